From an optimization exercise on the open Yosys and OpenROAD flow, aimed at small area, a short achievable clock period and few clock cycles per item; shortcuts taken in it are not production practice.
At most, simulation tests tie the RTL to the original design; equivalence was not proved.
Order is by start time. A run may have started before the one above it ended, and the first run may already hold edits.
The series may have gaps, and a smaller design here may also do less where the tests do not look.
The RTL of runs 3 to 8, 11, 12 and 17 was laid out without a check of its function.
No activity file was given, so power comes from the tool's default toggle rates.

[flow/run.sh]
#!/bin/bash
# synth_recipe.tcl (not shown) runs the flow's synth.tcl, then flattens the netlist and writes it again
# the make line also repeats each setting of config.mk as NAME=value (left out here)
make -C /OpenROAD-flow-scripts/flow DESIGN_CONFIG=/design/flow/config.mk WORK_HOME=/design/flow/orfs CLKGATE_MAP_FILE= SYNTH_SCRIPT=/design/flow/synth_recipe.tcl finish
[flow/config.mk]
export PLATFORM = sky130hd
export DESIGN_NAME = custom_master_slave
export DESIGN_NICKNAME = custom_master_slave
export VERILOG_FILES = /design/flow/design.v
export SDC_FILE = /design/flow/constraint.sdc
export NUM_CORES = 4
export LEC_CHECK = 0
export CAP_MARGIN = 20
export CORE_MARGIN = 2
export CORE_UTILIZATION = 40
export PLACE_DENSITY = 0.6
export SLEW_MARGIN = 20
[flow/constraint.sdc]
create_clock -name core_clock -period 8.0 [get_ports {clk}]
set_input_delay 1.6000 -clock core_clock [delete_from_list [all_inputs] [get_ports {clk}]]
set_output_delay 1.6000 -clock core_clock [all_outputs]
set_load 0.01 [all_outputs]
[flow/design.v]
module flex_counter
#(
  parameter NUM_CNT_BITS=4
)
(
	input wire clk,
	input wire n_rst,
	input wire clear,
	input wire count_enable,
	input wire [NUM_CNT_BITS-1:0]rollover_val,
	output reg [NUM_CNT_BITS-1:0]count_out,
	output reg rollover_flag
);
reg flag_reg;
reg [NUM_CNT_BITS-1:0] counter_reg;
always_ff @(posedge clk)
begin
	if(n_rst == 0)
	begin
		count_out<='0;
		rollover_flag<='0;
	end
	else
	begin
		count_out <= counter_reg;
		rollover_flag<= flag_reg;
	end
end
always_comb
begin
	if(clear == 1)
	begin
		counter_reg = '0;
		flag_reg = '0;
	end
	else if (count_enable == 1)
	begin
		counter_reg=(count_out == rollover_val)? 1: count_out+1;
		flag_reg = (counter_reg == rollover_val)? 1:0;
	end else
	begin
		counter_reg= count_out;
		flag_reg = rollover_flag;
	end
end
endmodule
module color_invert(
	input wire clk,
	input wire n_rst,	
	input wire [23:0] rgb_in,
	output reg [23:0] rgb_out
);
reg [23:0] rgb_next;
always_ff @ (posedge clk) begin
  if (n_rst == 0)
	rgb_out <= 8'h0;
  else 
	rgb_out <= rgb_next;
end
assign rgb_next = {8'hFF - rgb_in[23:16], 8'hFF - rgb_in[15:8], 8'hFF - rgb_in[7:0]};
endmodule
module invert_toplevel
(
	input wire clk, 
	input wire n_rst,
	input wire [7:0] red_data,
	input wire [7:0] green_data,
	input wire [7:0] blue_data, 
	input wire w_count_enable,      
	input wire w_flag_clear,        
	output wire w_image_done,       
	output wire [23:0] pixel_data  	
);
	reg [7:0] r_out;
  	reg [7:0] g_out;
  	reg [7:0] b_out;
	color_invert inv_calc(.clk(clk), .n_rst(n_rst), .rgb_in({red_data, green_data, blue_data}), .rgb_out(pixel_data));
	flex_counter #(.NUM_CNT_BITS(18)) numpixels ( .clk(clk), .n_rst(n_rst), .clear(w_flag_clear), .count_enable(w_count_enable), .rollover_flag(w_image_done), .rollover_val(18'd307200)); 
endmodule 
module edge_detect_filter
  (
  input wire clk,
  input wire n_rst,
  input wire [71:0] r_in,
  input wire [71:0] g_in,
  input wire [71:0] b_in,
  output reg [7:0] r_out,
  output reg [7:0] g_out,
  output reg [7:0] b_out
  );
reg [7:0] r_next;
reg [7:0] g_next;
reg [7:0] b_next;
reg r_overflow;   
reg r_underflow;   
reg g_overflow;   
reg g_underflow;   
reg b_overflow;   
reg b_underflow;   
always_ff @ (posedge clk) begin
  if (n_rst == 0) begin
	r_out <= 8'h0;
	g_out <= 8'h0;
	b_out <= 8'h0;
  end else begin
	r_out <= r_next;
	g_out <= g_next;
	b_out <= b_next;
  end
end
  wire [10:0]r_ext_reg_2 ;
  wire [10:0]r_ext_reg_4 ;
  wire [10:0]r_ext_reg_6 ;
  wire [10:0]r_ext_reg_8 ;
  wire [10:0]r_ext_reg_5 ;
  wire [10:0]g_ext_reg_2 ;
  wire [10:0]g_ext_reg_4 ;
  wire [10:0]g_ext_reg_6 ;
  wire [10:0]g_ext_reg_8 ;
  wire [10:0]g_ext_reg_5 ;
  wire [10:0]b_ext_reg_2 ;
  wire [10:0]b_ext_reg_4 ;
  wire [10:0]b_ext_reg_6 ;
  wire [10:0]b_ext_reg_8 ;
  wire [10:0]b_ext_reg_5 ;
  reg [10:0]r_neg_reg_2;
  reg [10:0]r_neg_reg_4;
  reg [10:0]r_neg_reg_6;
  reg [10:0]r_neg_reg_8;
  reg [10:0]g_neg_reg_2;
  reg [10:0]g_neg_reg_4;
  reg [10:0]g_neg_reg_6;
  reg [10:0]g_neg_reg_8;
  reg [10:0]b_neg_reg_2;
  reg [10:0]b_neg_reg_4;
  reg [10:0]b_neg_reg_6;
  reg [10:0]b_neg_reg_8;
  reg [10:0]r_out_p1;
  reg [10:0]r_out_p2;
  reg [10:0]r_temp;
  reg [10:0]g_out_p1;
  reg [10:0]g_out_p2;
  reg [10:0]g_temp;
  reg [10:0]b_out_p1;
  reg [10:0]b_out_p2;
  reg [10:0]b_temp;
  assign r_ext_reg_5 = {1'b0,r_in[39:32],2'b00};
  assign g_ext_reg_5 = {1'b0,g_in[39:32],2'b00};
  assign b_ext_reg_5 = {1'b0,b_in[39:32],2'b00};
  assign r_ext_reg_8 = {3'b111, (~r_in[15:8])};
  assign r_ext_reg_6 = {3'b111,(~r_in[31:24])};
  assign r_ext_reg_4 = {3'b111,(~r_in[47:40])};
  assign r_ext_reg_2 = {3'b111,(~r_in[63:56])};
  assign g_ext_reg_8 = {3'b111, (~g_in[15:8])};
  assign g_ext_reg_6 = {3'b111,(~g_in[31:24])};
  assign g_ext_reg_4 = {3'b111,(~g_in[47:40])};
  assign g_ext_reg_2 = {3'b111,(~g_in[63:56])};
  assign b_ext_reg_8 = {3'b111, (~b_in[15:8])};
  assign b_ext_reg_6 = {3'b111,(~b_in[31:24])};
  assign b_ext_reg_4 = {3'b111,(~b_in[47:40])};
  assign b_ext_reg_2 = {3'b111,(~b_in[63:56])};
  always @(r_ext_reg_2, r_ext_reg_4, r_ext_reg_6, r_ext_reg_8)
  begin
    r_neg_reg_2 = r_ext_reg_2 + 11'd1;
    r_neg_reg_4 = r_ext_reg_4 + 11'd1;  
    r_neg_reg_6 = r_ext_reg_6 + 11'd1;
    r_neg_reg_8 = r_ext_reg_8 + 11'd1;
  end
  always @(g_ext_reg_2, g_ext_reg_4, g_ext_reg_6, g_ext_reg_8)
  begin
    g_neg_reg_2 = g_ext_reg_2 + 11'd1;
    g_neg_reg_4 = g_ext_reg_4 + 11'd1;  
    g_neg_reg_6 = g_ext_reg_6 + 11'd1;
    g_neg_reg_8 = g_ext_reg_8 + 11'd1;
  end
  always @(b_ext_reg_2, b_ext_reg_4, b_ext_reg_6, b_ext_reg_8)
  begin
    b_neg_reg_2 = b_ext_reg_2 + 11'd1;
    b_neg_reg_4 = b_ext_reg_4 + 11'd1;  
    b_neg_reg_6 = b_ext_reg_6 + 11'd1;
    b_neg_reg_8 = b_ext_reg_8 + 11'd1;
  end
  always @(r_neg_reg_2,r_neg_reg_4,r_ext_reg_5,r_neg_reg_6,r_neg_reg_8)
  begin
    r_out_p1 = r_neg_reg_2 + r_neg_reg_4;
    r_out_p2 = r_neg_reg_6 + r_neg_reg_8;  
    r_temp = r_out_p1 + r_out_p2 + r_ext_reg_5;   
  end  
  always @(g_neg_reg_2,g_neg_reg_4,g_ext_reg_5,g_neg_reg_6,g_neg_reg_8)
  begin
    g_out_p1 = g_neg_reg_2 + g_neg_reg_4;
    g_out_p2 = g_neg_reg_6 + g_neg_reg_8;  
    g_temp = g_out_p1 + g_out_p2 + g_ext_reg_5;   
  end 
  always @(b_neg_reg_2,b_neg_reg_4,b_ext_reg_5,b_neg_reg_6,b_neg_reg_8)
  begin
    b_out_p1 = b_neg_reg_2 + b_neg_reg_4;
    b_out_p2 = b_neg_reg_6 + b_neg_reg_8;  
    b_temp = b_out_p1 + b_out_p2 + b_ext_reg_5;   
  end 
  assign r_next = (r_overflow == 1'b1)? 8'hFF : (r_underflow == 1'b1)? 8'h00 : r_temp[7:0];
  assign r_underflow = r_temp[10];
  assign r_overflow = (r_underflow == 1'b0)? r_temp[8] | r_temp[9]:0;
  assign g_next = (g_overflow == 1'b1)? 8'hFF : (g_underflow == 1'b1)? 8'h00 : g_temp[7:0];
  assign g_underflow = g_temp[10];
  assign g_overflow = (g_underflow == 1'b0)? g_temp[8] | g_temp[9]:0; 
  assign b_next = (b_overflow == 1'b1)? 8'hFF : (b_underflow == 1'b1)? 8'h00 : b_temp[7:0];
  assign b_underflow = b_temp[10];
  assign b_overflow = (b_underflow == 1'b0)? b_temp[8] | b_temp[9]:0;
endmodule
module noise_toplevel
(
	input wire clk, 
	input wire n_rst,
	input wire [71:0] red_data,
	input wire [71:0] green_data,
	input wire [71:0] blue_data, 
	output wire [23:0] pixel_data  	
);
	reg [7:0] r_out;
  	reg [7:0] g_out;
  	reg [7:0] b_out;
	edge_detect_filter edge_calc(.clk(clk), .n_rst(n_rst), .r_in(red_data), .g_in(green_data), .b_in(blue_data), .r_out(r_out), .g_out(g_out), .b_out(b_out));
	assign pixel_data = {r_out, g_out, b_out};
endmodule 
module min_max_finder
(
  input wire clk,
  input wire n_rst,
  input wire [71:0] r_in,
  input wire [71:0] g_in,
  input wire [71:0] b_in,
  output reg [7:0] r_out,
  output reg [7:0] g_out,
  output reg [7:0] b_out
);
reg [7:0] r_next;  
reg [7:0] min_r_12;  
reg [7:0] min_r_34; 
reg [7:0] min_r_67; 
reg [7:0] min_r_89;
reg [7:0] min_r_1234;  
reg [7:0] min_r_6789;
reg [7:0] min_r_final;   
reg [7:0] max_r_12;
reg [7:0] max_r_34;
reg [7:0] max_r_67;
reg [7:0] max_r_89;
reg [7:0] max_r_1234;
reg [7:0] max_r_6789;
reg [7:0] max_r_final;
reg [7:0] g_next;
reg [7:0] min_g_12;
reg [7:0] min_g_34;
reg [7:0] min_g_67;
reg [7:0] min_g_89;
reg [7:0] min_g_1234;
reg [7:0] min_g_6789;
reg [7:0] min_g_final;  
reg [7:0] max_g_12;
reg [7:0] max_g_34;
reg [7:0] max_g_67;
reg [7:0] max_g_89;
reg [7:0] max_g_1234;
reg [7:0] max_g_6789;
reg [7:0] max_g_final;
reg [7:0] b_next;
reg [7:0] min_b_12;
reg [7:0] min_b_34;
reg [7:0] min_b_67;
reg [7:0] min_b_89;
reg [7:0] min_b_1234;
reg [7:0] min_b_6789;
reg [7:0] min_b_final;  
reg [7:0] max_b_12;
reg [7:0] max_b_34;
reg [7:0] max_b_67;
reg [7:0] max_b_89;
reg [7:0] max_b_1234;
reg [7:0] max_b_6789;
reg [7:0] max_b_final;
always_ff @ (posedge clk) begin
  if (n_rst == 0) begin
	r_out <= 8'h0;
	g_out <= 8'h0;
	b_out <= 8'h0;
  end else begin
	r_out <= r_next;
	g_out <= g_next;
	b_out <= b_next;
  end
end
assign min_r_12 = (r_in[71:64]<r_in[63:56]?r_in[71:64]:r_in[63:56]);
assign min_r_34 = (r_in[55:48]<r_in[47:40]?r_in[55:48]:r_in[47:40]);
assign min_r_67 = (r_in[31:24]<r_in[23:16]?r_in[31:24]:r_in[23:16]);
assign min_r_89 = (r_in[15:8]<r_in[7:0]?r_in[15:8]:r_in[7:0]);
assign min_r_1234 = (min_r_12 < min_r_34 ? min_r_12 : min_r_34);
assign min_r_6789 = (min_r_67 < min_r_89 ? min_r_67 : min_r_89);
assign min_r_final = (min_r_1234 < min_r_6789 ? min_r_1234 : min_r_6789);
assign max_r_12 = (r_in[71:64]>r_in[63:56]?r_in[71:64]:r_in[63:56]);
assign max_r_34 = (r_in[55:48]>r_in[47:40]?r_in[55:48]:r_in[47:40]);
assign max_r_67 = (r_in[31:24]>r_in[23:16]?r_in[31:24]:r_in[23:16]);
assign max_r_89 = (r_in[15:8]>r_in[7:0]?r_in[15:8]:r_in[7:0]);
assign max_r_1234 = (max_r_12 > max_r_34 ? max_r_12 : max_r_34);
assign max_r_6789 = (max_r_67 > max_r_89 ? max_r_67 : max_r_89);
assign max_r_final = (max_r_1234 > max_r_6789 ? max_r_1234 : max_r_6789);
assign r_next = (r_in[39:32] > max_r_final ? max_r_final : (r_in[39:32] < min_r_final ? min_r_final : r_in[39:32]));
assign min_g_12 = (g_in[71:64]<g_in[63:56]?g_in[71:64]:g_in[63:56]);
assign min_g_34 = (g_in[55:48]<g_in[47:40]?g_in[55:48]:g_in[47:40]);
assign min_g_67 = (g_in[31:24]<g_in[23:16]?g_in[31:24]:g_in[23:16]);
assign min_g_89 = (g_in[15:8]<g_in[7:0]?g_in[15:8]:g_in[7:0]);
assign min_g_1234 = (min_g_12 < min_g_34 ? min_g_12 : min_g_34);
assign min_g_6789 = (min_g_67 < min_g_89 ? min_g_67 : min_g_89);
assign min_g_final = (min_g_1234 < min_g_6789 ? min_g_1234 : min_g_6789);
assign max_g_12 = (g_in[71:64]>g_in[63:56]?g_in[71:64]:g_in[63:56]);
assign max_g_34 = (g_in[55:48]>g_in[47:40]?g_in[55:48]:g_in[47:40]);
assign max_g_67 = (g_in[31:24]>g_in[23:16]?g_in[31:24]:g_in[23:16]);
assign max_g_89 = (g_in[15:8]>g_in[7:0]?g_in[15:8]:g_in[7:0]);
assign max_g_1234 = (max_g_12 > max_g_34 ? max_g_12 : max_g_34);
assign max_g_6789 = (max_g_67 > max_g_89 ? max_g_67 : max_g_89);
assign max_g_final = (max_g_1234 > max_g_6789 ? max_g_1234 : max_g_6789);
assign g_next = (g_in[39:32] > max_g_final ? max_g_final : (g_in[39:32] < min_g_final ? min_g_final : g_in[39:32]));
assign min_b_12 = (b_in[71:64]<b_in[63:56]?b_in[71:64]:b_in[63:56]);
assign min_b_34 = (b_in[55:48]<b_in[47:40]?b_in[55:48]:b_in[47:40]);
assign min_b_67 = (b_in[31:24]<b_in[23:16]?b_in[31:24]:b_in[23:16]);
assign min_b_89 = (b_in[15:8]<b_in[7:0]?b_in[15:8]:b_in[7:0]);
assign min_b_1234 = (min_b_12 < min_b_34 ? min_b_12 : min_b_34);
assign min_b_6789 = (min_b_67 < min_b_89 ? min_b_67 : min_b_89);
assign min_b_final = (min_b_1234 < min_b_6789 ? min_b_1234 : min_b_6789);
assign max_b_12 = (b_in[71:64]>b_in[63:56]?b_in[71:64]:b_in[63:56]);
assign max_b_34 = (b_in[55:48]>b_in[47:40]?b_in[55:48]:b_in[47:40]);
assign max_b_67 = (b_in[31:24]>b_in[23:16]?b_in[31:24]:b_in[23:16]);
assign max_b_89 = (b_in[15:8]>b_in[7:0]?b_in[15:8]:b_in[7:0]);
assign max_b_1234 = (max_b_12 > max_b_34 ? max_b_12 : max_b_34);
assign max_b_6789 = (max_b_67 > max_b_89 ? max_b_67 : max_b_89);
assign max_b_final = (max_b_1234 > max_b_6789 ? max_b_1234 : max_b_6789);
assign b_next = (b_in[39:32] > max_b_final ? max_b_final : (b_in[39:32] < min_b_final ? min_b_final : b_in[39:32]));
endmodule
module smooth_toplevel
(
	input wire clk, 
	input wire n_rst,
	input wire [71:0] red_data,
	input wire [71:0] green_data,
	input wire [71:0] blue_data, 
	output wire [23:0] pixel_data  	
);
	reg [7:0] r_out;
  	reg [7:0] g_out;
  	reg [7:0] b_out;
	min_max_finder smooth_calc(.clk(clk), .n_rst(n_rst), .r_in(red_data), .g_in(green_data), .b_in(blue_data), .r_out(r_out), .g_out(g_out), .b_out(b_out));
	assign pixel_data = {b_out, g_out, r_out};
endmodule 
module custom_master_slave #(
	parameter MASTER_ADDRESSWIDTH = 28 ,  	 
	parameter DATAWIDTH = 32     		 
)	
(	
	input logic  clk,
        input logic  reset_n,
	input logic [2:0] filter_sel,
        output logic [MASTER_ADDRESSWIDTH-1:0] master_address,
        output logic [DATAWIDTH-1:0] master_writedata,
        output logic  master_write,
        output logic  master_read,
        input logic [DATAWIDTH-1:0] master_readdata,
        input logic  master_readdatavalid,
        input logic  master_waitrequest
);
logic [15:0] rdwr_address;
assign rdwr_address = {1'b0, filter_sel, 12'h000};
parameter START_BYTE = 32'hF00BF00B;
parameter STOP_BYTE = 32'hDEADF00B;
parameter SDRAM_ADDR = 32'h08000000;
parameter BYTEENABLEWIDTH = 32;
logic [MASTER_ADDRESSWIDTH-1:0] address_r_invert, nextAddress_r_invert;
logic [23:0] write_data_edge;
logic [23:0] write_data_invert;
logic [23:0] write_data_smooth;
logic [MASTER_ADDRESSWIDTH-1:0] top_r_address, next_top_r_address,mid_r_address, next_mid_r_address,bot_r_address, next_bot_r_address;
logic [MASTER_ADDRESSWIDTH-1:0] address_w_edge, nextAddress_w_edge;
logic [MASTER_ADDRESSWIDTH-1:0] address_w_invert, nextAddress_w_invert;
logic [DATAWIDTH-1:0] nextRead_data, read_data;
logic [DATAWIDTH-1:0] nextData, wr_data;
logic w_image_done;
logic new_data_flag;
logic w_count_enable;
logic w_flag_clear;
logic next_w_flag_clear;
logic next_w_count_enable;
logic [1:0] filter_select;
reg [23:0] pixel1;
reg [23:0] pixel2;
reg [23:0] pixel3;
reg [23:0] pixel4;
reg [23:0] pixel5;
reg [23:0] pixel6;
reg [23:0] pixel7;
reg [23:0] pixel8;
reg [23:0] pixel9;
reg [23:0] pixel10;
reg [23:0] pixel11;
reg [23:0] pixel12;
reg [23:0] pixel1_next;
reg [23:0] pixel2_next;
reg [23:0] pixel3_next;
reg [23:0] pixel4_next;
reg [23:0] pixel5_next;
reg [23:0] pixel6_next;
reg [23:0] pixel7_next;
reg [23:0] pixel8_next;
reg [23:0] pixel9_next;
reg [23:0] pixel10_next;
reg [23:0] pixel11_next;
reg [23:0] pixel12_next;
reg row_end;
reg [31:0] row_end_address;
reg [31:0] next_row_end_address;
typedef enum {IDLE, WRITE, DUMMY,DELAY1, DELAY2, TRAP,READ_REQ, READ_DATA, CALC_INVERT,CHOICE_IDLE,INVERT_IDLE,EDGE_IDLE, ADDR_LOAD,BOT_READ_REQ1,BOT_READ_DATA1,MID_READ_REQ1,MID_READ_DATA1,TOP_READ_REQ1,TOP_READ_DATA1,BOT_READ_REQ2,BOT_READ_DATA2,MID_READ_REQ2,MID_READ_DATA2,TOP_READ_REQ2,TOP_READ_DATA2,BOT_READ_REQ3,BOT_READ_DATA3,MID_READ_REQ3,MID_READ_DATA3,TOP_READ_REQ3,TOP_READ_DATA3,BOT_READ_REQ4,BOT_READ_DATA4,MID_READ_REQ4,MID_READ_DATA4,TOP_READ_REQ4,TOP_READ_DATA4,PIXEL_WRITE,ADDR_INC,ADDR_INC1,ADDR_INC2,ADDR_INC3} state_t;
state_t state, nextState;
noise_toplevel TOP(
	.clk(clk),
	.n_rst(reset_n),
	.red_data({pixel1[23:16],pixel4[23:16],pixel7[23:16],pixel2[23:16],pixel5[23:16],pixel8[23:16],pixel3[23:16],pixel6[23:16],pixel9[23:16]}),  
	.green_data({pixel1[15:8],pixel4[15:8],pixel7[15:8],pixel2[15:8],pixel5[15:8],pixel8[15:8],pixel3[15:8],pixel6[15:8],pixel9[15:8]}),
	.blue_data({pixel1[7:0],pixel4[7:0],pixel7[7:0],pixel2[7:0],pixel5[7:0],pixel8[7:0],pixel3[7:0],pixel6[7:0],pixel9[7:0]}),
	.pixel_data(write_data_edge) 
);
smooth_toplevel TOP3(
	.clk(clk),
	.n_rst(reset_n),
	.red_data({pixel1[23:16],pixel4[23:16],pixel7[23:16],pixel2[23:16],pixel5[23:16],pixel8[23:16],pixel3[23:16],pixel6[23:16],pixel9[23:16]}),  
	.green_data({pixel1[15:8],pixel4[15:8],pixel7[15:8],pixel2[15:8],pixel5[15:8],pixel8[15:8],pixel3[15:8],pixel6[15:8],pixel9[15:8]}),
	.blue_data({pixel1[7:0],pixel4[7:0],pixel7[7:0],pixel2[7:0],pixel5[7:0],pixel8[7:0],pixel3[7:0],pixel6[7:0],pixel9[7:0]}),
	.pixel_data(write_data_smooth) 
);
invert_toplevel TOP2(
	.clk(clk),
	.n_rst(reset_n),
	.red_data(read_data[15:8]),
	.green_data(read_data[23:16]),
	.blue_data(read_data[31:24]),
	.w_count_enable(w_count_enable),
	.w_flag_clear(w_flag_clear),
	.w_image_done(w_image_done), 
	.pixel_data(write_data_invert) 
);
always_ff @ ( posedge clk ) begin 
	if (!reset_n) begin 
		address_r_invert <= 32'h0812C000;
		address_w_invert <= 32'h08000000;
		row_end_address <= 32'h080013FC;
		top_r_address <= 32'h0812C000;
		mid_r_address <= 32'h0812CA00;
		bot_r_address <= 32'h0812D400;
		address_w_edge <= 32'h08000A04;
		w_flag_clear <= 1;
		w_count_enable <= 0;
		state <= CHOICE_IDLE;
		read_data <= 32'hFEEDFEED;
		pixel1 <= 0;
		pixel2 <= 0;
		pixel3 <= 0;
		pixel4 <= 0;
		pixel5 <= 0;
		pixel6 <= 0;
		pixel7 <= 0;
		pixel8 <= 0;
		pixel9 <= 0;
		pixel10 <= 0;
		pixel11 <= 0;
		pixel12 <= 0;
	end else begin 
		address_r_invert <= nextAddress_r_invert;
		address_w_invert <= nextAddress_w_invert;
		row_end_address <= next_row_end_address;
		state <= nextState;
		top_r_address <= next_top_r_address;
		mid_r_address <= next_mid_r_address;
		bot_r_address <= next_bot_r_address;
		address_w_edge <= nextAddress_w_edge;
		w_flag_clear <= next_w_flag_clear;
		w_count_enable <= next_w_count_enable;
		read_data <= nextRead_data;
		pixel1 <= pixel1_next;
		pixel2 <= pixel2_next;
		pixel3 <= pixel3_next;
		pixel4 <= pixel4_next;
		pixel5 <= pixel5_next;
		pixel6 <= pixel6_next;
		pixel7 <= pixel7_next;
		pixel8 <= pixel8_next;
		pixel9 <= pixel9_next;
		pixel10 <= pixel10_next;
		pixel11 <= pixel11_next;
		pixel12 <= pixel12_next;
	end
end
always_comb begin 
	nextAddress_r_invert = address_r_invert;
	nextAddress_w_invert = address_w_invert;
	nextRead_data = read_data;
	pixel1_next = pixel1;
	pixel2_next = pixel2;
	pixel3_next = pixel3;
	pixel4_next = pixel4;
	pixel5_next = pixel5;
	pixel6_next = pixel6;
	pixel7_next = pixel7;
	pixel8_next = pixel8;
	pixel9_next = pixel9;
	pixel10_next = pixel10;
	pixel11_next = pixel11;
	pixel12_next = pixel12;
	next_row_end_address = row_end_address;
	next_w_flag_clear = 0;
	next_w_count_enable = 0;
	nextState = state;
	next_top_r_address = top_r_address;
	next_mid_r_address = mid_r_address;
	next_bot_r_address = bot_r_address;
	nextAddress_w_edge = address_w_edge;
	case( state ) 
		TRAP : begin
			nextState = TRAP;
		end
		CHOICE_IDLE : begin
				next_w_flag_clear = 1;
				if (rdwr_address[12] == 1 || rdwr_address[14] == 1)  
					nextState = EDGE_IDLE;
				else if (rdwr_address[13] == 1)
					nextState = INVERT_IDLE;
				else 
					nextState = CHOICE_IDLE;
		end
		INVERT_IDLE : begin 
				if (address_w_invert <= 32'h0812BFFC) begin 
					nextState = READ_REQ;
				end else begin 
					nextState = CHOICE_IDLE; 				
				end
		end 
		WRITE: begin
				if (!master_waitrequest) begin 
					nextAddress_w_invert = address_w_invert + 4;
					nextState = INVERT_IDLE;
				end
		end 
		DUMMY : begin
			nextState = WRITE;
		end
		CALC_INVERT : begin
			nextState = DUMMY;
		end
		READ_REQ : begin 
				if (!master_waitrequest) begin
					nextState = READ_DATA;
					nextAddress_r_invert = address_r_invert + 4;	
				end
		end
		READ_DATA : begin
				if ( master_readdatavalid) begin
					nextRead_data = master_readdata;
					nextState = CALC_INVERT;
				end
		end
		EDGE_IDLE : begin 
				if (address_w_edge <= 32'h0812B5F8) begin 
					nextState = BOT_READ_REQ1;				
				end
		end 
		BOT_READ_REQ1: begin
			if (!master_waitrequest) begin
				nextState = BOT_READ_DATA1;
			end
		end
		BOT_READ_DATA1: begin
			if ( master_readdatavalid) begin
				pixel3_next = master_readdata[31:8];
				nextState = MID_READ_REQ1;
			end
		end
		MID_READ_REQ1: begin
			if (!master_waitrequest) begin
				nextState = MID_READ_DATA1;
			end
		end
		MID_READ_DATA1: begin
			if ( master_readdatavalid) begin
				pixel2_next = master_readdata[31:8];
				nextState = TOP_READ_REQ1;
			end
		end
		TOP_READ_REQ1: begin
			if (!master_waitrequest) begin
				nextState = TOP_READ_DATA1;
			end
		end
		TOP_READ_DATA1: begin
			if ( master_readdatavalid) begin
				pixel1_next = master_readdata[31:8];
				nextState = ADDR_INC1;
			end
		end
		ADDR_INC1: begin
			next_top_r_address = top_r_address + 4;
			next_bot_r_address = bot_r_address + 4;
			next_mid_r_address = mid_r_address + 4;
			nextState = BOT_READ_REQ2;			
		end	
		BOT_READ_REQ2: begin
			if (!master_waitrequest) begin
				nextState = BOT_READ_DATA2;
			end
		end
		BOT_READ_DATA2: begin
			if ( master_readdatavalid) begin
				pixel6_next = master_readdata[31:8];
				nextState = MID_READ_REQ2;
			end
		end
		MID_READ_REQ2: begin
			if (!master_waitrequest) begin
				nextState = MID_READ_DATA2;
			end
		end
		MID_READ_DATA2: begin
			if ( master_readdatavalid) begin
				pixel5_next = master_readdata[31:8];
				nextState = TOP_READ_REQ2;
			end
		end
		TOP_READ_REQ2: begin
			if (!master_waitrequest) begin
				nextState = TOP_READ_DATA2;
			end
		end
		TOP_READ_DATA2: begin
			if ( master_readdatavalid) begin
				pixel4_next = master_readdata[31:8];
				nextState = ADDR_INC2;
			end
		end
		ADDR_INC2: begin
			next_top_r_address = top_r_address + 4;
			next_bot_r_address = bot_r_address + 4;
			next_mid_r_address = mid_r_address + 4;
			nextState = BOT_READ_REQ3;			
		end	
		BOT_READ_REQ3: begin
			if (!master_waitrequest) begin
				nextState = BOT_READ_DATA3;
			end
		end
		BOT_READ_DATA3: begin
			if ( master_readdatavalid) begin
				pixel9_next = master_readdata[31:8];
				nextState = MID_READ_REQ3;
			end
		end
		MID_READ_REQ3: begin
			if (!master_waitrequest) begin
				nextState = MID_READ_DATA3;
			end
		end
		MID_READ_DATA3: begin
			if ( master_readdatavalid) begin
				pixel8_next = master_readdata[31:8];
				nextState = TOP_READ_REQ3;
			end
		end
		TOP_READ_REQ3: begin
			if (!master_waitrequest) begin
				nextState = TOP_READ_DATA3;
			end
		end
		TOP_READ_DATA3: begin
			if ( master_readdatavalid) begin
				pixel7_next = master_readdata[31:8];
				nextState = ADDR_INC3;
			end
		end
		ADDR_INC3: begin  
			next_top_r_address = top_r_address + 4;
			next_bot_r_address = bot_r_address + 4;
			next_mid_r_address = mid_r_address + 4;
			nextState = BOT_READ_REQ4;			
		end	
		BOT_READ_REQ4: begin
			if (!master_waitrequest) begin
				nextState = BOT_READ_DATA4;
			end
		end
		BOT_READ_DATA4: begin
			if ( master_readdatavalid) begin
				pixel12_next = master_readdata[31:8];
				nextState = MID_READ_REQ4;
			end
		end
		MID_READ_REQ4: begin
			if (!master_waitrequest) begin
				nextState = MID_READ_DATA4;
			end
		end
		MID_READ_DATA4: begin
			if ( master_readdatavalid) begin
				pixel11_next = master_readdata[31:8];
				nextState = TOP_READ_REQ4;
			end
		end
		TOP_READ_REQ4: begin
			if (!master_waitrequest) begin
				nextState = TOP_READ_DATA4;
			end
		end
		TOP_READ_DATA4: begin
			if ( master_readdatavalid) begin
				pixel10_next = master_readdata[31:8];
				nextState = DELAY1;
			end
		end
		PIXEL_WRITE: begin
			if (!master_waitrequest) begin 
				nextState = ADDR_INC;
			end			
		end
		DELAY1: begin
				nextState = DELAY2;
		end
		DELAY2: begin
				nextState = PIXEL_WRITE;
		end
		ADDR_INC: begin
			nextAddress_w_edge =  address_w_edge + 4;
			next_top_r_address = top_r_address + 4;
			next_bot_r_address = bot_r_address + 4;
			next_mid_r_address = mid_r_address + 4;
			pixel1_next = pixel4;
			pixel2_next = pixel5;
			pixel3_next = pixel6;
			pixel4_next = pixel7;
			pixel5_next = pixel8;
			pixel6_next = pixel9;
			pixel7_next = pixel10;
			pixel8_next = pixel11;
			pixel9_next = pixel12;
			if (address_w_edge >= 32'h0812B5F8)
				nextState = TRAP;
			else begin
				if (address_w_edge == (row_end_address - 4)) 
				begin
					next_row_end_address = row_end_address + 32'h00000A00;
					nextAddress_w_edge = address_w_edge + 12;
					nextState = BOT_READ_REQ1;
					next_top_r_address = top_r_address; 
					next_mid_r_address = mid_r_address; 
					next_bot_r_address = bot_r_address; 
				end 
				else		
					nextState = BOT_READ_REQ4;	
			end		
		end
	endcase
end
always_comb begin 
	master_write = 1'b0;
	master_read = 1'b0;
	master_writedata = 32'h0;
	master_address = {MASTER_ADDRESSWIDTH{1'b0}};
	case(state) 
		WRITE : begin 
			master_write = 1;
			master_address =  address_w_invert;
			master_writedata = {8'h00,write_data_invert};
		end 
		READ_REQ : begin 
			master_address = address_r_invert;
			master_read = 1;	
		end
		PIXEL_WRITE : begin 
			master_write = 1;
			master_address =  address_w_edge;
			if (rdwr_address[12] == 1)
				master_writedata = {8'h00,write_data_edge};
			else
				master_writedata = {8'h00,write_data_smooth};
		end 
		BOT_READ_REQ1 : begin 
			master_address = bot_r_address;
			master_read = 1;	
		end
		BOT_READ_REQ2 : begin 
			master_address = bot_r_address;
			master_read = 1;	
		end
		BOT_READ_REQ3 : begin 
			master_address = bot_r_address;
			master_read = 1;	
		end
		BOT_READ_REQ4 : begin 
			master_address = bot_r_address;
			master_read = 1;	
		end
		MID_READ_REQ1 : begin
			master_address = mid_r_address;
			master_read = 1;	
		end
		MID_READ_REQ2 : begin
			master_address = mid_r_address;
			master_read = 1;	
		end
		MID_READ_REQ3 : begin
			master_address = mid_r_address;
			master_read = 1;	
		end
		MID_READ_REQ4 : begin
			master_address = mid_r_address;
			master_read = 1;	
		end
		TOP_READ_REQ1 : begin
			master_address = top_r_address;
			master_read = 1;	
		end
		TOP_READ_REQ2 : begin
			master_address = top_r_address;
			master_read = 1;	
		end
		TOP_READ_REQ3 : begin
			master_address = top_r_address;
			master_read = 1;	
		end
		TOP_READ_REQ4 : begin
			master_address = top_r_address;
			master_read = 1;	
		end
	endcase
end
endmodule
==> out/metrics.cfg, run 1 <==
[sta]
maxSlewHeadroom_pct=26.38
clock.fmax_mhz=130.7
hold_viol_final=0
tightest_slew_ps=1104
min_period_ps=7652
finalCritPeriodShare_pct=95.65
finClkSkew_ps=25.30
finalSetupViolCount=0
finalMaxSlewViolations=0
tns_ps=0

[grt]
first_global_vias=32028
grt_max_degree=177
grt_pass1_wl_um=191400
grt-ovfl-total=0
antenna_found_initial=2
grt_util_all_layers_pct=24.37

[yosys]
synth_area_leaders=dfxtp_1 (29%), ha_1 (10%), mux2i_1 (8.9%)
ys_seq_area_share_pct=29.03
synth.distinct_cells=86
ys.flop_type=dfxtp_1
synth-edff-count=0
syn_area_mm2=0.03924
synth_top_area_cell=dfxtp_1
synth_top_area_share_pct=29.03
ys_seq_elements=569
post-synth-top-count-cell=nand2_1
synth_cells=4765
ys_async_sr_fraction_pct=0
synth_warnings=61
synth_area_per_cell_um2=8.235
synthTopCellsByCount=nand2_1 (600), dfxtp_1 (569), a21oi_1 (389), inv_1 (352), mux2i_1 (349)

[clock_tree]
cts_tree=yes
clkTransAtPathRegs_ps=60
cts-root-buf=clkbuf_16
cts.sinks=569
cts_buffers=71
clk_latency_ps=650
clock_path_buffers=3
h-tree-depth=3
ctsHoldBuffers=0

[outcome]
status=timing/DRC/antenna clean

[finish]
fin_nets=5187
syn_to_final_growth_pct=12.32
finalInstanceArea_mm2=0.04408
drive_gt1_share_pct=7.459
finalNonFillerCells=6090

[drt]
num_vias=34205
ant_nets=0
wl_per_cell_um=20.50
drcViolationCount=0
drt_iter0_markers=2977
drt_wl_total_um=124800
firstDrtPassIters=6
viasPerCell=5.617

[critical_path]
startpoint_type=flip-flop
max_stage_delay_ps=390
required_ps=8490
r2r-end=TOP3.smooth_calc.g_out[0]
critPathMostFrequentCell=a21oi_1
rrSetupSlack_ps=350
worstSetupEndpointType=flip-flop
slowest_stage=dfxtp_1
criticalPathCategory=reg -> reg
worstReg2RegStart=pixel3[13]
crit_path_max_fanout=13
worst-endpoint-arrival_ps=8140
reg2regPathDepth=36

[floorplanning]
dieArea_mm2=0.1006
dieHeight_um=317.2
initial_core_util_pct=40.46
coreArea_mm2=0.09699
die-width_um=317.2
pin_count=101
rows=114

[pwr]
power_mw=9.486
ir_worst_vdd_uv=238.2
power_switching_mw=3.374
p_leak_nw=20.89
swShare_pct=35.56
pwr-share-clk_pct=34.1
power_frac_comb_pct=34.4
sequentialPowerShare_pct=31.5
power.density_mw_per_mm2=215.2
power.internal_mw=6.112

[placement]
dp_hpwl_um=89550
postPlaceCellArea_mm2=0.04146
port_buffers=82
gp_congestion=0.9446
dp.cells=5954

[min_path]
min_to=TOP2.inv_calc.rgb_out[7]
hp-class=reg -> reg
min_from=read_data[31]
holdPathStages=1

[job]
max-cap-violations=0

worst max path at each step:
stage | start | endpoint | slack [ps] | cells after the start
final | pixel3[13] | TOP3.smooth_calc.g_out[0] | 350 | 36
after global routing | pixel3[14] | TOP3.smooth_calc.g_out[7] | -50 | 36
after CTS | pixel9[9] | TOP3.smooth_calc.g_out[0] | 150 | 34
after detailed placement | pixel9[9] | TOP3.smooth_calc.g_out[1] | 230 | 34
after global placement | pixel9[9] | TOP3.smooth_calc.g_out[1] | 280 | 34
after floorplan | pixel4[17] | TOP3.smooth_calc.r_out[2] | 960 | 36
cell type report:
cell class	count	area, um^2
fillers	9547	52920
multi-input cells	3580	25780
flip-flops and latches	569	11390
clock buffers	100	2047
repair buffers	187	1667
well taps	1276	1597
inverters	352	1324
clock inverters	25	264.0
diodes	1	2.502
through the flow:
stage / setup slack, ps / utilization, % / hold slack (ps)
after CTS: 149.3 / 45.12 / 409.8
after global placement: 279.1 / 42.73 / 395.4
after detailed placement: 225.2 / 42.74 / 400.6
final: 348.4 / 45.44 / 407.7
after global routing: -46.01 / 45.44 / 426.0
after floorplan: 962.3 / - / 391.6
sequential cells by signal (all words and copies together) (netlist names), 26 cells and up:
signal and count:
address_r_invert 26, address_w_edge 26, address_w_invert 26, bot_r_address 26
mid_r_address 26, top_r_address 26
critical path: cells and delay by family (launching register included):
| family | cells | cell delay [ps] |
|---|---|---|
| AO/OA/AOI/OAI | 21 | 3840 |
| adder cells (fa/ha/maj) | 4 | 1170 |
| AND/OR/NAND/NOR | 6 | 1080 |
| multiplexers | 2 | 630 |
| flip-flops | 1 | 390 |
| buffers and inverters | 3 | 360 |
per-layer routing:
layer | GRT usage (%) | share of wire (%) | vias to the layer above
met5 | 0 | 0 | -
met4 | 7.896 | 3.2 | 0
met3 | 2.576 | 5.3 | 190
met2 | 38.60 | 45 | 898
met1 | 34.60 | 47 | 16491
li1 | - | - | 16626
repair_timing:
item,in CTS,in global routing
setup endpoints to repair,0,24
setup buffers,0,8
gates resized for setup,0,40
power by group through the flow:
stage	Sequential (mW)	Combinational, mW	Clock [mW]
CTS	2.99	3.11	3.29
global route	3.00	3.57	3.40
finish	2.99	3.26	3.23
detailed placement	3.05	3.09	0
global placement	3.05	3.06	0
floorplan	3.02	2.26	0
cell families after synthesis:
group	Yosys count	share of synthesized area, %
other	1	0.009556
xor gates and xnor gates	194	4.330
adders and majority gates	389	13.65
buffers and inverters	625	6.084
muxes	399	10.34
DFF	569	29.03
AOI/OAI and AO/OA	1130	19.58
and+or+nand+nor	1458	16.98
cells in the final DEF (no fill, tap or decap), types with 11 or more instances in the layout:
master	Yosys	final
nor2_1	324	320
or2_2	14	14
nor2b_1	74	73
o21ai_0	178	176
a21boi_0	79	79
o211a_1	168	168
a222oi_1	26	26
clkbuf_8	0	14
clkbuf_1	227	14
nand3_1	142	140
clkinv_2	0	11
and4_1	14	14
inv_1	352	351
or3_1	14	14
mux2_2	48	48
a22oi_1	33	33
xnor2_1	70	70
nor3_1	37	34
xor2_1	124	124
ha_1	321	321
o211ai_1	19	19
mux2i_1	349	345
dfxtp_1	569	569
clkdlybuf4s50_1	0	80
fa_1	66	66
a21oi_1	389	385
o22ai_1	17	11
a211oi_1	14	12
a21o_1	52	52
and2_1	47	45
buf_4	10	101
clkbuf_16	0	72
nand4_1	74	74
nand2b_1	25	25
o21a_1	41	39
and3_1	57	55
nand2_1	600	593
Testbench counts, summed over its fixed seeds: cycles 33,370,768, pixels 2,751,384.
==> run 2: changes to the inputs <==
==> flow/design.v (replaced) <==
module custom_master_slave #(
	parameter MASTER_ADDRESSWIDTH = 28,
	parameter DATAWIDTH = 32
)
(
	input  logic clk,
	input  logic reset_n,
	input  logic [2:0] filter_sel,
	output logic [MASTER_ADDRESSWIDTH-1:0] master_address,
	output logic [DATAWIDTH-1:0] master_writedata,
	output logic master_write,
	output logic master_read,
	input  logic [DATAWIDTH-1:0] master_readdata,
	input  logic master_readdatavalid,
	input  logic master_waitrequest
);
localparam int D = 4;                  
localparam int PW = 2;                 
localparam logic [19:0] IN_BASE  = 20'd307200;    
localparam logic [19:0] W_EDGE0  = 20'd641;       
logic running, inv, edge_m;
logic [19:0] maddr;                    
logic [23:0] wdata;
assign master_address   = {1'b1, 5'b00000, maddr, 2'b00};
assign master_writedata = {8'h00, wdata};
logic [19:0] raddr;
logic [1:0]  rj;                       
logic [9:0]  rc;                       
logic [8:0]  rr;                       
logic        rdone;
logic [PW:0] cnt;                      
logic [19:0] waddr;
logic        wj;
logic [9:0]  wc;
logic [1:0]  aj;
logic [9:0]  ac;
logic [23:0] dl [0:10];                
logic        v0, v1;
logic [23:0] fmem [0:D-1];
logic [PW-1:0] fwp, frp;
logic [PW:0] fcnt;
logic go, want_w, r_prod, r_last, rd_ok, do_w, do_r;
assign go     = !(master_read || master_write) || !master_waitrequest;
assign want_w = (fcnt != '0);
assign r_prod = inv || (rj[1] && (rc[9:1] != 9'd0));
assign r_last = (rc == 10'd639) && (inv ? (rr == 9'd479) : (rr == 9'd238 && rj == 2'd3));
assign rd_ok  = running && !rdone && (!r_prod || cnt < D);
assign do_w   = go && want_w;
assign do_r   = go && !want_w && rd_ok;
logic [19:0] rinc, winc;
always_comb begin
	if (inv)               rinc = 20'd1;
	else if (rj != 2'd3)   rinc = 20'd640;
	else if (rc != 10'd639) rinc = -20'd1919;
	else                   rinc = -20'd1279;
	if (inv)               winc = 20'd1;
	else if (!wj)          winc = 20'd640;
	else if (wc != 10'd638) winc = -20'd639;
	else                   winc = 20'd3;
end
always_ff @(posedge clk) begin
	if (!reset_n) begin
		running <= 1'b0;
		inv     <= 1'b0;
		edge_m  <= 1'b0;
		master_read  <= 1'b0;
		master_write <= 1'b0;
		raddr <= IN_BASE;
		waddr <= W_EDGE0;
		rj <= 2'd0; rc <= 10'd0; rr <= 9'd0;
		rdone <= 1'b0;
		cnt <= '0;
		wj <= 1'b0; wc <= 10'd1;
		frp <= '0;
	end else begin
		if (!running) begin
			if (filter_sel != 3'b000) begin
				running <= 1'b1;
				edge_m  <= filter_sel[0];
				inv     <= !filter_sel[0] && !filter_sel[2];
				if (!filter_sel[0] && !filter_sel[2]) waddr <= 20'd0;
			end
		end
		if (go) begin
			master_write <= want_w;
			master_read  <= !want_w && rd_ok;
		end
		if (do_w) begin
			maddr <= waddr;
			wdata <= fmem[frp];
			frp   <= (frp == PW'(D-1)) ? '0 : frp + 1'b1;
			waddr <= waddr + winc;
			wj    <= !wj;
			if (wj) wc <= (wc == 10'd638) ? 10'd1 : wc + 10'd1;
		end
		if (do_r) begin
			maddr <= raddr;
			raddr <= raddr + rinc;
			if (inv) begin
				if (rc == 10'd639) begin rc <= 10'd0; rr <= rr + 9'd1; end
				else rc <= rc + 10'd1;
			end else begin
				rj <= rj + 2'd1;
				if (rj == 2'd3) begin
					if (rc == 10'd639) begin rc <= 10'd0; rr <= rr + 9'd1; end
					else rc <= rc + 10'd1;
				end
			end
			if (r_last) rdone <= 1'b1;
		end
		cnt <= cnt + (PW+1)'(do_r && r_prod) - (PW+1)'(do_w);
	end
end
always_ff @(posedge clk) begin
	if (!reset_n) begin
		aj <= 2'd0; ac <= 10'd0;
		v0 <= 1'b0; v1 <= 1'b0;
	end else begin
		v0 <= master_readdatavalid && (inv || (aj[1] && (ac[9:1] != 9'd0)));
		v1 <= v0;
		if (master_readdatavalid) begin
			aj <= aj + 2'd1;
			if (aj == 2'd3) ac <= (ac == 10'd639) ? 10'd0 : ac + 10'd1;
		end
	end
end
always_ff @(posedge clk) begin
	if (master_readdatavalid) begin
		dl[0] <= master_readdata[31:8];
		for (int i = 1; i < 11; i++) dl[i] <= dl[i-1];
	end
end
logic [7:0]  cq [0:2];
logic [7:0]  mnq [0:2];
logic [7:0]  mxq [0:2];
logic [10:0] tq [0:2];
genvar L;
generate
for (L = 0; L < 3; L++) begin : lane
	wire [7:0] n0 = dl[10][8*L+7:8*L];
	wire [7:0] n1 = dl[6][8*L+7:8*L];
	wire [7:0] n2 = dl[2][8*L+7:8*L];
	wire [7:0] n3 = dl[9][8*L+7:8*L];
	wire [7:0] n4 = dl[1][8*L+7:8*L];
	wire [7:0] n5 = dl[8][8*L+7:8*L];
	wire [7:0] n6 = dl[4][8*L+7:8*L];
	wire [7:0] n7 = dl[0][8*L+7:8*L];
	wire [7:0] c  = dl[5][8*L+7:8*L];
	wire c01 = n0 < n1;
	wire c23 = n2 < n3;
	wire c45 = n4 < n5;
	wire c67 = n6 < n7;
	wire [7:0] lo01 = c01 ? n0 : n1;
	wire [7:0] hi01 = c01 ? n1 : n0;
	wire [7:0] lo23 = c23 ? n2 : n3;
	wire [7:0] hi23 = c23 ? n3 : n2;
	wire [7:0] lo45 = c45 ? n4 : n5;
	wire [7:0] hi45 = c45 ? n5 : n4;
	wire [7:0] lo67 = c67 ? n6 : n7;
	wire [7:0] hi67 = c67 ? n7 : n6;
	wire [7:0] lo03 = (lo01 < lo23) ? lo01 : lo23;
	wire [7:0] lo47 = (lo45 < lo67) ? lo45 : lo67;
	wire [7:0] hi03 = (hi01 > hi23) ? hi01 : hi23;
	wire [7:0] hi47 = (hi45 > hi67) ? hi45 : hi67;
	wire [7:0] mn = (lo03 < lo47) ? lo03 : lo47;
	wire [7:0] mx = (hi03 > hi47) ? hi03 : hi47;
	wire [10:0] t = {1'b0, c, 2'b00} - {3'b000, n1} - {3'b000, n6} - {3'b000, n3} - {3'b000, n4};
	always_ff @(posedge clk) begin
		cq[L]  <= inv ? dl[0][8*L+7:8*L] : c;
		mnq[L] <= mn;
		mxq[L] <= mx;
		tq[L]  <= t;
	end
end
endgenerate
logic [23:0] res, e_w, s_w, i_w;
generate
for (L = 0; L < 3; L++) begin : fin
	assign e_w[8*L+7:8*L] = tq[L][10] ? 8'h00 : (tq[L][9] || tq[L][8]) ? 8'hFF : tq[L][7:0];
	assign s_w[23-8*L:16-8*L] = (cq[L] > mxq[L]) ? mxq[L] : (cq[L] < mnq[L]) ? mnq[L] : cq[L];
	assign i_w[23-8*L:16-8*L] = ~cq[L];
end
endgenerate
assign res = inv ? i_w : edge_m ? e_w : s_w;
always_ff @(posedge clk) begin
	if (v1) fmem[fwp] <= res;
end
always_ff @(posedge clk) begin
	if (!reset_n) begin
		fwp  <= '0;
		fcnt <= '0;
	end else begin
		if (v1) fwp <= (fwp == PW'(D-1)) ? '0 : fwp + 1'b1;
		fcnt <= fcnt + (PW+1)'(v1) - (PW+1)'(do_w);
	end
end
endmodule
==> run 2 against run 1 <==
  * Count of clock-buffer cells in the layout decreased by 14
  * Flip-flop and latch count grew 42
  * Die area down 9.4%
  * Global-route usage shrank 6.3 points
  * Sequential share of layout area grew 15 points
  * Power rose by 30%
  * Setup slack better by 1000 ps
  * Critical path depth is 9 lower
  * Routed wire length down 34%
  * Register-to-register slack improved by 1000 ps
==> out/metrics.cfg, run 2 <==
[finish]
diodes=0
layout_commonest_cell=edfxtp_1
fin_nets=3742
syn_to_final_growth_pct=12.96
largest_reg_flops=264
seq_area_mm2=0.01628
largest_registers=dl x264, fmem x96, tq x33
drive_gt1_share_pct=9.238
largest_register=dl
finalNonFillerCells=4510
mostFrequentLayoutCells=edfxtp_1 (404), inv_1 (355), ha_1 (341)
multiInputGateArea_mm2=0.01756
num-fill-cells=8241

[critical_path]
worstSetupEndpointType=flip-flop
worstReg2RegStart=dl[6][4]
r2r-end=mxq[0][7]
reg2regPathDepth=27
startpoint_type=flip-flop
crit_path_max_fanout=12
criticalPathCategory=reg -> reg
rrSetupSlack_ps=1370
worst-endpoint-arrival_ps=7150
required_ps=8520

[sta]
tightest_slew_ps=1047
tns_ps=0
finalSetupViolCount=0
min_period_ps=6634
finalMaxSlewViolations=0
finClkSkew_ps=22.72
rsz0062_at_grt=no
hold_viol_final=0
finalCritPeriodShare_pct=82.93
fin_hold_ws_ps=404.4
maxSlewHeadroom_pct=29.72
clock.fmax_mhz=150.7

[pwr]
power.density_mw_per_mm2=306.6
swShare_pct=34.17
sequentialPowerShare_pct=35.7
p_leak_nw=17.07
ir_worst_vdd_uv=183.2
power_frac_comb_pct=36.6
power_mw=12.29
power_switching_mw=4.200
power.internal_mw=8.090
pwr-share-clk_pct=27.7

[clock_tree]
cts-root-buf=clkbuf_16
post_cts_resized=0
h-tree-depth=3
cts.sinks=611
ctsHoldBuffers=0
cts_buffers=70
clk_latency_ps=630
clkTransAtPathRegs_ps=60
postCtsSetupBuffers=0
clock_path_buffers=3
cts_tree=yes

[yosys]
ys_seq_area_share_pct=45.86
synth-edff-count=404
synthTopCellsByCount=edfxtp_1 (404), inv_1 (356), ha_1 (341), a21oi_1 (229), nor2_1 (215)
syn_area_mm2=0.03549
synth.distinct_cells=90
post-synth-top-count-cell=edfxtp_1
ys.flop_type=edfxtp_1
synth_top_area_share_pct=34.19
ys_seq_elements=611
synth_area_leaders=edfxtp_1 (34%), ha_1 (12%), dfxtp_1 (12%)
synth_warnings=6
synth_top_area_cell=edfxtp_1
synth_area_per_cell_um2=11.10
synth_cells=3198
ys_async_sr_fraction_pct=0

[min_path]
min_to=dl[8][13]
min_from=dl[7][13]
hp-class=reg -> reg
holdPathStages=0

[floorplanning]
die-width_um=301.9
pin_count=101
dieHeight_um=301.9
initial_core_util_pct=40.28
dieArea_mm2=0.09112
rows=109
coreArea_mm2=0.08810

[placement]
dp.cells=4382
dp_hpwl_um=61250
gp_congestion=0.8637
port_buffers=76

[grt]
grt_max_degree=74
grt_pass1_wl_um=128100
antenna_found_initial=0
grt_util_all_layers_pct=18.05
grt-ovfl-total=0
first_global_vias=22531

[drt]
drcViolationCount=0
firstDrtPassIters=5
wl_per_cell_um=18.18
num_vias=23273
drt_wl_total_um=81990
ant_nets=0
drt_iter0_markers=1356
viasPerCell=5.160

[job]
max-cap-violations=0

[outcome]
status=timing/DRC/antenna clean

## run 2: changes by cell type in the layout (fill, tap and decap cells not counted), sizes merged, moves of 80 or more
cell,delta
mux2i,-169
a21oi,-159
nand3,-86
o211a,-165
buf,-80
edfxtp,+404
nand2,-410
dfxtp,-362
o21ai,-86
nor2,-116
## run 2: worst max path at each step
stage	cells past startpoint	to	from
after floorplan	27	mxq[0][0]	dl[6][2]
after detailed placement	27	mxq[0][7]	dl[6][4]
after CTS	27	mxq[0][7]	dl[6][2]
after global routing	27	mxq[1][3]	dl[8][10]
after global placement	27	mxq[0][7]	dl[6][4]
final	27	mxq[0][7]	dl[6][4]
## run 2: worst max-delay path, cell delays in order (launching register included)
cell and delay [ps]:
edfxtp_1 440, inv_1 150, ha_1 260, a21oi_1 130, a2bb2oi_1 320, o211ai_1 170, a21oi_2 490, buf_4 290
mux2_2 360, ha_1 310, a21o_1 160, a21o_1 170, a21o_1 190, a211oi_1 280, nor2_1 110, a222oi_1 390
buf_4 260, a21oi_1 80, a31oi_1 240, ha_1 200, o21a_1 120, o21ai_0 70, nand2b_1 80, a21oi_1 60
nor2_1 90, a211oi_1 50, a21oi_1 640, mux2_2 420
## run 2: cells by family after synthesis
logic type,share of synthesized area (%)
and+or+nand+nor,9.403
DFF,45.86
AOI/OAI and AO/OA,11.33
buffers and inverters,5.014
adders and majority gates,16.17
muxes,9.752
xor gates and xnor gates,2.443
other,0.02116
## run 2: metrics by stage
stage / setup slack (ps) / util, % / cell area, um^2
detailed placement: 1467 / 42.67 / 37590
global route: 782.7 / 45.50 / 40090
CTS: 1423 / 45.48 / 40070
floorplan: 2182 / - / 35540
global placement: 1510 / 42.66 / 37580
finish: 1366 / 45.50 / 40090
## run 2: routing by layer
metal | vias up | track usage (%) | share of wire (%)
li1 | 11625 | - | -
met1 | 11102 | 26.49 | 49
met2 | 448 | 27.74 | 44
met3 | 98 | 2.507 | 4.5
met4 | 0 | 5.328 | 2.2
met5 | - | 0 | 0
## run 2: final cells by class
class	instances	area share, %
multi-input cells	2147	43.79
flip-flops and latches	611	40.61
inverters	358	3.352
repair buffers	102	2.416
clock inverters	41	1.358
clock buffers	86	4.832
well taps	1165	3.636
## run 2: power by group through the flow
stage / combinational [mW] / clock, mW / sequential, mW
final: 4.50 / 3.40 / 4.39
after CTS: 4.51 / 3.50 / 4.40
after global routing: 5.05 / 3.63 / 4.45
after floorplan: 3.33 / 0 / 4.30
after global placement: 4.43 / 0 / 4.46
after detailed placement: 4.48 / 0 / 4.46
Testbench counts for the RTL of run 2, summed over its fixed seeds: cycles 9,354,121, pixels 2,751,384.
==> run 3: changes to the inputs <==
--- a/flow/design.v
+++ b/flow/design.v
@@ -1,2 +1,19 @@
+module lt8 (
+	input  wire [7:0] a,
+	input  wire [7:0] b,
+	output wire       lt
+);
+	wire [7:0] g = ~a & b;           
+	wire [7:0] n = ~a | b;           
+	wire [8:0] c;
+	assign c[0] = 1'b0;
+	genvar i;
+	generate
+	for (i = 0; i < 8; i++) begin : ch
+		assign c[i+1] = g[i] | (n[i] & c[i]);
+	end
+	endgenerate
+	assign lt = c[8];
+endmodule
 module custom_master_slave #(
 	parameter MASTER_ADDRESSWIDTH = 28,
@@ -147,8 +164,9 @@
 	wire [7:0] n7 = dl[0][8*L+7:8*L];
 	wire [7:0] c  = dl[5][8*L+7:8*L];
-	wire c01 = n0 < n1;
-	wire c23 = n2 < n3;
-	wire c45 = n4 < n5;
-	wire c67 = n6 < n7;
+	wire c01, c23, c45, c67, l03, l47, h03, h47, cmn, cmx;
+	lt8 u01 (.a(n0), .b(n1), .lt(c01));
+	lt8 u23 (.a(n2), .b(n3), .lt(c23));
+	lt8 u45 (.a(n4), .b(n5), .lt(c45));
+	lt8 u67 (.a(n6), .b(n7), .lt(c67));
 	wire [7:0] lo01 = c01 ? n0 : n1;
 	wire [7:0] hi01 = c01 ? n1 : n0;
@@ -159,10 +177,16 @@
 	wire [7:0] lo67 = c67 ? n6 : n7;
 	wire [7:0] hi67 = c67 ? n7 : n6;
-	wire [7:0] lo03 = (lo01 < lo23) ? lo01 : lo23;
-	wire [7:0] lo47 = (lo45 < lo67) ? lo45 : lo67;
-	wire [7:0] hi03 = (hi01 > hi23) ? hi01 : hi23;
-	wire [7:0] hi47 = (hi45 > hi67) ? hi45 : hi67;
-	wire [7:0] mn = (lo03 < lo47) ? lo03 : lo47;
-	wire [7:0] mx = (hi03 > hi47) ? hi03 : hi47;
+	lt8 ul03 (.a(lo01), .b(lo23), .lt(l03));
+	lt8 ul47 (.a(lo45), .b(lo67), .lt(l47));
+	lt8 uh03 (.a(hi23), .b(hi01), .lt(h03));
+	lt8 uh47 (.a(hi67), .b(hi45), .lt(h47));
+	wire [7:0] lo03 = l03 ? lo01 : lo23;
+	wire [7:0] lo47 = l47 ? lo45 : lo67;
+	wire [7:0] hi03 = h03 ? hi01 : hi23;
+	wire [7:0] hi47 = h47 ? hi45 : hi67;
+	lt8 umn (.a(lo03), .b(lo47), .lt(cmn));
+	lt8 umx (.a(hi47), .b(hi03), .lt(cmx));
+	wire [7:0] mn = cmn ? lo03 : lo47;
+	wire [7:0] mx = cmx ? hi03 : hi47;
 	wire [10:0] t = {1'b0, c, 2'b00} - {3'b000, n1} - {3'b000, n6} - {3'b000, n3} - {3'b000, n4};
 	always_ff @(posedge clk) begin
@@ -178,5 +202,8 @@
 for (L = 0; L < 3; L++) begin : fin
 	assign e_w[8*L+7:8*L] = tq[L][10] ? 8'h00 : (tq[L][9] || tq[L][8]) ? 8'hFF : tq[L][7:0];
-	assign s_w[23-8*L:16-8*L] = (cq[L] > mxq[L]) ? mxq[L] : (cq[L] < mnq[L]) ? mnq[L] : cq[L];
+	wire sgt, slt;
+	lt8 usg (.a(mxq[L]), .b(cq[L]), .lt(sgt));
+	lt8 usl (.a(cq[L]), .b(mnq[L]), .lt(slt));
+	assign s_w[23-8*L:16-8*L] = sgt ? mxq[L] : slt ? mnq[L] : cq[L];
 	assign i_w[23-8*L:16-8*L] = ~cq[L];
 end
--- a/flow/config.mk
+++ b/flow/config.mk
@@ -6,7 +6,9 @@
 export NUM_CORES = 4
 export LEC_CHECK = 0
+export ABC_CLOCK_PERIOD_IN_PS = 3000
 export CAP_MARGIN = 20
 export CORE_MARGIN = 2
 export CORE_UTILIZATION = 40
 export PLACE_DENSITY = 0.6
+export SETUP_SLACK_MARGIN = 4.5
 export SLEW_MARGIN = 20
==> run 3 against run 2 <==
  * First-iteration DRC count grew 55%
  * Synthesized cell count shrank 3.3%
  * Critical path depth shrank 9
  * Non-clock buffer count grew 360
  * Clock skew grew 14 ps
  * Global-route usage grew 3.0 points
  * Setup slack gained 1700 ps
  * Synthesized area shrank 5.7%
  * Critical path type unchanged
  * Highest routed layer unchanged
==> out/metrics.cfg, run 3 <==
[outcome]
status=timing/DRC/antenna clean

[drt]
viasPerCell=5.527
drt_iter0_markers=2102
firstDrtPassIters=7
wl_per_cell_um=20.13
drcViolationCount=0
drt_wl_total_um=94400
num_vias=25914
ant_nets=0

[floorplanning]
initial_core_util_pct=40.17
coreArea_mm2=0.08329
dieArea_mm2=0.08598
pin_count=101
dieHeight_um=293.2
die-width_um=293.2
rows=106

[yosys]
synth_top_area_cell=edfxtp_1
synthTopCellsByCount=edfxtp_1 (404), inv_1 (240), nand2_1 (230), nor2_1 (230), dfxtp_1 (207)
synth_area_leaders=edfxtp_1 (36%), dfxtp_1 (12%), mux2i_1 (4.5%)
synth_top_area_share_pct=36.26
synth.distinct_cells=103
synth_warnings=11
syn_area_mm2=0.03346
ys_seq_area_share_pct=48.64
synth_area_per_cell_um2=10.82
synth_cells=3092
synth-edff-count=404
ys.flop_type=edfxtp_1
ys_async_sr_fraction_pct=0
ys_seq_elements=611
post-synth-top-count-cell=edfxtp_1

[critical_path]
path_cells=nor2b_1 -> maj3_2 -> o221ai_4 -> a221oi_4 -> or2_4 -> mux2_4 -> maj3_2 -> a2111oi_4 -> buf_4 -> buf_4 -> nor3_4 -> or3_4 -> mux2_4 -> maj3_2 -> a311oi_4 -> o31ai_4 -> buf_6 -> mux2_4
criticalPathCategory=reg -> reg
worstSetupEndpointType=flip-flop
required_ps=8530
crit_path_max_fanout=6
slowest_stage=or3_4
worst-endpoint-arrival_ps=5450
startpoint_type=flip-flop
max_stage_delay_ps=430

[job]
max-cap-violations=0

[clock_tree]
cts_buffers=72
h-tree-depth=3
cts_tree=yes
clock_path_buffers=3
clkTransAtPathRegs_ps=60
cts-root-buf=clkbuf_16
cts.sinks=611
clk_latency_ps=650

[grt]
grt_pass1_wl_um=142000
grt_util_all_layers_pct=21.06
antenna_found_initial=1
grt_max_degree=133
grt-ovfl-total=0
first_global_vias=24622

[sta]
finalSetupViolCount=0
hold_viol_final=0
min_period_ps=4924
clock.fmax_mhz=203.1
finalCritPeriodShare_pct=61.55
finClkSkew_ps=36.23
maxSlewHeadroom_pct=27.99
setup_ws_ps=3076
tns_ps=0
finalMaxSlewViolations=0
rsz0062_at_grt=yes
tightest_slew_ps=1080

[placement]
gp_congestion=0.8859
pre_cts_ws_ps=2078
port_buffers=76
dp_hpwl_um=60210

[finish]
diodes=0
num-fill-cells=7127
largest_register=dl
largest_registers=dl x264, fmem x96, tq x33
fin_nets=3744
drive_gt1_share_pct=30.76
mostFrequentLayoutCells=edfxtp_1 (404), buf_4 (310), inv_1 (225)
post-route-util_pct=52.60
syn_to_final_growth_pct=30.95
largest_reg_flops=264
layout_commonest_cell=edfxtp_1

[pwr]
p_leak_nw=17.14
power.density_mw_per_mm2=289.3
ir_worst_vdd_uv=161.5
power_mw=12.68

[min_path]
hp-class=reg -> reg

## run 3: final timing paths
path	startpoint	to	slack, ps	cells past startpoint
setup / recovery	dl[0][8]	mnq[1][1]	3080	18
setup reg to reg	dl[0][8]	mnq[1][1]	3080	18
hold reg to reg	dl[3][16]	dl[4][16]	420	0
hold / removal	dl[3][16]	dl[4][16]	420	0
## run 3: layout make-up
cell class                 instances  area, um^2  area share, %
clock buffer                      95        2036          4.646
tap                             1080        1351          3.084
multi-input combinational       2163       18590          42.43
sequential                       611       16330          37.27
clock inverter                    38       489.2          1.117
timing repair buffer             462        4113          9.387
inverter                         240       905.9          2.068
## run 3: power by group
part / internal, mW / switching (mW)
clock network: 2.00 / 1.43
registers: 3.94 / 0.374
logic: 2.44 / 2.49
## run 3: routing by layer
| layer | vias up | wire length (um) | global-route usage [%] |
|---|---|---|---|
| li1 | 12206 | - | - |
| met1 | 12598 | 42290 | 29.95 |
| met2 | 918 | 43130 | 33.29 |
| met3 | 192 | 6075 | 3.018 |
| met4 | 0 | 2911 | 6.496 |
| met5 | - | 0 | 0 |
## run 3: through the flow
stage                     hold slack [ps]  instances  area (um^2)
final                               415.3       4689        43810
after global placement              400.8       4175        35770
after global routing                421.7       4689        43810
after CTS                           406.6       4595        42040
after floorplan                     400.3       3106        34130
after detailed placement            404.5       4175        35770
## run 3: cells by family (layout without fill, tap and decap cells)
group           after synthesis  after routing  share of synthesized area, %
simple gates                847            848                         12.08
buf+inv                     344            835                         4.121
compound gates              709            716                         14.12
flops                       611            611                         48.64
mux                         258            258                         8.960
fa+ha+maj                   230            234                         9.674
other cells                   2             16                       0.02245
xor+xnor                     91             91                         2.382
## run 3: worst max-delay path: cells and delay by family (launching register included)
kind,cells,cell delay (ps)
flops,1,390
fa+ha+maj,3,990
mux,3,950
simple gates,4,940
buf+inv,3,440
compound gates,5,1070
## run 3: what timing repair did
action	CTS	global route
setup buffers	277	89
hold buffers	0	0
setup endpoints to repair	153	159
gates cloned	10	5
pin swaps	206	185
gates resized for setup	363	222
==> run 4: changes to the inputs <==
--- a/flow/config.mk
+++ b/flow/config.mk
@@ -6,9 +6,9 @@
 export NUM_CORES = 4
 export LEC_CHECK = 0
-export ABC_CLOCK_PERIOD_IN_PS = 3000
+export ABC_CLOCK_PERIOD_IN_PS = 4000
 export CAP_MARGIN = 20
 export CORE_MARGIN = 2
 export CORE_UTILIZATION = 40
 export PLACE_DENSITY = 0.6
-export SETUP_SLACK_MARGIN = 4.5
+export SETUP_SLACK_MARGIN = 3.5
 export SLEW_MARGIN = 20
==> run 4 against run 3 <==
  * Worst hold slack worse by 37 ps
  * Clock power decreased by 6.1%
  * Flip-flop and latch count did not move
  * Utilization decreased by 3.3 points
  * Count of clock-buffer cells in the layout shrank 8
  * Power fell by 8.5%
  * Final cell count shrank 3.4%
  * Clock skew increased by 10 ps
  * Synthesized area unchanged
  * First-iteration DRC count decreased by 1.0%
  * Via count down 4.5%
  * Combinational power fell by 17%
  * Critical path type unchanged
  * Largest power group is now registers
==> out/metrics.cfg, run 4 <==
[outcome]
status=timing/DRC/antenna clean

[sta]
finalCritPeriodShare_pct=61.24
rsz0062_at_grt=yes
finalMaxSlewViolations=0
clock.fmax_mhz=204.1
maxSlewHeadroom_pct=34.39
setup_ws_ps=3101
finalSetupViolCount=0
min_period_ps=4899
finClkSkew_ps=46.23
hold_viol_final=0
tns_ps=0
tightest_slew_ps=984.1

[finish]
num-fill-cells=7448
mostFrequentLayoutCells=edfxtp_1 (404), inv_1 (235), nor2_1 (226)
drive_gt1_share_pct=20.98
fin_nets=3588
finalNonFillerCells=4531
seq_area_mm2=0.01628
multiInputGateArea_mm2=0.01748
largest_registers=dl x264, fmem x96, tq x33
syn_to_final_growth_pct=22.86
diodes=0
largest_reg_flops=264
layout_commonest_cell=edfxtp_1
largest_register=dl
post-route-util_pct=49.35

[pwr]
p_leak_nw=15.98
power.density_mw_per_mm2=282.1
ir_worst_vdd_uv=175.8

[placement]
dp.cells=4178
port_buffers=76
gp_congestion=0.8905
pre_cts_ws_ps=2184
dp_hpwl_um=59580

[yosys]
syn_area_mm2=0.03346
ys_async_sr_fraction_pct=0
post-synth-top-count-cell=edfxtp_1
ys_seq_area_share_pct=48.64
synth_area_per_cell_um2=10.82
synthTopCellsByCount=edfxtp_1 (404), inv_1 (240), nand2_1 (230), nor2_1 (230), dfxtp_1 (207)
synth-edff-count=404
ys_seq_elements=611
synth_warnings=11
synth_top_area_share_pct=36.26
synth_cells=3092
ys.flop_type=edfxtp_1
synth_top_area_cell=edfxtp_1
synth_area_leaders=edfxtp_1 (36%), dfxtp_1 (12%), mux2i_1 (4.5%)
synth.distinct_cells=103

[grt]
globalRouteMet2Util_pct=32.13
met3_usage_pct=2.360
gr-max-usage-layer=met2
grt-ovfl-total=0
grt_max_degree=92
antenna_found_initial=0
first_global_vias=23371
grt_util_all_layers_pct=19.87
grt_pass1_wl_um=134000
met1_usage_pct=27.91

[floorplanning]
pin_count=101
dieHeight_um=293.2
rows=106
coreArea_mm2=0.08329
initial_core_util_pct=40.17
dieArea_mm2=0.08598
die-width_um=293.2

[critical_path]
max_stage_delay_ps=470
criticalPathCategory=reg -> reg
slowest_stage=edfxtp_1
critPathLaunch=dl[9][23]
path_cells=nand2b_4 -> nor3b_1 -> a311o_1 -> a21oi_4 -> buf_12 -> mux2_4 -> a211o_1 -> o41a_1 -> o311a_1 -> or2_1 -> a221o_1 -> maj3_2 -> o221ai_2 -> o211ai_1 -> maj3_2 -> a211oi_4 -> mux2_4
worstSetupEndpointType=flip-flop
worst-endpoint-arrival_ps=5400
crit_path_max_fanout=7
worstReg2RegStart=dl[9][23]
startpoint_type=flip-flop
required_ps=8500

[clock_tree]
cts_tree=yes
clock_path_buffers=3
clkTransAtPathRegs_ps=60
cts-root-buf=clkbuf_16
cts.sinks=611
clk_latency_ps=640
cts_buffers=69
ctsHoldBuffers=0
h-tree-depth=3

[drt]
viasPerCell=5.460
drcViolationCount=0
num_vias=24741
firstDrtPassIters=9
drt_wl_total_um=87550
wl_per_cell_um=19.32
drt_iter0_markers=2081
ant_nets=0

[min_path]
min_from=dl[3][1]
hp-class=reg -> reg

[job]
max-cap-violations=0

-- run 4: cell counts after synthesis --
Identical to the previous run, type by type.
-- run 4: worst paths after layout --
| kind | end | slack [ps] | cells past startpoint |
|---|---|---|---|
| setup / recovery | mxq[2][2] | 3100 | 17 |
| hold / removal | dl[4][1] | 380 | 0 |
| setup reg to reg | mxq[2][2] | 3100 | 17 |
| hold reg to reg | dl[4][1] | 380 | 0 |
-- run 4: critical path: cells and delay by family (launching register included) --
kind / cells / cell delay, ps
compound gates: 9 / 2250
fa+ha+maj: 2 / 680
mux: 2 / 630
simple gates: 3 / 590
flops: 1 / 470
buf+inv: 1 / 150
-- run 4: report_power, final --
part           total [mW]  switching [mW]  internal, mW
clock network        3.22            1.36          1.86
logic                4.10            2.18          1.92
registers            4.28           0.348          3.93
-- run 4: timing repair --
action,4_1_cts,5_1_grt
endpoints found under the setup margin,39,67
resized for setup,171,157
buffers inserted,147,73
pin swaps,74,74
cloned,3,2
-- run 4: metrics by stage --
stage,cell area (um^2),hold WS [ps],power [mW]
final,41110,377.9,11.60
after global routing,41110,390.1,12.24
after CTS,39830,368.2,11.43
after detailed placement,35440,404.5,7.760
after global placement,35440,400.5,7.731
after floorplan,33630,400.3,6.748
-- run 4: cell type report --
| class | instances | share of cell area (%) |
|---|---|---|
| clock buffers | 87 | 4.462 |
| well taps | 1080 | 3.287 |
| clock inverters | 41 | 1.236 |
| multi-input cells | 2155 | 42.53 |
| repair buffers | 317 | 6.678 |
| inverters | 240 | 2.201 |
| flip-flops and latches | 611 | 39.61 |
-- run 4: kinds of logic (layout without fill, tap and decap cells) --
| group | count (synthesis) | after routing | synth area share [%] |
|---|---|---|---|
| adder cells (fa/ha/maj) | 230 | 230 | 9.674 |
| AO/OA/AOI/OAI | 709 | 712 | 14.12 |
| other | 2 | 16 | 0.02245 |
| flip-flops | 611 | 611 | 48.64 |
| AND/OR/NAND/NOR | 847 | 848 | 12.08 |
| buffers and inverters | 344 | 685 | 4.121 |
| XOR/XNOR | 91 | 91 | 2.382 |
| multiplexers | 258 | 258 | 8.960 |
-- run 4: layer usage --
metal	part of all wire (%)	wire length (um)	up-vias
met4	2.9	2572	0
met2	46	40360	745
met1	46	40150	11970
met5	0	0	-
met3	5.1	4469	165
li1	-	-	11861
==> run 5: changes to the inputs <==
--- a/flow/design.v
+++ b/flow/design.v
@@ -15,4 +15,30 @@
 	endgenerate
 	assign lt = c[8];
+endmodule
+module minmax4 (
+	input  wire [7:0] v0,
+	input  wire [7:0] v1,
+	input  wire [7:0] v2,
+	input  wire [7:0] v3,
+	output wire [7:0] mn,
+	output wire [7:0] mx
+);
+	wire x01, x02, x03, x12, x13, x23;
+	lt8 c01 (.a(v1), .b(v0), .lt(x01));
+	lt8 c02 (.a(v2), .b(v0), .lt(x02));
+	lt8 c03 (.a(v3), .b(v0), .lt(x03));
+	lt8 c12 (.a(v2), .b(v1), .lt(x12));
+	lt8 c13 (.a(v3), .b(v1), .lt(x13));
+	lt8 c23 (.a(v3), .b(v2), .lt(x23));
+	wire n0 = !x01 && !x02 && !x03;
+	wire n1 =  x01 && !x12 && !x13;
+	wire n2 =  x02 &&  x12 && !x23;
+	wire n3 =  x03 &&  x13 &&  x23;
+	wire m0 =  x01 &&  x02 &&  x03;
+	wire m1 = !x01 &&  x12 &&  x13;
+	wire m2 = !x02 && !x12 &&  x23;
+	wire m3 = !x03 && !x13 && !x23;
+	assign mn = ({8{n0}} & v0) | ({8{n1}} & v1) | ({8{n2}} & v2) | ({8{n3}} & v3);
+	assign mx = ({8{m0}} & v0) | ({8{m1}} & v1) | ({8{m2}} & v2) | ({8{m3}} & v3);
 endmodule
 module custom_master_slave #(
@@ -148,51 +174,27 @@
 	end
 end
-logic [7:0]  cq [0:2];
-logic [7:0]  mnq [0:2];
-logic [7:0]  mxq [0:2];
-logic [10:0] tq [0:2];
+logic [7:0]  cq  [0:2];               
+logic [7:0]  la  [0:2];               
+logic [7:0]  lb  [0:2];               
+logic [7:0]  ha  [0:2];               
+logic [7:0]  hb  [0:2];               
+logic [9:0]  sq  [0:2];               
 genvar L;
 generate
 for (L = 0; L < 3; L++) begin : lane
-	wire [7:0] n0 = dl[10][8*L+7:8*L];
-	wire [7:0] n1 = dl[6][8*L+7:8*L];
-	wire [7:0] n2 = dl[2][8*L+7:8*L];
-	wire [7:0] n3 = dl[9][8*L+7:8*L];
-	wire [7:0] n4 = dl[1][8*L+7:8*L];
-	wire [7:0] n5 = dl[8][8*L+7:8*L];
-	wire [7:0] n6 = dl[4][8*L+7:8*L];
-	wire [7:0] n7 = dl[0][8*L+7:8*L];
-	wire [7:0] c  = dl[5][8*L+7:8*L];
-	wire c01, c23, c45, c67, l03, l47, h03, h47, cmn, cmx;
-	lt8 u01 (.a(n0), .b(n1), .lt(c01));
-	lt8 u23 (.a(n2), .b(n3), .lt(c23));
-	lt8 u45 (.a(n4), .b(n5), .lt(c45));
-	lt8 u67 (.a(n6), .b(n7), .lt(c67));
-	wire [7:0] lo01 = c01 ? n0 : n1;
-	wire [7:0] hi01 = c01 ? n1 : n0;
-	wire [7:0] lo23 = c23 ? n2 : n3;
-	wire [7:0] hi23 = c23 ? n3 : n2;
-	wire [7:0] lo45 = c45 ? n4 : n5;
-	wire [7:0] hi45 = c45 ? n5 : n4;
-	wire [7:0] lo67 = c67 ? n6 : n7;
-	wire [7:0] hi67 = c67 ? n7 : n6;
-	lt8 ul03 (.a(lo01), .b(lo23), .lt(l03));
-	lt8 ul47 (.a(lo45), .b(lo67), .lt(l47));
-	lt8 uh03 (.a(hi23), .b(hi01), .lt(h03));
-	lt8 uh47 (.a(hi67), .b(hi45), .lt(h47));
-	wire [7:0] lo03 = l03 ? lo01 : lo23;
-	wire [7:0] lo47 = l47 ? lo45 : lo67;
-	wire [7:0] hi03 = h03 ? hi01 : hi23;
-	wire [7:0] hi47 = h47 ? hi45 : hi67;
-	lt8 umn (.a(lo03), .b(lo47), .lt(cmn));
-	lt8 umx (.a(hi47), .b(hi03), .lt(cmx));
-	wire [7:0] mn = cmn ? lo03 : lo47;
-	wire [7:0] mx = cmx ? hi03 : hi47;
-	wire [10:0] t = {1'b0, c, 2'b00} - {3'b000, n1} - {3'b000, n6} - {3'b000, n3} - {3'b000, n4};
+	wire [7:0] c = dl[5][8*L+7:8*L];
+	wire [7:0] lo_a, hi_a, lo_b, hi_b;
+	minmax4 ga (.v0(dl[10][8*L+7:8*L]), .v1(dl[6][8*L+7:8*L]), .v2(dl[2][8*L+7:8*L]), .v3(dl[9][8*L+7:8*L]),
+	            .mn(lo_a), .mx(hi_a));
+	minmax4 gb (.v0(dl[1][8*L+7:8*L]), .v1(dl[8][8*L+7:8*L]), .v2(dl[4][8*L+7:8*L]), .v3(dl[0][8*L+7:8*L]),
+	            .mn(lo_b), .mx(hi_b));
 	always_ff @(posedge clk) begin
-		cq[L]  <= inv ? dl[0][8*L+7:8*L] : c;
-		mnq[L] <= mn;
-		mxq[L] <= mx;
-		tq[L]  <= t;
+		cq[L] <= inv ? dl[0][8*L+7:8*L] : c;
+		la[L] <= lo_a;
+		lb[L] <= lo_b;
+		ha[L] <= hi_a;
+		hb[L] <= hi_b;
+		sq[L] <= {2'b00, dl[6][8*L+7:8*L]} + {2'b00, dl[4][8*L+7:8*L]}
+		       + {2'b00, dl[9][8*L+7:8*L]} + {2'b00, dl[1][8*L+7:8*L]};
 	end
 end
@@ -201,9 +203,18 @@
 generate
 for (L = 0; L < 3; L++) begin : fin
-	assign e_w[8*L+7:8*L] = tq[L][10] ? 8'h00 : (tq[L][9] || tq[L][8]) ? 8'hFF : tq[L][7:0];
-	wire sgt, slt;
-	lt8 usg (.a(mxq[L]), .b(cq[L]), .lt(sgt));
-	lt8 usl (.a(cq[L]), .b(mnq[L]), .lt(slt));
-	assign s_w[23-8*L:16-8*L] = sgt ? mxq[L] : slt ? mnq[L] : cq[L];
+	wire [10:0] t = {1'b0, cq[L], 2'b00} - {1'b0, sq[L]};
+	assign e_w[8*L+7:8*L] = t[10] ? 8'h00 : (t[9] || t[8]) ? 8'hFF : t[7:0];
+	wire p, q, cla, clb, hac, hbc;
+	lt8 u0 (.a(lb[L]), .b(la[L]), .lt(p));      
+	lt8 u1 (.a(ha[L]), .b(hb[L]), .lt(q));      
+	lt8 u2 (.a(cq[L]), .b(la[L]), .lt(cla));
+	lt8 u3 (.a(cq[L]), .b(lb[L]), .lt(clb));
+	lt8 u4 (.a(ha[L]), .b(cq[L]), .lt(hac));
+	lt8 u5 (.a(hb[L]), .b(cq[L]), .lt(hbc));
+	wire above = hac && hbc;                    
+	wire below = cla && clb;                    
+	assign s_w[23-8*L:16-8*L] = ({8{above &&  q}} & hb[L]) | ({8{above && !q}} & ha[L])
+	                          | ({8{below &&  p}} & lb[L]) | ({8{below && !p}} & la[L])
+	                          | ({8{!above && !below}} & cq[L]);
 	assign i_w[23-8*L:16-8*L] = ~cq[L];
 end
--- a/flow/config.mk
+++ b/flow/config.mk
@@ -6,9 +6,9 @@
 export NUM_CORES = 4
 export LEC_CHECK = 0
-export ABC_CLOCK_PERIOD_IN_PS = 4000
+export ABC_CLOCK_PERIOD_IN_PS = 3000
 export CAP_MARGIN = 20
 export CORE_MARGIN = 2
 export CORE_UTILIZATION = 40
 export PLACE_DENSITY = 0.6
-export SETUP_SLACK_MARGIN = 3.5
+export SETUP_SLACK_MARGIN = 5
 export SLEW_MARGIN = 20
==> run 5 against run 4 <==
  * Synthesized area increased by 6.2%
  * Worst hold slack better by 22 ps
  * Maximum frequency up 54%
  * Critical path depth stayed put
  * Clock skew shrank 30 ps
  * Die area is 6.1% higher
  * Sequential power up 6.5%
  * Cell area increased by 6.7%
  * First-iteration DRC count rose by 46%
  * Power rose by 4.0%
  * Critical path type unchanged
  * Critical endpoint is now waddr[16]
==> out/metrics.cfg, run 5 <==
[yosys]
ys_async_sr_fraction_pct=0
syn_area_mm2=0.03553
synth-simple-area-share_pct=13.78
ys_seq_area_share_pct=48.34
synth_compound_area_share_pct=16.90
synth-xor-area-share_pct=2.514
ys.flop_type=edfxtp_1
synth_area_leaders=edfxtp_1 (34%), dfxtp_1 (14%), ha_1 (5.0%)
synth_cells=3369
synth_mux_area_share_pct=3.102
synth_warnings=15
synth.distinct_cells=90
synthTopCellsByCount=edfxtp_1 (404), inv_1 (306), nand2_1 (271), dfxtp_1 (252), nor2_1 (220)
synth_top_family_by_area=compound AO/OA/AOI/OAI gates
synth-edff-count=404
synth_top_area_share_pct=34.14
synth_top_area_cell=edfxtp_1
synth_fa_ha_area_share_pct=10.73
synth_area_per_cell_um2=10.55
post-synth-top-count-cell=edfxtp_1
ys_seq_elements=656

[drt]
wl_met2_um=45130
drt_wl_total_um=96850
dr_wl_met3_um=5570
wl_per_cell_um=19.77
maxUsedRoutingLayer=met4
ant_nets=0
firstDrtPassIters=9
wl_met1_um=43690
drcViolationCount=0
drt_iter0_markers=3029
viasPerCell=5.673
num_vias=27790

[pwr]
power.density_mw_per_mm2=275.0
power.internal_mw=7.970
p_leak_nw=16.86
swShare_pct=33.89
power_frac_comb_pct=33.3
ir_worst_vdd_uv=164.2
power_switching_mw=4.085
sequentialPowerShare_pct=37.9
pwr-share-clk_pct=28.8

[sta]
finalCritPeriodShare_pct=39.85
clock.fmax_mhz=313.7
tns_ps=0
min_period_ps=3188
maxSlewHeadroom_pct=46.38
finalMaxSlewViolations=0
tightest_slew_ps=804.2
rsz0062_at_grt=yes
hold_viol_final=0
finalSetupViolCount=0
finClkSkew_ps=16.32

[critical_path]
path_cells=inv_2 -> ha_4 -> nand2_2 -> nor3_2 -> and3_4 -> and3_4 -> fa_2 -> and3_4 -> a41oi_2 -> o21bai_1 -> a211oi_2 -> o31ai_2 -> o41ai_2 -> buf_4 -> xnor2_1 -> a22oi_1 -> nor2_1
critPathMostFrequentCell=and3_4
worstReg2RegStart=wc[0]
criticalPathCategory=reg -> reg
startpoint_type=flip-flop
slowest_stage=o41ai_2
worstSetupEndpointType=flip-flop
max_stage_delay_ps=390
reg2regPathDepth=17
rrSetupSlack_ps=4810
worst-endpoint-arrival_ps=3680
required_ps=8500
critPathBufInv=2
crit_path_max_fanout=4
cp_top_family=compound AO/OA/AOI/OAI gates
r2r-end=waddr[16]

[clock_tree]
cts_tree=yes
cts.sinks=656
clk_latency_ps=640
ctsHoldBuffers=0
clock_path_buffers=3
cts_buffers=75
h-tree-depth=3
clkTransAtPathRegs_ps=60
cts-root-buf=clkbuf_16

[finish]
largest_reg_flops=264
mostFrequentLayoutCells=edfxtp_1 (404), inv_1 (287), nand2_1 (267)
diodes=0
multiInputGateArea_mm2=0.01877
largest_register=dl
largest_registers=dl x264, fmem x96, sq x30
num-fill-cells=7841
seq_area_mm2=0.01723
drive_gt1_share_pct=21.13
syn_to_final_growth_pct=23.39
fin_nets=3904
finalNonFillerCells=4899
layout_commonest_cell=edfxtp_1

[placement]
dp_hpwl_um=64550
dp.cells=4534
gp_congestion=0.9001
port_buffers=76

[grt]
grt_max_degree=131
grt_util_all_layers_pct=20.49
grt-ovfl-total=0
antenna_found_initial=3
first_global_vias=25850
grt_pass1_wl_um=147900

[min_path]
hp-class=reg -> reg
min_from=dl[7][5]
min_to=dl[8][5]
holdPathStages=0

[job]
max-cap-violations=0

[outcome]
status=timing/DRC/antenna clean

[floorplanning]
coreArea_mm2=0.08824
rows=109
die-width_um=302.0
dieHeight_um=302.0
pin_count=101
initial_core_util_pct=40.27
dieArea_mm2=0.09123

## run 5: cell types whose count changed after synthesis, moves of 27 or more
cell,previous run,this run
nand2_1,230,271
a222oi_1,9,42
a22oi_1,10,52
dfxtp_1,207,252
and2_1,60,30
inv_1,240,306
mux2_2,75,33
ha_1,83,143
a221oi_1,10,37
mux2i_1,151,19
## run 5: per-layer routing
metal  vias up  track usage [%]
met2       932            32.70
li1      13163                -
met3       165            2.815
met5         -                0
met1     13530            28.94
met4         0            6.271
## run 5: timing repair
| action | in CTS | in global routing |
|---|---|---|
| buffers inserted | 127 | 93 |
| gates resized for setup | 303 | 218 |
| setup endpoints to repair | 475 | 312 |
| pin swaps | 98 | 181 |
| cloned | 3 | 2 |
## run 5: cells by family after synthesis
logic type      after synthesis
compound gates              837
xor+xnor                    102
fa+ha+maj                   293
buf+inv                     418
flops                       656
mux                          76
other cells                   2
simple gates                985
## run 5: how the worst max path moves through the flow
stage               cells past startpoint               start  slack [ps]   endpoint
finish                                 17               wc[0]        4810  waddr[16]
global route                           15               wc[5]        4640  waddr[16]
CTS                                    16               wc[0]        4870  waddr[19]
detailed placement                      7  master_waitrequest        3230  wdata[23]
global placement                        7  master_waitrequest        3240  wdata[23]
floorplan                              13  master_waitrequest        4680     cnt[2]
## run 5: final cells by class
class / count / share of cell area (%)
Timing Repair Buffer: 316 / 6.119
Tap cell: 1165 / 3.325
Clock inverter: 30 / 0.7163
Multi-Input combinational cell: 2312 / 42.81
Inverter: 309 / 2.671
Clock buffer: 110 / 5.037
Timing Repair inverter: 1 / 0.01712
Sequential cell: 656 / 39.30
## run 5: power by group through the flow
stage	registers (mW)	clock network (mW)	logic, mW
after floorplan	4.47	0	2.41
after global placement	4.65	0	3.22
after detailed placement	4.65	0	3.25
after CTS	4.56	3.56	3.64
after global routing	4.62	3.70	4.39
final	4.56	3.48	4.02
## run 5: per-stage QoR
step / total power [mW] / setup slack [ps] / utilization, % / instance area, um^2 / hold WS (ps)
finish: 12.06 / 4812 / 49.68 / 43840 / 400.0
global route: 12.71 / 4643 / 49.68 / 43840 / 419.8
CTS: 11.76 / 4873 / 47.72 / 42110 / 404.7
detailed placement: 7.907 / 3234 / 42.70 / 37680 / 404.5
global placement: 7.872 / 3241 / 42.70 / 37680 / 400.1
floorplan: 6.877 / 4676 / - / 35810 / 400.3
==> run 6: changes to the inputs <==
--- a/flow/config.mk
+++ b/flow/config.mk
@@ -6,9 +6,9 @@
 export NUM_CORES = 4
 export LEC_CHECK = 0
-export ABC_CLOCK_PERIOD_IN_PS = 3000
+export ABC_CLOCK_PERIOD_IN_PS = 3500
 export CAP_MARGIN = 20
 export CORE_MARGIN = 2
 export CORE_UTILIZATION = 40
 export PLACE_DENSITY = 0.6
-export SETUP_SLACK_MARGIN = 5
+export SETUP_SLACK_MARGIN = 4
 export SLEW_MARGIN = 20
==> run 6 against run 5 <==
  * Sequential power is essentially flat
  * Sequential share of layout area grew 3.5 points
  * Setup slack lost 550 ps
  * Worst hold slack gained 3.4 ps
  * Critical path type is now in -> reg
  * Critical endpoint is now fcnt[2]
  * Highest routed layer unchanged
==> out/metrics.cfg, run 6 <==
[outcome]
status=timing/DRC/antenna clean

[pwr]
power_switching_mw=3.734
p_leak_nw=15.35
sequentialPowerShare_pct=40.5
power.internal_mw=7.566
swShare_pct=33.04
power_mw=11.30
power.density_mw_per_mm2=281.6
pwr-share-clk_pct=30.7
power_frac_comb_pct=28.8
ir_worst_vdd_uv=181.4

[grt]
antenna_found_initial=2
grt_pass1_wl_um=143700
grt-ovfl-total=0
first_global_vias=25117
grt_max_degree=156
grt_util_all_layers_pct=19.97

[floorplanning]
die-width_um=302.0
dieArea_mm2=0.09123
rows=109
dieHeight_um=302.0
pin_count=101
coreArea_mm2=0.08824
initial_core_util_pct=40.27

[finish]
mostFrequentLayoutCells=edfxtp_1 (404), inv_1 (305), nand2_1 (271)
num-fill-cells=8155
layout_commonest_cell=edfxtp_1
fin_nets=3683
syn_to_final_growth_pct=12.92
seq_area_mm2=0.01718
largest_registers=dl x264, fmem x96, sq x30
largest_register=dl
largest_reg_flops=264
drive_gt1_share_pct=7.062
multiInputGateArea_mm2=0.01683

[yosys]
synth_area_per_cell_um2=10.55
ys.flop_type=edfxtp_1
synth_area_leaders=edfxtp_1 (34%), dfxtp_1 (14%), ha_1 (5.0%)
post-synth-top-count-cell=edfxtp_1
ys_async_sr_fraction_pct=0
ys_seq_area_share_pct=48.34
synth_cells=3369
syn_area_mm2=0.03553
synth.distinct_cells=90
synth_warnings=15
synth_top_area_share_pct=34.14
synthTopCellsByCount=edfxtp_1 (404), inv_1 (306), nand2_1 (271), dfxtp_1 (252), nor2_1 (220)
synth_top_area_cell=edfxtp_1
synth-edff-count=404
ys_seq_elements=656

[clock_tree]
cts-root-buf=clkbuf_16
clk_latency_ps=650
h-tree-depth=3
clkTransAtPathRegs_ps=60
cts.sinks=656
cts_tree=yes
cts_buffers=75
clock_path_buffers=3

[drt]
ant_nets=0
wl_per_cell_um=19.69
drt_iter0_markers=2573
drt_wl_total_um=92130
firstDrtPassIters=8
viasPerCell=5.639
num_vias=26378
drcViolationCount=0

[job]
max-cap-violations=0

[sta]
clock.fmax_mhz=267.9
finalMaxSlewViolations=0
min_period_ps=3733
hold_viol_final=0
finClkSkew_ps=28.76
finalSetupViolCount=0
rsz0062_at_grt=no
maxSlewHeadroom_pct=26.44
tightest_slew_ps=1103
finalCritPeriodShare_pct=46.67
tns_ps=0

[critical_path]
startpoint_type=input pin
slowest_stage=clkdlybuf4s50_1
crit_path_max_fanout=15
max_stage_delay_ps=490
critPathBufInv=4
path_cells=clkdlybuf4s50_1 -> o21ai_0 -> nand2b_2 -> clkinvlp_4 -> ha_1 -> inv_1 -> ha_1 -> inv_1 -> fa_1 -> xor2_1 -> xnor2_1 -> nor2_1
required_ps=8510
worstSetupEndpointType=flip-flop
worst-endpoint-arrival_ps=4240
criticalPathCategory=in -> reg
cp_top_family=buffers and inverters

[min_path]
hp-class=reg -> reg

[placement]
dp_hpwl_um=65150
port_buffers=76
gp_congestion=0.9030

[run 6: kinds of logic (layout without fill, tap and decap cells)]
logic type | after synthesis | after routing | synth area share, %
adders and majority gates | 293 | 293 | 10.73
other | 2 | 17 | 0.02114
muxes | 76 | 76 | 3.102
AOI/OAI and AO/OA | 837 | 837 | 16.90
xor gates and xnor gates | 102 | 102 | 2.514
buffers and inverters | 418 | 547 | 4.613
and+or+nand+nor | 985 | 985 | 13.78
DFF | 656 | 656 | 48.34
[run 6: layout make-up]
| type | count | area share [%] |
|---|---|---|
| multi-input cells | 2309 | 41.96 |
| inverters | 309 | 2.919 |
| well taps | 1165 | 3.633 |
| clock inverters | 37 | 0.9387 |
| flip-flops and latches | 656 | 42.83 |
| clock buffers | 102 | 5.227 |
| repair buffers | 99 | 2.489 |
| diodes | 1 | 0.006237 |
[run 6: final timing paths]
path | from | endpoint | slack (ps) | cells past startpoint
max | master_waitrequest | fcnt[2] | 4270 | 12
min | dl[7][15] | dl[8][15] | 400 | 0
max reg2reg | cq[2][0] | fmem[0][19] | 4280 | 10
min reg2reg | dl[7][15] | dl[8][15] | 400 | 0
[run 6: worst reg2reg max path: cells and delay by family, from the launching register on]
| family | cells | cell delay, ps |
|---|---|---|
| flip-flops | 1 | 530 |
| AND/OR/NAND/NOR | 1 | 150 |
| multiplexers | 1 | 320 |
| AO/OA/AOI/OAI | 7 | 2100 |
| adder cells (fa/ha/maj) | 1 | 350 |
[run 6: stage by stage]
stage	std cells	cell area, um^2	setup slack (ps)	hold WS, ps	utilization, %
CTS	4675	40060	4013	415.1	45.41
global placement	4531	37490	2840	400.3	42.49
global route	4677	40120	3992	424.1	45.46
finish	4678	40120	4267	403.4	45.47
floorplan	3383	35590	4135	400.3	-
detailed placement	4533	37530	2808	404.5	42.54
[run 6: power by group through the flow]
stage	logic, mW	clock network (mW)	registers [mW]
final	3.26	3.46	4.58
after global routing	3.63	3.68	4.64
after CTS	3.23	3.55	4.58
after detailed placement	3.20	0	4.65
after global placement	3.16	0	4.65
after floorplan	2.33	0	4.47
[run 6: repair_timing]
action,in CTS,in global routing
setup endpoints to repair,35,51
pin swaps,1,0
gates cloned,0,0
resized for setup,8,7
setup buffers,3,2
hold buffers,0,0
[run 6: per-layer routing]
layer	vias to the layer above	global-route usage [%]	wire, um
met5	-	0	0
met4	0	6.306	2264
met3	157	2.442	4960
met2	772	31.82	42000
met1	12745	28.38	42900
li1	12704	-	-
==> run 7: changes to the inputs <==
--- a/flow/design.v
+++ b/flow/design.v
@@ -58,8 +58,9 @@
 	input  logic master_waitrequest
 );
-localparam int D = 4;                  
-localparam int PW = 2;                 
-localparam logic [19:0] IN_BASE  = 20'd307200;    
-localparam logic [19:0] W_EDGE0  = 20'd641;       
+localparam int D  = 5;                 
+localparam int PW = 3;                 
+localparam int H  = 6;                 
+localparam logic [19:0] IN_BASE = 20'd307200;     
+localparam logic [19:0] W_EDGE0 = 20'd641;        
 logic running, inv, edge_m;
 logic [19:0] maddr;                    
@@ -68,5 +69,5 @@
 assign master_writedata = {8'h00, wdata};
 logic [19:0] raddr;
-logic [1:0]  rj;                       
+logic [2:0]  rj;                       
 logic [9:0]  rc;                       
 logic [8:0]  rr;                       
@@ -74,9 +75,11 @@
 logic [PW:0] cnt;                      
 logic [19:0] waddr;
-logic        wj;
-logic [9:0]  wc;
-logic [1:0]  aj;
+logic [1:0]  wj;                       
+logic [9:0]  wc;                       
+logic [6:0]  ws;                       
+logic [2:0]  aj;
 logic [9:0]  ac;
-logic [23:0] dl [0:10];                
+logic [6:0]  as_;
+logic [23:0] dl [0:2*H+2];             
 logic        v0, v1;
 logic [23:0] fmem [0:D-1];
@@ -84,8 +87,15 @@
 logic [PW:0] fcnt;
 logic go, want_w, r_prod, r_last, rd_ok, do_w, do_r;
+logic r_jend, r_cend, w_jend, w_cend, w_lastst;
+logic r_jend_q, r_cend_q, w_jend_q, w_cend_q, w_last_q;
+assign r_jend   = r_jend_q;
+assign r_cend   = r_cend_q;
+assign w_lastst = w_last_q;
+assign w_jend   = w_jend_q;
+assign w_cend   = w_cend_q;
 assign go     = !(master_read || master_write) || !master_waitrequest;
 assign want_w = (fcnt != '0);
-assign r_prod = inv || (rj[1] && (rc[9:1] != 9'd0));
-assign r_last = (rc == 10'd639) && (inv ? (rr == 9'd479) : (rr == 9'd238 && rj == 2'd3));
+assign r_prod = inv || (rj >= 3'd2 && rc >= 10'd2 && !(rr == 9'd119 && rj >= 3'd4));
+assign r_last = r_cend && (inv ? (rr == 9'd479) : (rr == 9'd119 && r_jend));
 assign rd_ok  = running && !rdone && (!r_prod || cnt < D);
 assign do_w   = go && want_w;
@@ -94,10 +104,10 @@
 always_comb begin
 	if (inv)               rinc = 20'd1;
-	else if (rj != 2'd3)   rinc = 20'd640;
-	else if (rc != 10'd639) rinc = -20'd1919;
+	else if (!r_jend)      rinc = 20'd640;
+	else if (!r_cend)      rinc = -20'd3199;
 	else                   rinc = -20'd1279;
 	if (inv)               winc = 20'd1;
-	else if (!wj)          winc = 20'd640;
-	else if (wc != 10'd638) winc = -20'd639;
+	else if (!w_jend)      winc = 20'd640;
+	else if (!w_cend)      winc = w_lastst ? -20'd639 : -20'd1919;
 	else                   winc = 20'd3;
 end
@@ -111,8 +121,10 @@
 		raddr <= IN_BASE;
 		waddr <= W_EDGE0;
-		rj <= 2'd0; rc <= 10'd0; rr <= 9'd0;
+		rj <= 3'd0; rc <= 10'd0; rr <= 9'd0;
 		rdone <= 1'b0;
 		cnt <= '0;
-		wj <= 1'b0; wc <= 10'd1;
+		wj <= 2'd0; wc <= 10'd1; ws <= 7'd0;
+		r_jend_q <= 1'b0; r_cend_q <= 1'b0;
+		w_jend_q <= 1'b0; w_cend_q <= 1'b0; w_last_q <= 1'b0;
 		frp <= '0;
 	end else begin
@@ -134,19 +146,38 @@
 			frp   <= (frp == PW'(D-1)) ? '0 : frp + 1'b1;
 			waddr <= waddr + winc;
-			wj    <= !wj;
-			if (wj) wc <= (wc == 10'd638) ? 10'd1 : wc + 10'd1;
+			if (!w_jend) begin
+				wj <= wj + 2'd1;
+				w_jend_q <= w_last_q ? 1'b1 : (wj == 2'd2);
+			end else begin
+				wj <= 2'd0;
+				w_jend_q <= 1'b0;
+				if (w_cend) begin
+					wc <= 10'd1;
+					w_cend_q <= 1'b0;
+					ws <= ws + 7'd1;
+					w_last_q <= (ws == 7'd118);
+				end else begin
+					wc <= wc + 10'd1;
+					w_cend_q <= (wc == 10'd637);
+				end
+			end
 		end
 		if (do_r) begin
 			maddr <= raddr;
 			raddr <= raddr + rinc;
-			if (inv) begin
-				if (rc == 10'd639) begin rc <= 10'd0; rr <= rr + 9'd1; end
-				else rc <= rc + 10'd1;
+			if (inv || r_jend) begin
+				rj <= 3'd0;
+				r_jend_q <= 1'b0;
+				if (r_cend) begin
+					rc <= 10'd0;
+					r_cend_q <= 1'b0;
+					rr <= rr + 9'd1;
+				end else begin
+					rc <= rc + 10'd1;
+					r_cend_q <= (rc == 10'd638);
+				end
 			end else begin
-				rj <= rj + 2'd1;
-				if (rj == 2'd3) begin
-					if (rc == 10'd639) begin rc <= 10'd0; rr <= rr + 9'd1; end
-					else rc <= rc + 10'd1;
-				end
+				rj <= rj + 3'd1;
+				r_jend_q <= (rj == 3'd4);
 			end
 			if (r_last) rdone <= 1'b1;
@@ -157,12 +188,15 @@
 always_ff @(posedge clk) begin
 	if (!reset_n) begin
-		aj <= 2'd0; ac <= 10'd0;
+		aj <= 3'd0; ac <= 10'd0; as_ <= 7'd0;
 		v0 <= 1'b0; v1 <= 1'b0;
 	end else begin
-		v0 <= master_readdatavalid && (inv || (aj[1] && (ac[9:1] != 9'd0)));
+		v0 <= master_readdatavalid && (inv || (aj >= 3'd2 && ac >= 10'd2 && !(as_ == 7'd119 && aj >= 3'd4)));
 		v1 <= v0;
 		if (master_readdatavalid) begin
-			aj <= aj + 2'd1;
-			if (aj == 2'd3) ac <= (ac == 10'd639) ? 10'd0 : ac + 10'd1;
+			if (aj == 3'd5) begin
+				aj <= 3'd0;
+				if (ac == 10'd639) begin ac <= 10'd0; as_ <= as_ + 7'd1; end
+				else ac <= ac + 10'd1;
+			end else aj <= aj + 3'd1;
 		end
 	end
@@ -171,5 +205,5 @@
 	if (master_readdatavalid) begin
 		dl[0] <= master_readdata[31:8];
-		for (int i = 1; i < 11; i++) dl[i] <= dl[i-1];
+		for (int i = 1; i <= 2*H+2; i++) dl[i] <= dl[i-1];
 	end
 end
@@ -183,9 +217,9 @@
 generate
 for (L = 0; L < 3; L++) begin : lane
-	wire [7:0] c = dl[5][8*L+7:8*L];
+	wire [7:0] c = dl[H+1][8*L+7:8*L];
 	wire [7:0] lo_a, hi_a, lo_b, hi_b;
-	minmax4 ga (.v0(dl[10][8*L+7:8*L]), .v1(dl[6][8*L+7:8*L]), .v2(dl[2][8*L+7:8*L]), .v3(dl[9][8*L+7:8*L]),
+	minmax4 ga (.v0(dl[2*H+2][8*L+7:8*L]), .v1(dl[H+2][8*L+7:8*L]), .v2(dl[2][8*L+7:8*L]), .v3(dl[2*H+1][8*L+7:8*L]),
 	            .mn(lo_a), .mx(hi_a));
-	minmax4 gb (.v0(dl[1][8*L+7:8*L]), .v1(dl[8][8*L+7:8*L]), .v2(dl[4][8*L+7:8*L]), .v3(dl[0][8*L+7:8*L]),
+	minmax4 gb (.v0(dl[1][8*L+7:8*L]), .v1(dl[2*H][8*L+7:8*L]), .v2(dl[H][8*L+7:8*L]), .v3(dl[0][8*L+7:8*L]),
 	            .mn(lo_b), .mx(hi_b));
 	always_ff @(posedge clk) begin
@@ -195,6 +229,6 @@
 		ha[L] <= hi_a;
 		hb[L] <= hi_b;
-		sq[L] <= {2'b00, dl[6][8*L+7:8*L]} + {2'b00, dl[4][8*L+7:8*L]}
-		       + {2'b00, dl[9][8*L+7:8*L]} + {2'b00, dl[1][8*L+7:8*L]};
+		sq[L] <= {2'b00, dl[H+2][8*L+7:8*L]} + {2'b00, dl[H][8*L+7:8*L]}
+		       + {2'b00, dl[2*H+1][8*L+7:8*L]} + {2'b00, dl[1][8*L+7:8*L]};
 	end
 end
--- a/flow/config.mk
+++ b/flow/config.mk
@@ -6,9 +6,9 @@
 export NUM_CORES = 4
 export LEC_CHECK = 0
-export ABC_CLOCK_PERIOD_IN_PS = 3500
+export ABC_CLOCK_PERIOD_IN_PS = 3000
 export CAP_MARGIN = 20
 export CORE_MARGIN = 2
 export CORE_UTILIZATION = 40
 export PLACE_DENSITY = 0.6
-export SETUP_SLACK_MARGIN = 4
+export SETUP_SLACK_MARGIN = 5
 export SLEW_MARGIN = 20
==> run 7 against run 6 <==
  * Still clean
  * Non-clock buffer count up 224
  * Clock power up 29%
  * Register-to-register slack better by 640 ps
  * Synthesized cell count up 7.5%
  * Die area up 14%
  * Critical path type is now reg -> out
  * Critical endpoint is now master_writedata[12]
==> out/metrics.cfg, run 7 <==
[yosys]
synth_top_area_share_pct=38.75
synth_cells=3622
ys_seq_elements=802
synth_top_area_cell=edfxtp_1
synth.distinct_cells=92
post-synth-top-count-cell=edfxtp_1
synth_area_leaders=edfxtp_1 (39%), dfxtp_1 (14%), ha_1 (4.7%)
ys_seq_area_share_pct=52.46
synth-edff-count=524
synth_area_per_cell_um2=11.21
synth_warnings=15
ys.flop_type=edfxtp_1
syn_area_mm2=0.04060
synthTopCellsByCount=edfxtp_1 (524), inv_1 (311), dfxtp_1 (278), nand2_1 (271), nor2_1 (267)
ys_async_sr_fraction_pct=0

[grt]
grt_max_degree=144
met3_usage_pct=2.920
grt_util_all_layers_pct=20.10
antenna_found_initial=1
first_global_vias=28322
grt-ovfl-total=0
met1_usage_pct=27.59
grt_pass1_wl_um=163500
gr-max-usage-layer=met2
globalRouteMet2Util_pct=32.84

[finish]
largest_registers=dl x360, fmem x120, sq x30
finalNonFillerCells=5353
num-fill-cells=8925
largest_reg_flops=360
largest_register=dl
mostFrequentLayoutCells=edfxtp_1 (524), inv_1 (294), nand2_1 (266)
fin_nets=4164
drive_gt1_share_pct=20.62
syn_to_final_growth_pct=21.87
diodes=0
post-route-util_pct=49.34
layout_commonest_cell=edfxtp_1
seq_area_mm2=0.02137
finalInstanceArea_mm2=0.04948
multiInputGateArea_mm2=0.01928

[clock_tree]
cts.sinks=802
h-tree-depth=3
cts_tree=yes
clk_latency_ps=680
cts_buffers=88
clkTransAtPathRegs_ps=60
cts-root-buf=clkbuf_16
clock_path_buffers=3
ctsHoldBuffers=0

[critical_path]
r2r-end=sq[0][9]
critPathBufInv=1
cp_top_family=flip-flops
worstSetupEndpointType=output port
crit_path_max_fanout=1
worstReg2RegStart=dl[1][1]
reg2regPathDepth=13
required_ps=6400
startpoint_type=flip-flop
worst-endpoint-arrival_ps=1490
criticalPathCategory=reg -> out
rrSetupSlack_ps=4920
path_cells=buf_2
max_stage_delay_ps=600
slowest_stage=edfxtp_1

[min_path]
min_to=dl[4][16]
hp-class=reg -> reg
holdPathStages=0
min_from=dl[3][16]

[outcome]
status=timing/DRC/antenna clean

[drt]
drt_wl_total_um=108100
num_vias=29932
viasPerCell=5.592
ant_nets=0
firstDrtPassIters=9
drt_iter0_markers=3070
drcViolationCount=0
wl_per_cell_um=20.19

[sta]
maxSlewHeadroom_pct=31.37
finClkSkew_ps=31.43
hold_viol_final=0
finalMaxSlewViolations=0
tightest_slew_ps=1029
min_period_ps=3091
finalSetupViolCount=0
tns_ps=0
setup_ws_ps=4909
fin_hold_ws_ps=402.4
clock.fmax_mhz=323.5
rsz0062_at_grt=yes
finalCritPeriodShare_pct=38.64

[floorplanning]
die-width_um=322.6
dieHeight_um=322.6
initial_core_util_pct=40.48
coreArea_mm2=0.1003
dieArea_mm2=0.1041
rows=116
pin_count=101

[pwr]
p_leak_nw=18.70
power_mw=13.98
ir_worst_vdd_uv=226.1
power.density_mw_per_mm2=282.5

[placement]
postPlaceCellArea_mm2=0.04294
dp.cells=4960
port_buffers=76
dp_hpwl_um=71210
gp_congestion=0.8841
pre_cts_ws_ps=3585

[job]
max-cap-violations=0

-- run 7: changes by cell type in the layout (fill, tap and decap cells not counted), sizes merged, moves of 18 or more --
cell	previous run	this run
nand3	85	67
edfxtp	404	524
dfxtp	252	278
a22oi	52	23
a32o	4	27
buf	24	251
a221o	23	76
mux2	33	51
nor2	220	267
clkdlybuf4s50	75	28
dlygate4sd2	0	22
-- run 7: what timing repair did --
item,4_1_cts,5_1_grt
pin swaps,80,158
gates resized for setup,277,229
gates cloned,2,1
hold endpoints to repair,0,0
buffers inserted,117,109
setup endpoints to repair,501,286
-- run 7: logic make-up (layout without fill, tap and decap cells) --
| family | after synthesis | count (layout) | synth area share [%] |
|---|---|---|---|
| AOI/OAI and AO/OA | 860 | 860 | 15.58 |
| xor gates and xnor gates | 111 | 111 | 2.394 |
| adders and majority gates | 312 | 313 | 9.907 |
| buffers and inverters | 444 | 803 | 4.280 |
| DFF | 802 | 802 | 52.46 |
| muxes | 111 | 111 | 3.633 |
| other | 2 | 16 | 0.01850 |
| and+or+nand+nor | 980 | 980 | 11.73 |
-- run 7: power by group --
group	switching, mW	total [mW]	internal (mW)	leakage (nW)
Combinational	2.18	4.04	1.86	9.83
Sequential	0.475	5.49	5.01	7.33
Clock	1.76	4.45	2.69	1.53
Total	4.42	14.0	9.56	18.7
-- run 7: worst max-delay path by stage --
stage | slack, ps | cells after the start | from | to
after floorplan | 4930 | 9 | master_waitrequest | cnt[1]
after CTS | 4900 | 1 | wdata[12] | master_writedata[12]
after global placement | 3620 | 8 | master_waitrequest | waddr[17]
after detailed placement | 3580 | 8 | master_waitrequest | waddr[1]
final | 4910 | 1 | wdata[12] | master_writedata[12]
after global routing | 4780 | 13 | dl[1][1] | sq[0][9]
-- run 7: final cells by class --
type	instances	area share (%)
tap	1357	3.431
clock inverter	55	1.601
sequential	802	43.18
clock buffer	109	4.822
inverter	315	2.448
timing repair inverter	1	0.01517
timing repair buffer	323	5.535
multi-input combinational	2391	38.97
-- run 7: per-layer routing --
metal  wire (um)  part of all wire, %
met5           0                    0
met4        2750                  2.5
met1       48410                   45
met2       50890                   47
met3        6039                  5.6
==> run 8: changes to the inputs <==
--- a/flow/config.mk
+++ b/flow/config.mk
@@ -10,4 +10,6 @@
 export CORE_MARGIN = 2
 export CORE_UTILIZATION = 40
+export CTS_BUF_LIST = sky130_fd_sc_hd__clkbuf_4 sky130_fd_sc_hd__clkbuf_8
+export CTS_CLUSTER_SIZE = 30
 export PLACE_DENSITY = 0.6
 export SETUP_SLACK_MARGIN = 5
==> run 8 against run 7 <==
  * Still clean on timing, DRC and antenna
  * Utilization fell by 0.43 points
  * Maximum frequency fell by 3.5%
  * Clock skew rose by 12 ps
  * Setup slack got worse by 110 ps
  * Synthesized cell count did not move
  * Cell area fell by 0.86%
  * Global-route usage rose by 0.24 points
  * Non-clock buffer count rose by 7
  * Count of clock-buffer cells in the layout rose by 85
  * Via count rose by 1.3%
  * Critical path type unchanged
  * Largest cell class unchanged
==> out/metrics.cfg, run 8 <==
[sta]
maxSlewHeadroom_pct=31.39
finClkSkew_ps=43.85
tightest_slew_ps=1029
finalSetupViolCount=0
finalMaxSlewViolations=0
finalCritPeriodShare_pct=40.03
rsz0062_at_grt=yes
tns_ps=0
setup_ws_ps=4797
hold_viol_final=0
clock.fmax_mhz=312.3
min_period_ps=3203

[yosys]
synth-simple-area-share_pct=11.73
synth_area_leaders=edfxtp_1 (39%), dfxtp_1 (14%), ha_1 (4.7%)
synth_mux_area_share_pct=3.633
syn_area_mm2=0.04060
ys_seq_area_share_pct=52.46
synth_cells=3622
synth_top_area_cell=edfxtp_1
synth_fa_ha_area_share_pct=9.907
synth_top_family_by_area=compound AO/OA/AOI/OAI gates
synthTopCellsByCount=edfxtp_1 (524), inv_1 (311), dfxtp_1 (278), nand2_1 (271), nor2_1 (267)
synth-edff-count=524
post-synth-top-count-cell=edfxtp_1
ys_seq_elements=802
synth_warnings=15
synth_compound_area_share_pct=15.58
ys_async_sr_fraction_pct=0
synth-xor-area-share_pct=2.394
ys.flop_type=edfxtp_1
synth.distinct_cells=92
synth_top_area_share_pct=38.75
synth_area_per_cell_um2=11.21

[critical_path]
path_cells=buf_2
max_stage_delay_ps=600
cp_top_family=flip-flops
worstReg2RegStart=dl[1][1]
slowest_stage=edfxtp_1
required_ps=6400
worstSetupEndpointType=output port
r2r-end=sq[0][9]
critPathBufInv=1
worst-endpoint-arrival_ps=1600
rrSetupSlack_ps=4890
criticalPathCategory=reg -> out
startpoint_type=flip-flop
crit_path_max_fanout=1
reg2regPathDepth=13

[grt]
first_global_vias=28791
grt_max_degree=144
antenna_found_initial=2
grt_util_all_layers_pct=20.34
grt-ovfl-total=0
grt_pass1_wl_um=164900

[clock_tree]
cts.sinks=802
h-tree-depth=4
cts_buffers=138
clk_latency_ps=810
cts-root-buf=clkbuf_8
clkTransAtPathRegs_ps=80
clock_path_buffers=3
ctsHoldBuffers=0
cts_tree=yes

[placement]
dp_hpwl_um=71210
pre_cts_ws_ps=3585
gp_congestion=0.8841
postPlaceCellArea_mm2=0.04294
port_buffers=76

[min_path]
hp-class=reg -> reg
min_to=dl[10][19]
min_from=dl[9][19]
holdPathStages=0

[finish]
syn_to_final_growth_pct=20.82
post-route-util_pct=48.91
drive_gt1_share_pct=23.11
finalInstanceArea_mm2=0.04906
mostFrequentLayoutCells=edfxtp_1 (524), inv_1 (295), nand2_1 (269)
largest_register=dl
largest_reg_flops=360
fin_nets=4223
layout_commonest_cell=edfxtp_1
num-fill-cells=9014
largest_registers=dl x360, fmem x120, sq x30

[drt]
firstDrtPassIters=7
viasPerCell=5.567
drt_iter0_markers=3009
drcViolationCount=0
ant_nets=0
num_vias=30323
drt_wl_total_um=109600
wl_per_cell_um=20.12

[pwr]
power_mw=13.27
ir_worst_vdd_uv=186.2
p_leak_nw=18.66
power.density_mw_per_mm2=270.4

[floorplanning]
rows=116
coreArea_mm2=0.1003
initial_core_util_pct=40.48
dieHeight_um=322.6
die-width_um=322.6
dieArea_mm2=0.1041
pin_count=101

[job]
max-cap-violations=0

[outcome]
status=timing/DRC/antenna clean

==> run 8: what timing repair did <==
item / in CTS / in global routing
buffers inserted: 123 / 109
pin swaps: 85 / 180
endpoints found under the setup margin: 386 / 386
gates resized for setup: 400 / 210
cloned: 2 / 4
==> run 8: metrics by stage <==
stage	instances	hold WS (ps)
5_1_grt	5447	410.0
4_1_cts	5333	392.0
3_3_place_gp	4960	400.1
2_1_floorplan	3636	400.3
3_5_place_dp	4960	404.5
6_report	5447	390.1
==> run 8: per-layer routing <==
metal | track usage [%] | part of all wire (%) | vias to the layer above
met3 | 3.190 | 5.6 | 177
met1 | 27.68 | 45 | 14919
li1 | - | - | 14253
met4 | 6.282 | 2.2 | 2
met2 | 33.32 | 47 | 972
met5 | 0 | 0.0082 | -
==> run 8: cells by family (layout without fill, tap and decap cells) <==
family	Yosys count	count (layout)
AOI/OAI and AO/OA	860	862
xor gates and xnor gates	111	111
adders and majority gates	312	313
buffers and inverters	444	894
DFF	802	802
muxes	111	111
other	2	17
and+or+nand+nor	980	980
==> run 8: worst max path at each step <==
| stage | startpoint | end | slack [ps] | cells after the start |
|---|---|---|---|---|
| finish | wdata[12] | master_writedata[12] | 4800 | 1 |
| global route | dl[1][1] | sq[0][9] | 4760 | 13 |
| CTS | wdata[12] | master_writedata[12] | 4760 | 1 |
| detailed placement | master_waitrequest | waddr[1] | 3580 | 8 |
| global placement | master_waitrequest | waddr[17] | 3620 | 8 |
| floorplan | master_waitrequest | cnt[1] | 4930 | 9 |
==> run 8: final cells by class <==
cell class	count	area, um^2	area share (%)
inverters	315	1202	2.451
well taps	1357	1698	3.461
multi-input cells	2393	19350	39.44
diodes	1	2.502	0.005101
clock buffers	194	2401	4.895
repair buffers	330	2684	5.471
flip-flops and latches	802	21360	43.55
repair inverters	1	7.507	0.01530
clock inverters	54	350.3	0.7142
==> run 8: power breakdown <==
part           leakage, nW  switching [mW]  internal, mW
Sequential            7.33           0.473          5.02
Combinational         9.88            2.20          1.84
Clock                 1.45            1.70          2.04
Total                 18.7            4.37          8.89
==> run 8: worst reg2reg max path, cell delays in order (launching register included) <==
cell      delay [ps]
edfxtp_1         440
buf_6            160
fa_1             480
fa_1             500
ha_2             200
inv_2             50
fa_2             370
inv_2             70
a21oi_2           40
o21bai_1         180
a21oi_1          100
o21bai_1         200
a21o_1           140
a21o_1            90
==> run 9: changes to the inputs <==
--- a/flow/design.v
+++ b/flow/design.v
@@ -61,4 +61,7 @@
 localparam int PW = 3;                 
 localparam int H  = 6;                 
+localparam int K  = H - 2;             
+localparam int NS = (478 + K - 1) / K;               
+localparam int LK = 478 - K * (NS - 1);              
 localparam logic [19:0] IN_BASE = 20'd307200;     
 localparam logic [19:0] W_EDGE0 = 20'd641;        
@@ -77,8 +80,8 @@
 logic [1:0]  wj;                       
 logic [9:0]  wc;                       
-logic [6:0]  ws;                       
+logic [7:0]  ws;                       
 logic [2:0]  aj;
 logic [9:0]  ac;
-logic [6:0]  as_;
+logic [7:0]  as_;
 logic [23:0] dl [0:2*H+2];             
 logic        v0, v1;
@@ -96,6 +99,6 @@
 assign go     = !(master_read || master_write) || !master_waitrequest;
 assign want_w = (fcnt != '0);
-assign r_prod = inv || (rj >= 3'd2 && rc >= 10'd2 && !(rr == 9'd119 && rj >= 3'd4));
-assign r_last = r_cend && (inv ? (rr == 9'd479) : (rr == 9'd119 && r_jend));
+assign r_prod = inv || (rj >= 3'd2 && rc >= 10'd2 && !(rr == 9'(NS-1) && rj >= 3'(2+LK)));
+assign r_last = r_cend && (inv ? (rr == 9'd479) : (rr == 9'(NS-1) && r_jend));
 assign rd_ok  = running && !rdone && (!r_prod || cnt < D);
 assign do_w   = go && want_w;
@@ -105,9 +108,9 @@
 	if (inv)               rinc = 20'd1;
 	else if (!r_jend)      rinc = 20'd640;
-	else if (!r_cend)      rinc = -20'd3199;
+	else if (!r_cend)      rinc = 20'd1 - 20'(640*(H-1));
 	else                   rinc = -20'd1279;
 	if (inv)               winc = 20'd1;
 	else if (!w_jend)      winc = 20'd640;
-	else if (!w_cend)      winc = w_lastst ? -20'd639 : -20'd1919;
+	else if (!w_cend)      winc = w_lastst ? 20'd1 - 20'(640*(LK-1)) : 20'd1 - 20'(640*(K-1));
 	else                   winc = 20'd3;
 end
@@ -124,5 +127,5 @@
 		rdone <= 1'b0;
 		cnt <= '0;
-		wj <= 2'd0; wc <= 10'd1; ws <= 7'd0;
+		wj <= 2'd0; wc <= 10'd1; ws <= 8'd0;
 		r_jend_q <= 1'b0; r_cend_q <= 1'b0;
 		w_jend_q <= 1'b0; w_cend_q <= 1'b0; w_last_q <= 1'b0;
@@ -148,16 +151,17 @@
 			if (!w_jend) begin
 				wj <= wj + 2'd1;
-				w_jend_q <= w_last_q ? 1'b1 : (wj == 2'd2);
+				w_jend_q <= (int'(wj) == (w_last_q ? LK : K) - 2);
 			end else begin
 				wj <= 2'd0;
-				w_jend_q <= 1'b0;
 				if (w_cend) begin
 					wc <= 10'd1;
 					w_cend_q <= 1'b0;
-					ws <= ws + 7'd1;
-					w_last_q <= (ws == 7'd118);
+					ws <= ws + 8'd1;
+					w_last_q <= (ws == 8'(NS-2));
+					w_jend_q <= (ws == 8'(NS-2)) && (LK == 1);
 				end else begin
 					wc <= wc + 10'd1;
 					w_cend_q <= (wc == 10'd637);
+					w_jend_q <= w_last_q && (LK == 1);
 				end
 			end
@@ -179,5 +183,5 @@
 			end else begin
 				rj <= rj + 3'd1;
-				r_jend_q <= (rj == 3'd4);
+				r_jend_q <= (rj == 3'(H-2));
 			end
 			if (r_last) rdone <= 1'b1;
@@ -188,13 +192,13 @@
 always_ff @(posedge clk) begin
 	if (!reset_n) begin
-		aj <= 3'd0; ac <= 10'd0; as_ <= 7'd0;
+		aj <= 3'd0; ac <= 10'd0; as_ <= 8'd0;
 		v0 <= 1'b0; v1 <= 1'b0;
 	end else begin
-		v0 <= master_readdatavalid && (inv || (aj >= 3'd2 && ac >= 10'd2 && !(as_ == 7'd119 && aj >= 3'd4)));
+		v0 <= master_readdatavalid && (inv || (aj >= 3'd2 && ac >= 10'd2 && !(as_ == 8'(NS-1) && aj >= 3'(2+LK))));
 		v1 <= v0;
 		if (master_readdatavalid) begin
-			if (aj == 3'd5) begin
+			if (aj == 3'(H-1)) begin
 				aj <= 3'd0;
-				if (ac == 10'd639) begin ac <= 10'd0; as_ <= as_ + 7'd1; end
+				if (ac == 10'd639) begin ac <= 10'd0; as_ <= as_ + 8'd1; end
 				else ac <= ac + 10'd1;
 			end else aj <= aj + 3'd1;
--- a/flow/config.mk
+++ b/flow/config.mk
@@ -10,6 +10,4 @@
 export CORE_MARGIN = 2
 export CORE_UTILIZATION = 40
-export CTS_BUF_LIST = sky130_fd_sc_hd__clkbuf_4 sky130_fd_sc_hd__clkbuf_8
-export CTS_CLUSTER_SIZE = 30
 export PLACE_DENSITY = 0.6
 export SETUP_SLACK_MARGIN = 5
==> run 9 against run 8 <==
  * Synthesized area is 1.1% lower
  * Still clean on timing, DRC and antenna
  * Non-clock buffer count fell by 39
  * Highest routed layer is now met4
  * Sequential share of layout area about the same
  * First-iteration DRC count shrank 26%
  * Register-to-register slack got worse by 550 ps
==> out/metrics.cfg, run 9 <==
[outcome]
status=timing/DRC/antenna clean

[drt]
viasPerCell=5.463
ant_nets=0
drt_iter0_markers=2230
drcViolationCount=0
wl_per_cell_um=19.66
firstDrtPassIters=6
num_vias=28406
drt_wl_total_um=102200

[critical_path]
worst-endpoint-arrival_ps=4220
criticalPathCategory=reg -> reg
startpoint_type=flip-flop
max_stage_delay_ps=480
required_ps=8560
crit_path_max_fanout=8
worstSetupEndpointType=flip-flop
critPathMostFrequentCell=maj3_2
path_cells=nand2b_4 -> maj3_2 -> maj3_2 -> maj3_2 -> maj3_2 -> maj3_2 -> maj3_2 -> maj3_2 -> and3b_2 -> a221o_1
slowest_stage=edfxtp_1
cp_top_family=adder cells
critPathBufInv=0

[yosys]
ys_seq_area_share_pct=53.15
synth_area_leaders=edfxtp_1 (39%), dfxtp_1 (14%), ha_1 (4.7%)
synth_top_area_share_pct=39.19
synth_area_per_cell_um2=11.33
ys.flop_type=edfxtp_1
synth_cells=3544
synth.distinct_cells=92
post-synth-top-count-cell=edfxtp_1
ys_async_sr_fraction_pct=0
syn_area_mm2=0.04015
synth-edff-count=524
synth_top_area_cell=edfxtp_1
synthTopCellsByCount=edfxtp_1 (524), inv_1 (325), nand2_1 (291), dfxtp_1 (280), nor2_1 (243)
synth_warnings=15
ys_seq_elements=804

[floorplanning]
pin_count=101
die-width_um=320.8
dieArea_mm2=0.1029
dieHeight_um=320.8
initial_core_util_pct=40.21
rows=116
coreArea_mm2=0.09986

[sta]
finalCritPeriodShare_pct=45.74
min_period_ps=3659
hold_viol_final=0
finalMaxSlewViolations=0
clock.fmax_mhz=273.3
finClkSkew_ps=30.64
finalSetupViolCount=0
tightest_slew_ps=1141
tns_ps=0
maxSlewHeadroom_pct=23.57
rsz0062_at_grt=yes

[finish]
num-fill-cells=8817
largest_reg_flops=360
largest_register=dl
mostFrequentLayoutCells=edfxtp_1 (524), inv_1 (310), nand2_1 (279)
finalNonFillerCells=5200
largest_registers=dl x360, fmem x120, sq x30
syn_to_final_growth_pct=22.35
fin_nets=4067
post-route-util_pct=49.19
drive_gt1_share_pct=22.58
layout_commonest_cell=edfxtp_1

[pwr]
power_frac_comb_pct=29.3
power_switching_mw=4.339
p_leak_nw=18.63
power_mw=13.67
ir_worst_vdd_uv=142.6
pwr-share-clk_pct=30.8
power.density_mw_per_mm2=278.2
swShare_pct=31.75
sequentialPowerShare_pct=40.0
power.internal_mw=9.327

[clock_tree]
cts_buffers=88
clock_path_buffers=3
cts.sinks=804
clkTransAtPathRegs_ps=70
h-tree-depth=3
cts-root-buf=clkbuf_16
clk_latency_ps=670
cts_tree=yes

[grt]
grt_max_degree=157
grt_util_all_layers_pct=19.29
antenna_found_initial=0
grt-ovfl-total=0
grt_pass1_wl_um=156700
first_global_vias=27332

[placement]
dp.cells=4835
port_buffers=76
dp_hpwl_um=66540
gp_congestion=0.8566

[job]
max-cap-violations=0

[min_path]
hp-class=reg -> reg

[run 9: changes by cell type after synthesis, sizes merged, moves of 13 or more]
| cell | before | now |
|---|---|---|
| nand2b | 79 | 49 |
| o31ai | 19 | 6 |
| a211oi | 36 | 18 |
| a221o | 76 | 46 |
| nor2 | 267 | 243 |
| maj3 | 109 | 189 |
| buf | 43 | 28 |
| a32o | 27 | 5 |
| o21ai | 118 | 133 |
| nor2b | 79 | 52 |
| nand2 | 271 | 291 |
| a22oi | 23 | 46 |
| a221oi | 27 | 14 |
[run 9: cell type report]
cell class	count	area, um^2	share of cell area [%]
sequential	804	21390	43.54
multi-input combinational	2313	19080	38.84
timing repair buffer	291	2753	5.604
clock buffer	110	2434	4.954
tap	1298	1624	3.306
inverter	327	1246	2.537
clock inverter	56	595.6	1.212
antenna	1	2.502	0.005094
[run 9: cells by family (layout without fill, tap and decap cells)]
family	Yosys count	after routing	synth area share, %
fa+ha+maj	392	392	12.03
simple gates	916	917	10.91
compound gates	773	774	13.49
mux	101	101	3.419
flops	804	804	53.15
other cells	2	17	0.01870
buf+inv	443	784	4.512
xor+xnor	113	113	2.465
[run 9: stage by stage]
step / cell area [um^2] / hold slack (ps) / setup slack (ps)
after floorplan: 40780 / 400.3 / 4544
after global placement: 42650 / 400.2 / 3577
after detailed placement: 42650 / 404.5 / 3563
after CTS: 47870 / 401.3 / 4374
after global routing: 49120 / 414.6 / 4298
final: 49120 / 393.8 / 4341
[run 9: what timing repair did]
item | CTS | global route
pin swaps | 162 | 167
endpoints found under the setup margin | 531 | 440
resized for setup | 362 | 179
buffers inserted | 135 | 57
gates cloned | 4 | 2
hold buffers | 0 | 0
[run 9: path summary, 6_finish.rpt]
check / start / end / slack (ps) / cells past startpoint
min: dl[4][11] / dl[5][11] / 390 / 0
max reg2reg: dl[0][16] / hb[2][3] / 4340 / 10
min reg2reg: dl[4][11] / dl[5][11] / 390 / 0
max: dl[0][16] / hb[2][3] / 4340 / 10
[run 9: layer usage]
metal | share of wire, % | track usage (%) | vias to the layer above | routed length [um]
met5 | 0 | 0 | - | 0
met4 | 2.3 | 5.701 | 0 | 2363
met3 | 5.4 | 2.821 | 154 | 5505
met2 | 46 | 30.63 | 765 | 46850
met1 | 46 | 27.37 | 13883 | 47500
li1 | - | - | 13604 | -
[run 9: power groups by stage]
stage	logic (mW)	clock network [mW]	registers, mW
after floorplan	2.44	0	5.36
after global placement	3.22	0	5.56
after detailed placement	3.26	0	5.56
after CTS	3.72	4.32	5.46
after global routing	4.36	4.48	5.53
final	4.00	4.20	5.46
Testbench counts for the RTL of run 9, summed over its fixed seeds: cycles 7,986,496, pixels 2,751,384.
==> run 10: changes to the inputs <==
--- a/flow/config.mk
+++ b/flow/config.mk
@@ -9,6 +9,6 @@
 export CAP_MARGIN = 20
 export CORE_MARGIN = 2
-export CORE_UTILIZATION = 40
-export PLACE_DENSITY = 0.6
+export CORE_UTILIZATION = 55
+export PLACE_DENSITY = 0.7
 export SETUP_SLACK_MARGIN = 5
 export SLEW_MARGIN = 20
==> run 10 against run 9 <==
  * Still clean
  * Setup slack better by 44 ps
  * Final cell count is 6.2% lower
  * Combinational power is 2% higher
  * Count of clock-buffer cells in the layout is 10 higher
  * Utilization is 18 points higher
  * Critical path type unchanged
  * Largest power group unchanged
==> out/metrics.cfg, run 10 <==
[outcome]
status=timing/DRC/antenna clean

[finish]
layout_commonest_cell=edfxtp_1
syn_to_final_growth_pct=21.31
largest_reg_flops=360
largest_registers=dl x360, fmem x120, sq x30
mostFrequentLayoutCells=edfxtp_1 (524), inv_1 (312), nand2_1 (278)
drive_gt1_share_pct=22.54
fin_nets=4088
finalNonFillerCells=4877
diodes=0
largest_register=dl
num-fill-cells=5357
post-route-util_pct=67.10

[sta]
finClkSkew_ps=21.68
rsz0062_at_grt=yes
tightest_slew_ps=1062
setup_ws_ps=4385
finalSetupViolCount=0
tns_ps=0
fin_hold_ws_ps=403.3
clock.fmax_mhz=276.6
finalMaxSlewViolations=0
hold_viol_final=0
finalCritPeriodShare_pct=45.19
maxSlewHeadroom_pct=29.20
min_period_ps=3615

[drt]
num_vias=28921
drt_wl_total_um=97550
ant_nets=0
drcViolationCount=0
drt_iter0_markers=3050
viasPerCell=5.930
firstDrtPassIters=8
wl_per_cell_um=20.00

[pwr]
ir_worst_vdd_uv=166.3
power_switching_mw=4.260
swShare_pct=31.46
p_leak_nw=18.63
power_frac_comb_pct=30.1
pwr-share-clk_pct=29.7
power.internal_mw=9.283
power.density_mw_per_mm2=278.1
sequentialPowerShare_pct=40.2

[critical_path]
slowest_stage=a221o_1
worstSetupEndpointType=flip-flop
path_cells=nor2b_4 -> maj3_2 -> maj3_2 -> maj3_2 -> maj3_2 -> a22o_4 -> maj3_2 -> maj3_2 -> mux2_4 -> a221o_1
worst-endpoint-arrival_ps=3970
criticalPathCategory=reg -> reg
max_stage_delay_ps=420
required_ps=8350
reg2regPathDepth=10
crit_cells=10
startpoint_type=flip-flop
crit_path_max_fanout=5
cp_top_family=adder cells
critPathMostFrequentCell=maj3_2
critPathBufInv=0

[floorplanning]
dieHeight_um=274.2
pin_count=101
rows=99
initial_core_util_pct=55.31
die-width_um=274.2
dieArea_mm2=0.07518
coreArea_mm2=0.07259

[min_path]
holdPathStages=0
hp-class=reg -> reg

[yosys]
synth_cells=3544
synth.distinct_cells=92
syn_area_mm2=0.04015
ys_seq_area_share_pct=53.15
synthTopCellsByCount=edfxtp_1 (524), inv_1 (325), nand2_1 (291), dfxtp_1 (280), nor2_1 (243)
synth_warnings=15
synth_area_per_cell_um2=11.33
synth_top_area_cell=edfxtp_1
ys_seq_elements=804
synth_top_area_share_pct=39.19
ys_async_sr_fraction_pct=0
ys.flop_type=edfxtp_1
synth_area_leaders=edfxtp_1 (39%), dfxtp_1 (14%), ha_1 (4.7%)
synth-edff-count=524
post-synth-top-count-cell=edfxtp_1

[clock_tree]
clkTransAtPathRegs_ps=60
cts.sinks=804
cts-root-buf=clkbuf_16
clk_latency_ps=650
cts_tree=yes
h-tree-depth=3
clock_path_buffers=3
ctsHoldBuffers=0
cts_buffers=86

[placement]
dp.cells=4497
pre_cts_ws_ps=3812
gp_congestion=0.9066
dp_hpwl_um=63190
port_buffers=76

[grt]
antenna_found_initial=0
first_global_vias=27829
grt_max_degree=170
grt_util_all_layers_pct=25.46
grt_pass1_wl_um=151500
grt-ovfl-total=0

[job]
max-cap-violations=0

[run 10: final cells by class]
type	count	area [um^2]	area share, %
clock inverters	40	462.9	0.9505
multi-input cells	2313	19130	39.29
well taps	959	1200	2.464
clock buffers	120	2409	4.945
flip-flops and latches	804	21390	43.92
repair buffers	314	2851	5.855
inverters	327	1256	2.579
[run 10: what timing repair did]
action / CTS / global route
setup endpoints to repair: 441 / 275
gates cloned: 5 / 0
pin swaps: 138 / 180
hold endpoints to repair: 0 / 0
resized for setup: 325 / 205
setup buffers: 150 / 65
[run 10: kinds of logic (layout without fill, tap and decap cells)]
family / count (synthesis) / count (layout) / synth area share, %
AOI/OAI and AO/OA: 773 / 774 / 13.49
xor gates and xnor gates: 113 / 113 / 2.465
adders and majority gates: 392 / 392 / 12.03
buffers and inverters: 443 / 801 / 4.512
DFF: 804 / 804 / 53.15
muxes: 101 / 101 / 3.419
other: 2 / 16 / 0.01870
and+or+nand+nor: 916 / 917 / 10.91
[run 10: final timing paths]
path / start / to / slack (ps)
setup / recovery: hb[1][0] / fmem[0][12] / 4380
hold / removal: dl[11][8] / dl[12][8] / 400
setup reg to reg: hb[1][0] / fmem[0][12] / 4380
hold reg to reg: dl[11][8] / dl[12][8] / 400
[run 10: stage by stage]
step	power, mW	instance area, um^2
global placement	8.720	42230
detailed placement	8.777	42240
CTS	13.25	47360
global route	14.22	48700
finish	13.54	48700
floorplan	7.803	40780
[run 10: worst reg2reg max path: stages (launching register included)]
cell and delay, ps:
dfxtp_2 320, nor2b_4 120, maj3_2 320, maj3_2 320, maj3_2 300, maj3_2 310, a22o_4 240, maj3_2 290
maj3_2 360, mux2_4 320, a221o_1 420
[run 10: power by group through the flow]
| stage | sequential (mW) | clock (mW) | combinational (mW) |
|---|---|---|---|
| global placement | 5.52 | 0 | 3.20 |
| CTS | 5.43 | 4.10 | 3.72 |
| finish | 5.44 | 4.02 | 4.08 |
| floorplan | 5.36 | 0 | 2.44 |
| detailed placement | 5.53 | 0 | 3.24 |
| global route | 5.50 | 4.27 | 4.45 |
[run 10: per-layer routing]
| layer | wire, um | GRT usage [%] | vias to the layer above |
|---|---|---|---|
| met4 | 2877 | 8.924 | 0 |
| li1 | - | - | 13642 |
| met2 | 46330 | 40.86 | 974 |
| met1 | 42430 | 35.64 | 14102 |
| met3 | 5911 | 3.398 | 203 |
| met5 | 0 | 0 | - |
==> run 11: changes to the inputs <==
--- a/flow/design.v
+++ b/flow/design.v
@@ -64,4 +64,5 @@
 localparam int NS = (478 + K - 1) / K;               
 localparam int LK = 478 - K * (NS - 1);              
+localparam int SW = (NS > 127) ? 8 : 7;              
 localparam logic [19:0] IN_BASE = 20'd307200;     
 localparam logic [19:0] W_EDGE0 = 20'd641;        
@@ -80,8 +81,8 @@
 logic [1:0]  wj;                       
 logic [9:0]  wc;                       
-logic [7:0]  ws;                       
+logic [SW-1:0] ws;                       
 logic [2:0]  aj;
 logic [9:0]  ac;
-logic [7:0]  as_;
+logic [SW-1:0] as_;
 logic [23:0] dl [0:2*H+2];             
 logic        v0, v1;
@@ -127,5 +128,5 @@
 		rdone <= 1'b0;
 		cnt <= '0;
-		wj <= 2'd0; wc <= 10'd1; ws <= 8'd0;
+		wj <= 2'd0; wc <= 10'd1; ws <= '0;
 		r_jend_q <= 1'b0; r_cend_q <= 1'b0;
 		w_jend_q <= 1'b0; w_cend_q <= 1'b0; w_last_q <= 1'b0;
@@ -157,7 +158,7 @@
 					wc <= 10'd1;
 					w_cend_q <= 1'b0;
-					ws <= ws + 8'd1;
-					w_last_q <= (ws == 8'(NS-2));
-					w_jend_q <= (ws == 8'(NS-2)) && (LK == 1);
+					ws <= ws + 1'b1;
+					w_last_q <= (ws == SW'(NS-2));
+					w_jend_q <= (ws == SW'(NS-2)) && (LK == 1);
 				end else begin
 					wc <= wc + 10'd1;
@@ -192,13 +193,13 @@
 always_ff @(posedge clk) begin
 	if (!reset_n) begin
-		aj <= 3'd0; ac <= 10'd0; as_ <= 8'd0;
+		aj <= 3'd0; ac <= 10'd0; as_ <= '0;
 		v0 <= 1'b0; v1 <= 1'b0;
 	end else begin
-		v0 <= master_readdatavalid && (inv || (aj >= 3'd2 && ac >= 10'd2 && !(as_ == 8'(NS-1) && aj >= 3'(2+LK))));
+		v0 <= master_readdatavalid && !inv && aj >= 3'd2 && ac >= 10'd2 && !(as_ == SW'(NS-1) && aj >= 3'(2+LK));
 		v1 <= v0;
 		if (master_readdatavalid) begin
 			if (aj == 3'(H-1)) begin
 				aj <= 3'd0;
-				if (ac == 10'd639) begin ac <= 10'd0; as_ <= as_ + 8'd1; end
+				if (ac == 10'd639) begin ac <= 10'd0; as_ <= as_ + 1'b1; end
 				else ac <= ac + 10'd1;
 			end else aj <= aj + 3'd1;
@@ -217,5 +218,4 @@
 logic [7:0]  ha  [0:2];               
 logic [7:0]  hb  [0:2];               
-logic [9:0]  sq  [0:2];               
 genvar L;
 generate
@@ -227,20 +227,19 @@
 	minmax4 gb (.v0(dl[1][8*L+7:8*L]), .v1(dl[2*H][8*L+7:8*L]), .v2(dl[H][8*L+7:8*L]), .v3(dl[0][8*L+7:8*L]),
 	            .mn(lo_b), .mx(hi_b));
+	wire [10:0] t = {1'b0, c, 2'b00} - {3'b000, dl[H+2][8*L+7:8*L]} - {3'b000, dl[H][8*L+7:8*L]}
+	              - {3'b000, dl[2*H+1][8*L+7:8*L]} - {3'b000, dl[1][8*L+7:8*L]};
 	always_ff @(posedge clk) begin
-		cq[L] <= inv ? dl[0][8*L+7:8*L] : c;
-		la[L] <= lo_a;
-		lb[L] <= lo_b;
+		cq[L] <= c;
+		la[L] <= edge_m ? t[7:0] : lo_a;
+		lb[L] <= edge_m ? {5'b00000, t[10:8]} : lo_b;
 		ha[L] <= hi_a;
 		hb[L] <= hi_b;
-		sq[L] <= {2'b00, dl[H+2][8*L+7:8*L]} + {2'b00, dl[H][8*L+7:8*L]}
-		       + {2'b00, dl[2*H+1][8*L+7:8*L]} + {2'b00, dl[1][8*L+7:8*L]};
 	end
 end
 endgenerate
-logic [23:0] res, e_w, s_w, i_w;
+logic [23:0] res, e_w, s_w;
 generate
 for (L = 0; L < 3; L++) begin : fin
-	wire [10:0] t = {1'b0, cq[L], 2'b00} - {1'b0, sq[L]};
-	assign e_w[8*L+7:8*L] = t[10] ? 8'h00 : (t[9] || t[8]) ? 8'hFF : t[7:0];
+	assign e_w[8*L+7:8*L] = lb[L][2] ? 8'h00 : (lb[L][1] || lb[L][0]) ? 8'hFF : la[L];
 	wire p, q, cla, clb, hac, hbc;
 	lt8 u0 (.a(lb[L]), .b(la[L]), .lt(p));      
@@ -255,10 +254,13 @@
 	                          | ({8{below &&  p}} & lb[L]) | ({8{below && !p}} & la[L])
 	                          | ({8{!above && !below}} & cq[L]);
-	assign i_w[23-8*L:16-8*L] = ~cq[L];
 end
 endgenerate
-assign res = inv ? i_w : edge_m ? e_w : s_w;
-always_ff @(posedge clk) begin
-	if (v1) fmem[fwp] <= res;
+assign res = edge_m ? e_w : s_w;
+logic        push;
+logic [23:0] pdata;
+assign push  = inv ? master_readdatavalid : v1;
+assign pdata = inv ? ~{master_readdata[15:8], master_readdata[23:16], master_readdata[31:24]} : res;
+always_ff @(posedge clk) begin
+	if (push) fmem[fwp] <= pdata;
 end
 always_ff @(posedge clk) begin
@@ -267,6 +269,6 @@
 		fcnt <= '0;
 	end else begin
-		if (v1) fwp <= (fwp == PW'(D-1)) ? '0 : fwp + 1'b1;
-		fcnt <= fcnt + (PW+1)'(v1) - (PW+1)'(do_w);
+		if (push) fwp <= (fwp == PW'(D-1)) ? '0 : fwp + 1'b1;
+		fcnt <= fcnt + (PW+1)'(push) - (PW+1)'(do_w);
 	end
 end
--- a/flow/config.mk
+++ b/flow/config.mk
@@ -9,6 +9,6 @@
 export CAP_MARGIN = 20
 export CORE_MARGIN = 2
-export CORE_UTILIZATION = 55
-export PLACE_DENSITY = 0.7
+export CORE_UTILIZATION = 40
+export PLACE_DENSITY = 0.6
 export SETUP_SLACK_MARGIN = 5
 export SLEW_MARGIN = 20
==> run 11 against run 10 <==
  * Still clean on timing, DRC and antenna
  * Global-route usage fell by 5.1 points
  * Count of clock-buffer cells in the layout fell by 15
  * Sequential share of layout area fell by 0.53 points
  * Register-to-register slack improved by 70 ps
==> out/metrics.cfg, run 11 <==
[clock_tree]
cts-root-buf=clkbuf_16
clock_path_buffers=3
clk_latency_ps=670
ctsHoldBuffers=0
clkTransAtPathRegs_ps=60
cts_tree=yes
cts_buffers=83
cts.sinks=772
h-tree-depth=3

[placement]
port_buffers=76
gp_congestion=0.8956
pre_cts_ws_ps=3807
dp_hpwl_um=71260

[outcome]
status=timing/DRC/antenna clean

[drt]
wl_per_cell_um=20.76
firstDrtPassIters=8
ant_nets=0
drcViolationCount=0
num_vias=29430
viasPerCell=5.725
drt_iter0_markers=2967
drt_wl_total_um=106700

[yosys]
post-synth-top-count-cell=edfxtp_1
synth_top_area_cell=edfxtp_1
ys_async_sr_fraction_pct=0
synth_area_per_cell_um2=11.17
synth-edff-count=524
synth_top_area_share_pct=39.84
synthTopCellsByCount=edfxtp_1 (524), inv_1 (323), nand2_1 (291), dfxtp_1 (248), nor2_1 (215)
synth_warnings=13
synth.distinct_cells=98
syn_area_mm2=0.03950
ys.flop_type=edfxtp_1
synth_cells=3537
synth_area_leaders=edfxtp_1 (40%), dfxtp_1 (13%), fa_1 (3.6%)
ys_seq_elements=772
ys_seq_area_share_pct=52.41

[finish]
largest_registers=dl x360, fmem x120
fin_nets=3984
syn_to_final_growth_pct=20.97
largest_register=dl
largest_reg_flops=360
num-fill-cells=8748
diodes=0
layout_commonest_cell=edfxtp_1
mostFrequentLayoutCells=edfxtp_1 (524), inv_1 (307), nand2_1 (288)
drive_gt1_share_pct=19.85

[pwr]
power_mw=13.05
power.density_mw_per_mm2=273.1
ir_worst_vdd_uv=158.0
p_leak_nw=17.56

[critical_path]
startpoint_type=flip-flop
critPathMostFrequentCell=fa_1
path_cells=fa_1 -> fa_1 -> inv_1 -> fa_1 -> ha_4 -> inv_4 -> o21bai_1 -> a21oi_2 -> o21bai_1 -> a21o_1 -> a31oi_2 -> mux2i_2 -> a41oi_1
rrSetupSlack_ps=4450
critPathBufInv=2
required_ps=8530
worstSetupEndpointType=flip-flop
max_stage_delay_ps=530
slowest_stage=fa_1
crit_path_max_fanout=2
worst-endpoint-arrival_ps=4070
criticalPathCategory=reg -> reg
cp_top_family=adder cells

[sta]
finalSetupViolCount=0
finalMaxSlewViolations=0
finalCritPeriodShare_pct=44.34
rsz0062_at_grt=yes
min_period_ps=3548
tightest_slew_ps=1020
setup_ws_ps=4452
clock.fmax_mhz=281.9
maxSlewHeadroom_pct=31.73
finClkSkew_ps=31.66
hold_viol_final=0
tns_ps=0

[grt]
first_global_vias=27702
grt_util_all_layers_pct=20.33
grt-ovfl-total=0
antenna_found_initial=2
grt_pass1_wl_um=161900
grt_max_degree=90

[job]
max-cap-violations=0

[floorplanning]
initial_core_util_pct=40.25
dieArea_mm2=0.1013
coreArea_mm2=0.09813
die-width_um=318.2
rows=115
pin_count=101
dieHeight_um=318.2

[min_path]
hp-class=reg -> reg

## run 11: cell count changes after synthesis, moves of 28 or more
cell | previous run | this run
maj3_1 | 177 | 100
ha_1 | 152 | 88
a22oi_1 | 46 | 84
a221o_1 | 46 | 10
dfxtp_1 | 280 | 248
a221oi_1 | 13 | 41
nor2_1 | 243 | 215
## run 11: final cells by class
cell class	instances	area (um^2)	share of cell area (%)
Sequential cell	772	20730	43.39
Multi-Input combinational cell	2336	19020	39.80
Clock buffer	105	2356	4.931
Timing Repair Buffer	264	2271	4.753
Tap cell	1287	1610	3.370
Inverter	325	1244	2.603
Clock inverter	49	530.5	1.110
Timing Repair inverter	3	18.77	0.03928
## run 11: worst reg2reg max path, stage by stage, from the launching register on
cell and delay, ps:
edfxtp_1 450, fa_1 530, fa_1 490, inv_1 50, fa_1 530, ha_4 230
inv_4 50, o21bai_1 80, a21oi_2 170, o21bai_1 100, a21o_1 190, a31oi_2 210
mux2i_2 290, a41oi_1 70
## run 11: cells by family after synthesis
group / Yosys count / synth area share (%)
AO/OA/AOI/OAI: 885 / 16.19
other: 2 / 0.01901
flip-flops: 772 / 52.41
buffers and inverters: 443 / 4.394
adder cells (fa/ha/maj): 270 / 9.256
AND/OR/NAND/NOR: 972 / 12.29
XOR/XNOR: 99 / 2.195
multiplexers: 94 / 3.247
## run 11: timing repair
action                                  in CTS  in global routing
pin swaps                                  108                103
resized for setup                          278                144
gates cloned                                 4                  2
endpoints found under the setup margin     490                307
setup buffers                              107                 55
## run 11: path summary, 6_finish.rpt
check,start,end,cells after the start
worst max register to register,dl[13][3],lb[0][1],13
worst max-delay path,dl[13][3],lb[0][1],13
worst min-delay path,dl[3][21],dl[4][21],0
worst min register to register,dl[3][21],dl[4][21],0
## run 11: per-layer routing
layer	routed length (um)	up-vias	GRT usage [%]
met5	0	-	0
met4	3611	0	7.825
met3	6422	213	3.078
met2	47780	1015	31.19
met1	48940	14416	28.98
li1	-	13786	-
## run 11: metrics by stage
stage	instance area, um^2	instances	hold WS (ps)	util (%)
2_1_floorplan	40090	3551	371.9	-
3_3_place_gp	42070	4819	400.3	42.87
3_5_place_dp	42070	4819	404.5	42.87
4_1_cts	46690	5084	413.6	47.58
5_1_grt	47780	5141	415.2	48.69
6_report	47780	5141	409.4	48.69
## run 11: where the power goes
| group | switching [mW] | total, mW | internal (mW) |
|---|---|---|---|
| Clock | 1.66 | 3.98 | 2.32 |
| Sequential | 0.488 | 5.29 | 4.80 |
| Combinational | 2.05 | 3.78 | 1.73 |
==> run 12: changes to the inputs <==
--- a/flow/config.mk
+++ b/flow/config.mk
@@ -6,5 +6,5 @@
 export NUM_CORES = 4
 export LEC_CHECK = 0
-export ABC_CLOCK_PERIOD_IN_PS = 3000
+export ABC_CLOCK_PERIOD_IN_PS = 2200
 export CAP_MARGIN = 20
 export CORE_MARGIN = 2
==> run 12 against run 11 <==
  * Largest cell class unchanged
  * Synthesized area is the same
  * Combinational power is essentially flat
  * Flip-flop and latch count is the same
  * Maximum frequency is the same
  * Critical path type unchanged
  * Sequential share of layout area is the same
  * Register-to-register slack is essentially flat
  * Die area is the same
  * Synthesized cell count is the same
  * Count of clock-buffer cells in the layout is the same
==> out/metrics.cfg, run 12 <==
[outcome]
status=timing/DRC/antenna clean

[clock_tree]
clk_latency_ps=670
cts.sinks=772
cts_tree=yes
clock_path_buffers=3
cts_buffers=83
clkTransAtPathRegs_ps=60
ctsHoldBuffers=0
cts-root-buf=clkbuf_16
h-tree-depth=3

[placement]
dp.cells=4819
postPlaceCellArea_mm2=0.04207
dp_hpwl_um=71260
port_buffers=76
gp_congestion=0.8956

[critical_path]
criticalPathCategory=reg -> reg
path_cells=fa_1 -> fa_1 -> inv_1 -> fa_1 -> ha_4 -> inv_4 -> o21bai_1 -> a21oi_2 -> o21bai_1 -> a21o_1 -> a31oi_2 -> mux2i_2 -> a41oi_1
startpoint_type=flip-flop
worst-endpoint-arrival_ps=4070
crit_path_max_fanout=2
slowest_stage=fa_1
critPathMostFrequentCell=fa_1
critPathBufInv=2
required_ps=8530
max_stage_delay_ps=530
worstSetupEndpointType=flip-flop
cp_top_family=adder cells

[floorplanning]
initial_core_util_pct=40.25
die-width_um=318.2
dieArea_mm2=0.1013
pin_count=101
coreArea_mm2=0.09813
dieHeight_um=318.2
rows=115

[sta]
rsz0062_at_grt=yes
finalMaxSlewViolations=0
clock.fmax_mhz=281.9
finClkSkew_ps=31.66
finalSetupViolCount=0
tightest_slew_ps=1020
fin_hold_ws_ps=409.4
tns_ps=0
hold_viol_final=0
maxSlewHeadroom_pct=31.73
min_period_ps=3548
finalCritPeriodShare_pct=44.34

[grt]
antenna_found_initial=2
grt_pass1_wl_um=161900
grt_max_degree=90
first_global_vias=27702
grt-ovfl-total=0
grt_util_all_layers_pct=20.33

[yosys]
synthTopCellsByCount=edfxtp_1 (524), inv_1 (323), nand2_1 (291), dfxtp_1 (248), nor2_1 (215)
post-synth-top-count-cell=edfxtp_1
synth_warnings=13
ys_seq_area_share_pct=52.41
ys_async_sr_fraction_pct=0
ys_seq_elements=772
synth_area_leaders=edfxtp_1 (40%), dfxtp_1 (13%), fa_1 (3.6%)
synth.distinct_cells=98
synth_cells=3537
synth-edff-count=524
synth_top_area_cell=edfxtp_1
syn_area_mm2=0.03950
synth_area_per_cell_um2=11.17
synth_top_area_share_pct=39.84
ys.flop_type=edfxtp_1

[finish]
finalInstanceArea_mm2=0.04778
fin_nets=3984
finalNonFillerCells=5141
num-fill-cells=8748
largest_register=dl
mostFrequentLayoutCells=edfxtp_1 (524), inv_1 (307), nand2_1 (288)
largest_registers=dl x360, fmem x120
syn_to_final_growth_pct=20.97
drive_gt1_share_pct=19.85
largest_reg_flops=360
layout_commonest_cell=edfxtp_1
diodes=0

[pwr]
ir_worst_vdd_uv=158.0
p_leak_nw=17.56
power.density_mw_per_mm2=273.1

[job]
max-cap-violations=0

[drt]
ant_nets=0
num_vias=29430
firstDrtPassIters=8
drt_wl_total_um=106700
wl_per_cell_um=20.76
drt_iter0_markers=2967
drcViolationCount=0
viasPerCell=5.725

[min_path]
hp-class=reg -> reg

[run 12: cell counts in the layout (fill, tap and decap cells not counted)]
Identical to the previous run, type by type.
[run 12: kinds of logic after synthesis]
| family | after synthesis | share of synthesized area [%] |
|---|---|---|
| fa+ha+maj | 270 | 9.256 |
| buf+inv | 443 | 4.394 |
| other cells | 2 | 0.01901 |
| xor+xnor | 99 | 2.195 |
| mux | 94 | 3.247 |
| simple gates | 972 | 12.29 |
| compound gates | 885 | 16.19 |
| flops | 772 | 52.41 |
[run 12: worst paths after layout]
path | startpoint | end | slack, ps | cells after the start
max | dl[13][3] | lb[0][1] | 4450 | 13
min | dl[3][21] | dl[4][21] | 410 | 0
max reg2reg | dl[13][3] | lb[0][1] | 4450 | 13
min reg2reg | dl[3][21] | dl[4][21] | 410 | 0
[run 12: where the power goes]
group / switching [mW] / leakage [nW] / internal, mW
Clock: 1.66 / 1.42 / 2.32
Sequential: 0.488 / 7.08 / 4.80
Combinational: 2.05 / 9.06 / 1.73
Total: 4.20 / 17.6 / 8.85
[run 12: layout make-up]
cell class                 instances  area (um^2)  area share (%)
clock buffer                     105         2356           4.931
timing repair inverter             3        18.77         0.03928
timing repair buffer             264         2271           4.753
sequential                       772        20730           43.39
clock inverter                    49        530.5           1.110
multi-input combinational       2336        19020           39.80
tap                             1287         1610           3.370
inverter                         325         1244           2.603
[run 12: through the flow]
step           setup WS, ps  total power [mW]  util, %
4_1_cts                4431             12.92    47.58
5_1_grt                4331             13.73    48.69
3_5_place_dp           3807             8.590    42.87
6_report               4452             13.05    48.69
2_1_floorplan          4670             7.571        -
3_3_place_gp           3841             8.557    42.87
[run 12: timing repair]
action | in CTS | in global routing
pin swaps | 108 | 103
buffers inserted | 107 | 55
setup endpoints to repair | 490 | 307
resized for setup | 278 | 144
cloned | 4 | 2
[run 12: per-layer routing]
layer  global-route usage (%)  wire length, um
met1                    28.98            48940
met2                    31.19            47780
met3                    3.078             6422
met4                    7.825             3611
met5                        0                0
==> run 13: changes to the inputs <==
--- a/flow/design.v
+++ b/flow/design.v
@@ -4,6 +4,4 @@
 	output wire       lt
 );
-	wire [7:0] g = ~a & b;           
-	wire [7:0] n = ~a | b;           
 	wire [8:0] c;
 	assign c[0] = 1'b0;
@@ -11,5 +9,5 @@
 	generate
 	for (i = 0; i < 8; i++) begin : ch
-		assign c[i+1] = g[i] | (n[i] & c[i]);
+		assign c[i+1] = (~a[i] & b[i]) | (~a[i] & c[i]) | (b[i] & c[i]);
 	end
 	endgenerate
@@ -227,10 +225,10 @@
 	minmax4 gb (.v0(dl[1][8*L+7:8*L]), .v1(dl[2*H][8*L+7:8*L]), .v2(dl[H][8*L+7:8*L]), .v3(dl[0][8*L+7:8*L]),
 	            .mn(lo_b), .mx(hi_b));
-	wire [10:0] t = {1'b0, c, 2'b00} - {3'b000, dl[H+2][8*L+7:8*L]} - {3'b000, dl[H][8*L+7:8*L]}
-	              - {3'b000, dl[2*H+1][8*L+7:8*L]} - {3'b000, dl[1][8*L+7:8*L]};
+	wire [9:0] sum = ({2'b00, dl[H+2][8*L+7:8*L]} + {2'b00, dl[H][8*L+7:8*L]})
+	               + ({2'b00, dl[2*H+1][8*L+7:8*L]} + {2'b00, dl[1][8*L+7:8*L]});
 	always_ff @(posedge clk) begin
 		cq[L] <= c;
-		la[L] <= edge_m ? t[7:0] : lo_a;
-		lb[L] <= edge_m ? {5'b00000, t[10:8]} : lo_b;
+		la[L] <= edge_m ? sum[7:0] : lo_a;
+		lb[L] <= edge_m ? {6'b000000, sum[9:8]} : lo_b;
 		ha[L] <= hi_a;
 		hb[L] <= hi_b;
@@ -241,5 +239,6 @@
 generate
 for (L = 0; L < 3; L++) begin : fin
-	assign e_w[8*L+7:8*L] = lb[L][2] ? 8'h00 : (lb[L][1] || lb[L][0]) ? 8'hFF : la[L];
+	wire [10:0] t = {1'b0, cq[L], 2'b00} - {1'b0, lb[L][1:0], la[L]};
+	assign e_w[8*L+7:8*L] = t[10] ? 8'h00 : (t[9] || t[8]) ? 8'hFF : t[7:0];
 	wire p, q, cla, clb, hac, hbc;
 	lt8 u0 (.a(lb[L]), .b(la[L]), .lt(p));      
--- a/flow/config.mk
+++ b/flow/config.mk
@@ -6,5 +6,4 @@
 export NUM_CORES = 4
 export LEC_CHECK = 0
-export ABC_CLOCK_PERIOD_IN_PS = 2200
 export CAP_MARGIN = 20
 export CORE_MARGIN = 2
==> run 13 against run 12 <==
  * Non-clock buffer count is 32 higher
  * First-iteration DRC count is 0.84% higher
  * Synthesized area up 1.8%
  * Critical endpoint is now la[1][7]
==> out/metrics.cfg, run 13 <==
[outcome]
status=timing/DRC/antenna clean

[finish]
layout_commonest_cell=edfxtp_1
syn_to_final_growth_pct=21.79
drive_gt1_share_pct=20.93
largest_registers=dl x360, fmem x120
diodes=0
largest_reg_flops=360
mostFrequentLayoutCells=edfxtp_1 (524), nand2_1 (304), inv_1 (266)
fin_nets=4150
largest_register=dl
finalInstanceArea_mm2=0.04899

[drt]
viasPerCell=5.810
drcViolationCount=0
wl_per_cell_um=20.62
drt_iter0_markers=2992
ant_nets=0
num_vias=30803
firstDrtPassIters=9
drt_wl_total_um=109300

[yosys]
ys.flop_type=edfxtp_1
synth_top_family_by_area=compound AO/OA/AOI/OAI gates
synth-edff-count=524
syn_area_mm2=0.04023
synth_compound_area_share_pct=17.71
synthTopCellsByCount=edfxtp_1 (524), nand2_1 (308), inv_1 (282), dfxtp_1 (248), nor2_1 (216)
synth-xor-area-share_pct=2.330
post-synth-top-count-cell=edfxtp_1
synth_area_per_cell_um2=11.00
synth-simple-area-share_pct=13.08
synth_warnings=13
ys_seq_elements=772
synth_top_area_cell=edfxtp_1
synth_mux_area_share_pct=2.687
synth_top_area_share_pct=39.12
synth_area_leaders=edfxtp_1 (39%), dfxtp_1 (12%), ha_1 (4.0%)
synth.distinct_cells=108
ys_async_sr_fraction_pct=0
synth_fa_ha_area_share_pct=8.647
synth_cells=3656
ys_seq_area_share_pct=51.46

[clock_tree]
ctsHoldBuffers=0
cts-root-buf=clkbuf_16
cts.sinks=772
cts_tree=yes
clk_latency_ps=670
clock_path_buffers=3
clkTransAtPathRegs_ps=60
cts_buffers=86
h-tree-depth=3

[pwr]
power_switching_mw=4.312
power_mw=13.28
swShare_pct=32.47
power.density_mw_per_mm2=271.1
power.internal_mw=8.966
power_frac_comb_pct=30.3
sequentialPowerShare_pct=39.9
pwr-share-clk_pct=29.8
p_leak_nw=17.99
ir_worst_vdd_uv=168.2

[job]
max-cap-violations=0

[floorplanning]
pin_count=101
dieArea_mm2=0.1031
dieHeight_um=321.1
initial_core_util_pct=40.28
die-width_um=321.1
rows=116
coreArea_mm2=0.09986

[grt]
antenna_found_initial=1
grt_pass1_wl_um=167800
grt-ovfl-total=0
grt_max_degree=146
grt_util_all_layers_pct=20.52
first_global_vias=29338

[critical_path]
crit_path_max_fanout=2
criticalPathCategory=reg -> reg
max_stage_delay_ps=530
critPathMostFrequentCell=o21ai_1
worst-endpoint-arrival_ps=3800
required_ps=8530
startpoint_type=flip-flop
slowest_stage=fa_1
cp_top_family=adder cells
worstSetupEndpointType=flip-flop
path_cells=fa_1 -> fa_1 -> ha_2 -> inv_2 -> fa_2 -> nor2b_1 -> o21ai_1 -> a21boi_1 -> o21ai_1 -> nand2_1 -> and2_4 -> o21ai_1 -> o31a_1
critPathBufInv=1
rrSetupSlack_ps=4720

[placement]
dp_hpwl_um=71140
port_buffers=76
postPlaceCellArea_mm2=0.04249
gp_congestion=0.8926

[sta]
fin_hold_ws_ps=374.5
rsz0062_at_grt=yes
hold_viol_final=0
finalMaxSlewViolations=0
finalCritPeriodShare_pct=40.95
min_period_ps=3276
finalSetupViolCount=0
tightest_slew_ps=988.5
tns_ps=0
maxSlewHeadroom_pct=33.85
clock.fmax_mhz=305.2
finClkSkew_ps=24.78

[min_path]
hp-class=reg -> reg

run 13: cell count changes in the layout (fill, tap and decap cells not counted), moves of 16 or more:
cell       change
nand2_1       +16
maj3_1        -36
a21oi_1       +41
nand4_1       -19
ha_1          +47
a22oi_1       -16
mux2i_1       -21
inv_1         -41
dfxtp_1       -20
buf_6         +27
o21ai_1       +24
o21ai_0       -26
nand2b_1      +22
o2111ai_1     +18
run 13: path summary, 6_finish.rpt:
check	startpoint	depth (start not counted)	endpoint
max	dl[1][9]	13	la[1][7]
min reg2reg	dl[7][8]	0	cq[1][0]
min	dl[7][8]	0	cq[1][0]
max reg2reg	dl[1][9]	13	la[1][7]
run 13: cell families (layout without fill, tap and decap cells):
| kind of cell | Yosys count | in the layout |
|---|---|---|
| flip-flops | 772 | 772 |
| AND/OR/NAND/NOR | 1044 | 1044 |
| AO/OA/AOI/OAI | 988 | 989 |
| multiplexers | 74 | 74 |
| adder cells (fa/ha/maj) | 260 | 260 |
| other | 2 | 16 |
| XOR/XNOR | 107 | 107 |
| buffers and inverters | 409 | 742 |
run 13: power groups by stage:
stage                     logic (mW)  clock network, mW  registers, mW
final                           4.02               3.96           5.30
after global routing            4.37               4.21           5.36
after CTS                       3.56               4.06           5.30
after detailed placement        3.10                  0           5.40
after global placement          3.07                  0           5.39
after floorplan                 2.36                  0           5.15
run 13: stage by stage:
| step | utilization (%) | instances | worst slack, ps |
|---|---|---|---|
| global route | 49.06 | 5302 | 4654 |
| global placement | 42.55 | 4937 | 3787 |
| CTS | 47.21 | 5220 | 4757 |
| detailed placement | 42.55 | 4937 | 3736 |
| floorplan | - | 3670 | 4717 |
| finish | 49.06 | 5302 | 4724 |
run 13: final cells by class:
type	count	area (um^2)
fillers	8879	50870
flip-flops and latches	772	20770
multi-input cells	2490	19940
repair buffers	296	2709
clock buffers	115	2385
well taps	1298	1624
inverters	283	1087
clock inverters	47	464.2
repair inverters	1	7.507
run 13: repair_timing:
item / CTS / global route
cloned: 5 / 1
pin swaps: 102 / 163
setup buffers: 116 / 81
gates resized for setup: 267 / 294
endpoints found under the setup margin: 582 / 243
run 13: metal layers:
| metal | share of wire (%) | vias up | GRT usage, % |
|---|---|---|---|
| met5 | 0 | - | 0 |
| met4 | 2.6 | 0 | 6.449 |
| li1 | - | 14390 | - |
| met3 | 5.9 | 191 | 2.884 |
| met1 | 45 | 15167 | 28.66 |
| met2 | 47 | 1055 | 32.98 |
Testbench counts for the RTL of run 13, summed over its fixed seeds: cycles 7,757,106, pixels 2,751,384.
==> run 14: changes to the inputs <==
--- a/flow/config.mk
+++ b/flow/config.mk
@@ -12,2 +12,4 @@
 export SETUP_SLACK_MARGIN = 5
 export SLEW_MARGIN = 20
+export SYNTH_HIERARCHICAL = 1
+export SYNTH_MINIMUM_KEEP_SIZE = 0
==> run 14 against run 13 <==
  * Clock skew increased by 8.1 ps
  * Clock power increased by 1%
  * Worst hold slack got worse by 11 ps
  * Highest routed layer unchanged
==> out/metrics.cfg, run 14 <==
[clock_tree]
cts.sinks=772
cts_tree=yes
cts-root-buf=clkbuf_16
cts_buffers=84
clkTransAtPathRegs_ps=60
clock_path_buffers=3
clk_latency_ps=660
h-tree-depth=3

[yosys]
synth-edff-count=524
synth_cells=3683
syn_area_mm2=0.04043
ys_async_sr_fraction_pct=0
ys_seq_area_share_pct=51.20
ys_seq_elements=772
synth_warnings=19
synthTopCellsByCount=edfxtp_1 (524), inv_1 (359), a22oi_1 (342), nand2_1 (277), dfxtp_1 (248)
synth.distinct_cells=84
post-synth-top-count-cell=edfxtp_1
synth_top_area_share_pct=38.92
synth_area_leaders=edfxtp_1 (39%), dfxtp_1 (12%), a22oi_1 (6.4%)
synth_top_area_cell=edfxtp_1
synth_area_per_cell_um2=10.98
ys.flop_type=edfxtp_1

[grt]
grt_util_all_layers_pct=20.66
grt-ovfl-total=0
first_global_vias=28403
antenna_found_initial=1
grt_pass1_wl_um=167100
grt_max_degree=143

[drt]
ant_nets=0
num_vias=30267
drt_wl_total_um=110200
viasPerCell=5.759
drcViolationCount=0
wl_per_cell_um=20.96
drt_iter0_markers=3009
firstDrtPassIters=9

[finish]
diodes=0
finalNonFillerCells=5256
layout_commonest_cell=edfxtp_1
largest_reg_flops=360
largest_register=dl
num-fill-cells=9090
fin_nets=4084
mostFrequentLayoutCells=edfxtp_1 (524), inv_1 (351), a22oi_1 (340)
syn_to_final_growth_pct=17.27
largest_registers=dl x360, fmem x120
drive_gt1_share_pct=17.61
finalInstanceArea_mm2=0.04741

[placement]
port_buffers=76
pre_cts_ws_ps=3383
postPlaceCellArea_mm2=0.04265
dp_hpwl_um=71170
gp_congestion=0.9084
dp.cells=4978

[sta]
clock.fmax_mhz=314.4
finClkSkew_ps=32.88
finalMaxSlewViolations=0
min_period_ps=3181
finalSetupViolCount=0
finalCritPeriodShare_pct=39.76
tns_ps=0
setup_ws_ps=4819
rsz0062_at_grt=yes
maxSlewHeadroom_pct=35.65
tightest_slew_ps=965.3
fin_hold_ws_ps=363.6
hold_viol_final=0

[critical_path]
crit_path_max_fanout=2
worst-endpoint-arrival_ps=3690
criticalPathCategory=reg -> reg
required_ps=8510
startpoint_type=flip-flop
worstSetupEndpointType=flip-flop

[pwr]
p_leak_nw=17.84
power.density_mw_per_mm2=272.6
power_switching_mw=4.206
swShare_pct=32.54
power.internal_mw=8.719
ir_worst_vdd_uv=194.6
pwr-share-clk_pct=31.0
sequentialPowerShare_pct=41.5
power_frac_comb_pct=27.5

[floorplanning]
dieHeight_um=321.9
dieArea_mm2=0.1036
pin_count=101
die-width_um=321.9
coreArea_mm2=0.1001
rows=116
initial_core_util_pct=40.37

[job]
max-cap-violations=0

[outcome]
status=timing/DRC/antenna clean

[min_path]
hp-class=reg -> reg

[run 14: final cells by class]
class	count	area, um^2	area share, %
timing repair inverter	1	7.507	0.01583
clock buffer	109	2297	4.845
multi-input combinational	2354	18460	38.93
timing repair buffer	205	1859	3.921
inverter	469	1782	3.758
tap	1298	1624	3.425
sequential	772	20780	43.84
clock inverter	48	599.3	1.264
[run 14: power by group through the flow]
stage | Combinational (mW) | Clock (mW) | Sequential, mW
5_1_grt | 3.93 | 4.26 | 5.41
4_1_cts | 3.29 | 4.11 | 5.35
3_5_place_dp | 3.09 | 0 | 5.47
2_1_floorplan | 2.35 | 0 | 5.21
3_3_place_gp | 3.06 | 0 | 5.47
6_report | 3.56 | 4.01 | 5.36
[run 14: worst paths after layout]
kind | end | start | slack (ps) | cells past startpoint
worst max-delay path | lb[0][1] | dl[6][1] | 4820 | 11
worst min-delay path | cq[1][0] | dl[7][8] | 360 | 0
worst max register to register | lb[0][1] | dl[6][1] | 4820 | 11
worst min register to register | cq[1][0] | dl[7][8] | 360 | 0
[run 14: routing by layer]
metal  share of wire [%]  routed length, um  GRT usage [%]  up-vias
met5                   0                  0              0        -
met4                 3.7               4099          6.957        0
met3                 6.3               6932          2.949      234
met2                  45              50060          32.64     1075
met1                  45              49070          29.10    14727
li1                    -                  -              -    14231
[run 14: timing repair]
item / in CTS / in global routing
cloned: 6 / 2
hold buffers: 0 / 0
setup endpoints to repair: 586 / 351
gates resized for setup: 171 / 145
pin swaps: 39 / 72
buffers inserted: 64 / 49
[run 14: modules after synthesis, one instance, submodules excluded]
| module | cells inside | copies in the design | flops+latches |
|---|---|---|---|
| lt8 | 20 | 54 | 0 |
| custom_master_slave | 2243 | 1 | 772 |
| minmax4 | 60 | 6 | 0 |
[run 14: logic make-up after synthesis]
kind of cell | after synthesis | synth area share, %
and+or+nand+nor | 1046 | 13.54
buffers and inverters | 576 | 5.775
other | 2 | 0.01858
xor gates and xnor gates | 97 | 2.101
DFF | 772 | 51.20
adders and majority gates | 212 | 7.174
muxes | 74 | 2.708
AOI/OAI and AO/OA | 904 | 17.49
[run 14: critical path, cell delays in order (launching register included)]
cell and delay, ps:
edfxtp_1 500, fa_1 590, fa_1 430, ha_2 210, inv_2 50, fa_2 200
nor2b_2 50, o21ai_2 180, a21oi_2 80, o21a_1 180, o21a_1 200, o41a_1 350
[run 14: metrics by stage]
step	power (mW)	util (%)
floorplan	7.564	-
global placement	8.522	42.59
detailed placement	8.555	42.59
CTS	12.75	46.42
global route	13.60	47.34
finish	12.93	47.34
==> run 15: changes to the inputs <==
--- a/flow/config.mk
+++ b/flow/config.mk
@@ -9,4 +9,6 @@
 export CORE_MARGIN = 2
 export CORE_UTILIZATION = 40
+export CTS_CLUSTER_DIAMETER = 100
+export CTS_CLUSTER_SIZE = 30
 export PLACE_DENSITY = 0.6
 export SETUP_SLACK_MARGIN = 5
==> run 15 against run 14 <==
  * Register-to-register slack about the same
  * First-iteration DRC count down 1.1%
  * Sequential share of layout area is 1.8 points higher
  * Clock skew is 10 ps higher
  * Critical path type unchanged
  * Largest power group unchanged
  * Die area stayed put
  * Non-clock buffer count decreased by 10
  * Critical endpoint is now la[0][7]
  * Final cell count decreased by 2.0%
  * Largest cell class unchanged
==> out/metrics.cfg, run 15 <==
[sta]
finClkSkew_ps=42.84
finalSetupViolCount=0
fin_hold_ws_ps=370.2
maxSlewHeadroom_pct=36.93
rsz0062_at_grt=yes
finalCritPeriodShare_pct=39.78
min_period_ps=3182
clock.fmax_mhz=314.3
tns_ps=0
tightest_slew_ps=946.0
finalMaxSlewViolations=0
setup_ws_ps=4818
hold_viol_final=0

[drt]
viasPerCell=5.790
firstDrtPassIters=9
ant_nets=0
wl_per_cell_um=21.08
drt_iter0_markers=2977
num_vias=29837
drcViolationCount=0
drt_wl_total_um=108600

[critical_path]
worstSetupEndpointType=flip-flop
r2r-end=la[0][7]
required_ps=8520
rrSetupSlack_ps=4820
path_cells=fa_1 -> fa_1 -> ha_2 -> inv_2 -> fa_2 -> nor2b_2 -> o21ai_2 -> a21oi_2 -> o21a_1 -> o21a_1 -> buf_4 -> o31ai_4
cp_top_family=adder cells
critPathBufInv=2
worst-endpoint-arrival_ps=3700
slowest_stage=fa_1
criticalPathCategory=reg -> reg
crit_path_max_fanout=2
crit_cells=12
reg2regPathDepth=12
max_stage_delay_ps=590
startpoint_type=flip-flop
critPathLaunch=dl[6][1]
worstReg2RegStart=dl[6][1]
crit_path_end=la[0][7]

[yosys]
synth_top_area_cell=edfxtp_1
synth-edff-count=524
synth.distinct_cells=84
synthTopCellsByCount=edfxtp_1 (524), inv_1 (359), a22oi_1 (342), nand2_1 (277), dfxtp_1 (248)
ys_async_sr_fraction_pct=0
synth_cells=3683
post-synth-top-count-cell=edfxtp_1
synth_area_leaders=edfxtp_1 (39%), dfxtp_1 (12%), a22oi_1 (6.4%)
synth_top_area_share_pct=38.92
syn_area_mm2=0.04043
synth_warnings=19
ys.flop_type=edfxtp_1
ys_seq_elements=772
ys_seq_area_share_pct=51.20
synth_area_per_cell_um2=10.98

[finish]
diodes=0
largest_register=dl
largest_reg_flops=360
fin_nets=4025
layout_commonest_cell=edfxtp_1
mostFrequentLayoutCells=edfxtp_1 (524), inv_1 (351), a22oi_1 (339)
finalInstanceArea_mm2=0.04555
drive_gt1_share_pct=15.33
largest_registers=dl x360, fmem x120
syn_to_final_growth_pct=12.66

[clock_tree]
clkTransAtPathRegs_ps=110
cts_buffers=35
cts_tree=yes
h-tree-depth=2
cts.sinks=772
clock_path_buffers=3
cts-root-buf=clkbuf_16
clk_latency_ps=610

[floorplanning]
rows=116
initial_core_util_pct=40.37
dieHeight_um=321.9
die-width_um=321.9
pin_count=101
dieArea_mm2=0.1036
coreArea_mm2=0.1001

[pwr]
p_leak_nw=16.96
ir_worst_vdd_uv=165.4
power.density_mw_per_mm2=244.5
power_mw=11.14

[grt]
antenna_found_initial=2
grt_max_degree=143
grt_util_all_layers_pct=20.17
first_global_vias=27707
grt_pass1_wl_um=163900
grt-ovfl-total=0

[placement]
postPlaceCellArea_mm2=0.04265
pre_cts_ws_ps=3383
port_buffers=76
gp_congestion=0.9084
dp_hpwl_um=71170

[outcome]
status=timing/DRC/antenna clean

[job]
max-cap-violations=0

[min_path]
hp-class=reg -> reg

-- run 15: cell types whose count changed in the layout (fill, tap and decap cells not counted), sizes merged --
cell,before,now
buf,131,120
clkdlybuf4s15,14,8
clkinvlp,5,2
dlygate4sd2,30,37
clkinv,84,57
bufinv,8,1
clkbuf,111,53
inv,421,423
-- run 15: metal layers --
metal / vias up / wire length (um) / GRT usage, %
met1: 14618 / 49130 / 28.75
li1: 14037 / - / -
met4: 2 / 3541 / 6.386
met2: 998 / 49670 / 32.18
met5: - / 13 / 0
met3: 182 / 6254 / 2.194
-- run 15: worst register-to-register path: stages, from the launching register on --
cell,delay (ps)
edfxtp_1,520
fa_1,590
fa_1,430
ha_2,210
inv_2,60
fa_2,210
nor2b_2,50
o21ai_2,170
a21oi_2,90
o21a_1,190
o21a_1,200
buf_4,140
o31ai_4,240
-- run 15: worst min path at each step --
stage	startpoint	to	slack, ps	depth (start not counted)
final	dl[7][5]	cq[0][5]	370	0
after global routing	dl[7][5]	cq[0][5]	390	0
after CTS	dl[7][5]	cq[0][5]	380	0
after detailed placement	dl[7][0]	cq[0][0]	350	0
after global placement	dl[7][12]	cq[1][4]	350	0
after floorplan	dl[7][0]	cq[0][0]	340	0
-- run 15: area by class of cell --
class / count / area (um^2)
Clock inverter: 13 / 192.7
Timing Repair Buffer: 195 / 1812
Timing Repair inverter: 1 / 7.507
Multi-Input combinational cell: 2354 / 18370
Clock buffer: 51 / 988.4
Sequential cell: 772 / 20780
Inverter: 469 / 1777
Fill cell: 9264 / 54600
Tap cell: 1298 / 1624
-- run 15: where the power goes --
part	switching [mW]	internal [mW]	total [mW]
clock network	1.34	0.956	2.29
logic	1.95	1.54	3.49
registers	0.541	4.81	5.35
total	3.83	7.30	11.1
-- run 15: through the flow --
step / instances / util, %
detailed placement: 4978 / 42.59
finish: 5153 / 45.48
floorplan: 3697 / -
CTS: 5102 / 44.58
global route: 5153 / 45.48
global placement: 4978 / 42.59
-- run 15: kinds of logic after synthesis --
group | synth area share (%)
other | 0.01858
AOI/OAI and AO/OA | 17.49
adders and majority gates | 7.174
buffers and inverters | 5.775
muxes | 2.708
xor gates and xnor gates | 2.101
and+or+nand+nor | 13.54
DFF | 51.20
-- run 15: timing repair --
item,4_1_cts,5_1_grt
setup endpoints to repair,609,393
gates resized for setup,160,122
gates cloned,4,4
pin swaps,37,69
hold buffers,0,0
setup buffers,56,47
-- run 15: modules after synthesis, one instance, submodules excluded --
module	cells	copies in the design	area [um^2]	flip-flops and latches
custom_master_slave	2243	1	31140	772
minmax4	60	6	421.7	0
lt8	20	54	125.1	0
==> run 16: changes to the inputs <==
--- a/flow/config.mk
+++ b/flow/config.mk
@@ -12,5 +12,5 @@
 export CTS_CLUSTER_SIZE = 30
 export PLACE_DENSITY = 0.6
-export SETUP_SLACK_MARGIN = 5
+export SETUP_SLACK_MARGIN = 4.8
 export SLEW_MARGIN = 20
 export SYNTH_HIERARCHICAL = 1
==> run 16 against run 15 <==
  * Via count down 1.4%
  * Worst hold slack better by 1.3 ps
  * Global-route usage up 0.15 points
  * Utilization down 0.87 points
  * Clock power about the same
  * First-iteration DRC count up 4.8%
  * Flip-flop and latch count unchanged
  * Final cell count down 0.83%
  * Clock skew up 3.2 ps
  * Register-to-register slack worse by 50 ps
  * Cell area down 1.9%
  * Combinational power down 4%
  * Critical endpoint is now lb[0][1]
  * Largest cell class unchanged
  * Highest routed layer is now met4
==> out/metrics.cfg, run 16 <==
[outcome]
status=timing/DRC/antenna clean

[grt]
grt_util_all_layers_pct=20.32
first_global_vias=27886
grt_max_degree=161
grt-ovfl-total=0
antenna_found_initial=1
grt_pass1_wl_um=164900

[yosys]
synth_area_per_cell_um2=10.98
synthTopCellsByCount=edfxtp_1 (524), inv_1 (359), a22oi_1 (342), nand2_1 (277), dfxtp_1 (248)
ys_async_sr_fraction_pct=0
synth_area_leaders=edfxtp_1 (39%), dfxtp_1 (12%), a22oi_1 (6.4%)
ys_seq_area_share_pct=51.20
synth.distinct_cells=84
ys.flop_type=edfxtp_1
synth_top_area_cell=edfxtp_1
ys_seq_elements=772
synth_warnings=19
post-synth-top-count-cell=edfxtp_1
synth_top_area_share_pct=38.92
synth_cells=3683
syn_area_mm2=0.04043
synth-edff-count=524

[pwr]
swShare_pct=34.04
power_frac_comb_pct=30.4
p_leak_nw=16.66
sequentialPowerShare_pct=48.8
power.internal_mw=7.246
power.density_mw_per_mm2=245.8
power_switching_mw=3.738
pwr-share-clk_pct=20.7
ir_worst_vdd_uv=172.1

[critical_path]
worstReg2RegStart=dl[6][1]
slowest_stage=fa_1
critPathLaunch=dl[6][1]
rrSetupSlack_ps=4770
criticalPathCategory=reg -> reg
crit_path_end=lb[0][1]
worstSetupEndpointType=flip-flop
max_stage_delay_ps=600
reg2regPathDepth=11
r2r-end=lb[0][1]
worst-endpoint-arrival_ps=3720
crit_path_max_fanout=2
path_cells=fa_1 -> fa_1 -> ha_2 -> inv_1 -> fa_2 -> nor2b_1 -> o21ai_1 -> a21oi_1 -> o21a_1 -> o21a_1 -> o41a_1
required_ps=8480
startpoint_type=flip-flop

[clock_tree]
clk_latency_ps=620
cts_buffers=35
clkTransAtPathRegs_ps=110
clock_path_buffers=3
h-tree-depth=2
ctsHoldBuffers=0
cts.sinks=772
cts_tree=yes
cts-root-buf=clkbuf_16

[job]
max-cap-violations=0

[finish]
largest_registers=dl x360, fmem x120
post-route-util_pct=44.62
mostFrequentLayoutCells=edfxtp_1 (524), inv_1 (353), a22oi_1 (340)
largest_reg_flops=360
drive_gt1_share_pct=12.07
num-fill-cells=9261
layout_commonest_cell=edfxtp_1
fin_nets=3983
syn_to_final_growth_pct=10.51
diodes=0
largest_register=dl
finalNonFillerCells=5110

[floorplanning]
die-width_um=321.9
initial_core_util_pct=40.37
pin_count=101
dieHeight_um=321.9
dieArea_mm2=0.1036
coreArea_mm2=0.1001
rows=116

[sta]
rsz0062_at_grt=yes
clock.fmax_mhz=309.4
min_period_ps=3232
finalCritPeriodShare_pct=40.40
tightest_slew_ps=979.8
hold_viol_final=0
maxSlewHeadroom_pct=34.68
fin_hold_ws_ps=371.5
finalMaxSlewViolations=0
tns_ps=0
finClkSkew_ps=46.03
finalSetupViolCount=0

[drt]
wl_per_cell_um=21.01
drt_iter0_markers=3119
viasPerCell=5.759
drt_wl_total_um=107300
num_vias=29428
ant_nets=0
firstDrtPassIters=8
drcViolationCount=0

[placement]
dp.cells=4983
dp_hpwl_um=71460
gp_congestion=0.9048
port_buffers=76

[min_path]
holdPathStages=0
hp-class=reg -> reg

## run 16: cell counts after synthesis
No cell type changed its count.
## run 16: per-stage QoR
step                      setup slack, ps  instance area [um^2]  total power, mW
after floorplan                      4288                 40690            7.550
after global placement               3426                 42610            8.516
after detailed placement             3370                 42620            8.551
after CTS                            4798                 44340            10.94
after global routing                 4687                 44680            11.61
final                                4768                 44680            10.98
## run 16: power by group through the flow
stage | Sequential [mW] | Combinational, mW | Clock [mW]
floorplan | 5.21 | 2.34 | 0
global placement | 5.48 | 3.03 | 0
detailed placement | 5.48 | 3.07 | 0
CTS | 5.37 | 3.22 | 2.36
global route | 5.42 | 3.71 | 2.48
finish | 5.36 | 3.34 | 2.28
## run 16: worst min-delay path by stage
stage	from	slack [ps]	endpoint
detailed placement	dl[7][5]	350	cq[0][5]
CTS	dl[7][10]	370	cq[1][2]
finish	dl[7][10]	370	cq[1][2]
global placement	dl[7][19]	350	cq[2][3]
global route	dl[7][5]	390	cq[0][5]
floorplan	dl[7][0]	340	cq[0][0]
## run 16: per-layer routing
metal  track usage [%]  vias up  wire length, um
met3             2.320      170             6684
met4             5.639        0             2796
li1                  -    13943                -
met5                 0        -                0
met1             28.51    14348            47810
met2             33.21      967            50050
## run 16: cell type report
| class | count | area, um^2 | area share [%] |
|---|---|---|---|
| Timing Repair inverter | 1 | 7.507 | 0.01680 |
| Sequential cell | 772 | 20720 | 46.38 |
| Clock buffer | 52 | 1035 | 2.316 |
| Clock inverter | 11 | 166.4 | 0.3724 |
| Inverter | 469 | 1774 | 3.971 |
| Tap cell | 1298 | 1624 | 3.635 |
| Multi-Input combinational cell | 2352 | 17930 | 40.14 |
| Timing Repair Buffer | 155 | 1415 | 3.167 |
## run 16: Yosys stat by module, one instance, submodules excluded
module | times used | cell area, um^2 | cells
custom_master_slave | 1 | 31140 | 2243
minmax4 | 6 | 421.7 | 60
lt8 | 54 | 125.1 | 20
## run 16: worst max-delay path, delay by kind of cell (launching register included)
kind | cells | cell delay, ps
compound gates | 5 | 1050
fa+ha+maj | 4 | 1440
buf+inv | 1 | 70
simple gates | 1 | 50
flops | 1 | 520
## run 16: kinds of logic (layout without fill, tap and decap cells)
family | after synthesis | after routing | synth area share [%]
simple gates | 1046 | 1048 | 13.54
compound gates | 904 | 905 | 17.49
flops | 772 | 772 | 51.20
buf+inv | 576 | 688 | 5.775
fa+ha+maj | 212 | 212 | 7.174
xor+xnor | 97 | 97 | 2.101
mux | 74 | 74 | 2.708
other cells | 2 | 16 | 0.01858
## run 16: repair_timing
action	4_1_cts	5_1_grt
gates cloned	3	1
endpoints found under the setup margin	511	314
buffers inserted	43	17
pin swaps	14	31
gates resized for setup	58	62
==> run 17: changes to the inputs <==
--- a/flow/design.v
+++ b/flow/design.v
@@ -1,4 +1,4 @@
 module lt8 (
-	input  wire [7:0] a,
+	input  wire [7:0] an,
 	input  wire [7:0] b,
 	output wire       lt
@@ -9,5 +9,5 @@
 	generate
 	for (i = 0; i < 8; i++) begin : ch
-		assign c[i+1] = (~a[i] & b[i]) | (~a[i] & c[i]) | (b[i] & c[i]);
+		assign c[i+1] = (an[i] & b[i]) | (an[i] & c[i]) | (b[i] & c[i]);
 	end
 	endgenerate
@@ -22,11 +22,14 @@
 	output wire [7:0] mx
 );
+	wire [7:0] v1n = ~v1;
+	wire [7:0] v2n = ~v2;
+	wire [7:0] v3n = ~v3;
 	wire x01, x02, x03, x12, x13, x23;
-	lt8 c01 (.a(v1), .b(v0), .lt(x01));
-	lt8 c02 (.a(v2), .b(v0), .lt(x02));
-	lt8 c03 (.a(v3), .b(v0), .lt(x03));
-	lt8 c12 (.a(v2), .b(v1), .lt(x12));
-	lt8 c13 (.a(v3), .b(v1), .lt(x13));
-	lt8 c23 (.a(v3), .b(v2), .lt(x23));
+	lt8 c01 (.an(v1n), .b(v0), .lt(x01));
+	lt8 c02 (.an(v2n), .b(v0), .lt(x02));
+	lt8 c03 (.an(v3n), .b(v0), .lt(x03));
+	lt8 c12 (.an(v2n), .b(v1), .lt(x12));
+	lt8 c13 (.an(v3n), .b(v1), .lt(x13));
+	lt8 c23 (.an(v3n), .b(v2), .lt(x23));
 	wire n0 = !x01 && !x02 && !x03;
 	wire n1 =  x01 && !x12 && !x13;
@@ -62,5 +65,4 @@
 localparam int NS = (478 + K - 1) / K;               
 localparam int LK = 478 - K * (NS - 1);              
-localparam int SW = (NS > 127) ? 8 : 7;              
 localparam logic [19:0] IN_BASE = 20'd307200;     
 localparam logic [19:0] W_EDGE0 = 20'd641;        
@@ -79,8 +81,7 @@
 logic [1:0]  wj;                       
 logic [9:0]  wc;                       
-logic [SW-1:0] ws;                       
 logic [2:0]  aj;
 logic [9:0]  ac;
-logic [SW-1:0] as_;
+logic        a_last;                   
 logic [23:0] dl [0:2*H+2];             
 logic        v0, v1;
@@ -126,5 +127,5 @@
 		rdone <= 1'b0;
 		cnt <= '0;
-		wj <= 2'd0; wc <= 10'd1; ws <= '0;
+		wj <= 2'd0; wc <= 10'd1;
 		r_jend_q <= 1'b0; r_cend_q <= 1'b0;
 		w_jend_q <= 1'b0; w_cend_q <= 1'b0; w_last_q <= 1'b0;
@@ -156,7 +157,6 @@
 					wc <= 10'd1;
 					w_cend_q <= 1'b0;
-					ws <= ws + 1'b1;
-					w_last_q <= (ws == SW'(NS-2));
-					w_jend_q <= (ws == SW'(NS-2)) && (LK == 1);
+					w_last_q <= (rr == 9'(NS-1));
+					w_jend_q <= (rr == 9'(NS-1)) && (LK == 1);
 				end else begin
 					wc <= wc + 10'd1;
@@ -191,13 +191,13 @@
 always_ff @(posedge clk) begin
 	if (!reset_n) begin
-		aj <= 3'd0; ac <= 10'd0; as_ <= '0;
+		aj <= 3'd0; ac <= 10'd0; a_last <= 1'b0;
 		v0 <= 1'b0; v1 <= 1'b0;
 	end else begin
-		v0 <= master_readdatavalid && !inv && aj >= 3'd2 && ac >= 10'd2 && !(as_ == SW'(NS-1) && aj >= 3'(2+LK));
+		v0 <= master_readdatavalid && !inv && aj >= 3'd2 && ac >= 10'd2 && !(a_last && aj >= 3'(2+LK));
 		v1 <= v0;
 		if (master_readdatavalid) begin
 			if (aj == 3'(H-1)) begin
 				aj <= 3'd0;
-				if (ac == 10'd639) begin ac <= 10'd0; as_ <= as_ + 1'b1; end
+				if (ac == 10'd639) begin ac <= 10'd0; a_last <= (rr == 9'(NS-1)); end
 				else ac <= ac + 10'd1;
 			end else aj <= aj + 3'd1;
@@ -241,12 +241,15 @@
 	wire [10:0] t = {1'b0, cq[L], 2'b00} - {1'b0, lb[L][1:0], la[L]};
 	assign e_w[8*L+7:8*L] = t[10] ? 8'h00 : (t[9] || t[8]) ? 8'hFF : t[7:0];
-	wire p, q, cla, clb, hac, hbc;
-	lt8 u0 (.a(lb[L]), .b(la[L]), .lt(p));      
-	lt8 u1 (.a(ha[L]), .b(hb[L]), .lt(q));      
-	lt8 u2 (.a(cq[L]), .b(la[L]), .lt(cla));
-	lt8 u3 (.a(cq[L]), .b(lb[L]), .lt(clb));
-	lt8 u4 (.a(ha[L]), .b(cq[L]), .lt(hac));
-	lt8 u5 (.a(hb[L]), .b(cq[L]), .lt(hbc));
-	wire above = hac && hbc;                    
+	wire [7:0] cqn = ~cq[L];
+	wire [7:0] lbn = ~lb[L];
+	wire [7:0] han = ~ha[L];
+	wire p, q, cla, clb, cha, chb;
+	lt8 u0 (.an(lbn), .b(la[L]), .lt(p));       
+	lt8 u1 (.an(han), .b(hb[L]), .lt(q));       
+	lt8 u2 (.an(cqn), .b(la[L]), .lt(cla));     
+	lt8 u3 (.an(cqn), .b(lb[L]), .lt(clb));     
+	lt8 u4 (.an(cqn), .b(ha[L]), .lt(cha));     
+	lt8 u5 (.an(cqn), .b(hb[L]), .lt(chb));     
+	wire above = !cha && !chb;                  
 	wire below = cla && clb;                    
 	assign s_w[23-8*L:16-8*L] = ({8{above &&  q}} & hb[L]) | ({8{above && !q}} & ha[L])
--- a/flow/config.mk
+++ b/flow/config.mk
@@ -12,5 +12,5 @@
 export CTS_CLUSTER_SIZE = 30
 export PLACE_DENSITY = 0.6
-export SETUP_SLACK_MARGIN = 4.8
+export SETUP_SLACK_MARGIN = 5
 export SLEW_MARGIN = 20
 export SYNTH_HIERARCHICAL = 1
==> run 17 against run 16 <==
  * First-iteration DRC count is 18% higher
  * Critical path depth rose by 1
  * Synthesized cell count shrank 7.0%
  * Final cell count down 3.8%
  * Utilization rose by 1.1 points
  * Non-clock buffer count rose by 74
  * Sequential share of layout area grew 0.17 points
  * Cell area decreased by 1.4%
  * Via count is 1.7% lower
  * Synthesized area down 4.4%
  * Clock power shrank 2%
  * Critical endpoint is now la[0][7]
  * Largest power group unchanged
==> out/metrics.cfg, run 17 <==
[min_path]
hp-class=reg -> reg

[grt]
first_global_vias=26874
grt-ovfl-total=0
antenna_found_initial=2
grt_max_degree=146
grt_pass1_wl_um=157400
grt_util_all_layers_pct=20.13

[finish]
largest_reg_flops=360
drive_gt1_share_pct=15.86
mostFrequentLayoutCells=edfxtp_1 (524), inv_1 (347), nand2_1 (337)
layout_commonest_cell=edfxtp_1
syn_to_final_growth_pct=13.95
finalNonFillerCells=4914
post-route-util_pct=45.75
fin_nets=3804
largest_register=dl
largest_registers=dl x360, fmem x120
finalInstanceArea_mm2=0.04405

[clock_tree]
clkTransAtPathRegs_ps=100
clk_latency_ps=630
cts_buffers=35
clock_path_buffers=3
cts.sinks=759
cts_tree=yes
cts-root-buf=clkbuf_16
h-tree-depth=2

[critical_path]
startpoint_type=flip-flop
worstSetupEndpointType=flip-flop
crit_path_max_fanout=2
worst-endpoint-arrival_ps=3720
criticalPathCategory=reg -> reg
required_ps=8480

[yosys]
synth_cells=3427
synth_warnings=19
synth_top_area_share_pct=40.71
synth-edff-count=524
ys_seq_elements=759
synthTopCellsByCount=edfxtp_1 (524), inv_1 (364), nand2_1 (338), a22oi_1 (240)
syn_area_mm2=0.03866
synth_area_leaders=edfxtp_1 (41%), dfxtp_1 (12%), a22oi_1 (4.7%)
ys.flop_type=edfxtp_1
ys_seq_area_share_pct=52.88
ys_async_sr_fraction_pct=0
synth_top_area_cell=edfxtp_1
synth_area_per_cell_um2=11.28
synth.distinct_cells=83
post-synth-top-count-cell=edfxtp_1

[drt]
wl_per_cell_um=21.01
drt_iter0_markers=3667
drt_wl_total_um=103200
drcViolationCount=0
viasPerCell=5.889
ant_nets=0
num_vias=28938
firstDrtPassIters=10

[placement]
dp.cells=4716
dp_hpwl_um=68090
port_buffers=76
postPlaceCellArea_mm2=0.04096
gp_congestion=0.8877
pre_cts_ws_ps=3569

[floorplanning]
dieHeight_um=314.9
initial_core_util_pct=40.15
dieArea_mm2=0.09914
die-width_um=314.9
pin_count=101
coreArea_mm2=0.09628
rows=114

[sta]
tightest_slew_ps=968.5
setup_ws_ps=4768
hold_viol_final=0
finalSetupViolCount=0
finalMaxSlewViolations=0
finalCritPeriodShare_pct=40.40
fin_hold_ws_ps=373.7
rsz0062_at_grt=yes
clock.fmax_mhz=309.4
tns_ps=0
min_period_ps=3232
maxSlewHeadroom_pct=35.44
finClkSkew_ps=61.09

[pwr]
power_mw=11.11
ir_worst_vdd_uv=127.7
power.density_mw_per_mm2=252.1
p_leak_nw=16.46

[job]
max-cap-violations=0

[outcome]
status=timing/DRC/antenna clean

run 17: cell count changes in the layout (fill, tap and decap cells not counted), sizes merged, moves of 39 or more:
| cell | before | now |
|---|---|---|
| inv | 420 | 367 |
| nor2 | 177 | 237 |
| o22ai | 1 | 55 |
| nand2 | 277 | 338 |
| buf | 81 | 153 |
| a211oi | 11 | 59 |
| clkinv | 59 | 7 |
| a22oi | 342 | 240 |
| o22a | 0 | 54 |
| a222oi | 58 | 120 |
| nand2b | 169 | 15 |
| a221oi | 74 | 113 |
| o221ai | 57 | 0 |
| maj3 | 54 | 0 |
run 17: layer usage:
| layer | track usage, % | routed length (um) | share of wire [%] | up-vias |
|---|---|---|---|---|
| met1 | 28.94 | 46140 | 45 | 14175 |
| met5 | 0 | 0 | 0 | - |
| met4 | 5.335 | 2412 | 2.3 | 0 |
| met2 | 31.58 | 46880 | 45 | 1165 |
| met3 | 3.184 | 7805 | 7.6 | 140 |
| li1 | - | - | - | 13458 |
run 17: modules after synthesis, one instance, submodules excluded:
module               flip-flops and latches  cell area (um^2)
lt8                                       0             93.84
custom_master_slave                     759             30520
minmax4                                   0             511.7
run 17: layout make-up:
type,count,area [um^2]
Antenna cell,1,2.502
Clock inverter,15,191.4
Timing Repair Buffer,229,2087
Multi-Input combinational cell,2218,17260
Tap cell,1276,1597
Inverter,366,1404
Sequential cell,759,20510
Clock buffer,49,991.0
Fill cell,8803,52230
Timing Repair inverter,1,7.507
run 17: what timing repair did:
action	CTS	global route
hold buffers	0	0
cloned	4	2
pin swaps	27	66
resized for setup	153	143
buffers inserted	74	53
endpoints found under the setup margin	428	172
run 17: path summary, 6_finish.rpt:
check	startpoint	to	slack [ps]	cells past startpoint
hold / removal	dl[7][6]	cq[0][6]	370	0
setup reg to reg	dl[1][1]	la[0][7]	4770	12
setup / recovery	dl[1][1]	la[0][7]	4770	12
hold reg to reg	dl[7][6]	cq[0][6]	370	0
run 17: report_power, final:
part	internal (mW)	leakage [nW]	switching, mW
logic	1.61	8.91	1.99
registers	4.76	6.98	0.517
clock network	0.929	0.572	1.30
run 17: cell families (layout without fill, tap and decap cells):
| family | count (synthesis) | after routing | synth area share (%) |
|---|---|---|---|
| compound gates | 974 | 976 | 20.04 |
| simple gates | 907 | 907 | 11.22 |
| flops | 759 | 759 | 52.88 |
| buf+inv | 466 | 660 | 4.955 |
| fa+ha+maj | 155 | 155 | 6.007 |
| xor+xnor | 91 | 91 | 2.062 |
| mux | 73 | 73 | 2.816 |
| other cells | 2 | 17 | 0.01943 |
run 17: critical path: stages (launching register included):
cell      delay, ps
edfxtp_1        490
fa_1            540
fa_1            510
ha_2            200
inv_2            40
fa_2            340
nor2b_2         130
o21ai_2          70
a21oi_2         160
o21a_1          150
nor2_1           50
xnor2_1         150
mux2_4          280
==> run 18: changes to the inputs <==
--- a/flow/design.v
+++ b/flow/design.v
@@ -225,11 +225,11 @@
 	minmax4 gb (.v0(dl[1][8*L+7:8*L]), .v1(dl[2*H][8*L+7:8*L]), .v2(dl[H][8*L+7:8*L]), .v3(dl[0][8*L+7:8*L]),
 	            .mn(lo_b), .mx(hi_b));
-	wire [9:0] sum = ({2'b00, dl[H+2][8*L+7:8*L]} + {2'b00, dl[H][8*L+7:8*L]})
-	               + ({2'b00, dl[2*H+1][8*L+7:8*L]} + {2'b00, dl[1][8*L+7:8*L]});
+	wire [8:0] s1 = {1'b0, dl[H+2][8*L+7:8*L]} + {1'b0, dl[H][8*L+7:8*L]};
+	wire [8:0] s2 = {1'b0, dl[2*H+1][8*L+7:8*L]} + {1'b0, dl[1][8*L+7:8*L]};
 	always_ff @(posedge clk) begin
 		cq[L] <= c;
-		la[L] <= edge_m ? sum[7:0] : lo_a;
-		lb[L] <= edge_m ? {6'b000000, sum[9:8]} : lo_b;
-		ha[L] <= hi_a;
+		la[L] <= edge_m ? s1[7:0] : lo_a;
+		lb[L] <= edge_m ? s2[7:0] : lo_b;
+		ha[L] <= edge_m ? {6'b000000, s2[8], s1[8]} : hi_a;
 		hb[L] <= hi_b;
 	end
@@ -239,5 +239,5 @@
 generate
 for (L = 0; L < 3; L++) begin : fin
-	wire [10:0] t = {1'b0, cq[L], 2'b00} - {1'b0, lb[L][1:0], la[L]};
+	wire [10:0] t = {1'b0, cq[L], 2'b00} - {2'b00, ha[L][0], la[L]} - {2'b00, ha[L][1], lb[L]};
 	assign e_w[8*L+7:8*L] = t[10] ? 8'h00 : (t[9] || t[8]) ? 8'hFF : t[7:0];
 	wire [7:0] cqn = ~cq[L];
==> run 18 against run 17 <==
  * Still clean
  * Combinational power rose by 12%
  * Die area is 1.4% higher
  * Maximum frequency is 2.7% higher
  * Non-clock buffer count fell by 68
  * Synthesized area increased by 1.5%
  * Critical path depth increased by 1
  * Synthesized cell count rose by 2.7%
  * Via count rose by 0.10%
  * Largest power group unchanged
==> out/metrics.cfg, run 18 <==
[drt]
drt_iter0_markers=3447
num_vias=28968
firstDrtPassIters=7
wl_per_cell_um=20.87
ant_nets=0
drcViolationCount=0
drt_wl_total_um=103000
viasPerCell=5.869

[grt]
grt_util_all_layers_pct=19.83
grt_pass1_wl_um=157100
grt_max_degree=154
antenna_found_initial=1
grt-ovfl-total=0
first_global_vias=27271

[floorplanning]
dieHeight_um=317.1
pin_count=101
coreArea_mm2=0.09699
rows=114
die-width_um=317.1
initial_core_util_pct=40.43
dieArea_mm2=0.1006

[clock_tree]
clkTransAtPathRegs_ps=110
cts_tree=yes
ctsHoldBuffers=0
cts.sinks=759
clk_latency_ps=610
h-tree-depth=2
clock_path_buffers=3
cts_buffers=36
cts-root-buf=clkbuf_16

[yosys]
synth_top_area_share_pct=40.12
synth_cells=3521
synth_area_leaders=edfxtp_1 (40%), dfxtp_1 (12%), a22oi_1 (4.3%)
ys.flop_type=edfxtp_1
post-synth-top-count-cell=edfxtp_1
ys_seq_area_share_pct=52.12
synthTopCellsByCount=edfxtp_1 (524), inv_1 (373), nand2_1 (329), nor2_1 (249), dfxtp_1 (235)
ys_seq_elements=759
synth_area_per_cell_um2=11.14
synth-edff-count=524
synth_warnings=19
ys_async_sr_fraction_pct=0
syn_area_mm2=0.03922
synth.distinct_cells=76
synth_top_area_cell=edfxtp_1

[critical_path]
critPathBufInv=3
startpoint_type=flip-flop
required_ps=8360
crit_path_max_fanout=8
cp_top_family=compound AO/OA/AOI/OAI gates
criticalPathCategory=reg -> reg
slowest_stage=fa_1
path_cells=inv_2 -> fa_1 -> ha_1 -> a21o_1 -> a21oi_2 -> o21bai_2 -> a2111oi_4 -> or2_4 -> o41ai_4 -> buf_6 -> buf_4 -> a21oi_4 -> nand2_4
worstSetupEndpointType=flip-flop
max_stage_delay_ps=470
worst-endpoint-arrival_ps=3510

[outcome]
status=timing/DRC/antenna clean

[sta]
rsz0062_at_grt=yes
tns_ps=0
finClkSkew_ps=40.63
min_period_ps=3148
finalMaxSlewViolations=0
finalSetupViolCount=0
tightest_slew_ps=1014
hold_viol_final=0
maxSlewHeadroom_pct=32.43
clock.fmax_mhz=317.7
finalCritPeriodShare_pct=39.35

[finish]
largest_registers=dl x360, fmem x120
largest_reg_flops=360
layout_commonest_cell=edfxtp_1
mostFrequentLayoutCells=edfxtp_1 (524), inv_1 (358), nand2_1 (321)
fin_nets=3834
num-fill-cells=8951
diodes=0
largest_register=dl
syn_to_final_growth_pct=12.64
drive_gt1_share_pct=14.56

[placement]
dp_hpwl_um=68750
port_buffers=76
gp_congestion=0.8938

[min_path]
hp-class=reg -> reg

[pwr]
power.density_mw_per_mm2=264.4
p_leak_nw=16.61
power_mw=11.68
ir_worst_vdd_uv=148.4

[job]
max-cap-violations=0

## run 18: changes by cell type after synthesis, moves of 10 or more
cell      before  now
a21o_1        17   31
a222oi_1     120  109
nand4_1       16   27
fa_1          51   33
a22oi_1      240  224
a21oi_1      108  122
xor2_1        43   53
mux2_2        46   61
ha_1         104  130
o21ai_0       62   80
nor2_1       235  249
xnor2_1       48   60
## run 18: kinds of logic (layout without fill, tap and decap cells)
family,count (synthesis),in the layout,synth area share [%]
AO/OA/AOI/OAI,1012,1013,20.22
XOR/XNOR,113,113,2.524
adder cells (fa/ha/maj),163,163,5.832
buffers and inverters,479,601,5.009
flip-flops,759,759,52.12
multiplexers,92,92,3.309
other,2,16,0.01915
AND/OR/NAND/NOR,901,903,10.96
## run 18: path summary, 6_finish.rpt
kind | start | endpoint | slack (ps) | depth (start not counted)
max | lb[2][2] | fmem[1][19] | 4850 | 13
min | dl[7][18] | cq[2][2] | 370 | 0
max reg2reg | lb[2][2] | fmem[1][19] | 4850 | 13
min reg2reg | dl[7][18] | cq[2][2] | 370 | 0
## run 18: repair_timing
action,CTS,global route
gates resized for setup,203,119
setup endpoints to repair,332,185
pin swaps,52,62
buffers inserted,36,32
cloned,4,0
## run 18: Yosys stat by module, one instance, submodules excluded
module | flip-flops and latches | cells inside | cell area [um^2] | copies in the design
minmax4 | 0 | 84 | 511.7 | 6
lt8 | 0 | 13 | 93.84 | 54
custom_master_slave | 759 | 2315 | 31080 | 1
## run 18: cell type report
cell class,instances,area [um^2],area share (%)
Tap cell,1276,1597,3.614
Multi-Input combinational cell,2300,17810,40.33
Clock inverter,18,281.5,0.6373
Clock buffer,48,988.4,2.238
Timing Repair Buffer,161,1510,3.419
Inverter,374,1435,3.249
Sequential cell,759,20550,46.51
## run 18: metal layers
layer  track usage, %  vias up  share of wire [%]
li1                 -    13673                  -
met1            27.67    14041                 44
met2            32.09     1093                 47
met3            2.582      161                6.4
met4            6.338        0                2.9
met5                0        -                  0
## run 18: stage by stage
step | utilization, % | instances | hold slack (ps) | setup slack, ps | cell area, um^2
CTS | 44.83 | 4904 | 368.3 | 4831 | 43480
global route | 45.54 | 4936 | 384.6 | 4790 | 44170
finish | 45.54 | 4936 | 373.8 | 4852 | 44170
floorplan | - | 3535 | 343.5 | 4832 | 39540
global placement | 42.73 | 4798 | 349.4 | 3743 | 41440
detailed placement | 42.73 | 4798 | 353.7 | 3719 | 41440
## run 18: power by group
group          internal, mW  leakage (nW)  switching [mW]
Sequential             4.77          6.99           0.531
Clock                  1.02         0.616            1.32
Combinational          1.80          9.00            2.24
Total                  7.59          16.6            4.09
## run 18: worst register-to-register path, stage by stage (launching register included)
cell,delay (ps)
dfxtp_2,380
inv_2,50
fa_1,470
ha_1,290
a21o_1,170
a21oi_2,180
o21bai_2,120
a2111oi_4,380
or2_4,230
o41ai_4,80
buf_6,180
buf_4,140
a21oi_4,160
nand2_4,100
Testbench counts for the RTL of run 18, summed over its fixed seeds: cycles 7,757,106, pixels 2,751,384.
==> run 19: changes to the inputs <==
--- a/flow/design.v
+++ b/flow/design.v
@@ -225,11 +225,22 @@
 	minmax4 gb (.v0(dl[1][8*L+7:8*L]), .v1(dl[2*H][8*L+7:8*L]), .v2(dl[H][8*L+7:8*L]), .v3(dl[0][8*L+7:8*L]),
 	            .mn(lo_b), .mx(hi_b));
-	wire [8:0] s1 = {1'b0, dl[H+2][8*L+7:8*L]} + {1'b0, dl[H][8*L+7:8*L]};
-	wire [8:0] s2 = {1'b0, dl[2*H+1][8*L+7:8*L]} + {1'b0, dl[1][8*L+7:8*L]};
+	wire [10:0] e0 = {1'b0, c, 2'b00};
+	wire [10:0] e1 = ~{3'b000, dl[H+2][8*L+7:8*L]};
+	wire [10:0] e2 = ~{3'b000, dl[H][8*L+7:8*L]};
+	wire [10:0] e3 = ~{3'b000, dl[2*H+1][8*L+7:8*L]};
+	wire [10:0] e4 = ~{3'b000, dl[1][8*L+7:8*L]};
+	wire [10:0] p1 = e0 ^ e1 ^ e2;
+	wire [10:0] g1 = (e0 & e1) | (e0 & e2) | (e1 & e2);
+	wire [10:0] q1 = {g1[9:0], 1'b0};
+	wire [10:0] p2 = p1 ^ q1 ^ e3;
+	wire [10:0] g2 = (p1 & q1) | (p1 & e3) | (q1 & e3);
+	wire [10:0] q2 = {g2[9:0], 1'b0};
+	wire [10:0] es = p2 ^ q2 ^ e4;                                   
+	wire [9:0]  ec = ((p2 & q2) | (p2 & e4) | (q2 & e4)) & 10'h3FF;   
 	always_ff @(posedge clk) begin
 		cq[L] <= c;
-		la[L] <= edge_m ? s1[7:0] : lo_a;
-		lb[L] <= edge_m ? s2[7:0] : lo_b;
-		ha[L] <= edge_m ? {6'b000000, s2[8], s1[8]} : hi_a;
+		la[L] <= edge_m ? es[7:0] : lo_a;
+		lb[L] <= edge_m ? ec[7:0] : lo_b;
+		ha[L] <= edge_m ? {es[10:8], ec[9:8], 3'b000} : hi_a;
 		hb[L] <= hi_b;
 	end
@@ -239,5 +250,5 @@
 generate
 for (L = 0; L < 3; L++) begin : fin
-	wire [10:0] t = {1'b0, cq[L], 2'b00} - {2'b00, ha[L][0], la[L]} - {2'b00, ha[L][1], lb[L]};
+	wire [10:0] t = {ha[L][7:5], la[L]} + {ha[L][4:3], lb[L], 1'b0} + 11'd4;
 	assign e_w[8*L+7:8*L] = t[10] ? 8'h00 : (t[9] || t[8]) ? 8'hFF : t[7:0];
 	wire [7:0] cqn = ~cq[L];
==> run 19 against run 18 <==
  * Flip-flop and latch count unchanged
  * Register-to-register slack better by 230 ps
  * Largest cell class unchanged
  * Critical endpoint is now master_writedata[14]
  * First-iteration DRC count down 1.6%
  * Power down 3.5%
  * Clock skew up 3.0 ps
  * Combinational power down 8.4%
  * Critical path type is now reg -> out
  * Synthesized area up 0.95%
==> out/metrics.cfg, run 19 <==
[sta]
maxSlewHeadroom_pct=36.70
clock.fmax_mhz=340.9
finalMaxSlewViolations=0
tightest_slew_ps=949.5
min_period_ps=2934
rsz0062_at_grt=yes
hold_viol_final=0
finClkSkew_ps=43.66
finalCritPeriodShare_pct=36.67
tns_ps=0
finalSetupViolCount=0

[drt]
drt_wl_total_um=100700
drcViolationCount=0
firstDrtPassIters=7
drt_iter0_markers=3393
num_vias=28688
viasPerCell=5.814
wl_per_cell_um=20.42
ant_nets=0

[finish]
layout_commonest_cell=edfxtp_1
finalNonFillerCells=4934
diodes=0
multiInputGateArea_mm2=0.01781
drive_gt1_share_pct=12.42
mostFrequentLayoutCells=edfxtp_1 (524), inv_1 (452), nand2_1 (303)
largest_register=dl
fin_nets=3846
seq_area_mm2=0.02050
syn_to_final_growth_pct=11.95
largest_reg_flops=360
num-fill-cells=9037
largest_registers=dl x360, fmem x120

[pwr]
ir_worst_vdd_uv=148.3
power.density_mw_per_mm2=254.5
p_leak_nw=17.05

[grt]
grt_pass1_wl_um=157900
met3_usage_pct=2.366
grt-ovfl-total=0
first_global_vias=27082
grt_util_all_layers_pct=19.39
antenna_found_initial=1
met1_usage_pct=27.83
globalRouteMet2Util_pct=30.66
gr-max-usage-layer=met2
grt_max_degree=144

[floorplanning]
dieHeight_um=318.6
initial_core_util_pct=40.28
coreArea_mm2=0.09828
pin_count=101
dieArea_mm2=0.1015
die-width_um=318.6
rows=115

[clock_tree]
h-tree-depth=2
cts_tree=yes
ctsHoldBuffers=0
cts_buffers=36
clkTransAtPathRegs_ps=110
cts.sinks=759
cts-root-buf=clkbuf_16
clk_latency_ps=630
clock_path_buffers=3

[critical_path]
worstSetupEndpointType=output port
cp_top_family=flip-flops
startpoint_type=flip-flop
worst-endpoint-arrival_ps=1330
max_stage_delay_ps=450
required_ps=6400
criticalPathCategory=reg -> out
critPathBufInv=1
slowest_stage=edfxtp_1
crit_path_max_fanout=1
path_cells=clkdlybuf4s15_2

[placement]
gp_congestion=0.8760
dp.cells=4827
dp_hpwl_um=68870
port_buffers=76

[yosys]
synth_cells=3536
synth_area_leaders=edfxtp_1 (40%), dfxtp_1 (12%), inv_1 (4.4%)
ys.flop_type=edfxtp_1
synth_top_area_share_pct=39.75
post-synth-top-count-cell=edfxtp_1
synthTopCellsByCount=edfxtp_1 (524), inv_1 (468), nand2_1 (307), nor2_1 (267), dfxtp_1 (235)
ys_async_sr_fraction_pct=0
ys_seq_elements=759
synth_warnings=19
synth.distinct_cells=86
synth_top_area_cell=edfxtp_1
synth-edff-count=524
synth_area_per_cell_um2=11.20
ys_seq_area_share_pct=51.63
syn_area_mm2=0.03959

[outcome]
status=timing/DRC/antenna clean

[job]
max-cap-violations=0

[min_path]
hp-class=reg -> reg

-- run 19: cell families (layout without fill, tap and decap cells) --
logic type | count (synthesis) | in the layout | synth area share (%)
buffers and inverters | 577 | 671 | 5.961
adder cells (fa/ha/maj) | 188 | 188 | 7.193
XOR/XNOR | 76 | 76 | 1.681
AND/OR/NAND/NOR | 868 | 870 | 10.52
multiplexers | 103 | 103 | 3.486
flip-flops | 759 | 759 | 51.63
AO/OA/AOI/OAI | 963 | 964 | 19.51
other | 2 | 16 | 0.01897
-- run 19: area by class of cell --
class,count,area share [%]
Tap cell,1287,3.634
Clock inverter,16,0.5336
Timing Repair inverter,1,0.01694
Multi-Input combinational cell,2217,40.19
Timing Repair Buffer,133,3.091
Inverter,471,4.066
Clock buffer,50,2.199
Sequential cell,759,46.27
-- run 19: what timing repair did --
action,in CTS,in global routing
setup buffers,19,15
gates cloned,6,0
pin swaps,20,38
endpoints found under the setup margin,465,208
gates resized for setup,158,122
-- run 19: stage by stage --
step | area [um^2] | hold WS (ps) | worst slack [ps] | util, % | power (mW)
global route | 44320 | 390.9 | 4959 | 45.10 | 11.94
CTS | 43570 | 396.6 | 4913 | 44.34 | 11.12
detailed placement | 41790 | 402.2 | 3532 | 42.52 | 8.628
floorplan | 39850 | 365.3 | 4792 | - | 7.587
global placement | 41790 | 400.4 | 3559 | 42.52 | 8.585
finish | 44320 | 392.8 | 5066 | 45.10 | 11.28
-- run 19: per-module statistics from Yosys (local to each module, per instance) --
| module | area (um^2) | cells inside | times used |
|---|---|---|---|
| custom_master_slave | 31450 | 2330 | 1 |
| minmax4 | 511.7 | 84 | 6 |
| lt8 | 93.84 | 13 | 54 |
-- run 19: layer usage --
layer | vias up | part of all wire, %
met2 | 1044 | 46
met4 | 2 | 2.7
li1 | 13491 | -
met5 | - | 0.0099
met1 | 13993 | 45
met3 | 158 | 6.1
-- run 19: path summary, 6_finish.rpt --
path                               end  slack [ps]      start  cells after the start
setup reg to reg            fmem[2][9]        5080   la[1][2]                     15
setup / recovery  master_writedata[14]        5070  wdata[14]                      1
hold / removal              dl[10][16]         390  dl[9][16]                      0
hold reg to reg             dl[10][16]         390  dl[9][16]                      0
-- run 19: report_power, final --
part           total (mW)  internal, mW  switching (mW)  leakage, nW
logic                3.70          1.66            2.05         9.48
registers            5.30          4.76           0.539         6.98
clock network        2.27         0.941            1.33        0.584
Testbench counts for the RTL of run 19, summed over its fixed seeds: cycles 7,757,106, pixels 2,751,384.
==> run 20: changes to the inputs <==
--- a/flow/config.mk
+++ b/flow/config.mk
@@ -8,8 +8,8 @@
 export CAP_MARGIN = 20
 export CORE_MARGIN = 2
-export CORE_UTILIZATION = 40
+export CORE_UTILIZATION = 50
 export CTS_CLUSTER_DIAMETER = 100
 export CTS_CLUSTER_SIZE = 30
-export PLACE_DENSITY = 0.6
+export PLACE_DENSITY = 0.75
 export SETUP_SLACK_MARGIN = 5
 export SLEW_MARGIN = 20
==> run 20 against run 19 <==
  * Still clean
  * Clock power shrank 5%
  * Routed wire length shrank 2.8%
  * Via count grew 1.7%
  * Power shrank 2.1%
  * Cell area shrank 1.6%
  * Flip-flop and latch count is the same
  * Utilization grew 10 points
  * Sequential share of layout area grew 0.72 points
  * Highest routed layer is now met4
==> out/metrics.cfg, run 20 <==
[drt]
wl_per_cell_um=20.88
viasPerCell=6.220
firstDrtPassIters=10
num_vias=29186
drt_iter0_markers=4099
drt_wl_total_um=97950
drcViolationCount=0
ant_nets=0

[finish]
fin_nets=3844
finalNonFillerCells=4692
post-route-util_pct=55.38
drive_gt1_share_pct=11.31
mostFrequentLayoutCells=edfxtp_1 (524), inv_1 (457), nand2_1 (304)
largest_registers=dl x360, fmem x120
diodes=0
largest_reg_flops=360
syn_to_final_growth_pct=10.16
num-fill-cells=6514
largest_register=dl
layout_commonest_cell=edfxtp_1

[sta]
finalSetupViolCount=0
setup_ws_ps=5005
min_period_ps=2995
hold_viol_final=0
rsz0062_at_grt=yes
maxSlewHeadroom_pct=36.54
finalMaxSlewViolations=0
tightest_slew_ps=951.9
finalCritPeriodShare_pct=37.44
tns_ps=0
finClkSkew_ps=43.69
clock.fmax_mhz=333.9

[critical_path]
required_ps=8350
slowest_stage=dfxtp_2
max_stage_delay_ps=380
crit_path_max_fanout=6
startpoint_type=flip-flop
path_cells=ha_1 -> ha_1 -> nor2b_2 -> o21a_1 -> o31a_1 -> o41ai_2 -> xnor2_1 -> buf_4 -> and2_4 -> a21o_4
critPathMostFrequentCell=ha_1
worstSetupEndpointType=flip-flop
criticalPathCategory=reg -> reg
reg2regPathDepth=10
worst-endpoint-arrival_ps=3340

[pwr]
power.internal_mw=7.220
power.density_mw_per_mm2=253.2
sequentialPowerShare_pct=48.0
swShare_pct=34.63
power_switching_mw=3.824
ir_worst_vdd_uv=166.4
power_frac_comb_pct=32.6
p_leak_nw=16.92
power_mw=11.04
pwr-share-clk_pct=19.4

[floorplanning]
dieHeight_um=285.4
coreArea_mm2=0.07874
rows=103
dieArea_mm2=0.08144
pin_count=101
die-width_um=285.4
initial_core_util_pct=50.28

[yosys]
ys_async_sr_fraction_pct=0
post-synth-top-count-cell=edfxtp_1
synth_top_area_share_pct=39.75
ys.flop_type=edfxtp_1
synthTopCellsByCount=edfxtp_1 (524), inv_1 (468), nand2_1 (307), nor2_1 (267), dfxtp_1 (235)
ys_seq_area_share_pct=51.63
synth_warnings=19
ys_seq_elements=759
synth-edff-count=524
synth_cells=3536
synth_area_per_cell_um2=11.20
synth_top_area_cell=edfxtp_1
synth_area_leaders=edfxtp_1 (40%), dfxtp_1 (12%), inv_1 (4.4%)
syn_area_mm2=0.03959
synth.distinct_cells=86

[clock_tree]
ctsHoldBuffers=0
clock_path_buffers=3
clk_latency_ps=610
cts-root-buf=clkbuf_16
clkTransAtPathRegs_ps=110
cts_tree=yes
h-tree-depth=2
cts.sinks=759
cts_buffers=34

[outcome]
status=timing/DRC/antenna clean

[placement]
dp_hpwl_um=66210
dp.cells=4589
pre_cts_ws_ps=3624
port_buffers=76
gp_congestion=0.9580

[grt]
antenna_found_initial=0
grt_max_degree=81
grt_util_all_layers_pct=23.34
grt_pass1_wl_um=152700
grt-ovfl-total=0
first_global_vias=27357

[job]
max-cap-violations=0

[min_path]
holdPathStages=0
hp-class=reg -> reg

[run 20: cell counts after synthesis]
No cell type changed its count.
[run 20: Yosys stat by module (local to each module, per instance)]
| module | area [um^2] | times used | cells | flip-flops and latches |
|---|---|---|---|---|
| lt8 | 93.84 | 54 | 13 | 0 |
| minmax4 | 511.7 | 6 | 84 | 0 |
| custom_master_slave | 31450 | 1 | 2330 | 759 |
[run 20: power groups by stage]
stage / Sequential [mW] / Combinational (mW) / Clock (mW)
2_1_floorplan: 5.16 / 2.42 / 0
3_3_place_gp: 5.38 / 3.12 / 0
3_5_place_dp: 5.38 / 3.19 / 0
4_1_cts: 5.29 / 3.40 / 2.19
5_1_grt: 5.36 / 3.95 / 2.32
6_report: 5.30 / 3.60 / 2.15
[run 20: critical path, delay by kind of cell (launching register included)]
kind / cells / cell delay (ps)
AOI/OAI and AO/OA: 4 / 1100
adders and majority gates: 2 / 630
DFF: 1 / 380
and+or+nand+nor: 2 / 360
buffers and inverters: 1 / 160
xor gates and xnor gates: 1 / 100
[run 20: logic make-up (layout without fill, tap and decap cells)]
| family | Yosys count | in the layout | synth area share [%] |
|---|---|---|---|
| AO/OA/AOI/OAI | 963 | 964 | 19.51 |
| multiplexers | 103 | 103 | 3.486 |
| buffers and inverters | 577 | 666 | 5.961 |
| adder cells (fa/ha/maj) | 188 | 188 | 7.193 |
| XOR/XNOR | 76 | 76 | 1.681 |
| flip-flops | 759 | 759 | 51.63 |
| other | 2 | 16 | 0.01897 |
| AND/OR/NAND/NOR | 868 | 870 | 10.52 |
[run 20: what timing repair did]
action / in CTS / in global routing
setup endpoints to repair: 568 / 298
resized for setup: 143 / 79
pin swaps: 21 / 22
buffers inserted: 20 / 16
cloned: 6 / 0
[run 20: through the flow]
stage,area (um^2),hold slack [ps]
2_1_floorplan,39850,365.3
3_3_place_gp,41470,378.8
3_5_place_dp,41470,383.2
4_1_cts,43120,390.6
5_1_grt,43610,395.6
6_report,43610,388.5
[run 20: cell type report]
| type | instances | area [um^2] | area share (%) |
|---|---|---|---|
| multi-input cells | 2217 | 17620 | 40.40 |
| clock buffers | 50 | 942.2 | 2.160 |
| repair buffers | 133 | 1301 | 2.984 |
| clock inverters | 11 | 141.4 | 0.3242 |
| flip-flops and latches | 759 | 20490 | 46.98 |
| well taps | 1050 | 1314 | 3.012 |
| repair inverters | 1 | 7.507 | 0.01721 |
| inverters | 471 | 1795 | 4.117 |
[run 20: final timing paths]
| kind | start | to | slack [ps] |
|---|---|---|---|
| max reg2reg | la[0][4] | fmem[0][7] | 5000 |
| max | la[0][4] | fmem[0][7] | 5000 |
| min reg2reg | dl[7][23] | cq[2][7] | 390 |
| min | dl[7][23] | cq[2][7] | 390 |
[run 20: per-layer routing]
metal	up-vias	share of wire (%)	global-route usage, %
li1	13500	-	-
met1	14202	43	33.03
met2	1294	47	37.65
met3	190	7.3	2.984
met4	0	2.7	7.029
met5	-	0	0

[afterwards: timing with drivers on the ports]
In the flow no input, the clock included, has a driving cell. The finished layouts below were timed again as built, in two steps.
Step 1 (the two cells are an assumption about what drives the block):
set clk [get_ports {clk}]
set_driving_cell -lib_cell sky130_fd_sc_hd__clkbuf_16 $clk
set_driving_cell -lib_cell sky130_fd_sc_hd__buf_2 [delete_from_list [all_inputs] $clk]
Step 2 times the ports against the registers' clock, not the clock port: input delays grow and output delays shrink by t, the midpoint of the rising clock arrivals with the driver on.
Three values: no drivers, after step 1, after step 2; two values: the first two.
| run | shift t [ns] | slack for setup (ns) | worst setup path after step 2 | clock arrival spread, ns | worst data-port slew with drivers (ns) |
|---|---|---|---|---|---|
| run 1 | 0.703 | 0.348 / 0.348 / 0.348 | register to register | 0.029 / 0.028 | 0.17 |
| run 2 | 0.685 | 1.366 / 1.366 / 1.366 | register to register | 0.024 / 0.024 | 0.05 |
| run 3 | 0.695 | 3.076 / 3.076 / 3.076 | register to register | 0.044 / 0.044 | 0.05 |
| run 4 | 0.686 | 3.101 / 3.101 / 3.101 | register to register | 0.055 / 0.055 | 0.05 |
| run 5 | 0.696 | 4.812 / 4.812 / 4.398 | input to register | 0.019 / 0.019 | 0.05 |
| run 6 | 0.697 | 4.267 / 4.282 / 3.605 | input to register | 0.031 / 0.031 | 0.05 |
| run 7 | 0.734 | 4.909 / 4.839 / 4.382 | input to register | 0.035 / 0.035 | 0.12 |
| run 8 | 0.853 | 4.797 / 4.728 / 4.256 | input to register | 0.045 / 0.045 | 0.10 |
| run 9 | 0.730 | 4.341 / 4.341 / 4.295 | input to register | 0.034 / 0.033 | 0.20 |
| run 10 | 0.706 | 4.385 / 4.385 / 4.313 | input to register | 0.023 / 0.022 | 0.14 |
| run 11 | 0.719 | 4.452 / 4.452 / 4.155 | input to register | 0.034 / 0.034 | 0.32 |
| run 12 | 0.719 | 4.452 / 4.452 / 4.155 | input to register | 0.034 / 0.034 | 0.32 |
| run 13 | 0.730 | 4.724 / 4.724 / 4.344 | input to register | 0.025 / 0.025 | 0.21 |
| run 14 | 0.710 | 4.819 / 4.819 / 4.246 | input to register | 0.039 / 0.039 | 0.06 |
| run 15 | 0.659 | 4.818 / 4.818 / 4.268 | input to register | 0.046 / 0.045 | 0.06 |
| run 16 | 0.657 | 4.768 / 4.768 / 4.189 | input to register | 0.048 / 0.047 | 0.06 |
| run 17 | 0.668 | 4.768 / 4.768 / 4.449 | input to register | 0.070 / 0.070 | 0.05 |
| run 18 | 0.653 | 4.852 / 4.852 / 4.427 | input to register | 0.053 / 0.053 | 0.06 |
| run 19 | 0.664 | 5.066 / 5.000 / 4.410 | input to register | 0.062 / 0.063 | 0.06 |
| run 20 | 0.659 | 5.005 / 4.998 / 4.435 | input to register | 0.046 / 0.046 | 0.07 |
After both steps every run listed still meets setup and hold. The setup slack of run 6, which loses most, moves by +0.015 ns with the drivers and by -0.662 ns with both steps.
